Background: an optimization exercise with open tools, aiming at small area. Do not read the settings as production practice. At most, simulation tests tie the RTL to the original design; equivalence was not proved. Order is by start time. A run may have started before the one above it ended, and the first run may already hold edits. Not every run is shown, and edits may drop behaviour that the tests do not exercise. Function not checked in runs 2, 4, 5, 12 and 17: the RTL went through the layout flow alone.

==> run.sh <==
#!/bin/bash
# synth_recipe.tcl (not shown) runs the flow's synth.tcl, then flattens the netlist and writes it again
# the make line also repeats each setting of config.mk as NAME=value (left out here)
make -C /OpenROAD-flow-scripts/flow DESIGN_CONFIG=/design/flow/config.mk WORK_HOME=/design/flow/orfs CLKGATE_MAP_FILE= SYNTH_SCRIPT=/design/flow/synth_recipe.tcl finish
==> config.mk <==
export PLATFORM = sky130hd
export DESIGN_NAME = decimation_filter
export DESIGN_NICKNAME = decimation_filter
export VERILOG_FILES = /design/flow/design.v
export SDC_FILE = /design/flow/constraint.sdc
export NUM_CORES = 4
export LEC_CHECK = 0
export CAP_MARGIN = 20
export CORE_MARGIN = 2
export CORE_UTILIZATION = 40
export SLEW_MARGIN = 20
==> design.v <==
module decimation_filter (
	input mclk1,    
	input reset,    
	input mdata1,   
	output reg [15:0] DATA,   
	output reg data_en, 
	input [15:0] dec_rate );
reg [36:0] ip_data1;
reg [36:0] acc1;
reg [36:0] acc2;
reg [36:0] acc3;
reg [36:0] acc3_d2;
reg [36:0] diff1;
reg [36:0] diff2;
reg [36:0] diff3;
reg [36:0] diff1_d;
reg [36:0] diff2_d;
reg [15:0] word_count;
reg word_clk;
reg enable;
wire word_clk_rise = !reset && (word_count == dec_rate/2 - 1) && !word_clk;
always @(*) begin
	if(mdata1 == 0)
		ip_data1 = 37'd0;   
	else
		ip_data1 = 37'd1;
end
always @(posedge mclk1) begin
	if (reset)
	begin
		acc1 <= 37'd0;
		acc2 <= 37'd0;
		acc3 <= 37'd0;
	end
	else begin
		acc1 <= acc1 + ip_data1;
		acc2 <= acc2 + acc1;
		acc3 <= acc3 + acc2;
	end
end
always @(posedge mclk1) begin
	if (reset) begin
		word_count <= 16'd0;
	end
	else if (word_count == dec_rate - 1) begin
		word_count <= 16'd0;
	end else begin
		word_count <= word_count + 16'b1;
	end
end
always @(posedge mclk1) begin
	if (reset) begin
		word_clk <= 1'b0;
	end
	else if (word_count == dec_rate/2 - 1) begin
		word_clk <= 1'b1;
	end else if (word_count == dec_rate - 1) begin
		word_clk <= 1'b0;
	end
end
always @(posedge mclk1) begin
	if (reset)
	begin
		acc3_d2 <= 37'd0;
		diff1_d <= 37'd0;
		diff2_d <= 37'd0;
		diff1 <= 37'd0;
		diff2 <= 37'd0;
		diff3 <= 37'd0;
	end
	else if (word_clk_rise) begin
		diff1 <= acc3 - acc3_d2;
		diff2 <= diff1 - diff1_d;
		diff3 <= diff2 - diff2_d;
		acc3_d2 <= acc3;
		diff1_d <= diff1;
		diff2_d <= diff2;
	end
end
always @ ( posedge mclk1 ) begin 
	if (word_clk_rise) begin
	case ( dec_rate ) 
		16'd32:
			begin 
				DATA <= (diff3[15:0] == 16'h8000) ? 16'hFFFF : {diff3[14:0], 1'b0}; 
			end 
		16'd64:
			begin 
				DATA <= (diff3[18:2] == 17'h10000) ? 16'hFFFF : diff3[17:2]; 
			end 
		16'd128:
			begin 
				DATA <= (diff3[21:5] == 17'h10000) ? 16'hFFFF : diff3[20:5]; 
			end 
		16'd256:
			begin 
				DATA <= (diff3[24:8] == 17'h10000) ? 16'hFFFF : diff3[23:8]; 
			end 
		16'd512:
			begin 
				DATA <= (diff3[27:11] == 17'h10000) ? 16'hFFFF : diff3[26:11]; 
			end 
		16'd1024:
			begin 
				DATA <= (diff3[30:14] == 17'h10000) ? 16'hFFFF : diff3[29:14]; 
			end 
		16'd2048:
			begin 
				DATA <= (diff3[33:17] == 17'h10000) ? 16'hFFFF : diff3[32:17]; 
			end 
		16'd4096:
			begin 
				DATA <= (diff3[36:20] == 17'h10000) ? 16'hFFFF : diff3[35:20]; 
			end 
		default:
			begin 
				DATA <= (diff3[24:8] == 17'h10000) ? 16'hFFFF : diff3[23:8]; 
			end 
	endcase 
	end
end 
always @( posedge mclk1 )  begin   
	if ( reset ) begin 
		data_en <= 1'b0; 
		enable <= 1'b1; 
	end 
	else  
		if ( (word_count == dec_rate/2 - 1) && enable ) begin 
			data_en <= 1'b1; 
			enable <= 1'b0; 
		end 
		else if ( (word_count == dec_rate - 1)  && ~enable )  begin 
			data_en <= 1'b0; 
			enable <= 1'b1; 
		end 
		else 
			data_en <= 1'b0; 
end
endmodule
==> constraint.sdc <==
create_clock -name core_clock -period 10.0 [get_ports {mclk1}]
set_input_delay 2.0000 -clock core_clock [delete_from_list [all_inputs] [get_ports {mclk1}]]
set_output_delay 2.0000 -clock core_clock [all_outputs]
set_load 0.01 [all_outputs]
==> flow_summary.json, run 1 <==
{
  "outcome": "finished clean",
  "required_ns": 10.53,
  "yosys_warnings": 1,
  "port_buffers": 35,
  "drt_iter0_drc": 1294,
  "clock-sinks": 368,
  "hold_viol": 0,
  "num_antenna_cells": 0,
  "grt_pass1_vias": 20270,
  "synth_largest_area_cell": "dfxtp_1",
  "die-area_um2": 61400,
  "slowest_stage": "or4_4",
  "nNetsFinal": 3305,
  "clk_latency_ns": 0.60,
  "dp_hpwl_um": 41460,
  "start_util_pct": 40.36,
  "drc": 0,
  "hp-class": "reg -> reg",
  "grt_pass1_wl_um": 97680,
  "die_h_um": 247.8,
  "drv_cap": 0,
  "postCtsSetupBuffers": 0,
  "viasPerCell": 5.362,
  "cp-end-kind": "flip-flop",
  "critPathMaxStageDelay_ns": 0.83,
  "place_congestion": 0.9100,
  "grt_overflow": 0,
  "cts_hold_buffers": 0,
  "drtPass1Iterations": 6,
  "worst_slack_ns": 4.839,
  "drive_gt1_share_pct": 3.866,
  "fmaxAchievable_ghz": 0.1938,
  "async_reset_ff_share_pct": 0,
  "post_drt_wl_per_cell_um": 14.94,
  "placementRows": 89,
  "ys_seq_area_share_pct": 31.66,
  "core_region_area_um2": 58910,
  "worst_slew_pin_slew_ns": 1.098,
  "rsz0062_at_grt": "false",
  "avgSynthCellArea_um2": 7.548,
  "clock-root-buffer": "clkbuf_16",
  "synthCells": 3150,
  "finalCritPeriodShare_pct": 51.61,
  "cts_tree": "built",
  "ioPinCount": 36,
  "synth.most_common_cell": "nand2_1",
  "fp.dieW_um": 247.8,
  "cts_buffers": 44,
  "cp_data_arrival_time_ns": 5.69,
  "synth_edf_count": 16,
  "setup_violations": 0,
  "track_usage_pct": 18.99,
  "netlist_top_cells_area": "dfxtp_1 30%, ha_1 9.8%, nand2_1 8.2%, a21oi_1 8.0%, xnor2_1 4.8%",
  "path_max_fanout": 150,
  "htreeDepth": 2,
  "synth_top_area_share_pct": 29.64,
  "synth.distinct_cells": 79,
  "grt_max_degree": 151,
  "routed_wl_um": 58310,
  "crit_path_start_kind": "input port",
  "area_delta_synth_final_pct": 10.56,
  "dp.cells": 3822,
  "path_clk_slew_ns": 0.06,
  "final_cells": 3903,
  "cts_buffer_depth": 3,
  "synth_seq_cells": 368,
  "syn_area_um2": 23780,
  "finClkSkew_ns": 0.02344,
  "setup_tns_ns": 0,
  "slew_violations": 0,
  "synth_flop_cell": "dfxtp_1",
  "pre_cts_slack_ns": 4.200,
  "critical_path_class": "in -> reg",
  "synthTopCellsByCount": "517 x nand2_1, 381 x a21oi_1, 352 x dfxtp_1",
  "crit_chain": "clkdlybuf4s50_1 -> nor3_1 -> nand3_1 -> xnor2_1 -> nand4_1 -> or4_4 -> buf_12 -> nor4b_1 -> a221o_1",
  "relSlewSlack_pct": 26.38,
  "antenna_found_initial": 1,
  "cts.repair.resized": 0,
  "antenna_left": 0,
  "syn_nets": 3360,
  "fin_crit_ns": 5.161,
  "vias": 20930
}
==> registers in the layout, indices dropped and copies added (netlist names) <==
register    cells
DATA           16
acc1           37
acc2           37
acc3           37
acc3_d2        37
data_en         1
diff1          37
diff1_d        37
diff2          37
diff2_d        37
diff3          37
enable          1
word_clk        1
word_count     16
==> critical path: cells and delay by family <==
kind / cells / cell delay (ns)
AO/OA/AOI/OAI: 1 / 0.14
buffers and inverters: 2 / 1.03
AND/OR/NAND/NOR: 5 / 2.11
XOR/XNOR: 1 / 0.36
==> layer usage <==
metal	track usage, %	wire [um]	vias to the layer above
li1	-	-	10850
met1	23.39	26890	9525
met2	33.48	27400	419
met3	2.855	2089	133
met4	6.728	1931	0
met5	0	0	-
==> cells in the final DEF (no fill, tap or decap), types with 15 or more instances in the layout <==
cell	synthesis	routed
a211oi_1	27	27
a21o_1	121	121
a21oi_1	381	381
a31oi_1	28	28
and2_1	15	15
and3_1	31	31
clkbuf_16	0	45
clkdlybuf4s50_1	0	34
dfxtp_1	352	352
edfxtp_1	16	16
ha_1	186	186
inv_1	162	162
nand2_1	517	517
nand2b_1	29	29
nand3_1	73	73
nand4_1	37	37
nor2_1	260	258
nor2b_1	27	27
nor3_1	74	73
o21a_1	19	19
o21ai_0	200	200
o21bai_1	24	24
o31ai_1	16	16
xnor2_1	131	131
xor2_1	111	111
==> cell families after synthesis <==
group | Yosys count | share of synthesized area (%)
AO/OA/AOI/OAI | 905 | 22.77
XOR/XNOR | 242 | 8.915
adder cells (fa/ha/maj) | 191 | 10.21
buffers and inverters | 312 | 5.021
flip-flops | 368 | 31.66
multiplexers | 3 | 0.1368
AND/OR/NAND/NOR | 1129 | 21.29
==> layout make-up <==
class                   instances  area (um2)
fillers                      5747       32620
multi-input cells            2470       15080
flip-flops and latches        368        7527
clock buffers                  59        1289
well taps                     773       967.2
inverters                     162       608.1
repair buffers                 49       485.5
clock inverters                22       331.6
==> stage by stage <==
stage	instance area [um2]	util [%]	hold WS, ns
after global placement	24660	41.86	0.4382
after CTS	26280	44.62	0.4508
after global routing	26290	44.62	0.4658
after detailed placement	24660	41.87	0.4431
after floorplan	23780	-	0.4319
final	26290	44.62	0.4472
==> path summary, 6_finish.rpt <==
path	startpoint	to	slack [ns]	cells after the start
setup / recovery	dec_rate[7]	diff3[34]	4.84	9
hold / removal	acc3_d2[15]	acc3_d2[15]	0.45	2
setup reg to reg	diff2[0]	diff3[34]	6.05	13
hold reg to reg	acc3_d2[15]	acc3_d2[15]	0.45	2
Power of run 1 is not shown: the default activity estimate is doubtful for this run.
==> run 2, diff against run 1 <==
==> design.v (replaced) <==
module decimation_filter (
	input mclk1,
	input reset,
	input mdata1,
	output reg [15:0] DATA,
	output reg data_en,
	input [15:0] dec_rate );
wire [7:0] rs = dec_rate[12:5];
wire [11:0] mask = {|dec_rate[12:12], |dec_rate[12:11], |dec_rate[12:10], |dec_rate[12:9],
                    |dec_rate[12:8], |dec_rate[12:7], |dec_rate[12:6], 5'h1F};
function [36:0] radd;
	input [36:0] a, b;
	input cin;
	integer i;
	reg c;
	begin
		c = cin;
		for (i = 0; i < 37; i = i + 1) begin
			radd[i] = a[i] ^ b[i] ^ c;
			c = (a[i] & b[i]) | (c & (a[i] ^ b[i]));
		end
	end
endfunction
function [23:0] kmux;
	input [7:0] s;
	input [23:0] k0, k1, k2, k3, k4, k5, k6, k7;
	kmux = ({24{s[0]}} & k0) | ({24{s[1]}} & k1) | ({24{s[2]}} & k2) | ({24{s[3]}} & k3)
	     | ({24{s[4]}} & k4) | ({24{s[5]}} & k5) | ({24{s[6]}} & k6) | ({24{s[7]}} & k7);
endfunction
wire [23:0] wa_rst = kmux(rs, 24'd136, 24'd528, 24'd2080, 24'd8256, 24'd32896, 24'd131328, 24'd524800, 24'd2098176);
wire [23:0] wb_rst = kmux(rs, 24'd768, 24'd3072, 24'd12288, 24'd49152, 24'd196608, 24'd786432, 24'd3145728, 24'd12582912);
wire [23:0] wc_rst = kmux(rs, 24'd120, 24'd496, 24'd2016, 24'd8128, 24'd32640, 24'd130816, 24'd523776, 24'd2096128);
wire [23:0] wa_0   = kmux(rs, 24'd528, 24'd2080, 24'd8256, 24'd32896, 24'd131328, 24'd524800, 24'd2098176, 24'd8390656);
wire [23:0] wb_0   = kmux(rs, 24'd496, 24'd2016, 24'd8128, 24'd32640, 24'd130816, 24'd523776, 24'd2096128, 24'd8386560);
reg [11:0] n;           
reg [23:0] wa, wb;      
reg [22:0] wc;
reg [2:0] xd;           
reg [36:0] y0;          
reg [35:0] y1;          
reg [33:0] y2;          
reg [15:0] f1, f2;      
wire last = &(n | ~mask);
wire x = xd[2];
wire [12:0] r13 = dec_rate[12:0];
wire [23:0] da = {{12{1'b1}}, n} & {{12{1'b1}}, mask} | ~{12'h000, mask};    
wire [36:0] db37 = radd({24'h0, r13}, ~{24'h0, n, 1'b0}, 1'b1);
wire [13:0] db = db37[13:0];                          
always @(posedge mclk1) begin
	if (reset) begin
		n <= dec_rate[12:1];
		data_en <= 1'b0;
		xd <= 3'b000;
		wa <= wa_rst;
		wb <= wb_rst;
		wc <= wc_rst[22:0];
	end else begin
		n <= radd({25'h0, n}, 37'd0, 1'b1) & mask;
		data_en <= last;
		xd <= {xd[1:0], mdata1};
		if (last) begin
			wa <= wa_0;
			wb <= wb_0;
			wc <= 23'd0;
		end else begin
			wa <= radd({13'h0, wa}, {13'h0, da}, 1'b0);
			wb <= radd({13'h0, wb}, {23'h0, {10{db[13]}}, db}, 1'b0);
			wc <= radd({14'h0, wc}, {25'h0, n}, 1'b0);
		end
	end
end
wire [23:0] xa = {24{x}} & wa;
wire [23:0] xb = {24{x}} & wb;
wire [22:0] xc = {23{x}} & wc;
always @(posedge mclk1) begin
	if (reset) begin
		y0 <= 37'd0;
		y1 <= 36'd0;
		y2 <= 34'd0;
	end else if (data_en) begin
		y0 <= radd({1'b0, y1}, {13'h0, xa}, 1'b0);
		y1 <= radd({3'b000, y2}, {13'h0, xb}, 1'b0);
		y2 <= xc;
	end else begin
		y0 <= radd(y0, {13'h0, xa}, 1'b0);
		y1 <= radd({1'b0, y1}, {13'h0, xb}, 1'b0);
		y2 <= radd({3'b000, y2}, {14'h0, xc}, 1'b0);
	end
end
wire [15:0] word =
	  ({16{rs[0]}} & {y0[14:0], 1'b0}) | ({16{rs[1]}} & y0[17:2])  | ({16{rs[2]}} & y0[20:5])
	| ({16{rs[3]}} & y0[23:8])         | ({16{rs[4]}} & y0[26:11]) | ({16{rs[5]}} & y0[29:14])
	| ({16{rs[6]}} & y0[32:17])        | ({16{rs[7]}} & y0[35:20])
	| {16{|(rs & {y0[36], y0[33], y0[30], y0[27], y0[24], y0[21], y0[18], y0[15]})}};
always @(posedge mclk1) begin
	if (reset) begin
		f1 <= 16'd0;
		f2 <= 16'd0;
		DATA <= 16'd0;
	end else if (data_en) begin
		f1 <= word;
		f2 <= f1;
		DATA <= f2;
	end
end
endmodule
==> run 2 against run 1 <==
Effect of this change:
- now fails the layout checks on negative setup slack
- area after synthesis shrank 39%
- clock-buffer cell count decreased by 16
- global-route usage fell by 1.4 points
- register-to-register slack worse by 6.7 ns
==> flow_summary.json, run 2 <==
{
  "outcome": "failed layout checks",
  "violations": "negative setup slack",
  "async_reset_ff_share_pct": 0,
  "fmaxAchievable_ghz": 0.09386,
  "synth_edf_count": 0,
  "start_util_pct": 40.71,
  "crit_path_end": "y1[34]",
  "cts_tree": "built",
  "holdWs_ns": 0.4413,
  "slew_violations": 0,
  "synthCells": 1349,
  "largest_reg_flops": 37,
  "worstReg2RegStart": "xd[2]",
  "finalCritPeriodShare_pct": 106.5,
  "netlist_top_cells_area": "dfxtp_1 33%, fa_1 23%, mux2i_1 8.4%, ha_1 7.9%, nor2_1 4.7%",
  "synth_top_area_share_pct": 33.38,
  "placementRows": 69,
  "path_max_fanout": 7,
  "antenna_left": 0,
  "drt_iter0_drc": 623,
  "synth.distinct_cells": 53,
  "die_h_um": 194.5,
  "regToRegSetupSlack_ns": -0.65,
  "most-common-layout-cells": "240 x dfxtp_1, 182 x nor2_1, 146 x fa_2, 122 x mux2i_1, 99 x inv_1",
  "ys_seq_area_share_pct": 33.38,
  "grt_pass1_vias": 10010,
  "syn_nets": 1629,
  "avgSynthCellArea_um2": 10.76,
  "area_delta_synth_final_pct": 20.84,
  "drtPass1Iterations": 5,
  "worst_slack_ns": -0.6540,
  "setup_tns_ns": -5.727,
  "finClkSkew_ns": 0.009768,
  "clk_latency_ns": 0.54,
  "critical_path_class": "reg -> reg",
  "ioPinCount": 36,
  "syn_area_um2": 14510,
  "hold_viol": 0,
  "routed_wl_um": 32930,
  "num_antenna_cells": 0,
  "synth_flop_cell": "dfxtp_1",
  "rsz0062_at_grt": "true",
  "final_common_cell": "dfxtp_1",
  "die-area_um2": 37820,
  "grt_pass1_wl_um": 54080,
  "worst_slew_pin_slew_ns": 1.096,
  "stdcell_area_um2": 17540,
  "slowest_stage": "fa_2",
  "crit_path_start_kind": "flip-flop",
  "synth.most_common_cell": "dfxtp_1",
  "antenna_found_initial": 0,
  "setup_violations": 17,
  "path_clk_slew_ns": 0.06,
  "max_flop_register": "y0",
  "track_usage_pct": 17.63,
  "critPathMaxStageDelay_ns": 0.37,
  "cts_buffers": 28,
  "synth_largest_area_cell": "dfxtp_1",
  "viasPerCell": 5.238,
  "port_buffers": 32,
  "post_drt_wl_per_cell_um": 17.82,
  "grt_max_degree": 84,
  "largestRegisters": "y0 (37), y1 (36), y2 (34)",
  "drv_cap": 0,
  "hp-class": "reg -> reg",
  "nNetsFinal": 1647,
  "crit_start": "xd[2]",
  "place_congestion": 0.8227,
  "fin_crit_ns": 10.65,
  "rr_worst_depth": 42,
  "relSlewSlack_pct": 26.47,
  "cp_data_arrival_time_ns": 11.06,
  "dpl_cell_area_um2": 16360,
  "grt_overflow": 0,
  "clock-sinks": 242,
  "fp.dieW_um": 194.5,
  "dp_hpwl_um": 23650,
  "synth_seq_cells": 242,
  "drive_gt1_share_pct": 24.22,
  "synthTopCellsByCount": "242 x dfxtp_1, 182 x nor2_1, 169 x fa_1",
  "drc": 0,
  "htreeDepth": 1,
  "cts_hold_buffers": 0,
  "cts_buffer_depth": 3,
  "core_region_area_um2": 35660,
  "vias": 9680,
  "reg2reg_to": "y1[34]",
  "cpMostUsedCell": "fa_2",
  "required_ns": 10.41,
  "clock-root-buffer": "clkbuf_16",
  "yosys_warnings": 1,
  "cp-end-kind": "flip-flop"
}
## run 2: cell types whose count changed in the layout (fill, tap and decap cells not counted), moves of 121 or more
cell,before,now
mux2i_1,1,122
fa_2,0,146
ha_1,186,34
xnor2_1,131,7
a21oi_1,381,9
nand2_1,517,29
o21ai_0,200,20
## run 2: cell families after synthesis
kind of cell | after synthesis | synth area share, %
adder cells (fa/ha/maj) | 261 | 31.24
AND/OR/NAND/NOR | 341 | 11.10
AO/OA/AOI/OAI | 169 | 9.431
buffers and inverters | 201 | 5.595
flip-flops | 242 | 33.38
XOR/XNOR | 10 | 0.6035
multiplexers | 125 | 8.647
## run 2: critical path, delay by kind of cell (launching register included)
kind	cells	cell delay (ns)
adders and majority gates	34	9.48
buffers and inverters	5	0.39
DFF	1	0.36
muxes	1	0.14
and+or+nand+nor	2	0.12
## run 2: stage by stage
stage	setup WS, ns	instances	utilization, %
2_1_floorplan	-0.4740	1349	-
3_3_place_gp	-1.235	1794	45.87
3_5_place_dp	-1.286	1794	45.87
4_1_cts	-0.7046	1844	48.58
5_1_grt	-0.9035	1848	49.19
6_report	-0.6540	1848	49.19
## run 2: repair_timing
item | CTS | global route
setup buffers | 0 | 4
pin swaps | 3 | 7
setup endpoints to repair | 18 | 22
resized for setup | 7 | 34
cloned | 0 | 1
## run 2: worst min-delay path by stage
stage	cells past startpoint	slack (ns)	start	endpoint
2_1_floorplan	1	0.41	xd[1]	xd[2]
3_3_place_gp	1	0.43	xd[1]	xd[2]
3_5_place_dp	1	0.43	xd[1]	xd[2]
4_1_cts	1	0.45	xd[1]	xd[2]
5_1_grt	1	0.46	xd[1]	xd[2]
6_report	1	0.44	xd[1]	xd[2]
## run 2: cell type report
cell class / count / area, um2
repair buffers: 73 / 675.6
fillers: 3192 / 18120
inverters: 116 / 447.9
clock buffers: 43 / 858.3
clock inverters: 7 / 110.1
multi-input cells: 906 / 10020
well taps: 461 / 576.8
flip-flops and latches: 242 / 4852
## run 2: per-layer routing
| metal | part of all wire, % | GRT usage, % | vias to the layer above |
|---|---|---|---|
| met5 | 0 | 0 | - |
| met4 | 2.2 | 4.957 | 0 |
| met3 | 4.9 | 2.343 | 51 |
| met2 | 45 | 28.22 | 220 |
| met1 | 48 | 25.05 | 4789 |
| li1 | - | - | 4620 |
Power of run 2 is not shown: the default activity estimate is doubtful for this run.
==> run 3, diff against run 2 <==
==> design.v (replaced) <==
module decimation_filter (
	input mclk1,
	input reset,
	input mdata1,
	output reg [15:0] DATA,
	output reg data_en,
	input [15:0] dec_rate );
function [36:0] radd;
	input [36:0] a, b;
	input cin;
	integer i;
	reg c;
	begin
		c = cin;
		for (i = 0; i < 37; i = i + 1) begin
			radd[i] = a[i] ^ b[i] ^ c;
			c = (a[i] & b[i]) | (c & (a[i] ^ b[i]));
		end
	end
endfunction
function rcarry;
	input [36:0] a, b;
	input cin;
	input integer k;
	integer i;
	reg c;
	begin
		c = cin;
		for (i = 0; i < 37; i = i + 1)
			if (i < k) c = (a[i] & b[i]) | (c & (a[i] ^ b[i]));
		rcarry = c;
	end
endfunction
wire [7:0] rs = dec_rate[12:5];
wire [11:0] mask = {|dec_rate[12:12], |dec_rate[12:11], |dec_rate[12:10], |dec_rate[12:9],
                    |dec_rate[12:8], |dec_rate[12:7], |dec_rate[12:6], 5'h1F};
function [23:0] kmux;
	input [7:0] s;
	input [23:0] k0, k1, k2, k3, k4, k5, k6, k7;
	kmux = ({24{s[0]}} & k0) | ({24{s[1]}} & k1) | ({24{s[2]}} & k2) | ({24{s[3]}} & k3)
	     | ({24{s[4]}} & k4) | ({24{s[5]}} & k5) | ({24{s[6]}} & k6) | ({24{s[7]}} & k7);
endfunction
wire [23:0] wa_rst = kmux(rs, 24'd120, 24'd496, 24'd2016, 24'd8128, 24'd32640, 24'd130816, 24'd523776, 24'd2096128);
wire [23:0] wb_rst = kmux(rs, 24'd768, 24'd3072, 24'd12288, 24'd49152, 24'd196608, 24'd786432, 24'd3145728, 24'd12582912);
wire [23:0] wc_rst = kmux(rs, 24'd136, 24'd528, 24'd2080, 24'd8256, 24'd32896, 24'd131328, 24'd524800, 24'd2098176);
wire [23:0] wa_0 = kmux(rs, 24'd528, 24'd2080, 24'd8256, 24'd32896, 24'd131328, 24'd524800, 24'd2098176, 24'd8390656);
wire [23:0] wb_0 = kmux(rs, 24'd496, 24'd2016, 24'd8128, 24'd32640, 24'd130816, 24'd523776, 24'd2096128, 24'd8386560);
localparam K = 12;      
reg [11:0] p;           
reg [23:0] wa, wb;      
reg [22:0] wc;          
reg [1:0] xd;           
reg [36:0] y0;
reg [35:0] y1;
reg [33:0] y2;
reg c0, c1, c2;         
reg [15:0] f1, f2;      
wire x = xd[1];
wire z = (p == 12'd0);            
wire last = &(p | ~mask);         
wire [11:0] mhi = mask & ~{1'b0, mask[11:1]};     
wire p_top = |(p & mhi);                          
wire [23:0] da = {12'hFFF, p | ~mask};
wire [23:0] db;
genvar gi;
generate
	for (gi = 0; gi < 24; gi = gi + 1) begin : g_db
		if (gi == 0) assign db[gi] = 1'b1;
		else if (gi <= 11) assign db[gi] = mask[gi] ? ~p[gi-1] : p_top;
		else assign db[gi] = p_top;
	end
endgenerate
always @(posedge mclk1) begin
	if (reset) begin
		p <= {dec_rate[12:2], 1'b1};
		data_en <= 1'b0;
		xd <= 2'b00;
		wa <= wa_rst;
		wb <= wb_rst;
		wc <= wc_rst[22:0];
	end else begin
		p <= radd({25'h0, p}, 37'd0, 1'b1) & mask;
		data_en <= z;
		xd <= {xd[0], mdata1};
		if (last) begin
			wa <= wa_0;
			wb <= wb_0;
			wc <= 23'd0;
		end else begin
			wa <= radd({13'h0, wa}, {13'h0, da}, 1'b0);
			wb <= radd({13'h0, wb}, {13'h0, db}, 1'b1);
			wc <= radd({14'h0, wc}, {25'h0, p}, 1'b0);
		end
	end
end
wire xz = x & z;
wire xn = x & ~z;
wire [23:0] a0 = {24{xn}} & wa;
wire [23:0] a1 = ({24{xz}} & wa) | ({24{xn}} & wb);
wire [23:0] a2 = ({24{xz}} & wb) | ({24{xn}} & {1'b0, wc});
wire [36:0] b0 = data_en ? {1'b0, y1} : y0;
wire bc0 = data_en ? c1 : c0;
wire [35:0] b1 = data_en ? {2'b00, y2} : y1;
wire bc1 = data_en ? c2 : c1;
wire [33:0] b2 = data_en ? 34'd0 : y2;
wire bc2 = data_en ? 1'b0 : c2;
always @(posedge mclk1) begin
	if (reset) begin
		y0 <= 37'd0;  c0 <= 1'b0;
		y1 <= 36'd0;  c1 <= 1'b0;
		y2 <= 34'd0;  c2 <= 1'b0;
	end else begin
		y0[K-1:0] <= radd(b0, {13'h0, a0}, 1'b0);
		c0        <= rcarry(b0, {13'h0, a0}, 1'b0, K);
		y0[36:K]  <= radd(b0 >> K, {13'h0, a0} >> K, bc0);
		y1[K-1:0] <= radd({1'b0, b1}, {13'h0, a1}, 1'b0);
		c1        <= rcarry({1'b0, b1}, {13'h0, a1}, 1'b0, K);
		y1[35:K]  <= radd({1'b0, b1} >> K, {13'h0, a1} >> K, bc1);
		y2[K-1:0] <= radd({3'h0, b2}, {13'h0, a2}, 1'b0);
		c2        <= rcarry({3'h0, b2}, {13'h0, a2}, 1'b0, K);
		y2[33:K]  <= radd({3'h0, b2} >> K, {13'h0, a2} >> K, bc2);
	end
end
wire [15:0] word =
	  ({16{rs[0]}} & {y0[14:0], 1'b0}) | ({16{rs[1]}} & y0[17:2])  | ({16{rs[2]}} & y0[20:5])
	| ({16{rs[3]}} & y0[23:8])         | ({16{rs[4]}} & y0[26:11]) | ({16{rs[5]}} & y0[29:14])
	| ({16{rs[6]}} & y0[32:17])        | ({16{rs[7]}} & y0[35:20])
	| {16{|(rs & {y0[36], y0[33], y0[30], y0[27], y0[24], y0[21], y0[18], y0[15]})}};
always @(posedge mclk1) begin
	if (reset) begin
		f1 <= 16'd0;
		f2 <= 16'd0;
		DATA <= 16'd0;
	end else if (data_en) begin
		f1 <= word;
		f2 <= f1;
		DATA <= f2;
	end
end
endmodule
==> run 3 against run 2 <==
Effect of this change:
- now clean on timing, DRC and antenna
- critical path type is now in -> reg
- area after synthesis shrank 6.6%
- synthesized cell count rose by 2.4%
- non-clock buffer count is 6 lower
- largest cell class unchanged
- clock-buffer cell count is 4 lower
- sequential cell count rose by 1
==> flow_summary.json, run 3 <==
{
  "synth_flop_cell": "dfxtp_1",
  "clock-sinks": 243,
  "synthTopCellsByCount": "243 x dfxtp_1, 134 x nor2_1, 129 x nand2_1",
  "syn_area_um2": 13560,
  "postCtsSetupBuffers": 0,
  "max_flop_register": "y0",
  "grt_pass1_wl_um": 52350,
  "slew_violations": 0,
  "ioPinCount": 36,
  "clock-root-buffer": "clkbuf_16",
  "dp.cells": 1798,
  "drt_iter0_drc": 781,
  "worst_slew_pin_slew_ns": 0.9702,
  "antenna_left": 0,
  "die-area_um2": 35390,
  "path_max_fanout": 2,
  "finClkSkew_ns": 0.009407,
  "largestRegisters": "y0 (37), y1 (36), y2 (34)",
  "dp_hpwl_um": 22320,
  "synth_largest_area_cell": "dfxtp_1",
  "final_common_cell": "dfxtp_1",
  "area_delta_synth_final_pct": 14.08,
  "finalCritPeriodShare_pct": 97.81,
  "ys_seq_area_share_pct": 35.87,
  "num_antenna_cells": 0,
  "post_drt_wl_per_cell_um": 17.10,
  "rsz0062_at_grt": "false",
  "final_cells": 1849,
  "synthCells": 1381,
  "hp-class": "reg -> reg",
  "vias": 9603,
  "worst_slack_ns": 0.2191,
  "cts_buffers": 28,
  "core_region_area_um2": 33450,
  "netlist_top_cells_area": "dfxtp_1 36%, fa_1 17%, ha_1 6.5%, mux2_2 4.4%, mux2i_1 4.1%",
  "nNetsFinal": 1581,
  "cp_data_arrival_time_ns": 10.20,
  "synth.distinct_cells": 53,
  "synth_top_area_share_pct": 35.87,
  "holdWs_ns": 0.4413,
  "antenna_found_initial": 1,
  "fin_crit_ns": 9.781,
  "yosys_warnings": 1,
  "grt_max_degree": 97,
  "outcome": "finished clean",
  "fp.dieW_um": 188.1,
  "place_congestion": 0.8353,
  "path_clk_slew_ns": 0.06,
  "crit_path_start_kind": "input port",
  "cts_tree": "built",
  "avgSynthCellArea_um2": 9.819,
  "port_buffers": 30,
  "async_reset_ff_share_pct": 0,
  "pre_cts_slack_ns": -0.4318,
  "setup_violations": 0,
  "critical_path_class": "in -> reg",
  "die_h_um": 188.1,
  "start_util_pct": 40.54,
  "synth_seq_cells": 243,
  "drtPass1Iterations": 6,
  "relSlewSlack_pct": 35.32,
  "most-common-layout-cells": "241 x dfxtp_1, 134 x nor2_1, 129 x nand2_1, 95 x fa_1, 89 x inv_1",
  "hold_viol": 0,
  "drc": 0,
  "cts_buffer_depth": 3,
  "cp-end-kind": "flip-flop",
  "track_usage_pct": 18.31,
  "largest_reg_flops": 37,
  "grt_pass1_vias": 9603,
  "htreeDepth": 1,
  "fillers": 3096,
  "fmaxAchievable_ghz": 0.1022,
  "drive_gt1_share_pct": 12.35,
  "synth.most_common_cell": "dfxtp_1",
  "syn_nets": 1582,
  "drv_cap": 0,
  "placementRows": 67,
  "clk_latency_ns": 0.54,
  "routed_wl_um": 31620,
  "synth_edf_count": 0,
  "viasPerCell": 5.194,
  "grt_overflow": 0,
  "required_ns": 10.42
}
[run 3: cell types whose count changed in the layout (fill, tap and decap cells not counted), sizes merged, moves of 34 or more]
cell   previous run  this run
mux2i           122        56
fa              169       112
nor2            183       136
o21ai            22        80
and2             78         4
nand2            33       129
mux2              3        53
and3              0        34
nor2b             8        82
[run 3: logic make-up after synthesis]
group,count (synthesis),synth area share [%]
fa+ha+maj,182,22.99
flops,243,35.87
xor+xnor,8,0.5167
compound gates,219,11.53
mux,109,8.535
buf+inv,189,5.333
simple gates,431,15.22
[run 3: metrics by stage]
step           util (%)  instance area, um2  setup TNS, ns
2_1_floorplan         -               13640       -0.03974
3_3_place_gp      43.10               14420        -0.6630
3_5_place_dp      43.10               14420        -0.7977
4_1_cts           46.18               15450              0
5_1_grt           46.25               15470              0
6_report          46.25               15470              0
[run 3: what timing repair did]
| item | in CTS | in global routing |
|---|---|---|
| setup endpoints to repair | 0 | 1 |
| hold buffers | 0 | 0 |
| gates resized for setup | 0 | 5 |
[run 3: worst max-delay path: stages]
cell	delay [ns]
clkdlybuf4s50_1	0.42
or4b_4	0.55
a221oi_4	0.27
a221oi_4	0.06
mux2_4	0.29
fa_2	0.36
fa_2	0.35
fa_2	0.36
fa_2	0.35
fa_2	0.36
fa_2	0.35
fa_2	0.35
fa_2	0.35
fa_2	0.35
fa_2	0.35
fa_2	0.35
fa_2	0.35
fa_2	0.35
fa_2	0.35
fa_2	0.35
inv_2	0.06
fa_1	0.15
inv_1	0.05
fa_2	0.33
fa_2	0.36
xor2_2	0.18
xnor2_1	0.14
o21ai_1	0.07
[run 3: worst paths after layout]
check | start | endpoint | slack [ns] | depth (start not counted)
worst max register to register | p[1] | y0[36] | 0.90 | 31
worst min-delay path | xd[0] | xd[1] | 0.44 | 1
worst max-delay path | dec_rate[8] | wb[23] | 0.22 | 28
worst min register to register | xd[0] | xd[1] | 0.44 | 1
[run 3: final cells by class]
| cell class | instances | area, um2 | area share [%] |
|---|---|---|---|
| repair buffers | 67 | 581.8 | 3.761 |
| clock inverters | 12 | 197.7 | 1.278 |
| clock buffers | 39 | 833.3 | 5.387 |
| inverters | 91 | 341.6 | 2.208 |
| well taps | 448 | 560.5 | 3.623 |
| flip-flops and latches | 243 | 4870 | 31.48 |
| multi-input cells | 949 | 8085 | 52.26 |
[run 3: routing by layer]
layer | up-vias | GRT usage [%] | share of wire, %
met4 | 0 | 6.541 | 3.4
met5 | - | 0 | 0
met3 | 67 | 2.508 | 5.0
met1 | 4609 | 26.29 | 48
li1 | 4670 | - | -
met2 | 257 | 28.16 | 43
Power of run 3 is not shown: the default activity estimate is doubtful for this run.
==> run 4, diff against run 3 <==
--- a/design.v
+++ b/design.v
@@ -56,3 +56,3 @@
 reg c0, c1, c2;         
-reg [15:0] f1, f2;      
+reg [15:0] f1, f2, fd;  
 wire x = xd[1];
@@ -128,13 +128,19 @@
 	| {16{|(rs & {y0[36], y0[33], y0[30], y0[27], y0[24], y0[21], y0[18], y0[15]})}};
+wire mv = (p[11:4] == 8'd1);
+reg [1:0] nw;           
 always @(posedge mclk1) begin
-	if (reset) begin
-		f1 <= 16'd0;
-		f2 <= 16'd0;
-		DATA <= 16'd0;
-	end else if (data_en) begin
-		f1 <= word;
-		f2 <= f1;
-		DATA <= f2;
-	end
+	f1 <= {(mv ? fd[0] : f1[0]), f1[15:1]};
+	f2 <= {(mv ? f1[0] : f2[0]), f2[15:1]};
+	if (data_en)
+		fd <= {word[0], word[15:1]};
+	else
+		fd <= {(mv ? f2[0] : fd[0]), fd[15:1]};
 end
+always @(posedge mclk1) begin
+	if (reset)
+		nw <= 2'd0;
+	else if (data_en && !(&nw))
+		nw <= nw + 2'd1;
+end
+always @(*) DATA = fd & {16{&nw}};
 endmodule
--- a/config.mk
+++ b/config.mk
@@ -9,3 +9,4 @@
 export CORE_MARGIN = 2
-export CORE_UTILIZATION = 40
+export CORE_UTILIZATION = 60
+export CTS_BUF_LIST = sky130_fd_sc_hd__clkbuf_4 sky130_fd_sc_hd__clkbuf_8
 export SLEW_MARGIN = 20
==> run 4 against run 3 <==
Effect of this change:
- still clean
- routed wire length rose by 2.3%
- final cell count fell by 9.7%
- non-clock buffer count rose by 6
- critical path type unchanged
==> flow_summary.json, run 4 <==
{
  "outcome": "finished clean",
  "worstHoldStart": "f1[13]",
  "path_clk_slew_ns": 0.06,
  "fillers": 1771,
  "fmaxAchievable_ghz": 0.1032,
  "final_common_cell": "dfxtp_1",
  "synthTopCellsByCount": "245 x dfxtp_1, 112 x fa_1, 103 x nor2_1",
  "path_max_fanout": 2,
  "grt_pass1_wl_um": 52380,
  "async_reset_ff_share_pct": 0,
  "port_buffers": 30,
  "cpMostUsedCell": "fa_2",
  "grt_max_degree": 91,
  "track_usage_pct": 28.18,
  "regToRegSetupSlack_ns": 0.47,
  "synth.most_common_cell": "dfxtp_1",
  "cts_buffer_depth": 3,
  "cts_tree": "built",
  "routed_wl_um": 32350,
  "hold_viol": 0,
  "largestRegisters": "y0 (37), y1 (36), y2 (34)",
  "die-area_um2": 23680,
  "hp-class": "reg -> reg",
  "hold_path_end": "f1[12]",
  "syn_area_um2": 13480,
  "met2WireLength_um": 13630,
  "worst_slew_pin_slew_ns": 0.9874,
  "rr_worst_depth": 29,
  "setup_violations": 0,
  "fp.dieW_um": 153.9,
  "area_delta_synth_final_pct": 11.79,
  "netlist_top_cells_area": "dfxtp_1 36%, fa_1 17%, ha_1 6.6%, mux2_2 5.9%, mux2i_1 4.0%",
  "fin_crit_ns": 9.693,
  "placementRows": 54,
  "grt_overflow": 0,
  "post_drt_wl_per_cell_um": 19.38,
  "synth_edf_count": 0,
  "viasPerCell": 5.780,
  "cp-end-kind": "flip-flop",
  "finClkSkew_ns": 0.01952,
  "vias": 9646,
  "relSlewSlack_pct": 33.62,
  "drtPass1Iterations": 7,
  "core_region_area_um2": 21960,
  "synth_seq_cells": 245,
  "synthCells": 1331,
  "cts_buffers": 43,
  "synth_top_area_share_pct": 36.39,
  "cts_hold_buffers": 0,
  "slowest_stage": "or4_4",
  "drc": 0,
  "clock-root-buffer": "clkbuf_8",
  "start_util_pct": 61.37,
  "synth.distinct_cells": 44,
  "cp_data_arrival_time_ns": 10.11,
  "drive_gt1_share_pct": 15.48,
  "top_layer": "met4",
  "ys_seq_area_share_pct": 36.39,
  "syn_nets": 1533,
  "nNetsFinal": 1561,
  "required_ns": 10.42,
  "die_h_um": 153.9,
  "largest_reg_flops": 37,
  "place_congestion": 0.9132,
  "synth_flop_cell": "dfxtp_1",
  "holdWs_ns": 0.3260,
  "synth_largest_area_cell": "dfxtp_1",
  "num_antenna_cells": 0,
  "avgSynthCellArea_um2": 10.13,
  "dp_hpwl_um": 22910,
  "max_flop_register": "y0",
  "rsz0062_at_grt": "false",
  "critPathMaxStageDelay_ns": 0.56,
  "drt_iter0_drc": 622,
  "antenna_found_initial": 0,
  "worstReg2RegStart": "p[8]",
  "holdPathStages": 0,
  "clock-sinks": 245,
  "crit_path_start_kind": "input port",
  "critical_path_class": "in -> reg",
  "wl_met3_um": 1952,
  "slew_violations": 0,
  "antenna_left": 0,
  "finalCritPeriodShare_pct": 96.93,
  "grt_pass1_vias": 9648,
  "wl_met1_um": 15120,
  "ioPinCount": 36,
  "reg2reg_to": "y0[35]",
  "yosys_warnings": 1,
  "drv_cap": 0,
  "most-common-layout-cells": "243 x dfxtp_1, 103 x nor2_1, 98 x fa_1, 92 x inv_1, 92 x nand2_1",
  "clk_latency_ns": 0.57,
  "htreeDepth": 2
}
## run 4: cell types whose count changed in the layout (fill, tap and decap cells not counted), sizes merged, moves of 18 or more
cell | previous run | this run
a221oi | 35 | 0
a22o | 36 | 7
a22oi | 0 | 66
and2 | 4 | 27
clkbuf | 39 | 64
mux2 | 53 | 71
nand2 | 129 | 92
nand2b | 24 | 6
nor2 | 136 | 103
nor3 | 7 | 29
o21ai | 80 | 41
## run 4: kinds of logic (layout without fill, tap and decap cells)
logic type                 count (synthesis)  count (layout)  synth area share [%]
buffers and inverters                    183             241                 5.450
adders and majority gates                183             183                 23.23
DFF                                      245             245                 36.39
AOI/OAI and AO/OA                        178             178                 9.099
and+or+nand+nor                          408             408                 15.30
muxes                                    125             125                 9.943
xor gates and xnor gates                   9               9                0.5849
## run 4: worst max path at each step
stage | from | to | slack (ns)
finish | dec_rate[12] | wb[23] | 0.31
global route | dec_rate[12] | wb[23] | 0.05
CTS | dec_rate[10] | wb[23] | 0.08
detailed placement | dec_rate[10] | wb[23] | -0.51
global placement | dec_rate[10] | wb[23] | -0.48
floorplan | dec_rate[12] | wb[23] | 0.03
## run 4: final cells by class
class	instances	area, um2	area share [%]
Clock buffer	64	837.1	5.556
Clock inverter	11	86.33	0.5730
Inverter	93	349.1	2.317
Multi-Input combinational cell	903	7906	52.48
Sequential cell	245	4910	32.59
Tap cell	280	350.3	2.325
Timing Repair Buffer	73	626.9	4.161
## run 4: critical path: cells and delay by family
kind / cells / cell delay [ns]
buffers and inverters: 4 / 0.61
xor gates and xnor gates: 2 / 0.32
and+or+nand+nor: 1 / 0.56
AOI/OAI and AO/OA: 4 / 0.42
adders and majority gates: 18 / 6.19
## run 4: per-layer routing
metal  vias to the layer above  global-route usage (%)
met2                       356                   41.76
met4                         0                   13.75
met1                      4633                   40.20
met5                         -                       0
li1                       4559                       -
met3                        98                   4.932
## run 4: metrics by stage
stage	setup WS, ns	instance area (um2)	utilization (%)	cells	TNS, ns
floorplan	0.03014	13540	-	1331	0
global placement	-0.4813	14130	64.36	1594	-0.7491
detailed placement	-0.5118	14130	64.36	1594	-0.8152
CTS	0.07753	15060	68.56	1669	0
global route	0.04603	15070	68.61	1669	0
finish	0.3073	15070	68.61	1669	0
## run 4: timing repair
action,CTS,global route
setup buffers,0,0
endpoints found under the setup margin,0,1
resized for setup,0,3
Power of run 4 is not shown: the default activity estimate is doubtful for this run.
==> run 5, diff against run 4 <==
--- a/design.v
+++ b/design.v
@@ -52,2 +52,3 @@
 reg [1:0] xd;           
+reg [1:0] rd;           
 reg [36:0] y0;
@@ -57,3 +58,3 @@
 reg [15:0] f1, f2, fd;  
-wire x = xd[1];
+wire x = xd[1] & ~reset;
 wire z = (p == 12'd0);            
@@ -100,14 +101,12 @@
 wire [23:0] a2 = ({24{xz}} & wb) | ({24{xn}} & {1'b0, wc});
-wire [36:0] b0 = data_en ? {1'b0, y1} : y0;
-wire bc0 = data_en ? c1 : c0;
-wire [35:0] b1 = data_en ? {2'b00, y2} : y1;
-wire bc1 = data_en ? c2 : c1;
-wire [33:0] b2 = data_en ? 34'd0 : y2;
-wire bc2 = data_en ? 1'b0 : c2;
+wire sh = data_en | reset | rd[0] | rd[1];
+wire [36:0] b0 = sh ? {1'b0, y1} : y0;
+wire bc0 = sh ? c1 : c0;
+wire [35:0] b1 = sh ? {2'b00, y2} : y1;
+wire bc1 = sh ? c2 : c1;
+wire [33:0] b2 = sh ? 34'd0 : y2;
+wire bc2 = sh ? 1'b0 : c2;
+always @(posedge mclk1) rd <= {rd[0], reset};
 always @(posedge mclk1) begin
-	if (reset) begin
-		y0 <= 37'd0;  c0 <= 1'b0;
-		y1 <= 36'd0;  c1 <= 1'b0;
-		y2 <= 34'd0;  c2 <= 1'b0;
-	end else begin
+	begin
 		y0[K-1:0] <= radd(b0, {13'h0, a0}, 1'b0);
==> run 5 against run 4 <==
Effect of this change:
- first-iteration DRC count shrank 5.6%
- die area shrank 4.7%
- final cell count shrank 6.4%
- critical path depth is the same
- sequential share of layout area grew 1.6 points
- clock-buffer cell count grew 3
==> flow_summary.json, run 5 <==
{
  "outcome": "finished clean",
  "clock-root-buffer": "clkbuf_8",
  "slowest_stage": "or3_4",
  "synth_edf_count": 0,
  "required_ns": 10.39,
  "drive_gt1_share_pct": 16.63,
  "drc": 0,
  "fin_util_pct": 68.86,
  "critical_path_class": "in -> reg",
  "most-common-layout-cells": "247 x dfxtp_1, 135 x inv_1, 107 x a22oi_1, 100 x fa_1, 71 x ha_1",
  "drv_cap": 0,
  "cts_buffer_depth": 3,
  "placementRows": 53,
  "vias": 8778,
  "relSlewSlack_pct": 44.67,
  "drtPass1Iterations": 5,
  "fin_crit_ns": 9.739,
  "crit_path_start_kind": "input port",
  "synth_largest_area_cell": "dfxtp_1",
  "path_max_fanout": 4,
  "die-area_um2": 22560,
  "fp.dieW_um": 150.2,
  "dp_hpwl_um": 21850,
  "async_reset_ff_share_pct": 0,
  "antenna_left": 0,
  "finalCritPeriodShare_pct": 97.39,
  "worst_slew_pin_slew_ns": 0.8269,
  "cts.repair.resized": 0,
  "worstHoldStart": "f1[13]",
  "largest_reg_flops": 37,
  "synth_flop_cell": "dfxtp_1",
  "finClkSkew_ns": 0.01454,
  "routed_wl_um": 29570,
  "die_h_um": 150.2,
  "clock-sinks": 247,
  "yosys_warnings": 1,
  "cts_hold_buffers": 0,
  "crit_start": "dec_rate[11]",
  "final_common_cell": "dfxtp_1",
  "cpMostUsedCell": "fa_2",
  "antenna_found_initial": 0,
  "avgSynthCellArea_um2": 10.57,
  "setup_violations": 0,
  "postCtsSetupBuffers": 0,
  "clk_latency_ns": 0.54,
  "nNetsFinal": 1462,
  "track_usage_pct": 27.37,
  "rsz0062_at_grt": "false",
  "core_region_area_um2": 21020,
  "slew_violations": 0,
  "ys_seq_area_share_pct": 38.56,
  "cp_data_arrival_time_ns": 10.13,
  "drt_iter0_drc": 587,
  "num_antenna_cells": 0,
  "grt_pass1_vias": 8717,
  "viasPerCell": 5.620,
  "cp-end-kind": "flip-flop",
  "ioPinCount": 36,
  "netlist_top_cells_area": "dfxtp_1 39%, fa_1 17%, ha_1 6.9%, a22oi_1 6.3%, mux2_2 4.7%",
  "synthCells": 1213,
  "synthTopCellsByCount": "247 x dfxtp_1, 136 x inv_1, 112 x fa_1",
  "hp-class": "reg -> reg",
  "largestRegisters": "y0 (37), y1 (36), y2 (34)",
  "setup_tns_ns": 0,
  "fmaxAchievable_ghz": 0.1027,
  "start_util_pct": 61.00,
  "worstReg2RegStart": "p[11]",
  "syn_area_um2": 12820,
  "max_flop_register": "y0",
  "stdcell_area_um2": 14480,
  "synth_top_area_share_pct": 38.56,
  "grt_overflow": 0,
  "post_drt_wl_per_cell_um": 18.93,
  "syn_nets": 1415,
  "grt_max_degree": 66,
  "port_buffers": 30,
  "cts_tree": "built",
  "dpl_cell_area_um2": 13570,
  "synth_seq_cells": 247,
  "critPathMaxStageDelay_ns": 0.44,
  "path_clk_slew_ns": 0.06,
  "place_congestion": 0.9329,
  "hold_viol": 0,
  "synth.most_common_cell": "dfxtp_1",
  "htreeDepth": 2,
  "synth.distinct_cells": 57,
  "area_delta_synth_final_pct": 12.89,
  "grt_pass1_wl_um": 47630,
  "cts_buffers": 42
}
==> run 5: cell types whose count changed in the layout (fill, tap and decap cells not counted), sizes merged, moves of 34 or more <==
cell and change:
a22oi +41, nand2 -34, nor2 -44, inv +44, and2 +38, nor2b -81
==> run 5: path summary, 6_finish.rpt <==
| kind | endpoint | slack, ns | cells past startpoint |
|---|---|---|---|
| worst max-delay path | wb[23] | 0.26 | 29 |
| worst min register to register | f1[12] | 0.32 | 0 |
| worst min-delay path | f1[12] | 0.32 | 0 |
| worst max register to register | y0[36] | 0.77 | 31 |
==> run 5: critical path, delay by kind of cell <==
family / cells / cell delay (ns)
adders and majority gates: 18 / 6.30
xor gates and xnor gates: 2 / 0.32
buffers and inverters: 4 / 0.60
and+or+nand+nor: 1 / 0.44
AOI/OAI and AO/OA: 4 / 0.47
==> run 5: kinds of logic after synthesis <==
family                   Yosys count  synth area share (%)
AND/OR/NAND/NOR                  260                 10.61
flip-flops                       247                 38.56
AO/OA/AOI/OAI                    221                 12.32
buffers and inverters            212                 6.635
adder cells (fa/ha/maj)          183                 24.41
multiplexers                      81                 6.849
XOR/XNOR                           9                0.6147
==> run 5: metrics by stage <==
stage               setup WS, ns  instances  hold slack, ns
detailed placement       -0.5451       1490          0.3132
CTS                     0.004271       1561          0.3250
global placement         -0.5078       1490          0.3111
finish                    0.2609       1562          0.3246
floorplan                0.01990       1213          0.3096
global route            0.005480       1562          0.3338
==> run 5: area by class of cell <==
| class | count | area, um2 |
|---|---|---|
| inverters | 137 | 514.2 |
| flip-flops and latches | 247 | 4945 |
| fillers | 1653 | 6545 |
| clock buffers | 67 | 840.8 |
| clock inverters | 4 | 30.03 |
| well taps | 275 | 344.1 |
| repair buffers | 78 | 669.4 |
| multi-input cells | 754 | 7133 |
==> run 5: per-layer routing <==
layer / share of wire (%) / up-vias / GRT usage (%)
met5: 0 / - / 0
met4: 2.6 / 0 / 8.255
met1: 49 / 4148 / 41.12
met3: 6.1 / 72 / 4.545
met2: 43 / 320 / 40.68
li1: - / 4238 / -
Power of run 5 is not shown: the default activity estimate is doubtful for this run.
==> run 6, diff against run 5 <==
--- a/design.v
+++ b/design.v
@@ -34,4 +34,7 @@
 wire [7:0] rs = dec_rate[12:5];
-wire [11:0] mask = {|dec_rate[12:12], |dec_rate[12:11], |dec_rate[12:10], |dec_rate[12:9],
-                    |dec_rate[12:8], |dec_rate[12:7], |dec_rate[12:6], 5'h1F};
+reg [6:0] mr;
+always @(posedge mclk1)
+	mr <= {|dec_rate[12:12], |dec_rate[12:11], |dec_rate[12:10], |dec_rate[12:9],
+	       |dec_rate[12:8], |dec_rate[12:7], |dec_rate[12:6]};
+wire [11:0] mask = {mr, 5'h1F};
 function [23:0] kmux;
@@ -47,3 +50,3 @@
 wire [23:0] wb_0 = kmux(rs, 24'd496, 24'd2016, 24'd8128, 24'd32640, 24'd130816, 24'd523776, 24'd2096128, 24'd8386560);
-localparam K = 12;      
+localparam K = 13;      
 reg [11:0] p;           
@@ -52,3 +55,3 @@
 reg [1:0] xd;           
-reg [1:0] rd;           
+reg [2:0] rd;           
 reg [36:0] y0;
@@ -58,3 +61,3 @@
 reg [15:0] f1, f2, fd;  
-wire x = xd[1] & ~reset;
+wire x = xd[1];
 wire z = (p == 12'd0);            
@@ -101,3 +104,3 @@
 wire [23:0] a2 = ({24{xz}} & wb) | ({24{xn}} & {1'b0, wc});
-wire sh = data_en | reset | rd[0] | rd[1];
+wire sh = data_en | rd[0] | rd[1] | rd[2];
 wire [36:0] b0 = sh ? {1'b0, y1} : y0;
@@ -108,3 +111,3 @@
 wire bc2 = sh ? 1'b0 : c2;
-always @(posedge mclk1) rd <= {rd[0], reset};
+always @(posedge mclk1) rd <= {rd[1:0], reset};
 always @(posedge mclk1) begin
==> run 6 against run 5 <==
Effect of this change:
- via count grew 0.34%
- global-route usage fell by 0.50 points
- hold slack gained 0.0012 ns
- clock-buffer cell count decreased by 7
- critical path type is now reg -> reg
- sequential share of layout area up 1.3 points
- maximum frequency rose by 3.4%
- routed wire length shrank 2.2%
- critical path depth is 1 lower
- cell area fell by 0.67%
- first-iteration DRC count increased by 17%
- setup slack better by 0.32 ns
- register-to-register slack got worse by 0.19 ns
==> flow_summary.json, run 6 <==
{
  "die-area_um2": 22580,
  "port_buffers": 30,
  "syn_area_um2": 12840,
  "start_util_pct": 61.07,
  "synth_edf_count": 0,
  "drive_gt1_share_pct": 13.40,
  "core_region_area_um2": 21020,
  "drc": 0,
  "drv_cap": 0,
  "synth_top_area_share_pct": 39.77,
  "antenna_left": 0,
  "wl_met1_um": 13740,
  "die_h_um": 150.3,
  "finalCritPeriodShare_pct": 94.16,
  "stdcell_area_um2": 14380,
  "clk_latency_ns": 0.57,
  "wl_met3_um": 1911,
  "setup_violations": 0,
  "cp_data_arrival_time_ns": 9.89,
  "slowest_stage": "fa_1",
  "place_congestion": 0.8954,
  "fin_crit_ns": 9.416,
  "ioPinCount": 36,
  "cts_tree": "built",
  "met2WireLength_um": 12410,
  "avgSynthCellArea_um2": 10.70,
  "hp-class": "reg -> reg",
  "cts.repair.resized": 0,
  "placementRows": 53,
  "fmaxAchievable_ghz": 0.1062,
  "slew_violations": 0,
  "htreeDepth": 2,
  "fillers": 1653,
  "finClkSkew_ns": 0.01884,
  "synth_largest_area_cell": "dfxtp_1",
  "num_antenna_cells": 0,
  "post_drt_wl_per_cell_um": 18.83,
  "cts_buffers": 44,
  "ys_seq_area_share_pct": 39.77,
  "pre_cts_slack_ns": 0.6234,
  "track_usage_pct": 26.87,
  "cp-end-kind": "flip-flop",
  "critPathMaxStageDelay_ns": 0.41,
  "dp.cells": 1457,
  "synth_seq_cells": 255,
  "dpl_cell_area_um2": 13360,
  "area_delta_synth_final_pct": 12.02,
  "top_layer": "met4",
  "synth_xor_area_share_pct": 0.5458,
  "synth_compound_area_share_pct": 12.07,
  "synth-simple-area-share_pct": 10.10,
  "synth_top_family_by_area": "adder cells",
  "grt_overflow": 0,
  "largestRegisters": "y0 (37), y1 (36), y2 (34)",
  "hold_viol": 0,
  "rsz0062_at_grt": "false",
  "crit_path_start_kind": "flip-flop",
  "worst_slack_ns": 0.5843,
  "antenna_found_initial": 0,
  "drt_iter0_drc": 684,
  "required_ns": 10.47,
  "viasPerCell": 5.734,
  "drtPass1Iterations": 5,
  "grt_pass1_vias": 8749,
  "critical_path_class": "reg -> reg",
  "largest_reg_flops": 37,
  "synth_flop_cell": "dfxtp_1",
  "yosys_warnings": 1,
  "cpMostUsedCell": "fa_1",
  "grt_pass1_wl_um": 47330,
  "postCtsSetupBuffers": 0,
  "synth.most_common_cell": "dfxtp_1",
  "grt_max_degree": 69,
  "clock-sinks": 255,
  "worst_slew_pin_slew_ns": 0.8317,
  "most-common-layout-cells": "255 x dfxtp_1, 140 x inv_1, 112 x fa_1, 109 x a22oi_1, 71 x ha_1",
  "vias": 8808,
  "syn_nets": 1402,
  "cts_buffer_depth": 3,
  "outcome": "finished clean",
  "yosys.area_share.adder_pct": 24.39,
  "routed_wl_um": 28930,
  "path_clk_slew_ns": 0.06,
  "cts_hold_buffers": 0,
  "nNetsFinal": 1430,
  "path_max_fanout": 3,
  "async_reset_ff_share_pct": 0,
  "fp.dieW_um": 150.3,
  "synth.distinct_cells": 56,
  "max_flop_register": "y0",
  "synth_mux_area_share_pct": 6.676,
  "netlist_top_cells_area": "dfxtp_1 40%, fa_1 17%, ha_1 6.9%, a22oi_1 6.4%, mux2_2 4.6%",
  "setup_tns_ns": 0,
  "dp_hpwl_um": 20390,
  "clock-root-buffer": "clkbuf_8",
  "synthTopCellsByCount": "255 x dfxtp_1, 140 x inv_1, 112 x fa_1",
  "final_cells": 1536,
  "relSlewSlack_pct": 44.04,
  "synthCells": 1200,
  "final_common_cell": "dfxtp_1"
}
run 6: cell count changes in the layout (fill, tap and decap cells not counted), moves of 12 or more:
| cell | delta |
|---|---|
| buf_4 | -27 |
| fa_1 | +12 |
| fa_2 | -12 |
| nor2_1 | -12 |
| o21ai_0 | +15 |
run 6: cell families (layout without fill, tap and decap cells):
family	count (synthesis)	in the layout
flops	255	255
simple gates	252	252
compound gates	215	215
fa+ha+maj	183	183
mux	79	79
xor+xnor	8	8
buf+inv	208	269
run 6: metrics by stage:
stage,util [%],hold WS [ns]
final,68.41,0.3257
after global routing,68.41,0.3336
after detailed placement,63.57,0.3121
after CTS,68.41,0.3244
after floorplan,-,0.3096
after global placement,63.57,0.3123
run 6: worst paths after layout:
kind	startpoint	depth (start not counted)	slack, ns	endpoint
min	f1[14]	0	0.33	f1[13]
max reg2reg	wb[1]	28	0.58	wb[23]
max	wb[1]	28	0.58	wb[23]
min reg2reg	f1[14]	0	0.33	f1[13]
run 6: critical path: cells and delay by family, from the launching register on:
family	cells	cell delay (ns)
xor+xnor	1	0.18
compound gates	1	0.19
flops	1	0.36
buf+inv	3	0.19
fa+ha+maj	22	8.22
simple gates	1	0.22
run 6: area by class of cell:
type / instances / area [um2] / area share, %
Multi-Input combinational cell: 737 / 6948 / 48.32
Sequential cell: 255 / 5105 / 35.50
Clock buffer: 60 / 763.2 / 5.308
Inverter: 141 / 529.3 / 3.681
Timing Repair Buffer: 49 / 437.9 / 3.045
Tap cell: 275 / 344.1 / 2.393
Clock inverter: 19 / 252.7 / 1.758
run 6: layer usage:
metal	up-vias	track usage, %
li1	4164	-
met1	4263	39.56
met2	302	38.95
met3	79	5.758
met4	0	10.05
met5	-	0
Power of run 6 is not shown: the default activity estimate is doubtful for this run.
==> run 7, diff against run 6 <==
==> flow/run.sh (new file) <==
#!/bin/bash
# Standard ORFS layout (standard.sh) with two changes:
#  - clock tree synthesis without dummy loads, with small leaf buffers;
#  - port buffers of the smallest buffer cell.
# The make output goes to flow.log in the work folder; ORFS keeps each
# step's own log under orfs/logs.
set -euo pipefail
export CTS_ARGS="-sink_clustering_enable -repair_clock_nets -dont_use_dummy_load -buf_list {sky130_fd_sc_hd__clkbuf_4 sky130_fd_sc_hd__clkbuf_8} -sink_clustering_size 20 -sink_clustering_max_diameter 60"
export BUFFER_PORTS_ARGS="-buffer_cell sky130_fd_sc_hd__buf_1"
bash standard.sh > flow.log 2>&1
==> standard.sh (new file) <==
#!/bin/bash
# synth_recipe.tcl (not shown) runs the flow's synth.tcl, then flattens the netlist and writes it again
# the make line also repeats each setting of config.mk as NAME=value (left out here)
make -C /OpenROAD-flow-scripts/flow DESIGN_CONFIG=/design/flow/config.mk WORK_HOME=/design/flow/orfs CLKGATE_MAP_FILE= SYNTH_SCRIPT=/design/flow/synth_recipe.tcl "${@:-finish}"
--- a/config.mk
+++ b/config.mk
@@ -10,3 +10,2 @@
 export CORE_UTILIZATION = 60
-export CTS_BUF_LIST = sky130_fd_sc_hd__clkbuf_4 sky130_fd_sc_hd__clkbuf_8
 export SLEW_MARGIN = 20
removed: run.sh
==> run 7 against run 6 <==
Effect of this change:
- still clean
- via count is 4.1% lower
- non-clock buffer count unchanged
- sequential cell count unchanged
- area after synthesis did not move
- sequential share of layout area up 2.4 points
- critical path depth stayed put
- die area did not move
- maximum frequency is 0.13% higher
==> flow_summary.json, run 7 <==
{
  "outcome": "finished clean",
  "drt_iter0_drc": 677,
  "synth_edf_count": 0,
  "cpMostUsedCell": "fa_1",
  "pre_cts_slack_ns": 0.6588,
  "fmaxAchievable_ghz": 0.1063,
  "postCtsSetupBuffers": 0,
  "nNetsFinal": 1407,
  "async_reset_ff_share_pct": 0,
  "stdcell_area_um2": 13470,
  "fp.dieW_um": 150.3,
  "final_cells": 1478,
  "cts.repair.resized": 0,
  "drv_cap": 0,
  "cp_data_arrival_time_ns": 9.84,
  "synth_largest_area_cell": "dfxtp_1",
  "ys_seq_area_share_pct": 39.77,
  "place_congestion": 0.8762,
  "num_antenna_cells": 0,
  "finClkSkew_ns": 0.06379,
  "clock-sinks": 255,
  "placementRows": 53,
  "path_clk_slew_ns": 0.11,
  "cts_buffers": 21,
  "hold_viol": 0,
  "crit_path_start_kind": "flip-flop",
  "yosys_warnings": 1,
  "grt_overflow": 0,
  "most-common-layout-cells": "255 x dfxtp_1, 140 x inv_1, 112 x fa_1, 109 x a22oi_1, 71 x ha_1",
  "critical_path_class": "reg -> reg",
  "synth_seq_cells": 255,
  "dp_hpwl_um": 20510,
  "syn_area_um2": 12840,
  "ioPinCount": 36,
  "clock-root-buffer": "clkbuf_8",
  "drive_gt1_share_pct": 9.227,
  "synth.distinct_cells": 56,
  "start_util_pct": 61.07,
  "netlist_top_cells_area": "dfxtp_1 40%, fa_1 17%, ha_1 6.9%, a22oi_1 6.4%, mux2_2 4.6%",
  "synth.most_common_cell": "dfxtp_1",
  "port_buffers": 30,
  "setup_tns_ns": 0,
  "viasPerCell": 5.717,
  "synthTopCellsByCount": "255 x dfxtp_1, 140 x inv_1, 112 x fa_1",
  "cts_tree": "built",
  "antenna_left": 0,
  "max_flop_register": "y0",
  "required_ns": 10.44,
  "cp-end-kind": "flip-flop",
  "worst_slew_pin_slew_ns": 0.7486,
  "clk_latency_ns": 0.56,
  "cts_buffer_depth": 3,
  "final_common_cell": "dfxtp_1",
  "syn_nets": 1402,
  "die-area_um2": 22580,
  "die_h_um": 150.3,
  "grt_max_degree": 69,
  "setup_violations": 0,
  "critPathMaxStageDelay_ns": 0.40,
  "synth_flop_cell": "dfxtp_1",
  "vias": 8449,
  "largestRegisters": "y0 (37), y1 (36), y2 (34)",
  "hp-class": "reg -> reg",
  "slew_violations": 0,
  "post_drt_wl_per_cell_um": 18.94,
  "dpl_cell_area_um2": 13180,
  "finalCritPeriodShare_pct": 94.03,
  "slowest_stage": "fa_1",
  "synth_top_area_share_pct": 39.77,
  "drtPass1Iterations": 5,
  "largest_reg_flops": 37,
  "relSlewSlack_pct": 49.63,
  "grt_pass1_vias": 8439,
  "grt_pass1_wl_um": 45410,
  "routed_wl_um": 27990,
  "htreeDepth": 1,
  "cts_hold_buffers": 0,
  "track_usage_pct": 25.79,
  "rsz0062_at_grt": "false",
  "dp.cells": 1457,
  "worst_slack_ns": 0.5969,
  "synthCells": 1200,
  "antenna_found_initial": 0,
  "path_max_fanout": 3,
  "core_region_area_um2": 21020,
  "drc": 0,
  "area_delta_synth_final_pct": 4.942,
  "avgSynthCellArea_um2": 10.70,
  "fin_crit_ns": 9.403
}
[run 7: cells by family (layout without fill, tap and decap cells)]
family | count (synthesis) | after routing | share of synthesized area [%]
multiplexers | 79 | 79 | 6.676
adder cells (fa/ha/maj) | 183 | 183 | 24.39
AND/OR/NAND/NOR | 252 | 252 | 10.10
AO/OA/AOI/OAI | 215 | 215 | 12.07
XOR/XNOR | 8 | 8 | 0.5458
flip-flops | 255 | 255 | 39.77
buffers and inverters | 208 | 211 | 6.462
[run 7: per-stage QoR]
step	util, %	hold slack (ns)
after detailed placement	62.71	0.3121
after floorplan	-	0.3096
final	64.09	0.2963
after CTS	64.09	0.3031
after global routing	64.09	0.3074
after global placement	62.71	0.3119
[run 7: per-layer routing]
layer	vias up	GRT usage [%]	routed length [um]
met5	-	0	0
met4	0	8.726	921
met3	63	4.455	1710
met2	267	37.59	11690
met1	4038	38.84	13660
li1	4081	-	-
[run 7: area by class of cell]
cell class	instances	area, um2
flip-flops and latches	255	5105
fillers	1768	7550
inverters	141	529.3
clock buffers	21	289.0
multi-input cells	737	6948
repair buffers	49	256.5
well taps	275	344.1
[run 7: worst paths after layout]
check        slack, ns      to   start  cells past startpoint
min               0.30  f1[14]  f1[15]                      0
max               0.60  wb[23]   wb[1]                     28
max reg2reg       0.60  wb[23]   wb[1]                     28
min reg2reg       0.30  f1[14]  f1[15]                      0
[run 7: worst max-delay path, delay by kind of cell (launching register included)]
kind,cells,cell delay (ns)
compound gates,1,0.17
xor+xnor,1,0.17
fa+ha+maj,22,8.17
buf+inv,3,0.18
flops,1,0.37
simple gates,1,0.21
Power of run 7 is not shown: the default activity estimate is doubtful for this run.
==> run 8, diff against run 7 <==
--- a/flow/run.sh
+++ b/flow/run.sh
@@ -7,3 +7,3 @@
 set -euo pipefail
-export CTS_ARGS="-sink_clustering_enable -repair_clock_nets -dont_use_dummy_load -buf_list {sky130_fd_sc_hd__clkbuf_4 sky130_fd_sc_hd__clkbuf_8} -sink_clustering_size 20 -sink_clustering_max_diameter 60"
+export CTS_ARGS="-sink_clustering_enable -repair_clock_nets -dont_use_dummy_load -buf_list {sky130_fd_sc_hd__clkbuf_4 sky130_fd_sc_hd__clkbuf_8} -sink_clustering_size 16 -sink_clustering_max_diameter 50"
 export BUFFER_PORTS_ARGS="-buffer_cell sky130_fd_sc_hd__buf_1"
--- a/config.mk
+++ b/config.mk
@@ -9,3 +9,4 @@
 export CORE_MARGIN = 2
-export CORE_UTILIZATION = 60
+export CORE_UTILIZATION = 75
+export GPL_TIMING_DRIVEN = 0
 export SLEW_MARGIN = 20
==> run 8 against run 7 <==
Effect of this change:
- non-clock buffer count grew 47
- critical endpoint unchanged
- routed wire length grew 22%
- largest cell class unchanged
- global-route usage grew 13 points
- still clean
- utilization grew 18 points
==> flow_summary.json, run 8 <==
{
  "outcome": "finished clean",
  "cts_tree": "built",
  "grt_max_degree": 17,
  "cp-end-kind": "flip-flop",
  "ioPinCount": 36,
  "largest_reg_flops": 37,
  "cts.repair.resized": 0,
  "vias": 9466,
  "final_common_cell": "dfxtp_1",
  "critPathMaxStageDelay_ns": 0.43,
  "grt_pass1_wl_um": 53940,
  "regArea_um2": 5105,
  "regToRegSetupSlack_ns": 0.26,
  "drive_gt1_share_pct": 9.308,
  "avgSynthCellArea_um2": 10.70,
  "worstHoldStart": "f2[11]",
  "path_buf_inv": 3,
  "synthTopCellsByCount": "255 x dfxtp_1, 140 x inv_1, 112 x fa_1",
  "fp.dieW_um": 134.8,
  "core_region_area_um2": 16640,
  "start_util_pct": 77.14,
  "port_buffers": 29,
  "crit_start": "wb[1]",
  "routed_wl_um": 34120,
  "postCtsSetupBuffers": 0,
  "finClkSkew_ns": 0.04329,
  "slew_violations": 0,
  "track_usage_pct": 39.21,
  "cts_hold_buffers": 0,
  "fillers": 1043,
  "area_delta_synth_final_pct": 5.994,
  "dp_hpwl_um": 26440,
  "cp.depth": 28,
  "synthCells": 1200,
  "drt_iter0_drc": 1264,
  "crit_path_start_kind": "flip-flop",
  "reg2reg_to": "wb[23]",
  "fin_util_pct": 81.76,
  "crit_path_end": "wb[23]",
  "path_clk_slew_ns": 0.10,
  "netlist_top_cells_area": "dfxtp_1 40%, fa_1 17%, ha_1 6.9%, a22oi_1 6.4%, mux2_2 4.6%",
  "die-area_um2": 18180,
  "synth_largest_area_cell": "dfxtp_1",
  "multi_input_area_um2": 6903,
  "finalCritPeriodShare_pct": 97.36,
  "drv_cap": 0,
  "fin_crit_ns": 9.736,
  "clk_latency_ns": 0.57,
  "drc": 0,
  "antenna_left": 0,
  "synth.distinct_cells": 56,
  "worst_slew_pin_slew_ns": 0.9029,
  "required_ns": 10.47,
  "synth_seq_cells": 255,
  "async_reset_ff_share_pct": 0,
  "drtPass1Iterations": 7,
  "fmaxAchievable_ghz": 0.1027,
  "syn_nets": 1402,
  "most-common-layout-cells": "255 x dfxtp_1, 140 x inv_1, 112 x fa_1, 109 x a22oi_1, 71 x ha_1",
  "rr_worst_depth": 28,
  "cpMostUsedCell": "fa_1",
  "syn_area_um2": 12840,
  "antenna_found_initial": 0,
  "setup_violations": 0,
  "path_max_fanout": 3,
  "viasPerCell": 6.409,
  "clock-root-buffer": "clkbuf_8",
  "yosys_warnings": 1,
  "post_drt_wl_per_cell_um": 23.10,
  "rsz0062_at_grt": "false",
  "setup_tns_ns": 0,
  "synth_edf_count": 0,
  "synth_top_area_share_pct": 39.77,
  "place_congestion": 1.007,
  "num_antenna_cells": 0,
  "cts_buffers": 28,
  "htreeDepth": 1,
  "ys_seq_area_share_pct": 39.77,
  "critical_path_class": "reg -> reg",
  "worstReg2RegStart": "wb[1]",
  "synth.most_common_cell": "dfxtp_1",
  "grt_pass1_vias": 10150,
  "slowest_stage": "fa_1",
  "cp_data_arrival_time_ns": 10.20,
  "max_flop_register": "y0",
  "cts_buffer_depth": 3,
  "grt_overflow": 0,
  "die_h_um": 134.8,
  "nNetsFinal": 1461,
  "relSlewSlack_pct": 39.53,
  "largestRegisters": "y0 (37), y1 (36), y2 (34)",
  "hold_viol": 0,
  "synth_flop_cell": "dfxtp_1",
  "hp-class": "reg -> reg",
  "cp_top_family": "adder cells",
  "placementRows": 47,
  "clock-sinks": 255
}
## run 8: cell count changes in the layout (fill, tap and decap cells not counted), sizes merged
cell,previous run,this run
clkbuf,22,65
buf,48,59
## run 8: kinds of logic (layout without fill, tap and decap cells)
family | after synthesis | count (layout) | synth area share (%)
adder cells (fa/ha/maj) | 183 | 183 | 24.39
XOR/XNOR | 8 | 8 | 0.5458
flip-flops | 255 | 255 | 39.77
multiplexers | 79 | 79 | 6.676
buffers and inverters | 208 | 265 | 6.462
AND/OR/NAND/NOR | 252 | 252 | 10.10
AO/OA/AOI/OAI | 215 | 215 | 12.07
## run 8: area by class of cell
class                   instances  share of cell area [%]
plain buffers                  67                   2.207
clock buffers                  28                   2.832
inverters                     141                   3.890
multi-input cells             737                   50.73
flip-flops and latches        255                   37.52
well taps                     220                   2.023
repair buffers                 29                  0.8000
## run 8: per-layer routing
| metal | GRT usage, % | part of all wire (%) | vias up |
|---|---|---|---|
| li1 | - | - | 4189 |
| met1 | 49.85 | 38 | 4563 |
| met2 | 64.35 | 47 | 563 |
| met3 | 7.545 | 9.7 | 151 |
| met4 | 20.06 | 5.6 | 0 |
| met5 | 0 | 0 | - |
## run 8: worst min path at each step
stage | endpoint | slack, ns | cells after the start
after floorplan | f1[0] | 0.31 | 0
after global routing | f2[10] | 0.33 | 0
final | f2[10] | 0.32 | 0
after detailed placement | f2[1] | 0.31 | 0
after CTS | f2[10] | 0.32 | 0
after global placement | f1[5] | 0.31 | 0
## run 8: metrics by stage
step,instances,setup slack (ns),hold WS (ns),area (um2)
3_5_place_dp,1449,0.3338,0.3132,13220
2_1_floorplan,1200,1.060,0.3096,12840
3_3_place_gp,1449,0.5700,0.3118,13220
4_1_cts,1477,0.3048,0.3186,13610
5_1_grt,1477,0.03619,0.3260,13610
6_report,1477,0.2643,0.3169,13610
Power of run 8 is not shown: the default activity estimate is doubtful for this run.
==> run 9, diff against run 8 <==
--- a/flow/run.sh
+++ b/flow/run.sh
@@ -7,3 +7,3 @@
 set -euo pipefail
-export CTS_ARGS="-sink_clustering_enable -repair_clock_nets -dont_use_dummy_load -buf_list {sky130_fd_sc_hd__clkbuf_4 sky130_fd_sc_hd__clkbuf_8} -sink_clustering_size 16 -sink_clustering_max_diameter 50"
+export CTS_ARGS="-sink_clustering_enable -repair_clock_nets -dont_use_dummy_load -buf_list {sky130_fd_sc_hd__clkbuf_4 sky130_fd_sc_hd__clkbuf_8} -sink_clustering_size 20 -sink_clustering_max_diameter 60"
 export BUFFER_PORTS_ARGS="-buffer_cell sky130_fd_sc_hd__buf_1"
--- a/config.mk
+++ b/config.mk
@@ -9,4 +9,3 @@
 export CORE_MARGIN = 2
-export CORE_UTILIZATION = 75
-export GPL_TIMING_DRIVEN = 0
+export CORE_UTILIZATION = 50
 export SLEW_MARGIN = 20
==> run 9 against run 8 <==
Effect of this change:
- clock skew increased by 0.0015 ns
- critical path depth did not move
- routed wire length shrank 19%
- sequential share of layout area is 0.087 points higher
- sequential cell count did not move
- non-clock buffer count decreased by 46
- still clean
- clock-buffer cell count down 5
- synthesized cell count did not move
- critical endpoint unchanged
==> flow_summary.json, run 9 <==
{
  "outcome": "finished clean",
  "placementRows": 58,
  "relSlewSlack_pct": 34.56,
  "crit_path_start_kind": "flip-flop",
  "synth_edf_count": 0,
  "slowest_stage": "fa_1",
  "drt_iter0_drc": 599,
  "rr_worst_depth": 28,
  "synth_top_area_share_pct": 39.77,
  "clock-sinks": 255,
  "vias": 8441,
  "core_region_area_um2": 25180,
  "cts_hold_buffers": 0,
  "hold_viol": 0,
  "drc": 0,
  "post_drt_wl_per_cell_um": 18.03,
  "drive_gt1_share_pct": 9.453,
  "synth_xor_area_share_pct": 0.5458,
  "cts_buffers": 23,
  "synthTopCellsByCount": "255 x dfxtp_1, 140 x inv_1, 112 x fa_1",
  "ys_seq_area_share_pct": 39.77,
  "avgSynthCellArea_um2": 10.70,
  "cp-end-kind": "flip-flop",
  "place_congestion": 0.8906,
  "netlist_top_cells_area": "dfxtp_1 40%, fa_1 17%, ha_1 6.9%, a22oi_1 6.4%, mux2_2 4.6%",
  "clock-root-buffer": "clkbuf_8",
  "num_antenna_cells": 0,
  "syn_nets": 1402,
  "grt_max_degree": 69,
  "antenna_found_initial": 0,
  "cp_data_arrival_time_ns": 9.85,
  "path_max_fanout": 3,
  "cts_buffer_depth": 3,
  "cts.repair.resized": 0,
  "ioPinCount": 36,
  "holdPathStages": 0,
  "cp.depth": 28,
  "synth_compound_area_share_pct": 12.07,
  "path_buf_inv": 3,
  "synth_flop_cell": "dfxtp_1",
  "grt_overflow": 0,
  "setup_violations": 0,
  "routed_wl_um": 27690,
  "final_cells": 1536,
  "viasPerCell": 5.495,
  "postCtsSetupBuffers": 0,
  "path_clk_slew_ns": 0.11,
  "synth_mux_area_share_pct": 6.676,
  "yosys_warnings": 1,
  "largestRegisters": "y0 (37), y1 (36), y2 (34)",
  "fin_crit_ns": 9.408,
  "most-common-layout-cells": "255 x dfxtp_1, 140 x inv_1, 112 x fa_1, 109 x a22oi_1, 71 x ha_1",
  "grt_pass1_wl_um": 44990,
  "rsz0062_at_grt": "false",
  "yosys.area_share.adder_pct": 24.39,
  "finClkSkew_ns": 0.04481,
  "hp-class": "reg -> reg",
  "fp.dieW_um": 164.2,
  "slew_violations": 0,
  "synth_top_family_by_area": "adder cells",
  "synthCells": 1200,
  "dp_hpwl_um": 20270,
  "track_usage_pct": 21.31,
  "synth_seq_cells": 255,
  "port_buffers": 30,
  "max_flop_register": "y0",
  "drtPass1Iterations": 6,
  "cpMostUsedCell": "fa_1",
  "htreeDepth": 1,
  "die-area_um2": 26970,
  "area_delta_synth_final_pct": 5.750,
  "start_util_pct": 50.98,
  "synth_largest_area_cell": "dfxtp_1",
  "synth.most_common_cell": "dfxtp_1",
  "pre_cts_slack_ns": 0.6863,
  "required_ns": 10.44,
  "cp_top_family": "adder cells",
  "dp.cells": 1513,
  "syn_area_um2": 12840,
  "grt_pass1_vias": 8270,
  "critical_path_class": "reg -> reg",
  "worst_slew_pin_slew_ns": 0.9726,
  "fmaxAchievable_ghz": 0.1063,
  "critPathMaxStageDelay_ns": 0.41,
  "final_common_cell": "dfxtp_1",
  "nNetsFinal": 1410,
  "async_reset_ff_share_pct": 0,
  "cts_tree": "built",
  "synth.distinct_cells": 56,
  "finalCritPeriodShare_pct": 94.08,
  "drv_cap": 0,
  "worst_slack_ns": 0.5923,
  "clk_latency_ns": 0.56,
  "setup_tns_ns": 0,
  "antenna_left": 0,
  "holdWs_ns": 0.2960,
  "die_h_um": 164.2,
  "synth-simple-area-share_pct": 10.10,
  "largest_reg_flops": 37,
  "fillers": 2220
}
[run 9: changes by cell type in the layout (fill, tap and decap cells not counted), moves of 5 or more]
cell,delta
buf_4,+18
clkbuf_8,-5
clkbuf_1,-37
buf_1,-5
buf_2,-21
[run 9: stage by stage]
step | util, % | cell area, um2
after floorplan | - | 12840
after global placement | 52.65 | 13260
after detailed placement | 52.65 | 13260
after CTS | 53.91 | 13580
after global routing | 53.91 | 13580
final | 53.91 | 13580
[run 9: layout make-up]
cell class / instances / area (um2) / area share [%]
Sequential cell: 255 / 5105 / 37.60
Clock buffer: 23 / 316.6 / 2.332
Tap cell: 330 / 412.9 / 3.041
Inverter: 141 / 529.3 / 3.899
Multi-Input combinational cell: 737 / 6948 / 51.18
Timing Repair Buffer: 50 / 264.0 / 1.945
[run 9: per-layer routing]
layer | wire length, um | global-route usage, % | vias up
met5 | 0 | 0 | -
met4 | 634 | 6.579 | 0
met3 | 1572 | 3.384 | 49
met2 | 11730 | 31.59 | 261
met1 | 13750 | 31.89 | 4046
li1 | - | - | 4085
[run 9: cell families (layout without fill, tap and decap cells)]
family	after synthesis	count (layout)
AND/OR/NAND/NOR	252	252
adder cells (fa/ha/maj)	183	183
buffers and inverters	208	214
AO/OA/AOI/OAI	215	215
XOR/XNOR	8	8
multiplexers	79	79
flip-flops	255	255
[run 9: worst paths after layout]
check	from	to	slack (ns)
setup / recovery	wb[1]	wb[23]	0.59
hold / removal	f1[10]	f1[9]	0.30
setup reg to reg	wb[1]	wb[23]	0.59
hold reg to reg	f1[10]	f1[9]	0.30
Power of run 9 is not shown: the default activity estimate is doubtful for this run.
==> run 10, diff against run 9 <==
--- a/flow/run.sh
+++ b/flow/run.sh
@@ -7,3 +7,3 @@
 set -euo pipefail
-export CTS_ARGS="-sink_clustering_enable -repair_clock_nets -dont_use_dummy_load -buf_list {sky130_fd_sc_hd__clkbuf_4 sky130_fd_sc_hd__clkbuf_8} -sink_clustering_size 20 -sink_clustering_max_diameter 60"
+export CTS_ARGS="-sink_clustering_enable -repair_clock_nets -dont_use_dummy_load -buf_list {sky130_fd_sc_hd__clkbuf_8 sky130_fd_sc_hd__clkbuf_16} -sink_clustering_size 24 -sink_clustering_max_diameter 45"
 export BUFFER_PORTS_ARGS="-buffer_cell sky130_fd_sc_hd__buf_1"
--- a/config.mk
+++ b/config.mk
@@ -9,3 +9,3 @@
 export CORE_MARGIN = 2
-export CORE_UTILIZATION = 50
+export CORE_UTILIZATION = 60
 export SLEW_MARGIN = 20
==> run 10 against run 9 <==
Effect of this change:
- die area fell by 16%
- non-clock buffer count shrank 1
- area after synthesis stayed put
- still clean on timing, DRC and antenna
- synthesized cell count stayed put
- hold slack better by 0.032 ns
- setup slack better by 0.021 ns
==> flow_summary.json, run 10 <==
{
  "finalCritPeriodShare_pct": 93.87,
  "track_usage_pct": 26.58,
  "path_max_fanout": 3,
  "drc": 0,
  "avgSynthCellArea_um2": 10.70,
  "postCtsSetupBuffers": 0,
  "post_drt_wl_per_cell_um": 19.19,
  "holdPathStages": 0,
  "netlist_top_cells_area": "dfxtp_1 40%, fa_1 17%, ha_1 6.9%, a22oi_1 6.4%, mux2_2 4.6%",
  "synthCells": 1200,
  "setup_violations": 0,
  "routed_wl_um": 28650,
  "drt_iter0_drc": 626,
  "synth_seq_cells": 255,
  "slew_violations": 0,
  "synth_edf_count": 0,
  "vias": 8605,
  "place_congestion": 0.8762,
  "regArea_um2": 5105,
  "drive_gt1_share_pct": 10.34,
  "hold_viol": 0,
  "max_flop_register": "y0",
  "num_antenna_cells": 0,
  "viasPerCell": 5.764,
  "port_buffers": 30,
  "cts_hold_buffers": 0,
  "largest_reg_flops": 37,
  "yosys_warnings": 1,
  "syn_area_um2": 12840,
  "placementRows": 53,
  "rr_worst_depth": 28,
  "grt_use_met2_pct": 38.59,
  "drv_cap": 0,
  "grt_max_degree": 69,
  "clk_latency_ns": 0.50,
  "crit_path_start_kind": "flip-flop",
  "grt_pass1_vias": 8617,
  "die-area_um2": 22580,
  "cp-end-kind": "flip-flop",
  "htreeDepth": 2,
  "cpMostUsedCell": "fa_1",
  "final_common_cell": "dfxtp_1",
  "ys_seq_area_share_pct": 39.77,
  "core_region_area_um2": 21020,
  "worst_slew_pin_slew_ns": 0.7475,
  "synth_top_area_share_pct": 39.77,
  "path_clk_slew_ns": 0.07,
  "drtPass1Iterations": 5,
  "cts_buffers": 36,
  "cts.repair.resized": 0,
  "clock-root-buffer": "clkbuf_16",
  "synth.distinct_cells": 56,
  "setup_tns_ns": 0,
  "outcome": "finished clean",
  "antenna_found_initial": 0,
  "fmaxAchievable_ghz": 0.1065,
  "start_util_pct": 61.07,
  "required_ns": 10.39,
  "grt_overflow": 0,
  "synth.most_common_cell": "dfxtp_1",
  "ioPinCount": 36,
  "synth_flop_cell": "dfxtp_1",
  "syn_nets": 1402,
  "cts_tree": "built",
  "cp_data_arrival_time_ns": 9.78,
  "relSlewSlack_pct": 49.71,
  "nNetsFinal": 1422,
  "slowest_stage": "fa_1",
  "die_h_um": 150.3,
  "finClkSkew_ns": 0.04547,
  "critical_path_class": "reg -> reg",
  "grt_pass1_wl_um": 46530,
  "area_delta_synth_final_pct": 9.708,
  "met1_usage_pct": 39.37,
  "rsz0062_at_grt": "false",
  "async_reset_ff_share_pct": 0,
  "fin_crit_ns": 9.387,
  "multi_input_area_um2": 6948,
  "dp_hpwl_um": 20510,
  "clock-sinks": 255,
  "most-common-layout-cells": "255 x dfxtp_1, 140 x inv_1, 112 x fa_1, 109 x a22oi_1, 71 x ha_1",
  "fillers": 1692,
  "cts_buffer_depth": 3,
  "grt.met3_usage_pct": 5.455,
  "synth_largest_area_cell": "dfxtp_1",
  "grt.busiest_layer": "met1",
  "fp.dieW_um": 150.3,
  "largestRegisters": "y0 (37), y1 (36), y2 (34)",
  "synthTopCellsByCount": "255 x dfxtp_1, 140 x inv_1, 112 x fa_1",
  "antenna_left": 0,
  "hp-class": "reg -> reg",
  "critPathMaxStageDelay_ns": 0.40
}
run 10: cells by family after synthesis:
family	count (synthesis)	share of synthesized area [%]
multiplexers	79	6.676
buffers and inverters	208	6.462
XOR/XNOR	8	0.5458
AND/OR/NAND/NOR	252	10.10
AO/OA/AOI/OAI	215	12.07
adder cells (fa/ha/maj)	183	24.39
flip-flops	255	39.77
run 10: final timing paths:
kind,start,slack [ns],endpoint
max,wb[1],0.61,wb[23]
max reg2reg,wb[1],0.61,wb[23]
min,f1[8],0.33,f1[7]
min reg2reg,f1[8],0.33,f1[7]
run 10: layout make-up:
type	count	share of cell area (%)
clock buffer	36	6.397
inverter	141	3.758
multi-input combinational	737	49.33
sequential	255	36.25
tap	275	2.443
timing repair buffer	49	1.821
run 10: layer usage:
| layer | vias to the layer above | routed length, um |
|---|---|---|
| met1 | 4097 | 13710 |
| met4 | 0 | 1054 |
| met3 | 87 | 1944 |
| met2 | 314 | 11940 |
| met5 | - | 0 |
| li1 | 4107 | - |
run 10: critical path: cells and delay by family (launching register included):
| kind | cells | cell delay, ns |
|---|---|---|
| AOI/OAI and AO/OA | 1 | 0.17 |
| xor gates and xnor gates | 1 | 0.18 |
| adders and majority gates | 22 | 8.17 |
| buffers and inverters | 3 | 0.18 |
| DFF | 1 | 0.35 |
| and+or+nand+nor | 1 | 0.21 |
run 10: per-stage QoR:
step	cells	worst slack (ns)	hold slack, ns	instance area, um2	utilization [%]
3_3_place_gp	1457	0.7349	0.3119	13180	62.71
5_1_grt	1493	0.2756	0.3336	14080	67.00
4_1_cts	1493	0.6232	0.3296	14080	67.00
2_1_floorplan	1200	1.060	0.3096	12840	-
6_report	1493	0.6129	0.3282	14080	67.00
3_5_place_dp	1457	0.6588	0.3121	13180	62.71
Power of run 10 is not shown: the default activity estimate is doubtful for this run.
==> run 11, diff against run 10 <==
--- a/design.v
+++ b/design.v
@@ -46,3 +46,2 @@
 wire [23:0] wa_rst = kmux(rs, 24'd120, 24'd496, 24'd2016, 24'd8128, 24'd32640, 24'd130816, 24'd523776, 24'd2096128);
-wire [23:0] wb_rst = kmux(rs, 24'd768, 24'd3072, 24'd12288, 24'd49152, 24'd196608, 24'd786432, 24'd3145728, 24'd12582912);
 wire [23:0] wc_rst = kmux(rs, 24'd136, 24'd528, 24'd2080, 24'd8256, 24'd32896, 24'd131328, 24'd524800, 24'd2098176);
@@ -50,5 +49,5 @@
 wire [23:0] wb_0 = kmux(rs, 24'd496, 24'd2016, 24'd8128, 24'd32640, 24'd130816, 24'd523776, 24'd2096128, 24'd8386560);
-localparam K = 13;      
+localparam K = 16;      
 reg [11:0] p;           
-reg [23:0] wa, wb;      
+reg [23:0] wa;          
 reg [22:0] wc;          
@@ -64,14 +63,6 @@
 wire last = &(p | ~mask);         
-wire [11:0] mhi = mask & ~{1'b0, mask[11:1]};     
-wire p_top = |(p & mhi);                          
 wire [23:0] da = {12'hFFF, p | ~mask};
-wire [23:0] db;
-genvar gi;
-generate
-	for (gi = 0; gi < 24; gi = gi + 1) begin : g_db
-		if (gi == 0) assign db[gi] = 1'b1;
-		else if (gi <= 11) assign db[gi] = mask[gi] ? ~p[gi-1] : p_top;
-		else assign db[gi] = p_top;
-	end
-endgenerate
+wire [23:0] m2l = {mask[11], mask[11], mask[10], mask[10], mask[9], mask[9], mask[8], mask[8],
+                   mask[7], mask[7], mask[6], mask[6], mask[5], mask[5], mask[4], mask[4],
+                   mask[3], mask[3], mask[2], mask[2], mask[1], mask[1], mask[0], mask[0]};
 always @(posedge mclk1) begin
@@ -82,3 +73,2 @@
 		wa <= wa_rst;
-		wb <= wb_rst;
 		wc <= wc_rst[22:0];
@@ -90,3 +80,2 @@
 			wa <= wa_0;
-			wb <= wb_0;
 			wc <= 23'd0;
@@ -94,3 +83,2 @@
 			wa <= radd({13'h0, wa}, {13'h0, da}, 1'b0);
-			wb <= radd({13'h0, wb}, {13'h0, db}, 1'b1);
 			wc <= radd({14'h0, wc}, {25'h0, p}, 1'b0);
@@ -102,4 +90,5 @@
 wire [23:0] a0 = {24{xn}} & wa;
-wire [23:0] a1 = ({24{xz}} & wa) | ({24{xn}} & wb);
-wire [23:0] a2 = ({24{xz}} & wb) | ({24{xn}} & {1'b0, wc});
+wire [23:0] a2 = ({24{xz}} & wb_0) | ({24{xn}} & {1'b0, wc});
+wire [35:0] p1 = {{12{xn}}, {24{xn}} & ~wa};
+wire [35:0] q1 = {12'h000, ({24{xn}} & ~{1'b0, wc} & m2l) | ({24{xz}} & wa_0)};
 wire sh = data_en | rd[0] | rd[1] | rd[2];
@@ -112,14 +101,14 @@
 always @(posedge mclk1) rd <= {rd[1:0], reset};
+wire [35:0] s1 = b1 ^ p1 ^ q1;
+wire [35:0] k1 = {(b1[34:0] & p1[34:0]) | (b1[34:0] & q1[34:0]) | (p1[34:0] & q1[34:0]), xn};
 always @(posedge mclk1) begin
-	begin
-		y0[K-1:0] <= radd(b0, {13'h0, a0}, 1'b0);
-		c0        <= rcarry(b0, {13'h0, a0}, 1'b0, K);
-		y0[36:K]  <= radd(b0 >> K, {13'h0, a0} >> K, bc0);
-		y1[K-1:0] <= radd({1'b0, b1}, {13'h0, a1}, 1'b0);
-		c1        <= rcarry({1'b0, b1}, {13'h0, a1}, 1'b0, K);
-		y1[35:K]  <= radd({1'b0, b1} >> K, {13'h0, a1} >> K, bc1);
-		y2[K-1:0] <= radd({3'h0, b2}, {13'h0, a2}, 1'b0);
-		c2        <= rcarry({3'h0, b2}, {13'h0, a2}, 1'b0, K);
-		y2[33:K]  <= radd({3'h0, b2} >> K, {13'h0, a2} >> K, bc2);
-	end
+	y0[K-1:0] <= radd(b0, {13'h0, a0}, 1'b0);
+	c0        <= rcarry(b0, {13'h0, a0}, 1'b0, K);
+	y0[36:K]  <= radd(b0 >> K, {13'h0, a0} >> K, bc0);
+	y1[K-1:0] <= radd({1'b0, s1}, {1'b0, k1}, xn);
+	c1        <= rcarry({1'b0, s1}, {1'b0, k1}, xn, K);
+	y1[35:K]  <= radd({1'b0, s1} >> K, {1'b0, k1} >> K, bc1);
+	y2[K-1:0] <= radd({3'h0, b2}, {13'h0, a2}, 1'b0);
+	c2        <= rcarry({3'h0, b2}, {13'h0, a2}, 1'b0, K);
+	y2[33:K]  <= radd({3'h0, b2} >> K, {13'h0, a2} >> K, bc2);
 end
--- a/flow/run.sh
+++ b/flow/run.sh
@@ -7,3 +7,3 @@
 set -euo pipefail
-export CTS_ARGS="-sink_clustering_enable -repair_clock_nets -dont_use_dummy_load -buf_list {sky130_fd_sc_hd__clkbuf_8 sky130_fd_sc_hd__clkbuf_16} -sink_clustering_size 24 -sink_clustering_max_diameter 45"
+export CTS_ARGS="-sink_clustering_enable -repair_clock_nets -dont_use_dummy_load -buf_list {sky130_fd_sc_hd__clkbuf_4 sky130_fd_sc_hd__clkbuf_8} -sink_clustering_size 20 -sink_clustering_max_diameter 60"
 export BUFFER_PORTS_ARGS="-buffer_cell sky130_fd_sc_hd__buf_1"
==> run 11 against run 10 <==
Effect of this change:
- die area fell by 3.5%
- setup slack improved by 0.68 ns
- maximum frequency rose by 7.8%
- hold slack improved by 0.0066 ns
- via count fell by 4.4%
- critical path depth rose by 4
- first-iteration DRC count fell by 1.3%
- area after synthesis fell by 3.5%
- register-to-register slack improved by 0.68 ns
- global-route usage barely moved
- final cell count fell by 1.7%
==> flow_summary.json, run 11 <==
{
  "most-common-layout-cells": "232 x dfxtp_1, 148 x inv_1, 125 x fa_1, 88 x nand2_1, 81 x nor2_1",
  "stdcell_area_um2": 12980,
  "fillers": 1716,
  "nNetsFinal": 1414,
  "vias": 8227,
  "netlist_top_cells_area": "dfxtp_1 38%, fa_1 20%, ha_1 7.1%, mux2_2 5.5%, inv_1 4.5%",
  "synth_top_area_share_pct": 37.51,
  "outcome": "finished clean",
  "async_reset_ff_share_pct": 0,
  "dp_hpwl_um": 20410,
  "cts.repair.resized": 0,
  "synth_edf_count": 0,
  "largest_reg_flops": 37,
  "synthTopCellsByCount": "232 x dfxtp_1, 148 x inv_1, 125 x fa_1",
  "setup_tns_ns": 0,
  "slew_violations": 0,
  "clock-sinks": 232,
  "grt_pass1_wl_um": 45180,
  "synth_flop_cell": "dfxtp_1",
  "track_usage_pct": 26.58,
  "cts_hold_buffers": 0,
  "synth_largest_area_cell": "dfxtp_1",
  "path_clk_slew_ns": 0.10,
  "yosys_warnings": 1,
  "fmaxAchievable_ghz": 0.1149,
  "cp_data_arrival_time_ns": 9.11,
  "crit_path_start_kind": "flip-flop",
  "drv_cap": 0,
  "die_h_um": 147.7,
  "cts_buffer_depth": 3,
  "viasPerCell": 5.604,
  "area_delta_synth_final_pct": 4.861,
  "finClkSkew_ns": 0.03996,
  "ioPinCount": 36,
  "slowest_stage": "and3_1",
  "worst_slew_pin_slew_ns": 0.6321,
  "max_flop_register": "y0",
  "antenna_left": 0,
  "synth.most_common_cell": "dfxtp_1",
  "drtPass1Iterations": 6,
  "largestRegisters": "y0 (37), y1 (36), y2 (34)",
  "final_common_cell": "dfxtp_1",
  "relSlewSlack_pct": 57.47,
  "fin_crit_ns": 8.706,
  "rsz0062_at_grt": "false",
  "drc": 0,
  "postCtsSetupBuffers": 0,
  "cts_buffers": 20,
  "pre_cts_slack_ns": 0.8455,
  "fp.dieW_um": 147.7,
  "cts_tree": "built",
  "grt_max_degree": 76,
  "hp-class": "reg -> reg",
  "synth_seq_cells": 232,
  "clock-root-buffer": "clkbuf_8",
  "grt_pass1_vias": 8239,
  "drive_gt1_share_pct": 9.265,
  "die-area_um2": 21800,
  "required_ns": 10.41,
  "worst_slack_ns": 1.294,
  "num_antenna_cells": 0,
  "dpl_cell_area_um2": 12710,
  "synthCells": 1197,
  "finalCritPeriodShare_pct": 87.06,
  "start_util_pct": 61.19,
  "synth.distinct_cells": 52,
  "routed_wl_um": 27690,
  "grt_overflow": 0,
  "core_region_area_um2": 20230,
  "clk_latency_ns": 0.55,
  "placementRows": 52,
  "hold_viol": 0,
  "syn_nets": 1411,
  "dp.cells": 1448,
  "critPathMaxStageDelay_ns": 0.56,
  "path_max_fanout": 8,
  "cp-end-kind": "flip-flop",
  "cpMostUsedCell": "fa_1",
  "final_cells": 1468,
  "syn_area_um2": 12380,
  "antenna_found_initial": 1,
  "drt_iter0_drc": 618,
  "port_buffers": 30,
  "place_congestion": 0.8284,
  "avgSynthCellArea_um2": 10.34,
  "critical_path_class": "reg -> reg",
  "htreeDepth": 1,
  "setup_violations": 0,
  "ys_seq_area_share_pct": 37.51,
  "post_drt_wl_per_cell_um": 18.86
}
## run 11: area by class of cell
type                       count  area, um2  area share, %
timing repair buffer          49      269.0          2.072
multi-input combinational    749       6902          53.16
clock buffer                  20      275.3          2.120
inverter                     148      555.5          4.279
sequential                   232       4644          35.77
tap                          270      337.8          2.602
## run 11: path summary, 6_finish.rpt
check             slack, ns   from  cells past startpoint     end
setup / recovery       1.29   p[1]                     32  y1[35]
hold / removal         0.33  f2[2]                      0   f2[1]
setup reg to reg       1.29   p[1]                     32  y1[35]
hold reg to reg        0.33  f2[2]                      0   f2[1]
## run 11: kinds of logic (layout without fill, tap and decap cells)
| group | count (synthesis) | after routing | synth area share, % |
|---|---|---|---|
| compound gates | 171 | 171 | 8.943 |
| xor+xnor | 9 | 9 | 0.6367 |
| fa+ha+maj | 195 | 195 | 27.28 |
| buf+inv | 216 | 217 | 6.801 |
| flops | 232 | 232 | 37.51 |
| mux | 81 | 81 | 7.205 |
| simple gates | 293 | 293 | 11.62 |
## run 11: worst max-delay path: cells and delay by family (launching register included)
kind | cells | cell delay, ns
adder cells (fa/ha/maj) | 21 | 6.25
flip-flops | 1 | 0.32
buffers and inverters | 3 | 0.29
XOR/XNOR | 3 | 0.42
AND/OR/NAND/NOR | 5 | 1.31
## run 11: metrics by stage
step	util (%)	hold slack, ns
global route	64.17	0.3458
CTS	64.17	0.3360
finish	64.17	0.3348
detailed placement	62.81	0.3121
global placement	62.81	0.3116
floorplan	-	0.3096
## run 11: layer usage
layer / GRT usage, % / share of wire (%)
met2: 38.86 / 42
met3: 4.105 / 7.3
met4: 7.596 / 3.0
met1: 41.08 / 48
met5: 0 / 0
Power of run 11 is not shown: the default activity estimate is doubtful for this run.
==> run 12, diff against run 11 <==
--- a/design.v
+++ b/design.v
@@ -34,6 +34,4 @@
 wire [7:0] rs = dec_rate[12:5];
-reg [6:0] mr;
-always @(posedge mclk1)
-	mr <= {|dec_rate[12:12], |dec_rate[12:11], |dec_rate[12:10], |dec_rate[12:9],
-	       |dec_rate[12:8], |dec_rate[12:7], |dec_rate[12:6]};
+wire [6:0] mr = {|dec_rate[12:12], |dec_rate[12:11], |dec_rate[12:10], |dec_rate[12:9],
+                 |dec_rate[12:8], |dec_rate[12:7], |dec_rate[12:6]};
 wire [11:0] mask = {mr, 5'h1F};
@@ -120,6 +118,7 @@
 wire mv = (p[11:4] == 8'd1);
-reg [1:0] nw;           
+reg zf;                 
+always @(posedge mclk1) zf <= reset | (zf & ~data_en);
 always @(posedge mclk1) begin
-	f1 <= {(mv ? fd[0] : f1[0]), f1[15:1]};
-	f2 <= {(mv ? f1[0] : f2[0]), f2[15:1]};
+	f1 <= {(mv ? fd[0] : f1[0]) & ~zf, f1[15:1]};
+	f2 <= {(mv ? f1[0] : f2[0]) & ~zf, f2[15:1]};
 	if (data_en)
@@ -127,11 +126,5 @@
 	else
-		fd <= {(mv ? f2[0] : fd[0]), fd[15:1]};
+		fd <= {(mv ? f2[0] : fd[0]) & ~zf, fd[15:1]};
 end
-always @(posedge mclk1) begin
-	if (reset)
-		nw <= 2'd0;
-	else if (data_en && !(&nw))
-		nw <= nw + 2'd1;
-end
-always @(*) DATA = fd & {16{&nw}};
+always @(*) DATA = fd;
 endmodule
==> run 12 against run 11 <==
Effect of this change:
- utilization shrank 0.35 points
- synthesized cell count fell by 3.6%
- highest routed layer unchanged
- critical path depth shrank 3
- routed wire length decreased by 1.8%
- non-clock buffer count is 5 higher
- still clean
- maximum frequency fell by 5.1%
- via count down 1.9%
- die area fell by 1.7%
- global-route usage decreased by 0.17 points
- hold slack improved by 0.0019 ns
==> flow_summary.json, run 12 <==
{
  "synth_largest_area_cell": "dfxtp_1",
  "cpMostUsedCell": "fa_1",
  "drive_gt1_share_pct": 10.09,
  "yosys.area_share.adder_pct": 27.66,
  "worst_slew_pin_slew_ns": 0.7695,
  "htreeDepth": 1,
  "cts_buffer_depth": 3,
  "path_max_fanout": 3,
  "synth_compound_area_share_pct": 11.08,
  "viasPerCell": 5.647,
  "num_antenna_cells": 0,
  "rr_worst_depth": 32,
  "worstHoldStart": "f2[1]",
  "slowest_stage": "fa_1",
  "regToRegSetupSlack_ns": 1.05,
  "synth_top_area_share_pct": 36.85,
  "cts_tree": "built",
  "relSlewSlack_pct": 48.70,
  "die_h_um": 146.4,
  "place_congestion": 0.8547,
  "finalCritPeriodShare_pct": 91.75,
  "vias": 8070,
  "yosys_warnings": 1,
  "post_drt_wl_per_cell_um": 19.03,
  "start_util_pct": 60.72,
  "drc": 0,
  "synth.distinct_cells": 55,
  "grt_max_degree": 94,
  "setup_tns_ns": 0,
  "synth_edf_count": 0,
  "required_ns": 10.47,
  "hold_path_end": "f2[0]",
  "clock-sinks": 224,
  "netlist_top_cells_area": "dfxtp_1 37%, fa_1 21%, ha_1 7.1%, mux2_2 5.5%, inv_1 4.5%",
  "synth_mux_area_share_pct": 7.023,
  "synth_seq_cells": 224,
  "largestRegisters": "y0 (37), y1 (36), y2 (34)",
  "port_buffers": 30,
  "path_clk_slew_ns": 0.10,
  "postCtsSetupBuffers": 0,
  "finClkSkew_ns": 0.04330,
  "outcome": "finished clean",
  "antenna_left": 0,
  "slew_violations": 0,
  "cts.repair.resized": 0,
  "core_region_area_um2": 20040,
  "syn_nets": 1367,
  "grt_overflow": 0,
  "antenna_found_initial": 0,
  "clock-root-buffer": "clkbuf_8",
  "grt_pass1_wl_um": 44660,
  "syn_area_um2": 12170,
  "fp.dieW_um": 146.4,
  "fillers": 1746,
  "cts_hold_buffers": 0,
  "crit_path_start_kind": "input port",
  "rsz0062_at_grt": "false",
  "reg2reg_to": "y1[35]",
  "drv_cap": 0,
  "routed_wl_um": 27200,
  "hold_viol": 0,
  "avgSynthCellArea_um2": 10.54,
  "fin_crit_ns": 9.175,
  "worstReg2RegStart": "p[1]",
  "synthTopCellsByCount": "224 x dfxtp_1, 147 x inv_1, 125 x fa_1",
  "clk_latency_ns": 0.55,
  "setup_violations": 0,
  "track_usage_pct": 26.41,
  "nNetsFinal": 1374,
  "largest_reg_flops": 37,
  "ioPinCount": 36,
  "synth.most_common_cell": "dfxtp_1",
  "multi_input_area_um2": 6829,
  "cp_data_arrival_time_ns": 9.64,
  "die-area_um2": 21430,
  "synth_flop_cell": "dfxtp_1",
  "fmaxAchievable_ghz": 0.1090,
  "holdPathStages": 0,
  "grt_pass1_vias": 8130,
  "critPathMaxStageDelay_ns": 0.41,
  "area_delta_synth_final_pct": 5.100,
  "drtPass1Iterations": 6,
  "most-common-layout-cells": "224 x dfxtp_1, 147 x inv_1, 125 x fa_1, 87 x nand2_1, 69 x ha_1",
  "placementRows": 52,
  "dp_hpwl_um": 19920,
  "synth_xor_area_share_pct": 0.5758,
  "critical_path_class": "in -> reg",
  "synthCells": 1154,
  "hp-class": "reg -> reg",
  "final_common_cell": "dfxtp_1",
  "max_flop_register": "y0",
  "synth_top_family_by_area": "adder cells",
  "cp-end-kind": "flip-flop",
  "regArea_um2": 4484,
  "synth-simple-area-share_pct": 9.728,
  "ys_seq_area_share_pct": 36.85,
  "drt_iter0_drc": 521,
  "async_reset_ff_share_pct": 0,
  "cts_buffers": 20
}
==> run 12: cell types whose count changed after synthesis, sizes merged, moves of 8 or more <==
cell    before  now
buf         14   27
dfxtp      232  224
nand3b       9    0
o22a         0   17
nor2        81   65
o21ai       60   42
clkbuf      54   42
and2        37   23
a21boi       1   13
==> run 12: worst max path at each step <==
stage	to	cells past startpoint	start
final	y1[35]	29	dec_rate[10]
after global routing	y1[35]	29	dec_rate[10]
after CTS	y1[35]	29	dec_rate[10]
after detailed placement	y1[35]	29	dec_rate[10]
after global placement	y1[35]	29	dec_rate[10]
after floorplan	y1[35]	29	dec_rate[10]
==> run 12: cell type report <==
| cell class | instances | share of cell area, % |
|---|---|---|
| Multi-Input combinational cell | 713 | 53.40 |
| Tap cell | 270 | 2.642 |
| Sequential cell | 224 | 35.07 |
| Timing Repair Buffer | 54 | 2.397 |
| Clock buffer | 20 | 2.152 |
| Inverter | 148 | 4.344 |
==> run 12: cells by family after synthesis <==
kind of cell	Yosys count
AOI/OAI and AO/OA	189
xor gates and xnor gates	8
adders and majority gates	194
buffers and inverters	217
DFF	224
muxes	78
and+or+nand+nor	244
==> run 12: metrics by stage <==
step	setup slack, ns	instances	instance area [um2]	hold WS, ns	utilization [%]
after floorplan	0.8974	1154	12170	0.3096	-
after global placement	0.4073	1409	12510	0.3098	62.44
after detailed placement	0.3480	1409	12510	0.3121	62.44
after CTS	0.8697	1429	12790	0.3391	63.82
after global routing	0.5643	1429	12790	0.3465	63.82
final	0.8248	1429	12790	0.3367	63.82
==> run 12: critical path, delay by kind of cell <==
kind / cells / cell delay, ns
xor+xnor: 3 / 0.48
buf+inv: 3 / 0.22
simple gates: 3 / 0.77
fa+ha+maj: 20 / 6.17
==> run 12: per-layer routing <==
metal  wire [um]  track usage (%)  share of wire, %  up-vias
met3        1414            4.094               5.2       52
met5           0                0                 0        -
met4         614            6.262               2.3        0
met2       11800            39.48                43      211
li1            -                -                 -     3828
met1       13370            40.66                49     3979
Power of run 12 is not shown: the default activity estimate is doubtful for this run.
==> run 13, diff against run 12 <==
--- a/design.v
+++ b/design.v
@@ -34,4 +34,6 @@
 wire [7:0] rs = dec_rate[12:5];
-wire [6:0] mr = {|dec_rate[12:12], |dec_rate[12:11], |dec_rate[12:10], |dec_rate[12:9],
-                 |dec_rate[12:8], |dec_rate[12:7], |dec_rate[12:6]};
+reg [6:0] mr;
+always @(posedge mclk1)
+	mr <= {|dec_rate[12:12], |dec_rate[12:11], |dec_rate[12:10], |dec_rate[12:9],
+	       |dec_rate[12:8], |dec_rate[12:7], |dec_rate[12:6]};
 wire [11:0] mask = {mr, 5'h1F};
==> run 13 against run 12 <==
Effect of this change:
- utilization barely moved
- hold slack worse by 0.023 ns
- still clean on timing, DRC and antenna
- largest cell class unchanged
- critical path depth is 3 higher
- synthesized cell count fell by 1.4%
- final cell count decreased by 0.63%
- register-to-register slack got worse by 0.24 ns
- highest routed layer unchanged
- clock-buffer cell count grew 1
- clock skew rose by 0.025 ns
- die area grew 0.17%
==> flow_summary.json, run 13 <==
{
  "outcome": "finished clean",
  "finClkSkew_ns": 0.06862,
  "cp-end-kind": "flip-flop",
  "htreeDepth": 1,
  "grt_pass1_vias": 8099,
  "core_region_area_um2": 20100,
  "async_reset_ff_share_pct": 0,
  "place_congestion": 0.8218,
  "dp_hpwl_um": 20380,
  "path_clk_slew_ns": 0.11,
  "antenna_found_initial": 0,
  "slew_violations": 0,
  "num_antenna_cells": 0,
  "largestRegisters": "y0 (37), y1 (36), y2 (34)",
  "clk_latency_ns": 0.57,
  "syn_area_um2": 12190,
  "fin_crit_ns": 9.194,
  "drt_iter0_drc": 613,
  "worstHoldStart": "rd[0]",
  "post_drt_wl_per_cell_um": 19.49,
  "drtPass1Iterations": 5,
  "fillers": 1670,
  "cp_data_arrival_time_ns": 9.63,
  "syn_nets": 1351,
  "cts_buffers": 21,
  "clock-root-buffer": "clkbuf_8",
  "setup_violations": 0,
  "track_usage_pct": 26.71,
  "worstReg2RegStart": "p[1]",
  "reg2reg_to": "y1[35]",
  "nNetsFinal": 1365,
  "grt.busiest_layer": "met1",
  "ys_seq_area_share_pct": 37.94,
  "drive_gt1_share_pct": 9.739,
  "crit_path_start_kind": "flip-flop",
  "max_flop_register": "y0",
  "cts.repair.resized": 0,
  "avgSynthCellArea_um2": 10.71,
  "drc": 0,
  "die-area_um2": 21470,
  "synthTopCellsByCount": "231 x dfxtp_1, 153 x inv_1, 125 x fa_1",
  "regToRegSetupSlack_ns": 0.81,
  "placementRows": 52,
  "grt.met3_usage_pct": 2.969,
  "worst_slew_pin_slew_ns": 1.098,
  "viasPerCell": 5.632,
  "cts_buffer_depth": 3,
  "setup_tns_ns": 0,
  "relSlewSlack_pct": 26.19,
  "grt_overflow": 0,
  "grt_use_met2_pct": 39.81,
  "start_util_pct": 60.63,
  "area_delta_synth_final_pct": 5.215,
  "cp.depth": 32,
  "cp_top_family": "adder cells",
  "crit_path_end": "y1[35]",
  "vias": 7998,
  "grt_pass1_wl_um": 44830,
  "synth_edf_count": 0,
  "yosys_warnings": 1,
  "cts_tree": "built",
  "ioPinCount": 36,
  "synth_top_area_share_pct": 37.94,
  "critical_path_class": "reg -> reg",
  "hold_viol": 0,
  "finalCritPeriodShare_pct": 91.94,
  "postCtsSetupBuffers": 0,
  "cpMostUsedCell": "fa_1",
  "critPathMaxStageDelay_ns": 0.48,
  "synth.most_common_cell": "dfxtp_1",
  "rr_worst_depth": 32,
  "synth_flop_cell": "dfxtp_1",
  "fmaxAchievable_ghz": 0.1088,
  "rsz0062_at_grt": "false",
  "path_buf_inv": 4,
  "synth_seq_cells": 231,
  "netlist_top_cells_area": "dfxtp_1 38%, fa_1 21%, ha_1 7.1%, mux2_2 5.5%, inv_1 4.7%",
  "path_max_fanout": 18,
  "cts_hold_buffers": 0,
  "final_common_cell": "dfxtp_1",
  "slowest_stage": "nor4b_1",
  "die_h_um": 146.5,
  "antenna_left": 0,
  "hp-class": "reg -> reg",
  "synth.distinct_cells": 53,
  "drv_cap": 0,
  "required_ns": 10.43,
  "port_buffers": 30,
  "grt_max_degree": 58,
  "routed_wl_um": 27670,
  "largest_reg_flops": 37,
  "most-common-layout-cells": "231 x dfxtp_1, 153 x inv_1, 125 x fa_1, 81 x nand2_1, 69 x ha_1",
  "fp.dieW_um": 146.5,
  "crit_start": "p[1]",
  "synthCells": 1138,
  "clock-sinks": 231,
  "synth_largest_area_cell": "dfxtp_1",
  "met1_usage_pct": 41.64
}
[run 13: cell types whose count changed in the layout (fill, tap and decap cells not counted), moves of 8 or more]
cell and change:
a21boi_0 -9, nand3b_1 +9, nor2_1 -9, nor2b_1 +8, nor3_1 -9, o21ai_0 +10
[run 13: worst min path at each step]
stage                     slack (ns)      to  cells past startpoint
after floorplan                 0.31   f1[0]                      0
after global placement          0.31   f1[5]                      0
after detailed placement        0.31  f1[11]                      0
after CTS                       0.31   rd[1]                      0
after global routing            0.30   rd[1]                      0
final                           0.31   rd[1]                      0
[run 13: area by class of cell]
class                   instances  area (um2)  share of cell area (%)
multi-input cells             694        6731                   52.49
flip-flops and latches        231        4624                   36.06
clock buffers                  21       289.0                   2.254
inverters                     154       578.1                   4.507
repair buffers                 50       264.0                   2.059
well taps                     270       337.8                   2.634
[run 13: layer usage]
layer	up-vias	wire, um
li1	3755	-
met1	3936	13470
met2	258	11880
met3	49	1746
met4	0	573
met5	-	0
[run 13: cell families after synthesis]
family / Yosys count / synth area share, %
AO/OA/AOI/OAI: 165 / 9.331
XOR/XNOR: 8 / 0.5749
buffers and inverters: 213 / 6.908
AND/OR/NAND/NOR: 243 / 10.13
multiplexers: 84 / 7.504
flip-flops: 231 / 37.94
adder cells (fa/ha/maj): 194 / 27.61
[run 13: through the flow]
stage | cells | util [%] | worst slack (ns) | hold slack, ns | area [um2]
6_report | 1420 | 63.79 | 0.8061 | 0.3136 | 12820
3_3_place_gp | 1399 | 62.34 | 0.7463 | 0.3110 | 12530
3_5_place_dp | 1399 | 62.34 | 0.6726 | 0.3121 | 12530
5_1_grt | 1420 | 63.79 | 0.2437 | 0.3040 | 12820
2_1_floorplan | 1138 | - | 1.069 | 0.3096 | 12190
4_1_cts | 1420 | 63.78 | 0.8070 | 0.3129 | 12820
Power of run 13 is not shown: the default activity estimate is doubtful for this run.
==> run 14, diff against run 13 <==
--- a/design.v
+++ b/design.v
@@ -34,6 +34,4 @@
 wire [7:0] rs = dec_rate[12:5];
-reg [6:0] mr;
-always @(posedge mclk1)
-	mr <= {|dec_rate[12:12], |dec_rate[12:11], |dec_rate[12:10], |dec_rate[12:9],
-	       |dec_rate[12:8], |dec_rate[12:7], |dec_rate[12:6]};
+wire [6:0] mr = {|dec_rate[12:12], |dec_rate[12:11], |dec_rate[12:10], |dec_rate[12:9],
+                 |dec_rate[12:8], |dec_rate[12:7], |dec_rate[12:6]};
 wire [11:0] mask = {mr, 5'h1F};
@@ -80,6 +78,6 @@
 			wa <= wa_0;
-			wc <= 23'd0;
+			wc <= wb_0[22:0];
 		end else begin
 			wa <= radd({13'h0, wa}, {13'h0, da}, 1'b0);
-			wc <= radd({14'h0, wc}, {25'h0, p}, 1'b0);
+			wc <= z ? 23'd0 : radd({14'h0, wc}, {25'h0, p}, 1'b0);
 		end
@@ -87,8 +85,7 @@
 end
-wire xz = x & z;
 wire xn = x & ~z;
 wire [23:0] a0 = {24{xn}} & wa;
-wire [23:0] a2 = ({24{xz}} & wb_0) | ({24{xn}} & {1'b0, wc});
+wire [23:0] a2 = {24{x}} & {1'b0, wc};
 wire [35:0] p1 = {{12{xn}}, {24{xn}} & ~wa};
-wire [35:0] q1 = {12'h000, ({24{xn}} & ~{1'b0, wc} & m2l) | ({24{xz}} & wa_0)};
+wire [35:0] q1 = {12'h000, {24{x}} & ~{1'b0, wc} & m2l};
 wire sh = data_en | rd[0] | rd[1] | rd[2];
@@ -107,4 +104,4 @@
 	y0[36:K]  <= radd(b0 >> K, {13'h0, a0} >> K, bc0);
-	y1[K-1:0] <= radd({1'b0, s1}, {1'b0, k1}, xn);
-	c1        <= rcarry({1'b0, s1}, {1'b0, k1}, xn, K);
+	y1[K-1:0] <= radd({1'b0, s1}, {1'b0, k1}, x);
+	c1        <= rcarry({1'b0, s1}, {1'b0, k1}, x, K);
 	y1[35:K]  <= radd({1'b0, s1} >> K, {1'b0, k1} >> K, bc1);
--- a/flow/run.sh
+++ b/flow/run.sh
@@ -7,3 +7,3 @@
 set -euo pipefail
-export CTS_ARGS="-sink_clustering_enable -repair_clock_nets -dont_use_dummy_load -buf_list {sky130_fd_sc_hd__clkbuf_4 sky130_fd_sc_hd__clkbuf_8} -sink_clustering_size 20 -sink_clustering_max_diameter 60"
+export CTS_ARGS="-sink_clustering_enable -repair_clock_nets -dont_use_dummy_load -buf_list {sky130_fd_sc_hd__clkbuf_4} -sink_clustering_size 10 -sink_clustering_max_diameter 40"
 export BUFFER_PORTS_ARGS="-buffer_cell sky130_fd_sc_hd__buf_1"
==> run 14 against run 13 <==
Effect of this change:
- register-to-register slack improved by 0.38 ns
- hold slack better by 0.0097 ns
- die area down 1.7%
- sequential cell count is 7 lower
- maximum frequency increased by 2.4%
- first-iteration DRC count is 15% lower
- critical path type is now in -> reg
- critical endpoint unchanged
- largest cell class unchanged
- highest routed layer unchanged
==> flow_summary.json, run 14 <==
{
  "drc": 0,
  "largest_reg_flops": 37,
  "grt_pass1_wl_um": 46290,
  "synth_seq_cells": 224,
  "path_clk_slew_ns": 0.10,
  "antenna_left": 0,
  "clock-root-buffer": "clkbuf_4",
  "synth-simple-area-share_pct": 10.48,
  "synthCells": 1107,
  "fmaxAchievable_ghz": 0.1114,
  "synth_edf_count": 0,
  "drv_cap": 0,
  "ys_seq_area_share_pct": 37.45,
  "nNetsFinal": 1353,
  "stdcell_area_um2": 12650,
  "path_max_fanout": 4,
  "regArea_um2": 4484,
  "synth_top_area_share_pct": 37.45,
  "dp_hpwl_um": 20870,
  "area_delta_synth_final_pct": 5.642,
  "fp.dieW_um": 145.3,
  "cts_buffers": 37,
  "htreeDepth": 2,
  "port_buffers": 30,
  "die_h_um": 145.3,
  "cts_tree": "built",
  "grt_max_degree": 66,
  "post_drt_wl_per_cell_um": 20.41,
  "rsz0062_at_grt": "false",
  "max_flop_register": "y0",
  "yosys.area_share.adder_pct": 28.27,
  "finClkSkew_ns": 0.1041,
  "place_congestion": 0.8799,
  "netlist_top_cells_area": "dfxtp_1 37%, fa_1 21%, ha_1 7.2%, mux2_2 6.6%, a22oi_1 3.9%",
  "hp-class": "reg -> reg",
  "clock-sinks": 224,
  "ioPinCount": 36,
  "setup_tns_ns": 0,
  "fin_crit_ns": 8.979,
  "largestRegisters": "y0 (37), y1 (36), y2 (34)",
  "slew_violations": 0,
  "drt_iter0_drc": 522,
  "avgSynthCellArea_um2": 10.82,
  "final_common_cell": "dfxtp_1",
  "vias": 8205,
  "core_region_area_um2": 19530,
  "drive_gt1_share_pct": 12.49,
  "cp-end-kind": "flip-flop",
  "synth_flop_cell": "dfxtp_1",
  "routed_wl_um": 28640,
  "placementRows": 51,
  "cts_buffer_depth": 3,
  "viasPerCell": 5.848,
  "synth_xor_area_share_pct": 0.5851,
  "synth.most_common_cell": "dfxtp_1",
  "finalCritPeriodShare_pct": 89.79,
  "syn_nets": 1321,
  "outcome": "finished clean",
  "relSlewSlack_pct": 25.65,
  "dpl_cell_area_um2": 12370,
  "antenna_found_initial": 1,
  "crit_path_start_kind": "input port",
  "synthTopCellsByCount": "224 x dfxtp_1, 126 x fa_1, 110 x inv_1",
  "fillers": 1627,
  "grt_pass1_vias": 8213,
  "yosys_warnings": 1,
  "die-area_um2": 21100,
  "hold_viol": 0,
  "synth.distinct_cells": 55,
  "cts_hold_buffers": 0,
  "grt_overflow": 0,
  "postCtsSetupBuffers": 0,
  "synth_largest_area_cell": "dfxtp_1",
  "async_reset_ff_share_pct": 0,
  "regToRegSetupSlack_ns": 1.19,
  "synth_top_family_by_area": "adder cells",
  "multi_input_area_um2": 6814,
  "worst_slew_pin_slew_ns": 1.108,
  "clk_latency_ns": 0.67,
  "start_util_pct": 61.33,
  "cp_data_arrival_time_ns": 9.55,
  "drtPass1Iterations": 5,
  "syn_area_um2": 11980,
  "setup_violations": 0,
  "required_ns": 10.57,
  "track_usage_pct": 28.13,
  "cts.repair.resized": 0,
  "critical_path_class": "in -> reg",
  "most-common-layout-cells": "224 x dfxtp_1, 126 x fa_1, 110 x inv_1, 91 x nor2_1, 70 x mux2_2",
  "synth_compound_area_share_pct": 10.12,
  "synth_mux_area_share_pct": 7.335
}
[run 14: area by class of cell]
cell class | count | share of cell area [%]
multi-input combinational | 707 | 53.86
sequential | 224 | 35.45
inverter | 111 | 3.293
tap | 265 | 2.621
timing repair buffer | 58 | 2.562
clock buffer | 37 | 2.196
antenna | 1 | 0.01978
[run 14: routing by layer]
| layer | track usage (%) | vias to the layer above | share of wire (%) |
|---|---|---|---|
| li1 | - | 3819 | - |
| met1 | 42.25 | 4005 | 47 |
| met2 | 42.01 | 321 | 44 |
| met3 | 4.654 | 60 | 6.6 |
| met4 | 8.480 | 0 | 2.4 |
| met5 | 0 | - | 0 |
[run 14: cell families after synthesis]
kind of cell | after synthesis
xor+xnor | 8
buf+inv | 176
simple gates | 256
mux | 79
fa+ha+maj | 195
flops | 224
compound gates | 169
[run 14: worst max-delay path, stage by stage]
cell     delay, ns
buf_1         0.30
nor4_4        0.10
or3_1         0.35
fa_1          0.44
inv_1         0.09
fa_1          0.19
fa_1          0.19
fa_1          0.19
fa_1          0.19
fa_1          0.19
fa_1          0.21
fa_1          0.21
fa_1          0.21
fa_1          0.18
inv_1         0.05
fa_1          0.40
fa_1          0.41
fa_1          0.40
fa_1          0.39
fa_1          0.40
fa_1          0.40
fa_1          0.40
fa_1          0.41
fa_1          0.40
fa_1          0.39
xnor2_1       0.14
xnor2_1       0.21
xnor2_1       0.14
[run 14: through the flow]
step	util (%)	worst slack (ns)	hold WS, ns	instances
2_1_floorplan	-	1.018	0.3096	1107
3_3_place_gp	63.35	0.4868	0.3103	1365
3_5_place_dp	63.35	0.4655	0.3121	1365
4_1_cts	64.78	1.116	0.3285	1402
5_1_grt	64.79	0.7213	0.3328	1403
6_report	64.79	1.021	0.3234	1403
[run 14: final timing paths]
kind                                   from     end  cells after the start
worst max-delay path            dec_rate[9]  y1[35]                     28
worst min-delay path                 f1[10]   f1[9]                      0
worst max register to register         p[6]  y1[35]                     30
worst min register to register       f1[10]   f1[9]                      0
Power of run 14 is not shown: the default activity estimate is doubtful for this run.
==> run 15, diff against run 14 <==
--- a/flow/run.sh
+++ b/flow/run.sh
@@ -7,3 +7,3 @@
 set -euo pipefail
-export CTS_ARGS="-sink_clustering_enable -repair_clock_nets -dont_use_dummy_load -buf_list {sky130_fd_sc_hd__clkbuf_4} -sink_clustering_size 10 -sink_clustering_max_diameter 40"
+export CTS_ARGS="-sink_clustering_enable -repair_clock_nets -dont_use_dummy_load -buf_list {sky130_fd_sc_hd__clkbuf_4 sky130_fd_sc_hd__clkbuf_8} -sink_clustering_size 20 -sink_clustering_max_diameter 60"
 export BUFFER_PORTS_ARGS="-buffer_cell sky130_fd_sc_hd__buf_1"
==> run 15 against run 14 <==
Effect of this change:
- setup slack lost 0.16 ns
- hold slack gained 0.012 ns
- area after synthesis is the same
- final cell count shrank 1.4%
- clock-buffer cell count shrank 19
- global-route usage shrank 0.44 points
- utilization shrank 0.17 points
- routed wire length shrank 0.71%
- critical path depth is the same
==> flow_summary.json, run 15 <==
{
  "drv_cap": 0,
  "rsz0062_at_grt": "false",
  "syn_nets": 1321,
  "cts_buffers": 18,
  "yosys_warnings": 1,
  "final_common_cell": "dfxtp_1",
  "setup_violations": 0,
  "fp.dieW_um": 145.3,
  "slew_violations": 0,
  "clk_latency_ns": 0.53,
  "most-common-layout-cells": "224 x dfxtp_1, 126 x fa_1, 110 x inv_1, 91 x nor2_1, 70 x mux2_2",
  "critPathMaxStageDelay_ns": 0.44,
  "finClkSkew_ns": 0.04400,
  "crit_start": "dec_rate[9]",
  "dp_hpwl_um": 20870,
  "grt.busiest_layer": "met1",
  "viasPerCell": 5.789,
  "path_max_fanout": 4,
  "stdcell_area_um2": 12620,
  "area_delta_synth_final_pct": 5.371,
  "routed_wl_um": 28430,
  "fin_crit_ns": 9.136,
  "antenna_found_initial": 0,
  "outcome": "finished clean",
  "grt_pass1_wl_um": 45950,
  "required_ns": 10.45,
  "crit_path_end": "y1[35]",
  "critical_path_class": "in -> reg",
  "largest_reg_flops": 37,
  "die_h_um": 145.3,
  "synth_seq_cells": 224,
  "synthCells": 1107,
  "antenna_left": 0,
  "postCtsSetupBuffers": 0,
  "grt_overflow": 0,
  "hp-class": "reg -> reg",
  "drive_gt1_share_pct": 11.00,
  "setup_tns_ns": 0,
  "met1_usage_pct": 42.72,
  "slowest_stage": "fa_1",
  "hold_viol": 0,
  "die-area_um2": 21100,
  "place_congestion": 0.8799,
  "ys_seq_area_share_pct": 37.45,
  "post_drt_wl_per_cell_um": 20.56,
  "nNetsFinal": 1334,
  "cts_buffer_depth": 3,
  "num_antenna_cells": 0,
  "synth_flop_cell": "dfxtp_1",
  "finalCritPeriodShare_pct": 91.36,
  "netlist_top_cells_area": "dfxtp_1 37%, fa_1 21%, ha_1 7.2%, mux2_2 6.6%, a22oi_1 3.9%",
  "cp-end-kind": "flip-flop",
  "cts_hold_buffers": 0,
  "holdWs_ns": 0.3349,
  "drc": 0,
  "cts_tree": "built",
  "cts.repair.resized": 0,
  "worst_slew_pin_slew_ns": 1.107,
  "async_reset_ff_share_pct": 0,
  "htreeDepth": 1,
  "largestRegisters": "y0 (37), y1 (36), y2 (34)",
  "synth.distinct_cells": 55,
  "synth_edf_count": 0,
  "reg2reg_to": "y1[15]",
  "grt_max_degree": 66,
  "cpMostUsedCell": "fa_1",
  "path_clk_slew_ns": 0.11,
  "relSlewSlack_pct": 25.71,
  "fmaxAchievable_ghz": 0.1095,
  "regToRegSetupSlack_ns": 1.16,
  "crit_path_start_kind": "input port",
  "avgSynthCellArea_um2": 10.82,
  "core_region_area_um2": 19530,
  "worstReg2RegStart": "p[6]",
  "placementRows": 51,
  "clock-sinks": 224,
  "grt_use_met2_pct": 41.97,
  "dpl_cell_area_um2": 12370,
  "clock-root-buffer": "clkbuf_8",
  "port_buffers": 30,
  "track_usage_pct": 27.69,
  "synth_top_area_share_pct": 37.45,
  "drt_iter0_drc": 598,
  "grt.met3_usage_pct": 3.805,
  "ioPinCount": 36,
  "vias": 8006,
  "fin_util_pct": 64.62,
  "start_util_pct": 61.33,
  "synth.most_common_cell": "dfxtp_1",
  "max_flop_register": "y0",
  "synthTopCellsByCount": "224 x dfxtp_1, 126 x fa_1, 110 x inv_1",
  "drtPass1Iterations": 5,
  "synth_largest_area_cell": "dfxtp_1",
  "syn_area_um2": 11980,
  "cp_data_arrival_time_ns": 9.58,
  "rr_worst_depth": 22,
  "grt_pass1_vias": 8048
}
==> run 15: cell count changes in the layout (fill, tap and decap cells not counted) <==
| cell | previous run | this run |
|---|---|---|
| diode_2 | 1 | 0 |
| clkbuf_8 | 0 | 18 |
| clkbuf_4 | 37 | 0 |
==> run 15: routing by layer <==
metal	vias up	share of wire (%)
met4	0	1.7
met5	-	0
met3	35	6.1
li1	3759	-
met2	265	44
met1	3947	48
==> run 15: worst min-delay path by stage <==
stage	slack [ns]	cells past startpoint	end	start
6_report	0.33	0	f2[10]	f2[11]
3_5_place_dp	0.31	0	f2[6]	f2[7]
4_1_cts	0.34	0	f2[6]	f2[7]
2_1_floorplan	0.31	0	f1[0]	f1[1]
3_3_place_gp	0.31	0	f1[8]	f1[9]
5_1_grt	0.34	0	f2[6]	f2[7]
==> run 15: cell type report <==
| type | count | area [um2] |
|---|---|---|
| clock buffer | 18 | 247.7 |
| fill | 1609 | 6908 |
| inverter | 111 | 416.7 |
| multi-input combinational | 707 | 6814 |
| sequential | 224 | 4484 |
| tap | 265 | 331.6 |
| timing repair buffer | 58 | 324.1 |
==> run 15: per-stage QoR <==
stage	cells	worst slack (ns)
2_1_floorplan	1107	1.018
3_3_place_gp	1365	0.4868
3_5_place_dp	1365	0.4655
4_1_cts	1383	0.9675
5_1_grt	1383	0.6376
6_report	1383	0.8641
==> run 15: kinds of logic (layout without fill, tap and decap cells) <==
logic type,count (synthesis),count (layout),synth area share (%)
compound gates,169,169,10.12
xor+xnor,8,8,0.5851
fa+ha+maj,195,195,28.27
buf+inv,176,187,5.757
flops,224,224,37.45
mux,79,79,7.335
simple gates,256,256,10.48
==> run 15: worst max-delay path, delay by kind of cell <==
family,cells,cell delay [ns]
adder cells (fa/ha/maj),20,6.20
XOR/XNOR,3,0.49
buffers and inverters,3,0.46
AND/OR/NAND/NOR,2,0.45
Power of run 15 is not shown: the default activity estimate is doubtful for this run.
==> run 16, diff against run 15 <==
--- a/config.mk
+++ b/config.mk
@@ -7,5 +7,5 @@
 export LEC_CHECK = 0
-export CAP_MARGIN = 20
+export CAP_MARGIN = 5
 export CORE_MARGIN = 2
 export CORE_UTILIZATION = 60
-export SLEW_MARGIN = 20
+export SLEW_MARGIN = 5
==> run 16 against run 15 <==
Effect of this change:
- via count unchanged
- routed wire length unchanged
- largest cell class unchanged
- global-route usage unchanged
- sequential share of layout area unchanged
- sequential cell count unchanged
- highest routed layer unchanged
- maximum frequency unchanged
- register-to-register slack about the same
==> flow_summary.json, run 16 <==
{
  "outcome": "finished clean",
  "syn_nets": 1321,
  "clock-sinks": 224,
  "synth_largest_area_cell": "dfxtp_1",
  "ioPinCount": 36,
  "cts_tree": "built",
  "yosys_warnings": 1,
  "hold_viol": 0,
  "cts_buffer_depth": 3,
  "dpl_cell_area_um2": 12370,
  "fp.dieW_um": 145.3,
  "crit_path_start_kind": "input port",
  "dp_hpwl_um": 20870,
  "synth.most_common_cell": "dfxtp_1",
  "drtPass1Iterations": 5,
  "async_reset_ff_share_pct": 0,
  "slew_violations": 0,
  "ys_seq_area_share_pct": 37.45,
  "final_common_cell": "dfxtp_1",
  "setup_tns_ns": 0,
  "avgSynthCellArea_um2": 10.82,
  "stdcell_area_um2": 12620,
  "cts.repair.resized": 0,
  "worst_slew_pin_slew_ns": 1.107,
  "grt_pass1_wl_um": 45950,
  "grt_max_degree": 66,
  "cts_hold_buffers": 0,
  "num_antenna_cells": 0,
  "relSlewSlack_pct": 25.71,
  "drc": 0,
  "drt_iter0_drc": 598,
  "cp_data_arrival_time_ns": 9.58,
  "synthCells": 1107,
  "required_ns": 10.45,
  "largest_reg_flops": 37,
  "die_h_um": 145.3,
  "finClkSkew_ns": 0.04400,
  "die-area_um2": 21100,
  "worst_slack_ns": 0.8641,
  "critical_path_class": "in -> reg",
  "nNetsFinal": 1334,
  "postCtsSetupBuffers": 0,
  "most-common-layout-cells": "224 x dfxtp_1, 126 x fa_1, 110 x inv_1, 91 x nor2_1, 70 x mux2_2",
  "post_drt_wl_per_cell_um": 20.56,
  "grt_overflow": 0,
  "largestRegisters": "y0 (37), y1 (36), y2 (34)",
  "drive_gt1_share_pct": 11.00,
  "synth_seq_cells": 224,
  "synth_flop_cell": "dfxtp_1",
  "finalCritPeriodShare_pct": 91.36,
  "track_usage_pct": 27.69,
  "drv_cap": 0,
  "syn_area_um2": 11980,
  "pre_cts_slack_ns": 0.4655,
  "place_congestion": 0.8799,
  "placementRows": 51,
  "area_delta_synth_final_pct": 5.371,
  "hp-class": "reg -> reg",
  "cp-end-kind": "flip-flop",
  "vias": 8006,
  "antenna_left": 0,
  "clock-root-buffer": "clkbuf_8",
  "synthTopCellsByCount": "224 x dfxtp_1, 126 x fa_1, 110 x inv_1",
  "synth.distinct_cells": 55,
  "viasPerCell": 5.789,
  "synth_edf_count": 0,
  "fillers": 1609,
  "path_max_fanout": 4,
  "fmaxAchievable_ghz": 0.1095,
  "path_clk_slew_ns": 0.11,
  "start_util_pct": 61.33,
  "netlist_top_cells_area": "dfxtp_1 37%, fa_1 21%, ha_1 7.2%, mux2_2 6.6%, a22oi_1 3.9%",
  "setup_violations": 0,
  "port_buffers": 30,
  "synth_top_area_share_pct": 37.45,
  "routed_wl_um": 28430,
  "core_region_area_um2": 19530,
  "htreeDepth": 1,
  "fin_crit_ns": 9.136,
  "clk_latency_ns": 0.53,
  "rsz0062_at_grt": "false",
  "antenna_found_initial": 0,
  "grt_pass1_vias": 8048,
  "cts_buffers": 18,
  "max_flop_register": "y0"
}
## run 16: cell counts after synthesis
Identical to the previous run, type by type.
## run 16: metrics by stage
| step | hold slack [ns] | instances | utilization (%) |
|---|---|---|---|
| final | 0.3349 | 1383 | 64.62 |
| after global routing | 0.3439 | 1383 | 64.62 |
| after CTS | 0.3374 | 1383 | 64.62 |
| after detailed placement | 0.3121 | 1365 | 63.35 |
| after global placement | 0.3103 | 1365 | 63.35 |
| after floorplan | 0.3096 | 1107 | - |
## run 16: path summary, 6_finish.rpt
check | startpoint | endpoint | slack [ns] | cells after the start
max | dec_rate[9] | y1[35] | 0.86 | 28
min reg2reg | f2[11] | f2[10] | 0.33 | 0
max reg2reg | p[6] | y1[15] | 1.16 | 22
min | f2[11] | f2[10] | 0.33 | 0
## run 16: routing by layer
| metal | vias to the layer above | part of all wire, % | GRT usage [%] |
|---|---|---|---|
| met4 | 0 | 1.7 | 5.637 |
| met1 | 3947 | 48 | 42.72 |
| met5 | - | 0 | 0 |
| met3 | 35 | 6.1 | 3.805 |
| li1 | 3759 | - | - |
| met2 | 265 | 44 | 41.97 |
## run 16: worst max-delay path: stages
cell	delay [ns]
buf_1	0.32
nor4_4	0.10
or3_1	0.35
fa_1	0.44
inv_1	0.09
fa_1	0.19
fa_1	0.19
fa_1	0.19
fa_1	0.19
fa_1	0.19
fa_1	0.21
fa_1	0.21
fa_1	0.21
fa_1	0.18
inv_1	0.05
fa_1	0.40
fa_1	0.41
fa_1	0.40
fa_1	0.39
fa_1	0.40
fa_1	0.40
fa_1	0.40
fa_1	0.41
fa_1	0.40
fa_1	0.39
xnor2_1	0.14
xnor2_1	0.21
xnor2_1	0.14
## run 16: cell families after synthesis
logic type / count (synthesis) / synth area share [%]
xor+xnor: 8 / 0.5851
compound gates: 169 / 10.12
simple gates: 256 / 10.48
flops: 224 / 37.45
fa+ha+maj: 195 / 28.27
mux: 79 / 7.335
buf+inv: 176 / 5.757
## run 16: cell type report
type                    count  area [um2]  area share [%]
inverters                 111       416.7           3.302
multi-input cells         707        6814           54.00
repair buffers             58       324.1           2.568
well taps                 265       331.6           2.628
clock buffers              18       247.7           1.963
flip-flops and latches    224        4484           35.54
Power of run 16 is not shown: the default activity estimate is doubtful for this run.
==> run 17, diff against run 16 <==
--- a/design.v
+++ b/design.v
@@ -49,3 +49,3 @@
 reg [11:0] p;           
-reg [23:0] wa;          
+reg [22:0] wa;          
 reg [22:0] wc;          
@@ -70,3 +70,3 @@
 		xd <= 2'b00;
-		wa <= wa_rst;
+		wa <= wa_rst[22:0];
 		wc <= wc_rst[22:0];
@@ -77,6 +77,6 @@
 		if (last) begin
-			wa <= wa_0;
+			wa <= wa_0[22:0];
 			wc <= wb_0[22:0];
 		end else begin
-			wa <= radd({13'h0, wa}, {13'h0, da}, 1'b0);
+			wa <= radd({14'h0, wa}, {13'h0, da}, 1'b0);
 			wc <= z ? 23'd0 : radd({14'h0, wc}, {25'h0, p}, 1'b0);
@@ -86,5 +86,5 @@
 wire xn = x & ~z;
-wire [23:0] a0 = {24{xn}} & wa;
+wire [23:0] a0 = {24{xn}} & {1'b0, wa};
 wire [23:0] a2 = {24{x}} & {1'b0, wc};
-wire [35:0] p1 = {{12{xn}}, {24{xn}} & ~wa};
+wire [35:0] p1 = {{12{xn}}, {24{xn}} & ~{1'b0, wa}};
 wire [35:0] q1 = {12'h000, {24{x}} & ~{1'b0, wc} & m2l};
--- a/config.mk
+++ b/config.mk
@@ -7,5 +7,5 @@
 export LEC_CHECK = 0
-export CAP_MARGIN = 5
+export CAP_MARGIN = 20
 export CORE_MARGIN = 2
 export CORE_UTILIZATION = 60
-export SLEW_MARGIN = 5
+export SLEW_MARGIN = 20
==> run 17 against run 16 <==
Effect of this change:
- synthesized cell count shrank 0.99%
- first-iteration DRC count grew 19%
- setup slack gained 0.017 ns
- register-to-register slack gained 0.06 ns
- largest cell class unchanged
==> flow_summary.json, run 17 <==
{
  "outcome": "finished clean",
  "fmaxAchievable_ghz": 0.1097,
  "finalCritPeriodShare_pct": 91.18,
  "track_usage_pct": 27.22,
  "synth_edf_count": 0,
  "required_ns": 10.47,
  "clock-sinks": 223,
  "vias": 7753,
  "drt_iter0_drc": 714,
  "ioPinCount": 36,
  "dp.cells": 1354,
  "syn_nets": 1309,
  "yosys_warnings": 1,
  "ys_seq_area_share_pct": 37.66,
  "cpMostUsedCell": "fa_1",
  "nNetsFinal": 1324,
  "drive_gt1_share_pct": 11.45,
  "async_reset_ff_share_pct": 0,
  "rsz0062_at_grt": "false",
  "viasPerCell": 5.643,
  "grt_overflow": 0,
  "setup_tns_ns": 0,
  "grt.met3_usage_pct": 4.371,
  "cp-end-kind": "flip-flop",
  "worst_slew_pin_slew_ns": 0.7464,
  "slew_violations": 0,
  "largest_reg_flops": 37,
  "holdWs_ns": 0.3338,
  "drv_cap": 0,
  "clk_latency_ns": 0.55,
  "start_util_pct": 61.10,
  "synthTopCellsByCount": "223 x dfxtp_1, 125 x fa_1, 108 x inv_1",
  "cts_buffers": 20,
  "fin_crit_ns": 9.118,
  "met1_usage_pct": 39.53,
  "antenna_left": 0,
  "clock-root-buffer": "clkbuf_8",
  "max_flop_register": "y0",
  "largestRegisters": "y0 (37), y1 (36), y2 (34)",
  "postCtsSetupBuffers": 0,
  "synth_largest_area_cell": "dfxtp_1",
  "grt_max_degree": 58,
  "area_delta_synth_final_pct": 5.690,
  "dp_hpwl_um": 19860,
  "port_buffers": 30,
  "synth_seq_cells": 223,
  "netlist_top_cells_area": "dfxtp_1 38%, fa_1 21%, ha_1 7.3%, mux2_2 6.7%, a22oi_1 4.0%",
  "hold_viol": 0,
  "drtPass1Iterations": 6,
  "fp.dieW_um": 144.6,
  "crit_path_start_kind": "input port",
  "slowest_stage": "fa_1",
  "placementRows": 51,
  "cts.repair.resized": 0,
  "path_clk_slew_ns": 0.11,
  "synth.most_common_cell": "dfxtp_1",
  "cp_data_arrival_time_ns": 9.58,
  "drc": 0,
  "syn_area_um2": 11850,
  "antenna_found_initial": 0,
  "most-common-layout-cells": "223 x dfxtp_1, 125 x fa_1, 108 x inv_1, 103 x nor2_1, 70 x mux2_2",
  "synth_top_area_share_pct": 37.66,
  "synth_flop_cell": "dfxtp_1",
  "path_max_fanout": 5,
  "hp-class": "reg -> reg",
  "core_region_area_um2": 19400,
  "cts_buffer_depth": 3,
  "relSlewSlack_pct": 50.05,
  "grt_pass1_vias": 7814,
  "grt_use_met2_pct": 43.18,
  "grt.busiest_layer": "met2",
  "synthCells": 1096,
  "post_drt_wl_per_cell_um": 19.60,
  "cts_tree": "built",
  "place_congestion": 0.8871,
  "critPathMaxStageDelay_ns": 0.41,
  "critical_path_class": "in -> reg",
  "setup_violations": 0,
  "die-area_um2": 20890,
  "htreeDepth": 1,
  "finClkSkew_ns": 0.05645,
  "num_antenna_cells": 0,
  "final_cells": 1374,
  "synth.distinct_cells": 52,
  "final_common_cell": "dfxtp_1",
  "grt_pass1_wl_um": 43290,
  "avgSynthCellArea_um2": 10.81,
  "cts_hold_buffers": 0,
  "routed_wl_um": 26930,
  "die_h_um": 144.6
}
[run 17: worst max-delay path, delay by kind of cell]
kind,cells,cell delay (ns)
xor+xnor,3,0.46
fa+ha+maj,20,6.11
buf+inv,3,0.37
simple gates,3,0.63
[run 17: per-layer routing]
layer	vias up	part of all wire, %	routed length, um
li1	3683	-	-
met3	37	5.7	1537
met2	220	46	12470
met4	0	2.1	560
met5	-	0	0
met1	3813	46	12360
[run 17: area by class of cell]
cell class / instances / area [um2]
Timing Repair Buffer: 56 / 309.0
Inverter: 109 / 409.1
Tap cell: 265 / 331.6
Multi-Input combinational cell: 701 / 6738
Fill cell: 1652 / 6872
Sequential cell: 223 / 4464
Clock buffer: 20 / 275.3
[run 17: final timing paths]
| path | from | end | slack [ns] | cells past startpoint |
|---|---|---|---|---|
| min reg2reg | f2[5] | f2[4] | 0.33 | 0 |
| max reg2reg | p[1] | y1[35] | 1.22 | 31 |
| max | dec_rate[12] | y1[35] | 0.88 | 29 |
| min | f2[5] | f2[4] | 0.33 | 0 |
[run 17: kinds of logic (layout without fill, tap and decap cells)]
family	after synthesis	in the layout	share of synthesized area, %
AND/OR/NAND/NOR	277	277	11.38
flip-flops	223	223	37.66
adder cells (fa/ha/maj)	194	194	28.40
buffers and inverters	172	185	5.616
AO/OA/AOI/OAI	141	141	8.772
multiplexers	81	81	7.580
XOR/XNOR	8	8	0.5912
[run 17: metrics by stage]
step	utilization (%)	setup WS, ns	cell area [um2]
floorplan	-	0.9233	11850
global placement	63.16	0.4631	12250
detailed placement	63.16	0.4499	12250
CTS	64.58	0.9402	12530
global route	64.58	0.5226	12530
finish	64.58	0.8815	12530
Power of run 17 is not shown: the default activity estimate is doubtful for this run.
==> run 18, diff against run 17 <==
--- a/design.v
+++ b/design.v
@@ -49,4 +49,6 @@
 reg [11:0] p;           
-reg [22:0] wa;          
-reg [22:0] wc;          
+reg [22:0] wan;         
+reg [22:0] wcn;         
+wire [22:0] wa = ~wan;
+wire [22:0] wc = ~wcn;
 reg [1:0] xd;           
@@ -61,3 +63,2 @@
 wire last = &(p | ~mask);         
-wire [23:0] da = {12'hFFF, p | ~mask};
 wire [23:0] m2l = {mask[11], mask[11], mask[10], mask[10], mask[9], mask[9], mask[8], mask[8],
@@ -70,4 +71,4 @@
 		xd <= 2'b00;
-		wa <= wa_rst[22:0];
-		wc <= wc_rst[22:0];
+		wan <= ~wa_rst[22:0];
+		wcn <= ~wc_rst[22:0];
 	end else begin
@@ -77,7 +78,7 @@
 		if (last) begin
-			wa <= wa_0[22:0];
-			wc <= wb_0[22:0];
+			wan <= ~wa_0[22:0];
+			wcn <= ~wb_0[22:0];
 		end else begin
-			wa <= radd({14'h0, wa}, {13'h0, da}, 1'b0);
-			wc <= z ? 23'd0 : radd({14'h0, wc}, {25'h0, p}, 1'b0);
+			wan <= radd({14'h0, wan}, {25'h0, ~p & mask}, 1'b1);    
+			wcn <= z ? 23'h7FFFFF : radd({14'h0, wcn}, {25'h0, ~{11'h000, p}}, 1'b1);    
 		end
@@ -88,4 +89,4 @@
 wire [23:0] a2 = {24{x}} & {1'b0, wc};
-wire [35:0] p1 = {{12{xn}}, {24{xn}} & ~{1'b0, wa}};
-wire [35:0] q1 = {12'h000, {24{x}} & ~{1'b0, wc} & m2l};
+wire [35:0] p1 = {{12{xn}}, {24{xn}} & {1'b1, wan}};
+wire [35:0] q1 = {12'h000, {24{x}} & {1'b1, wcn} & m2l};
 wire sh = data_en | rd[0] | rd[1] | rd[2];
==> run 18 against run 17 <==
Effect of this change:
- global-route usage shrank 0.26 points
- routed wire length shrank 1.5%
- setup slack gained 0.017 ns
- clock-buffer cell count shrank 1
- critical path depth is the same
- register-to-register slack gained 0.07 ns
- clock skew shrank 0.012 ns
- synthesized cell count shrank 1.7%
- non-clock buffer count shrank 2
- maximum frequency grew 0.19%
- critical path type unchanged
- first-iteration DRC count shrank 25%
- utilization shrank 0.43 points
==> flow_summary.json, run 18 <==
{
  "synth_top_area_share_pct": 37.82,
  "die-area_um2": 20810,
  "outcome": "finished clean",
  "cts_buffers": 19,
  "final_cells": 1354,
  "critPathMaxStageDelay_ns": 0.43,
  "synth_largest_area_cell": "dfxtp_1",
  "crit_path_start_kind": "input port",
  "avgSynthCellArea_um2": 10.96,
  "worst_slew_pin_slew_ns": 0.8752,
  "cts_hold_buffers": 0,
  "dp_hpwl_um": 19310,
  "ys_seq_area_share_pct": 37.82,
  "most-common-layout-cells": "223 x dfxtp_1, 125 x fa_1, 102 x inv_1, 74 x nor2_1, 69 x ha_1",
  "grt_max_degree": 59,
  "antenna_left": 0,
  "synthTopCellsByCount": "223 x dfxtp_1, 125 x fa_1, 102 x inv_1",
  "fin_crit_ns": 9.101,
  "required_ns": 10.47,
  "synth_flop_cell": "dfxtp_1",
  "ioPinCount": 36,
  "finalCritPeriodShare_pct": 91.01,
  "clk_latency_ns": 0.53,
  "hp-class": "reg -> reg",
  "hold_viol": 0,
  "drive_gt1_share_pct": 11.31,
  "cp-end-kind": "flip-flop",
  "finClkSkew_ns": 0.04465,
  "area_delta_synth_final_pct": 5.417,
  "nNetsFinal": 1303,
  "place_congestion": 0.9234,
  "grt_pass1_wl_um": 42770,
  "max_flop_register": "y0",
  "cts_buffer_depth": 3,
  "setup_violations": 0,
  "clock-sinks": 223,
  "dp.cells": 1334,
  "grt_pass1_vias": 7804,
  "drc": 0,
  "setup_tns_ns": 0,
  "routed_wl_um": 26530,
  "path_max_fanout": 4,
  "core_region_area_um2": 19400,
  "grt_overflow": 0,
  "cts_tree": "built",
  "yosys_warnings": 1,
  "postCtsSetupBuffers": 0,
  "htreeDepth": 1,
  "path_clk_slew_ns": 0.10,
  "slew_violations": 0,
  "cts.repair.resized": 0,
  "synth.most_common_cell": "dfxtp_1",
  "relSlewSlack_pct": 41.51,
  "async_reset_ff_share_pct": 0,
  "synth.distinct_cells": 58,
  "post_drt_wl_per_cell_um": 19.59,
  "rsz0062_at_grt": "false",
  "clock-root-buffer": "clkbuf_8",
  "synth_edf_count": 0,
  "viasPerCell": 5.788,
  "critical_path_class": "in -> reg",
  "cp_data_arrival_time_ns": 9.57,
  "vias": 7837,
  "track_usage_pct": 26.96,
  "start_util_pct": 60.85,
  "syn_area_um2": 11800,
  "drv_cap": 0,
  "fp.dieW_um": 144.3,
  "cpMostUsedCell": "fa_1",
  "fillers": 1672,
  "synth_seq_cells": 223,
  "netlist_top_cells_area": "dfxtp_1 38%, fa_1 21%, ha_1 7.3%, mux2_2 6.4%, a22oi_1 4.1%",
  "slowest_stage": "fa_1",
  "fmaxAchievable_ghz": 0.1099,
  "drtPass1Iterations": 7,
  "placementRows": 51,
  "port_buffers": 30,
  "synthCells": 1077,
  "die_h_um": 144.3,
  "largest_reg_flops": 37,
  "final_common_cell": "dfxtp_1",
  "syn_nets": 1290,
  "drt_iter0_drc": 538,
  "antenna_found_initial": 1,
  "largestRegisters": "y0 (37), y1 (36), y2 (34)"
}
[run 18: cell types whose count changed after synthesis, moves of 4 or more]
| cell | delta |
|---|---|
| nor3_1 | +5 |
| o311ai_0 | -4 |
| nor2_1 | -29 |
| buf_2 | -6 |
| inv_1 | -6 |
| nand2_1 | +7 |
| clkbuf_1 | +5 |
| o311a_1 | +5 |
| o21ai_0 | -9 |
[run 18: per-stage QoR]
step | setup WS [ns] | cell area, um2 | util [%] | hold slack (ns)
after global routing | 0.6737 | 12440 | 64.13 | 0.3425
after detailed placement | 0.4956 | 12180 | 62.78 | 0.3121
final | 0.8990 | 12440 | 64.14 | 0.3366
after floorplan | 0.9408 | 11800 | - | 0.3096
after CTS | 0.9858 | 12440 | 64.13 | 0.3330
after global placement | 0.5326 | 12180 | 62.78 | 0.3120
[run 18: routing by layer]
layer	global-route usage, %	routed length (um)	share of wire (%)
met5	0	0	0
met4	8.789	886	3.3
met3	4.669	1560	5.9
met2	42.03	11970	45
met1	38.59	12110	46
[run 18: critical path, delay by kind of cell]
family | cells | cell delay, ns
adders and majority gates | 20 | 6.21
and+or+nand+nor | 3 | 0.41
buffers and inverters | 3 | 0.44
xor gates and xnor gates | 3 | 0.49
[run 18: final timing paths]
path / slack, ns / to / cells after the start / from
max reg2reg: 1.29 / y1[35] / 31 / p[9]
min reg2reg: 0.34 / f1[8] / 0 / f1[9]
min: 0.34 / f1[8] / 0 / f1[9]
max: 0.90 / y1[35] / 29 / dec_rate[11]
[run 18: logic make-up (layout without fill, tap and decap cells)]
logic type / Yosys count / after routing / synth area share (%)
AND/OR/NAND/NOR: 262 / 262 / 10.99
flip-flops: 223 / 223 / 37.82
adder cells (fa/ha/maj): 194 / 194 / 28.51
buffers and inverters: 166 / 177 / 5.512
AO/OA/AOI/OAI: 146 / 146 / 9.243
multiplexers: 78 / 78 / 7.325
XOR/XNOR: 8 / 8 / 0.5936
other: 0 / 1 / 0
[run 18: layout make-up]
type | count | area (um2) | share of cell area [%]
Multi-Input combinational cell | 688 | 6699 | 53.84
Sequential cell | 223 | 4464 | 35.88
Inverter | 104 | 390.4 | 3.137
Tap cell | 265 | 331.6 | 2.665
Timing Repair Buffer | 54 | 294.0 | 2.363
Clock buffer | 19 | 261.5 | 2.102
Antenna cell | 1 | 2.502 | 0.02011
Power of run 18 is not shown: the default activity estimate is doubtful for this run.

-- re-timing with driven ports --
The flow's constraints put no driver on any port. The routed layouts listed below were extracted and timed again, unchanged, in two steps.
Step 1: set_driving_cell puts a clkbuf_16 on mclk1 and a buf_2 on each other input, an assumption about the parent block.
Step 2 also shifts input and output timing later by t, the mid clock arrival at the registers, as if the neighbouring blocks saw the same clock.
Slacks: ideal ports / drivers / drivers and shift; pairs: ideal ports / drivers.
run	t (ns)	setup slack, ns	slew at the worst register clock pin (ns)	worst slew at a driven data input, ns
run 1	0.643	4.839 / 4.875 / 4.232	0.06 / 0.06	0.08
run 2	0.592	-0.654 / -0.654 / -0.783	0.06 / 0.06	0.04
run 3	0.587	0.219 / 0.250 / -0.337	0.06 / 0.06	0.06
run 4	0.600	0.307 / 0.330 / -0.270	0.07 / 0.07	0.04
run 5	0.575	0.261 / 0.284 / -0.292	0.07 / 0.07	0.05
run 6	0.598	0.584 / 0.584 / 0.584	0.07 / 0.07	0.05
run 7	0.575	0.597 / 0.597 / 0.597	0.12 / 0.12	0.04
run 8	0.593	0.264 / 0.264 / 0.264	0.10 / 0.10	0.04
run 9	0.578	0.592 / 0.592 / 0.592	0.11 / 0.11	0.04
run 10	0.528	0.613 / 0.613 / 0.613	0.07 / 0.07	0.04
run 11	0.574	1.294 / 1.294 / 0.745	0.11 / 0.11	0.03
run 12	0.570	0.825 / 0.844 / 0.274	0.11 / 0.11	0.08
run 13	0.577	0.806 / 0.806 / 0.547	0.11 / 0.11	0.03
run 14	0.666	1.021 / 1.033 / 0.367	0.10 / 0.10	0.07
run 15	0.553	0.864 / 0.879 / 0.325	0.11 / 0.11	0.07
run 16	0.553	0.864 / 0.879 / 0.325	0.11 / 0.11	0.07
run 17	0.569	0.882 / 0.904 / 0.335	0.12 / 0.12	0.06
run 18	0.553	0.899 / 0.887 / 0.334	0.11 / 0.11	0.06
Met with ideal ports but missed after step 2: setup timing in run 3, run 4 and run 5. The setup slack of run 14, which loses most, moves by +0.012 ns with the drivers and by -0.654 ns with both steps.
